This is an optimization exercise on Yosys and OpenROAD, whose aim is small area, not a production implementation. RTL that was checked went through simulation tests only; none was proved equivalent to the original. Runs are listed by start time; runs that overlapped did not see each other's results, and the first one shown may already differ from the original design. The series may have gaps, and a smaller design here may also do less where the tests do not look. No functional check of the RTL was part of runs 2 to 4. No driver is modelled on the clock port, so clocking that relies on it looks cheaper here than on a real chip. No activity file was given, so power comes from the tool's default toggle rates.

==> run.sh <==
#!/bin/bash
# synth_recipe.tcl (not shown) runs the flow's synth.tcl, then flattens the netlist and writes it again
# the make line also repeats each setting of config.mk as NAME=value (left out here)
make -C /OpenROAD-flow-scripts/flow DESIGN_CONFIG=/design/flow/config.mk WORK_HOME=/design/flow/orfs CLKGATE_MAP_FILE= SYNTH_SCRIPT=/design/flow/synth_recipe.tcl finish
==> config.mk <==
export PLATFORM = sky130hd
export DESIGN_NAME = top_stopwatch_watch
export DESIGN_NICKNAME = top_stopwatch_watch
export VERILOG_FILES = /design/flow/design.v
export SDC_FILE = /design/flow/constraint.sdc
export NUM_CORES = 4
export LEC_CHECK = 0
export CAP_MARGIN = 20
export CORE_MARGIN = 2
export CORE_UTILIZATION = 40
export SLEW_MARGIN = 20
==> constraint.sdc <==
create_clock -name core_clock -period 10.0 [get_ports {clk}]
set_input_delay 2.0000 -clock core_clock [delete_from_list [all_inputs] [get_ports {clk}]]
set_output_delay 2.0000 -clock core_clock [all_outputs]
set_load 0.01 [all_outputs]
==> design.v <==
`timescale 1ns / 1ps
module top_stopwatch_watch (
    input               clk,
    input               reset,
    input   [3:0]       sw_under,
    input   [1:0]       sw_upper,
    input               btn_l,
    input               btn_r,
    input               btn_u,
    input               btn_d,
    input               uart_rx,
    output              uart_tx,
    output  [3:0]       fnd_digit,
    output  [7:0]       fnd_data
);
    reg [2:0] c8;
    reg       b_tick;
    reg [2:0] dsel;
    reg [2:0] m5;
    always @(posedge clk, posedge reset) begin
        if (reset) begin
            c8     <= 3'd0;
            b_tick <= 1'b0;
            dsel   <= 3'd0;
            m5     <= 3'd0;
        end
        else begin
            c8     <= c8 + 3'd1;
            b_tick <= &c8[1:0];
            if (b_tick & ~c8[2]) dsel <= dsel + 3'd1;
            if (&c8[1:0]) m5 <= {m5[1:0], ~(m5[2] | m5[1])};
        end
    end
    wire w_tick = b_tick & ~(|m5);
    wire o_btn_r, o_btn_l, o_btn_up, o_btn_down;
    btn_debounce U_BD_RUNSTOP(.clk(clk), .reset(reset), .sample_en(b_tick), .i_btn(btn_r), .o_btn(o_btn_r));
    btn_debounce U_BD_CLEAR  (.clk(clk), .reset(reset), .sample_en(b_tick), .i_btn(btn_l), .o_btn(o_btn_l));
    btn_debounce U_BD_UP     (.clk(clk), .reset(reset), .sample_en(b_tick), .i_btn(btn_u), .o_btn(o_btn_up));
    btn_debounce U_BD_DOWN   (.clk(clk), .reset(reset), .sample_en(b_tick), .i_btn(btn_d), .o_btn(o_btn_down));
    wire op_r, op_l, op_u, op_d, op_0, op_1, op_2;
    wire w_monitor_type;
    wire [27:0] w_out_time;
    uart_top U_UART (
        .clk        (clk),
        .reset      (reset),
        .b_tick     (b_tick),
        .uart_rx    (uart_rx),
        .uart_tx    (uart_tx),
        .type_sw_w  (w_monitor_type),
        .time_bcd   (w_out_time),
        .op_r(op_r), .op_l(op_l), .op_u(op_u), .op_d(op_d),
        .op_0(op_0), .op_1(op_1), .op_2(op_2)
    );
    reg mode_sel_reg, sw_w_sel_reg, displayarea_sel_reg;
    always @(posedge clk, posedge reset) begin
        if (reset) begin
            mode_sel_reg <= 1'b0;
            sw_w_sel_reg <= 1'b0;
            displayarea_sel_reg <= 1'b0;
        end
        else begin
            mode_sel_reg <= mode_sel_reg ^ op_0;
            sw_w_sel_reg <= sw_w_sel_reg ^ op_1;
            displayarea_sel_reg <= displayarea_sel_reg ^ op_2;
        end
    end
    wire w_mode_sel        = sw_under[3] ? mode_sel_reg        : sw_under[0];
    wire w_sw_w_sel        = sw_under[3] ? sw_w_sel_reg        : sw_under[1];
    wire w_displayarea_sel = sw_under[3] ? displayarea_sel_reg : sw_under[2];
    wire w_modify_mode, w_run, w_clear;
    control_unit U_CTRL_UNIT(
        .clk            (clk),
        .reset          (reset),
        .sel_sw_w       (w_sw_w_sel),
        .sel_modify     (sw_upper[1]),
        .btn_l          (o_btn_l | op_l),
        .btn_r          (o_btn_r | op_r),
        .o_monitor_type (w_monitor_type),
        .o_w_modify_mode(w_modify_mode),
        .o_sw_run       (w_run),
        .o_sw_clear     (w_clear)
    );
    wire w_up   = o_btn_up | op_u;
    wire w_down = o_btn_down | op_d;
    reg [4:0] swc;
    wire swc_20 = swc[4] & swc[2];
    wire swc_19 = swc[4] & swc[1] & swc[0];
    always @(posedge clk, posedge reset) begin
        if (reset) swc <= 5'd0;
        else if (swc_20) swc <= {4'd0, w_run};
        else swc <= swc + {4'd0, w_run | swc_19};
    end
    wire [27:0] sw_time;
    wire sw_c0, sw_c1, sw_c2;
    bcd_field #(.TW(4), .MAX_T(9), .MAX_U(9)) U_SW_MSEC (
        .clk(clk), .reset(reset), .clear(w_clear), .step(swc_20 & w_run), .down(w_mode_sel),
        .tens(sw_time[7:4]), .units(sw_time[3:0]), .wrap(sw_c0));
    bcd_field #(.TW(3), .MAX_T(5), .MAX_U(9)) U_SW_SEC (
        .clk(clk), .reset(reset), .clear(w_clear), .step(sw_c0), .down(w_mode_sel),
        .tens(sw_time[14:12]), .units(sw_time[11:8]), .wrap(sw_c1));
    bcd_field #(.TW(3), .MAX_T(5), .MAX_U(9)) U_SW_MIN (
        .clk(clk), .reset(reset), .clear(w_clear), .step(sw_c1), .down(w_mode_sel),
        .tens(sw_time[21:19]), .units(sw_time[18:15]), .wrap(sw_c2));
    bcd_field #(.TW(2), .MAX_T(2), .MAX_U(3)) U_SW_HOUR (
        .clk(clk), .reset(reset), .clear(w_clear), .step(sw_c2), .down(w_mode_sel),
        .tens(sw_time[27:26]), .units(sw_time[25:22]), .wrap());
    wire [27:0] w_time;
    wire w_c0, w_c1, w_c2, w_c0r, w_c1r, w_c2r;
    wire [3:0] msel;
    assign msel[0] = w_modify_mode & ~w_displayarea_sel & ~sw_upper[0];
    assign msel[1] = w_modify_mode & ~w_displayarea_sel &  sw_upper[0];
    assign msel[2] = w_modify_mode &  w_displayarea_sel & ~sw_upper[0];
    assign msel[3] = w_modify_mode &  w_displayarea_sel &  sw_upper[0];
    wire w_ud = w_up | w_down;
    bcd_field #(.TW(4), .MAX_T(9), .MAX_U(9)) U_W_MSEC (
        .clk(clk), .reset(reset), .clear(1'b0),
        .step(msel[0] ? w_ud : w_tick), .down(msel[0] & ~w_up),
        .tens(w_time[7:4]), .units(w_time[3:0]), .wrap(w_c0r));
    assign w_c0 = w_c0r & ~msel[0];
    bcd_field #(.TW(3), .MAX_T(5), .MAX_U(9)) U_W_SEC (
        .clk(clk), .reset(reset), .clear(1'b0),
        .step(msel[1] ? w_ud : w_c0), .down(msel[1] & ~w_up),
        .tens(w_time[14:12]), .units(w_time[11:8]), .wrap(w_c1r));
    assign w_c1 = w_c1r & ~msel[1];
    bcd_field #(.TW(3), .MAX_T(5), .MAX_U(9)) U_W_MIN (
        .clk(clk), .reset(reset), .clear(1'b0),
        .step(msel[2] ? w_ud : w_c1), .down(msel[2] & ~w_up),
        .tens(w_time[21:19]), .units(w_time[18:15]), .wrap(w_c2r));
    assign w_c2 = w_c2r & ~msel[2];
    bcd_field #(.TW(2), .MAX_T(2), .MAX_U(3)) U_W_HOUR (
        .clk(clk), .reset(reset), .clear(1'b0),
        .step(msel[3] ? w_ud : w_c2), .down(msel[3] & ~w_up),
        .tens(w_time[27:26]), .units(w_time[25:22]), .wrap());
    assign w_out_time = w_monitor_type ? w_time : sw_time;
    fnd_controller U_FND_CTRL(
        .sel_display(w_displayarea_sel),
        .digit_sel  (dsel),
        .time_bcd   (w_out_time),
        .fnd_digit  (fnd_digit),
        .fnd_data   (fnd_data)
    );
endmodule
module bcd_field #(
    parameter TW = 3,
    parameter MAX_T = 5,
    parameter MAX_U = 9
) (
    input               clk,
    input               reset,
    input               clear,
    input               step,
    input               down,
    output reg [TW-1:0] tens,
    output reg [3:0]    units,
    output              wrap
);
    localparam [TW-1:0] MT = MAX_T;
    localparam [3:0]    MU = MAX_U;
    wire t_max  = &(tens | ~MT);
    wire u_max  = &(units | ~MU);
    wire u_9    = units[3] & units[0];
    wire t_zero = ~(|tens);
    wire u_zero = ~(|units);
    wire at_top = t_max & u_max;
    wire at_bot = t_zero & u_zero;
    assign wrap = step & (down ? at_bot : at_top);
    always @(posedge clk, posedge reset) begin
        if (reset) begin
            tens  <= {TW{1'b0}};
            units <= 4'd0;
        end
        else if (clear) begin
            tens  <= {TW{1'b0}};
            units <= 4'd0;
        end
        else if (step) begin
            if (down) begin
                if (at_bot) begin
                    tens  <= MT;
                    units <= MU;
                end
                else if (u_zero) begin
                    tens  <= tens - 1'b1;
                    units <= 4'd9;
                end
                else begin
                    units <= units - 4'd1;
                end
            end
            else begin
                if (at_top) begin
                    tens  <= {TW{1'b0}};
                    units <= 4'd0;
                end
                else if (u_9) begin
                    tens  <= tens + 1'b1;
                    units <= 4'd0;
                end
                else begin
                    units <= units + 4'd1;
                end
            end
        end
    end
endmodule
`timescale 1ns / 1ps
module uart_top (
    input         clk,
    input         reset,
    input         b_tick,        
    input         uart_rx,
    output        uart_tx,
    input         type_sw_w,     
    input  [27:0] time_bcd,
    output        op_r,
    output        op_l,
    output        op_u,
    output        op_d,
    output        op_0,
    output        op_1,
    output        op_2
);
    localparam IDLE = 2'd0, START = 2'd1, DATA = 2'd2, STOP = 2'd3;
    reg [1:0] rs;
    reg [3:0] rtc;       
    reg [2:0] rbit;
    reg [7:0] rbuf;
    reg [1:0] rp;        
    wire r_idle = (rs == IDLE);
    wire r_end  = b_tick & (rtc == 4'd7);
    always @(posedge clk, posedge reset) begin
        if (reset) begin
            rs   <= IDLE;
            rtc  <= 4'd0;
            rbit <= 3'd0;
            rbuf <= 8'd0;
            rp   <= 2'd0;
        end
        else begin
            rtc <= r_idle ? 4'd0 : rtc + {3'd0, b_tick};
            rp  <= (rs == STOP && r_end) ? 2'd1 : rp + {1'b0, |rp};
            case (rs)
                IDLE:  if (b_tick & ~uart_rx) rs <= START;
                START: if (r_end) rs <= DATA;
                DATA:  if (r_end) begin
                           rbuf <= {uart_rx, rbuf[7:1]};
                           rbit <= rbit + 3'd1;
                           if (rbit == 3'd7) rs <= STOP;
                       end
                STOP:  if (r_end) rs <= IDLE;
            endcase
        end
    end
    wire rx_done = (rp == 2'd1);
    wire cmd     = (rp == 2'd3);
    assign op_r = cmd & (rbuf == 8'h72);
    assign op_l = cmd & (rbuf == 8'h6C);
    assign op_u = cmd & (rbuf == 8'h75);
    assign op_d = cmd & (rbuf == 8'h64);
    assign op_0 = cmd & (rbuf == 8'h30);
    assign op_1 = cmd & (rbuf == 8'h31);
    assign op_2 = cmd & (rbuf == 8'h32);
    wire   op_s = cmd & (rbuf == 8'h73);
    localparam S_IDLE = 5'd0, S_WAIT = 5'd1, S_START_SPACE = 5'd2;
    localparam S_ALPHA_S = 5'd3, S_ALPHA_W = 5'd4;
    localparam S_COLON = 5'd5, S_SPACE = 5'd6;
    localparam S_HOUR_UP = 5'd7, S_HOUR_LOW = 5'd8, S_HOUR_COL = 5'd9;
    localparam S_MIN_UP = 5'd10, S_MIN_LOW = 5'd11, S_MIN_COL = 5'd12;
    localparam S_SEC_UP = 5'd13, S_SEC_LOW = 5'd14, S_SEC_DOT = 5'd15;
    localparam S_MSEC_UP = 5'd16, S_MSEC_LOW = 5'd17, S_END_SPACE = 5'd18;
    reg [4:0] ss;
    reg       s_tx_start;
    reg       running;
    wire t_busy;
    reg  t_done;
    always @(posedge clk, posedge reset) begin
        if (reset) begin
            ss         <= S_IDLE;
            s_tx_start <= 1'b0;
            running    <= 1'b0;
        end
        else begin
            running    <= (ss != S_IDLE) | op_s;
            s_tx_start <= 1'b0;
            case (ss)
                S_IDLE: if (op_s) ss <= S_WAIT;
                S_WAIT: if (~t_busy) begin
                    s_tx_start <= 1'b1;
                    ss <= S_START_SPACE;
                end
                S_START_SPACE: if (t_done) begin
                    s_tx_start <= 1'b1;
                    ss <= type_sw_w ? S_ALPHA_W : S_ALPHA_S;
                end
                S_END_SPACE: if (t_done) begin
                    s_tx_start <= 1'b1;
                    ss <= S_IDLE;
                end
                default: if (t_done) begin
                    s_tx_start <= 1'b1;
                    ss <= ss + 5'd1;
                end
            endcase
        end
    end
    reg [3:0] digit;
    reg [7:0] s_data;
    always @(*) begin
        digit = 4'd0;
        case (ss)
            S_HOUR_UP:  digit = {2'b00, time_bcd[27:26]};
            S_HOUR_LOW: digit = time_bcd[25:22];
            S_MIN_UP:   digit = {1'b0, time_bcd[21:19]};
            S_MIN_LOW:  digit = time_bcd[18:15];
            S_SEC_UP:   digit = {1'b0, time_bcd[14:12]};
            S_SEC_LOW:  digit = time_bcd[11:8];
            S_MSEC_UP:  digit = time_bcd[7:4];
            S_MSEC_LOW: digit = time_bcd[3:0];
            default:    digit = 4'd0;
        endcase
        case (ss)
            S_ALPHA_S:                          s_data = 8'h53;
            S_ALPHA_W:                          s_data = 8'h57;
            S_COLON, S_HOUR_COL, S_MIN_COL:     s_data = 8'h3A;
            S_START_SPACE, S_SPACE, S_END_SPACE: s_data = 8'h20;
            S_SEC_DOT:                          s_data = 8'h2E;
            S_HOUR_UP, S_HOUR_LOW, S_MIN_UP, S_MIN_LOW,
            S_SEC_UP, S_SEC_LOW, S_MSEC_UP, S_MSEC_LOW:
                                                s_data = {4'h3, digit};
            default:                            s_data = 8'h00;
        endcase
    end
    wire       tx_start = running ? s_tx_start : rx_done;
    wire [7:0] tx_data  = running ? s_data : rbuf;
    reg [1:0] ts;
    reg [3:0] ttc;       
    reg [2:0] tbit;      
    reg [7:0] tbuf;
    reg       txr;
    wire t_idle = (ts == IDLE);
    wire t_end  = b_tick & (&ttc);
    assign t_busy = ~t_idle;
    always @(posedge clk, posedge reset) begin
        if (reset) begin
            ts     <= IDLE;
            ttc    <= 4'd0;
            tbit   <= 3'd0;
            tbuf   <= 8'd0;
            txr    <= 1'b1;
            t_done <= 1'b0;
        end
        else begin
            ttc    <= ttc + {3'd0, b_tick & ~t_idle};
            t_done <= (ts == STOP) & t_end;
            case (ts)
                IDLE:  txr <= 1'b1;
                START: txr <= 1'b0;
                DATA:  txr <= tbuf[0];
                STOP:  txr <= 1'b1;
            endcase
            case (ts)
                IDLE:  begin
                    tbuf <= tx_data;
                    if (tx_start) ts <= START;
                end
                START: if (t_end) ts <= DATA;
                DATA:  if (t_end) begin
                    tbuf <= {1'b0, tbuf[7:1]};
                    tbit <= tbit + 3'd1;
                    if (tbit == 3'd7) ts <= STOP;
                end
                STOP:  if (t_end) ts <= IDLE;
            endcase
        end
    end
    assign uart_tx = txr;
endmodule
`timescale 1ns / 1ps
module control_unit(
    input           clk,
    input           reset,
    input           sel_sw_w,
    input           sel_modify,
    input           btn_l,
    input           btn_r,
    output reg      o_monitor_type,  
    output reg      o_w_modify_mode,
    output reg      o_sw_run,
    output reg      o_sw_clear
);
    always @(posedge clk, posedge reset) begin
        if (reset) begin
            o_monitor_type  <= 1'b0;
            o_w_modify_mode <= 1'b0;
            o_sw_run        <= 1'b0;
            o_sw_clear      <= 1'b0;
        end
        else begin
            o_monitor_type  <= sel_sw_w;
            o_w_modify_mode <= sel_sw_w & sel_modify;
            o_sw_clear      <= ~o_monitor_type & ~o_sw_run & ~o_sw_clear & btn_l;
            if (o_sw_run)
                o_sw_run <= o_monitor_type | ~btn_r;
            else
                o_sw_run <= ~o_monitor_type & ~o_sw_clear & ~btn_l & btn_r;
        end
    end
endmodule
`timescale 1ns / 1ps
module fnd_controller(
    input         sel_display,
    input  [2:0]  digit_sel,
    input  [27:0] time_bcd,      
    output [3:0]  fnd_digit,
    output [7:0]  fnd_data
);
    assign fnd_digit = ~(4'b0001 << digit_sel[1:0]);
    reg [3:0] digit;
    always @(*) begin
        case ({sel_display, digit_sel[1:0]})
            3'b000: digit = time_bcd[3:0];
            3'b001: digit = time_bcd[7:4];
            3'b010: digit = time_bcd[11:8];
            3'b011: digit = {1'b0, time_bcd[14:12]};
            3'b100: digit = time_bcd[18:15];
            3'b101: digit = {1'b0, time_bcd[21:19]};
            3'b110: digit = time_bcd[25:22];
            3'b111: digit = {2'b00, time_bcd[27:26]};
        endcase
    end
    wire [3:0] ms_t = time_bcd[7:4];
    wire dot_off = ms_t[3] | (ms_t[2] & (ms_t[1] | ms_t[0]));
    wire [6:0] seg;
    seg7 U_SEG (.d(digit), .seg(seg));
    assign fnd_data[6:0] = ~seg | {7{digit_sel[2]}};
    assign fnd_data[7]   = ~(digit_sel == 3'b110) | dot_off;
endmodule
module seg7 (
    input  [3:0] d,
    output [6:0] seg
);
    wire D = d[3], C = d[2], B = d[1], A = d[0];
    assign seg[0] = D | B | ~(C ^ A);                                    
    assign seg[1] = ~C | ~(B ^ A);                                       
    assign seg[2] = C | ~B | A;                                          
    assign seg[3] = D | (~C & ~A) | (B & ~A) | (~C & B) | (C & ~B & A);  
    assign seg[4] = (~C & ~A) | (B & ~A);                                
    assign seg[5] = D | (~B & ~A) | (C & ~B) | (C & ~A);                 
    assign seg[6] = D | (C ^ B) | (B & ~A);                              
endmodule
`timescale 1ns / 1ps
module btn_debounce(
    input  clk,
    input  reset,
    input  sample_en,
    input  i_btn,
    output o_btn
);
    reg [3:0] cnt;
    always @(posedge clk, posedge reset) begin
        if (reset) begin
            cnt <= 4'd0;
        end
        else if (cnt[3]) begin
            cnt <= (sample_en & ~i_btn) ? 4'd0 : 4'd9;
        end
        else if (sample_en) begin
            cnt <= i_btn ? cnt + 4'd1 : 4'd0;
        end
    end
    assign o_btn = cnt[3] & ~cnt[0];
endmodule
==> run notes, run 1 <==
status=finished clean; Avg Cell Area, Syn=8.764 µm²; wire length per cell=17.02 µm; reported max-cap violation count=0; number of buffers on the longest clock path=2; first-pass GRT wire length=40,990 µm; via count of the first global-routing pass=7,791; overall die width=160.6 µm; final antenna-violating net count=0; floorplan die area=0.02579 mm²; final worst clock skew=0.009930 ns; total wire length after detailed routing=24,670 µm; placer congestion estimate=0.9074; clock tree sinks=139; initial cell density of the core=40.56%; most common cell in the synthesized netlist=sky130_fd_sc_hd__dfrtp_1; pin count of the biggest net entering global routing=79; Via density=5.674; via count=8,228; Comb pwr share=23.7%; internal power summed over all cells=1154 µW; Crit path arrival time=5.83 ns; instance count of the mapped netlist=1,119; aggregate global-route resource usage=19.68%; clock transition time at the flip-flop clock pins of the worst setup and hold paths=0.07 ns; area taken by flip-flops and latches=0.003480 mm²; number of flops mapped to enable cells by yosys=0; post-synth cell types=81; Crit Path Class=input port to output pin; number of port buffers=25; Sum Neg Setup Slack=0 ns; worst-margin pin slew=1.001 ns; core region area=0.02418 mm²; cts-stage hold buffer count=0; CP Capture Type=output pin; Req. time, crit path=8.00 ns; leading area contributor after synthesis=sky130_fd_sc_hd__dfrtp_1; starting DRC count in detailed routing=594; Finished Core Util=45.15%; area of the multi-input gates=0.005846 mm²; minimum clock period after layout=7.825 ns; die outline height=160.6 µm; Synth Register Bits=139; final number of setup-violating endpoints=0; syn_nets=1,211; summed instance area of the synthesized netlist=0.009807 mm²; switching power as a share of total power=36.76%; clock latency of the later-clocked register in the worst-skew pair=0.43 ns; Setup crit start kind=input port; count of instances resized after the clock tree is built=0; DRC violations left=0; CTS buffer count=17; number of nets in the final layout=1,205; f_max=127.8 MHz; fraction of layout cells with a size suffix above 1=8.348%; most frequently used flop master after synthesis=sky130_fd_sc_hd__dfrtp_1; share of flip-flops with an asynchronous set or reset=100.0%; Final Non-Filler Cells=1,450; Rows=57; post-route worst setup slack=2.175 ns; antenna violations before repair=0; number of max-slew violations in the final report=0; Power Dens Cells=167.2 mW/mm²; TritonCTS clock tree=built; largest cells by area after synthesis=sky130_fd_sc_hd__dfrtp_1 35%, sky130_fd_sc_hd__ha_1 10%, sky130_fd_sc_hd__nor2_1 3.9%, sky130_fd_sc_hd__a21oi_1 3.6%, sky130_fd_sc_hd__mux2_2 3.6%; clock network fraction of design power=34.7%; area fraction of the dominant cell type after synthesis=35.21%; total leakage power=0.004750 µW; placed inst area=0.01031 mm²; number of inserted diodes=0; Seq/Total Area, Yosys=35.48%; count of warnings emitted by yosys=8; Detailed Routing Iterations Pass 1=5; largest registers=U_UART.rbuf: 8 flops, U_UART.tbuf: 8 flops; type of the worst min-delay path=flop to flop; top cells by count, synth=138 x sky130_fd_sc_hd__dfrtp_1, 103 x sky130_fd_sc_hd__nor2_1, 90 x sky130_fd_sc_hd__nand2_1; cell at the root of the clock tree=sky130_fd_sc_hd__clkbuf_16; worst max-slew margin expressed relative to the limit=33.11%; peak ir drop on the vdd network=82.59 µV; layout filler cell count=2,312; placed cells=1,418; Post-CTS Setup Repair Bufs=0; count of final hold-check violations=0; Final HPWL DP=17,810 µm; net switching power=670.8 µW; number of top-level pins=26; unrepaired setup endpoints after global routing=false; finished layout cell area=0.01092 mm²; Area Overhead vs Synth=11.32%; overflow left after global routing=0; CTS H-tree depth=4; sequential power share=41.6%; period utilization=78.25%; crit path max fanout=13; Setup WS pre-CTS=2.223 ns
## worst max-delay path, stage by stage
cell	delay, ns
sky130_fd_sc_hd__clkdlybuf4s50_1	0.74
sky130_fd_sc_hd__mux2_2	0.53
sky130_fd_sc_hd__a2111oi_2	0.68
sky130_fd_sc_hd__a311oi_1	0.09
sky130_fd_sc_hd__o221a_2	0.35
sky130_fd_sc_hd__ha_1	0.22
sky130_fd_sc_hd__or4_1	0.50
sky130_fd_sc_hd__o21ai_0	0.17
sky130_fd_sc_hd__clkdlybuf4s50_1	0.55
## final timing paths
path | slack (ns) | depth (start not counted) | endpoint | from
worst max register to register | 6.72 | 8 | U_SW_SEC.tens[1] | U_SW_MSEC.units[0]
min in group asynchronous | 2.07 | 2 | U_UART.rtc[1] | reset
worst min register to register | 0.42 | 1 | c8[0] | c8[0]
max in group asynchronous | 6.59 | 3 | dsel[0] | reset
worst min-delay path | 0.42 | 1 | c8[0] | c8[0]
worst max-delay path | 2.17 | 9 | fnd_data[3] | sw_under[3]
## power by group through the flow
stage	registers [µW]	clock network [µW]	logic (µW)
2_1_floorplan	694	0	371
3_3_place_gp	770	0	419
3_5_place_dp	769	0	428
4_1_cts	760	652	432
5_1_grt	772	674	496
6_report	759	634	433
## cells in the final DEF, fill, tap and decap left out, drive strengths merged, types with 18 or more instances in the layout
cell and n:
o21ai 69, dfrtp 138, mux2 31, mux2i 34, inv 77, a211oi 18, nand2 90, nand3 33
nor3 43, clkdlybuf4s50 25, ha 79, nor2 103, nor2b 24, a21oi 72
## cells by family after synthesis
logic type,after synthesis,share of synthesized area [%]
fa+ha+maj,79,10.08
compound gates,291,19.74
flops,139,35.48
buf+inv,129,5.167
simple gates,398,20.62
mux,67,7.489
xor+xnor,16,1.429
## routing by layer
metal	part of all wire, %	routed length, µm	track usage (%)	vias up
met4	2.8	689	7.576	0
met2	46	11240	30.80	221
li1	-	-	-	4068
met3	4.6	1140	3.667	33
met5	0	0	0	-
met1	47	11600	27.08	3906
## per-stage QoR
step,total power [µW],hold slack (ns)
final,1825,0.4210
after floorplan,1065,0.4006
after CTS,1843,0.4290
after detailed placement,1198,0.4176
after global placement,1189,0.4154
after global routing,1942,0.4663
## cell type report
type / count / share of cell area [%]
multi-input cells: 851 / 53.55
flip-flops and latches: 139 / 31.87
clock buffers: 17 / 3.897
well taps: 324 / 3.713
repair buffers: 33 / 2.842
inverters: 71 / 2.487
clock inverters: 15 / 1.639
==> run 2, diff against run 1 <==
--- a/design.v
+++ b/design.v
@@ -92,18 +92,18 @@
     end
     wire [27:0] sw_time;
     wire sw_c0, sw_c1, sw_c2;
-    bcd_field #(.TW(4), .MAX_T(9), .MAX_U(9)) U_SW_MSEC (
+    bcd_field #(.TW(4), .MAX_T(9)) U_SW_MSEC (
         .clk(clk), .reset(reset), .clear(w_clear), .step(swc_20 & w_run), .down(w_mode_sel),
         .tens(sw_time[7:4]), .units(sw_time[3:0]), .wrap(sw_c0));
-    bcd_field #(.TW(3), .MAX_T(5), .MAX_U(9)) U_SW_SEC (
+    bcd_field #(.TW(3), .MAX_T(5)) U_SW_SEC (
         .clk(clk), .reset(reset), .clear(w_clear), .step(sw_c0), .down(w_mode_sel),
         .tens(sw_time[14:12]), .units(sw_time[11:8]), .wrap(sw_c1));
-    bcd_field #(.TW(3), .MAX_T(5), .MAX_U(9)) U_SW_MIN (
+    bcd_field #(.TW(3), .MAX_T(5)) U_SW_MIN (
         .clk(clk), .reset(reset), .clear(w_clear), .step(sw_c1), .down(w_mode_sel),
         .tens(sw_time[21:19]), .units(sw_time[18:15]), .wrap(sw_c2));
-    bcd_field #(.TW(2), .MAX_T(2), .MAX_U(3)) U_SW_HOUR (
+    hour_field U_SW_HOUR (
         .clk(clk), .reset(reset), .clear(w_clear), .step(sw_c2), .down(w_mode_sel),
-        .tens(sw_time[27:26]), .units(sw_time[25:22]), .wrap());
+        .tens(sw_time[27:26]), .units(sw_time[25:22]));
     wire [27:0] w_time;
     wire w_c0, w_c1, w_c2, w_c0r, w_c1r, w_c2r;
     wire [3:0] msel;
@@ -112,25 +112,25 @@
     assign msel[2] = w_modify_mode &  w_displayarea_sel & ~sw_upper[0];
     assign msel[3] = w_modify_mode &  w_displayarea_sel &  sw_upper[0];
     wire w_ud = w_up | w_down;
-    bcd_field #(.TW(4), .MAX_T(9), .MAX_U(9)) U_W_MSEC (
+    bcd_field #(.TW(4), .MAX_T(9)) U_W_MSEC (
         .clk(clk), .reset(reset), .clear(1'b0),
         .step(msel[0] ? w_ud : w_tick), .down(msel[0] & ~w_up),
         .tens(w_time[7:4]), .units(w_time[3:0]), .wrap(w_c0r));
     assign w_c0 = w_c0r & ~msel[0];
-    bcd_field #(.TW(3), .MAX_T(5), .MAX_U(9)) U_W_SEC (
+    bcd_field #(.TW(3), .MAX_T(5)) U_W_SEC (
         .clk(clk), .reset(reset), .clear(1'b0),
         .step(msel[1] ? w_ud : w_c0), .down(msel[1] & ~w_up),
         .tens(w_time[14:12]), .units(w_time[11:8]), .wrap(w_c1r));
     assign w_c1 = w_c1r & ~msel[1];
-    bcd_field #(.TW(3), .MAX_T(5), .MAX_U(9)) U_W_MIN (
+    bcd_field #(.TW(3), .MAX_T(5)) U_W_MIN (
         .clk(clk), .reset(reset), .clear(1'b0),
         .step(msel[2] ? w_ud : w_c1), .down(msel[2] & ~w_up),
         .tens(w_time[21:19]), .units(w_time[18:15]), .wrap(w_c2r));
     assign w_c2 = w_c2r & ~msel[2];
-    bcd_field #(.TW(2), .MAX_T(2), .MAX_U(3)) U_W_HOUR (
+    hour_field U_W_HOUR (
         .clk(clk), .reset(reset), .clear(1'b0),
         .step(msel[3] ? w_ud : w_c2), .down(msel[3] & ~w_up),
-        .tens(w_time[27:26]), .units(w_time[25:22]), .wrap());
+        .tens(w_time[27:26]), .units(w_time[25:22]));
     assign w_out_time = w_monitor_type ? w_time : sw_time;
     fnd_controller U_FND_CTRL(
         .sel_display(w_displayarea_sel),
@@ -142,64 +142,91 @@
 endmodule
 module bcd_field #(
     parameter TW = 3,
-    parameter MAX_T = 5,
-    parameter MAX_U = 9
+    parameter MAX_T = 5
 ) (
     input               clk,
     input               reset,
     input               clear,
     input               step,
     input               down,
-    output reg [TW-1:0] tens,
-    output reg [3:0]    units,
+    output [TW-1:0]     tens,
+    output [3:0]        units,
     output              wrap
 );
-    localparam [TW-1:0] MT = MAX_T;
-    localparam [3:0]    MU = MAX_U;
-    wire t_max  = &(tens | ~MT);
-    wire u_max  = &(units | ~MU);
-    wire u_9    = units[3] & units[0];
-    wire t_zero = ~(|tens);
-    wire u_zero = ~(|units);
-    wire at_top = t_max & u_max;
-    wire at_bot = t_zero & u_zero;
-    assign wrap = step & (down ? at_bot : at_top);
+    wire u_zero, u_max, t_zero, t_max;
+    wire step_t = step & (down ? u_zero : u_max);
+    assign wrap = step_t & (down ? t_zero : t_max);
+    bcd_digit #(.W(4), .MAX(9)) U_UNITS (
+        .clk(clk), .reset(reset), .clear(clear), .step(step), .down(down),
+        .q(units), .zero(u_zero), .max(u_max));
+    bcd_digit #(.W(TW), .MAX(MAX_T)) U_TENS (
+        .clk(clk), .reset(reset), .clear(clear), .step(step_t), .down(down),
+        .q(tens), .zero(t_zero), .max(t_max));
+endmodule
+module bcd_digit #(
+    parameter W = 4,
+    parameter MAX = 9
+) (
+    input              clk,
+    input              reset,
+    input              clear,
+    input              step,
+    input              down,
+    output reg [W-1:0] q,
+    output             zero,
+    output             max
+);
+    wire [3:0] x = {{(4-W){1'b0}}, q};    
+    wire [3:0] t_up, t_dn;
+    generate
+        if (MAX == 9) begin : g9
+            assign t_up = {x[0] & (x[3] | (x[1] & x[2])), x[0] & x[1], x[0] & ~x[3], 1'b1};
+            assign t_dn = {~x[0] & ~x[1] & ~x[2], ~x[0] & ~x[1] & (x[2] | x[3]),
+                           ~x[0] & (x[1] | x[2] | x[3]), 1'b1};
+            assign max  = x[3] & x[0];
+        end
+        else begin : g5
+            assign t_up = {1'b0, x[0] & (x[1] | x[2]), x[0] & ~x[2], 1'b1};
+            assign t_dn = {1'b0, ~x[0] & ~x[1], ~x[0] & (x[1] | x[2]), 1'b1};
+            assign max  = x[2] & x[0];
+        end
+    endgenerate
+    assign zero = ~(|q);
+    wire [W-1:0] t = down ? t_dn[W-1:0] : t_up[W-1:0];
+    always @(posedge clk, posedge reset) begin
+        if (reset) q <= {W{1'b0}};
+        else q <= {W{~clear}} & (q ^ ({W{step}} & t));
+    end
+endmodule
+module hour_field (
+    input            clk,
+    input            reset,
+    input            clear,
+    input            step,
+    input            down,
+    output reg [1:0] tens,
+    output reg [3:0] units
+);
+    wire [3:0] u = units;
+    wire [1:0] h = tens;
+    wire u_zero = ~(|u);
+    wire u_max  = u[3] & u[0];
+    wire at23   = h[1] & u[1] & u[0];
+    wire [3:0] tu_up = {u[0] & (u[3] | (u[1] & u[2])), u[0] & u[1] & ~h[1], u[0] & ~u[3], 1'b1};
+    wire [3:0] tu_dn = {~u[0] & ~u[1] & ~u[2] & (u[3] | h[0] | h[1]), ~u[0] & ~u[1] & (u[2] | u[3]),
+                        ~u[0] & (u[1] | u[2] | u[3] | ~(h[0] | h[1])), 1'b1};
+    wire [1:0] th_up = {(u_max & h[0]) | at23, u_max};
+    wire [1:0] th_dn = {u_zero & ~h[0], u_zero & (h[0] | h[1])};
+    wire [3:0] tu = down ? tu_dn : tu_up;
+    wire [1:0] th = down ? th_dn : th_up;
     always @(posedge clk, posedge reset) begin
         if (reset) begin
-            tens  <= {TW{1'b0}};
-            units <= 4'd0;
-        end
-        else if (clear) begin
-            tens  <= {TW{1'b0}};
+            tens  <= 2'd0;
             units <= 4'd0;
         end
-        else if (step) begin
-            if (down) begin
-                if (at_bot) begin
-                    tens  <= MT;
-                    units <= MU;
-                end
-                else if (u_zero) begin
-                    tens  <= tens - 1'b1;
-                    units <= 4'd9;
-                end
-                else begin
-                    units <= units - 4'd1;
-                end
-            end
-            else begin
-                if (at_top) begin
-                    tens  <= {TW{1'b0}};
-                    units <= 4'd0;
-                end
-                else if (u_9) begin
-                    tens  <= tens + 1'b1;
-                    units <= 4'd0;
-                end
-                else begin
-                    units <= units + 4'd1;
-                end
-            end
+        else begin
+            tens  <= {2{~clear}} & (tens ^ ({2{step}} & th));
+            units <= {4{~clear}} & (units ^ ({4{step}} & tu));
         end
     end
 endmodule
@@ -457,15 +484,19 @@
     output o_btn
 );
     reg [3:0] cnt;
+    wire g = sample_en & ~i_btn;     
+    wire a0 = sample_en & cnt[0];
+    wire a1 = a0 & cnt[1];
+    wire a2 = a1 & cnt[2];
     always @(posedge clk, posedge reset) begin
         if (reset) begin
             cnt <= 4'd0;
         end
-        else if (cnt[3]) begin
-            cnt <= (sample_en & ~i_btn) ? 4'd0 : 4'd9;
-        end
-        else if (sample_en) begin
-            cnt <= i_btn ? cnt + 4'd1 : 4'd0;
+        else begin
+            cnt[0] <= ~g & (cnt[3] | (cnt[0] ^ sample_en));
+            cnt[1] <= ~g & ~cnt[3] & (cnt[1] ^ a0);
+            cnt[2] <= ~g & ~cnt[3] & (cnt[2] ^ a1);
+            cnt[3] <= ~g & (cnt[3] | a2);
         end
     end
     assign o_btn = cnt[3] & ~cnt[0];
--- a/config.mk
+++ b/config.mk
@@ -5,7 +5,11 @@
 export SDC_FILE = /design/flow/constraint.sdc
 export NUM_CORES = 4
 export LEC_CHECK = 0
+export ABC_AREA = 1
 export CAP_MARGIN = 20
 export CORE_MARGIN = 2
 export CORE_UTILIZATION = 40
+export CTS_BUF_LIST = sky130_fd_sc_hd__clkbuf_8
+export CTS_CLUSTER_DIAMETER = 100
+export CTS_CLUSTER_SIZE = 30
 export SLEW_MARGIN = 20
==> run 2 against run 1 <==
Net effect:
- non-clock buffer count is 3 lower
- core utilization up 0.30 points
- via count down 11%
- global-route usage fell by 1.0 points
- combinational power is 33% lower
- highest routed layer unchanged
- setup slack improved by 0.63 ns
- cell area fell by 12%
==> run notes, run 2 <==
share of flip-flops with an asynchronous set or reset=100.0%; Synth Register Bits=139; Final HPWL DP=14,780 µm; clock transition time at the flip-flop clock pins of the worst setup and hold paths=0.10 ns; number of top-level pins=26; Sum Neg Setup Slack=0 ns; overflow left after global routing=0; number of flops mapped to enable cells by yosys=0; period utilization=72.00%; count of final hold-check violations=0; flop2flop setup slack=7.55 ns; Detailed Routing Iterations Pass 1=5; peak ir drop on the vdd network=97.25 µV; initial cell density of the core=41.11%; final number of setup-violating endpoints=0; largest cells by area after synthesis=sky130_fd_sc_hd__dfrtp_1 40%, sky130_fd_sc_hd__nand2_1 8.9%, sky130_fd_sc_hd__inv_1 7.1%, sky130_fd_sc_hd__ha_1 7.1%, sky130_fd_sc_hd__o21ai_0 6.4%; Setup WS pre-CTS=2.841 ns; count of instances resized after the clock tree is built=0; antenna violations before repair=1; via count=7,327; most common cell in the synthesized netlist=sky130_fd_sc_hd__nand2_1; Hold Crit Endpoint=c8[0]; Rows=53; starting DRC count in detailed routing=531; floorplan die area=0.02294 mm²; worst flop-to-flop path startpoint=mode_sel_reg; Req. time, crit path=8.00 ns; final antenna-violating net count=0; Post-CTS Setup Repair Bufs=0; overall die width=151.4 µm; instance count of the mapped netlist=1,125; fraction of layout cells with a size suffix above 1=6.609%; startpoint of the tightest hold check path=c8[0]; capturing point of the worst reg2reg path=U_SW_HOUR.units[2]; most common cell after layout, fill and taps aside=sky130_fd_sc_hd__nand2_1; leading area contributor after synthesis=sky130_fd_sc_hd__dfrtp_1; placer congestion estimate=0.9210; worst max-slew margin expressed relative to the limit=51.11%; Seq/Total Area, Yosys=40.01%; clock latency of the later-clocked register in the worst-skew pair=0.46 ns; number of buffers on the longest clock path=2; CP Capture Type=output pin; post-synth cell types=54; Crit Path Class=input port to output pin; worst-margin pin slew=0.7257 ns; wire length per cell=13.99 µm; pin count of the biggest net entering global routing=81; largest registers=U_UART.rbuf: 8 flops, U_UART.tbuf: 8 flops; CTS buffer count=17; Area Overhead vs Synth=10.58%; layout filler cell count=2,106; Crit path arrival time=5.20 ns; DRC violations left=0; crit path max fanout=7; number of nets in the final layout=1,214; total leakage power=0.004646 µW; post-route worst setup slack=2.800 ns; number of port buffers=25; cell at the root of the clock tree=sky130_fd_sc_hd__clkbuf_8; top library cells by usage in the layout, fill and taps aside=207 x sky130_fd_sc_hd__nand2_1, 164 x sky130_fd_sc_hd__inv_1, 138 x sky130_fd_sc_hd__dfrtp_1, 133 x sky130_fd_sc_hd__nor2_1, 112 x sky130_fd_sc_hd__o21ai_0; number of inserted diodes=0; Via density=5.088; core region area=0.02115 mm²; cts-stage hold buffer count=0; R2R cell count=13; f_max=138.9 MHz; first-pass GRT wire length=33,670 µm; Power Dens Cells=147.4 mW/mm²; summed instance area of the synthesized netlist=0.008696 mm²; most frequently used flop master after synthesis=sky130_fd_sc_hd__dfrtp_1; status=finished clean; reported max-cap violation count=0; die outline height=151.4 µm; Avg Cell Area, Syn=7.730 µm²; top cells by count, synth=207 x sky130_fd_sc_hd__nand2_1, 164 x sky130_fd_sc_hd__inv_1, 138 x sky130_fd_sc_hd__dfrtp_1; hold-critical path depth=1; aggregate global-route resource usage=18.64%; total wire length after detailed routing=20,140 µm; TritonCTS clock tree=built; clock tree sinks=139; via count of the first global-routing pass=6,930; Setup crit start kind=input port; unrepaired setup endpoints after global routing=false; area fraction of the dominant cell type after synthesis=39.71%; type of the worst min-delay path=flop to flop; count of warnings emitted by yosys=8; final worst clock skew=0.01915 ns; CTS H-tree depth=4; syn_nets=1,187; number of max-slew violations in the final report=0; minimum clock period after layout=7.200 ns
## run 2: worst max-delay path, stage by stage
cell                              delay, ns
sky130_fd_sc_hd__clkdlybuf4s50_1       0.53
sky130_fd_sc_hd__nand2_1               0.10
sky130_fd_sc_hd__nand2_1               0.23
sky130_fd_sc_hd__inv_1                 0.17
sky130_fd_sc_hd__nor2_1                0.26
sky130_fd_sc_hd__a22o_1                0.20
sky130_fd_sc_hd__a21oi_1               0.04
sky130_fd_sc_hd__nand4_1               0.09
sky130_fd_sc_hd__o21ai_0               0.28
sky130_fd_sc_hd__ha_1                  0.33
sky130_fd_sc_hd__nor3_1                0.23
sky130_fd_sc_hd__o211ai_1              0.12
sky130_fd_sc_hd__nand2_1               0.09
sky130_fd_sc_hd__clkdlybuf4s50_1       0.53
## run 2: kinds of logic after synthesis
kind of cell / after synthesis / share of synthesized area, %
buffers and inverters: 193 / 8.460
AO/OA/AOI/OAI: 231 / 15.54
adder cells (fa/ha/maj): 49 / 7.050
XOR/XNOR: 55 / 5.540
flip-flops: 139 / 40.01
AND/OR/NAND/NOR: 454 / 22.88
multiplexers: 4 / 0.5179
## run 2: metal layers
layer	share of wire, %	routed length [µm]	GRT usage, %	up-vias
met5	0	0	0	-
met4	1.9	380	5.981	0
met3	4.7	955	3.916	26
met2	45	8986	29.52	158
met1	49	9816	25.53	3398
li1	-	-	-	3745
## run 2: how the worst max path moves through the flow
stage / cells past startpoint / slack (ns) / endpoint / from
floorplan: 7 / 4.25 / fnd_data[0] / sw_under[3]
global placement: 10 / 2.90 / fnd_data[0] / sw_under[3]
detailed placement: 10 / 2.84 / fnd_data[0] / sw_under[3]
CTS: 10 / 2.84 / fnd_data[0] / sw_under[3]
global route: 14 / 2.54 / fnd_data[3] / sw_under[3]
finish: 14 / 2.80 / fnd_data[3] / sw_under[3]
## run 2: where the power goes
part,internal [µW],total (µW),switching [µW]
Combinational,107,292,186
Clock,181,440,259
Sequential,623,685,61.7
## run 2: cell type report
type                    instances  area, µm²  area share [%]
multi-input cells             793       4481           46.60
flip-flops and latches        139       3480           36.19
inverters                     171      646.9           6.727
well taps                     275      344.1           3.578
repair buffers                 30      300.3           3.123
clock buffers                  17      234.0           2.433
clock inverters                15      130.1           1.353
## run 2: through the flow
stage	instances	hold WS, ns	cell area, µm²	util [%]	power, µW
floorplan	1125	0.4006	8696	-	904.1
global route	1440	0.4783	9615	45.45	1514
detailed placement	1407	0.4257	9231	43.64	984.4
CTS	1439	0.4409	9595	45.36	1430
finish	1440	0.4376	9615	45.45	1417
global placement	1407	0.4185	9231	43.64	979.5
==> run 3, diff against run 2 <==
--- a/config.mk
+++ b/config.mk
@@ -10,6 +10,4 @@
 export CORE_MARGIN = 2
 export CORE_UTILIZATION = 40
 export CTS_BUF_LIST = sky130_fd_sc_hd__clkbuf_8
-export CTS_CLUSTER_DIAMETER = 100
-export CTS_CLUSTER_SIZE = 30
 export SLEW_MARGIN = 20
==> run 3 against run 2 <==
Net effect:
- core utilization is the same
- area after synthesis stayed put
- register-to-register slack is essentially flat
- still clean on timing, DRC and antenna
- die area unchanged
==> run notes, run 3 <==
status=finished clean; startpoint of the worst setup timing path=sw_under[3]; pin count of the biggest net entering global routing=81; most common cell after layout, fill and taps aside=sky130_fd_sc_hd__nand2_1; reported max-cap violation count=0; minimum clock period after layout=7.200 ns; top library cells by usage in the layout, fill and taps aside=207 x sky130_fd_sc_hd__nand2_1, 164 x sky130_fd_sc_hd__inv_1, 138 x sky130_fd_sc_hd__dfrtp_1, 133 x sky130_fd_sc_hd__nor2_1, 112 x sky130_fd_sc_hd__o21ai_0; final antenna-violating net count=0; total wire length after detailed routing=20,140 µm; flop2flop setup slack=7.55 ns; cell at the root of the clock tree=sky130_fd_sc_hd__clkbuf_8; largest cells by area after synthesis=sky130_fd_sc_hd__dfrtp_1 40%, sky130_fd_sc_hd__nand2_1 8.9%, sky130_fd_sc_hd__inv_1 7.1%, sky130_fd_sc_hd__ha_1 7.1%, sky130_fd_sc_hd__o21ai_0 6.4%; area fraction of the dominant cell type after synthesis=39.71%; CTS buffer count=17; first-pass GRT wire length=33,670 µm; CTS H-tree depth=4; layout filler cell count=2,106; CP Capture Type=output pin; Detailed Routing Iterations Pass 1=5; Crit Path Class=input port to output pin; instance count of the mapped netlist=1,125; fraction of layout cells with a size suffix above 1=6.609%; summed instance area of the synthesized netlist=0.008696 mm²; number of flops mapped to enable cells by yosys=0; Total Power=1417 µW; number of buffers on the longest clock path=2; post-synth cell types=54; Via density=5.088; Seq/Total Area, Yosys=40.01%; top cells by count, synth=207 x sky130_fd_sc_hd__nand2_1, 164 x sky130_fd_sc_hd__inv_1, 138 x sky130_fd_sc_hd__dfrtp_1; period utilization=72.00%; DRC violations left=0; cts-stage hold buffer count=0; clock transition time at the flip-flop clock pins of the worst setup and hold paths=0.10 ns; overall die width=151.4 µm; TritonCTS clock tree=built; capturing point of the worst reg2reg path=U_SW_HOUR.units[2]; type of the worst min-delay path=flop to flop; clock latency of the later-clocked register in the worst-skew pair=0.46 ns; placer congestion estimate=0.9210; count of final hold-check violations=0; share of flip-flops with an asynchronous set or reset=100.0%; number of port buffers=25; capturing element of the worst setup path=fnd_data[3]; worst-margin pin slew=0.7257 ns; Sum Neg Setup Slack=0 ns; Setup crit start kind=input port; total leakage power=0.004646 µW; number of nets in the final layout=1,214; count of warnings emitted by yosys=8; Crit path arrival time=5.20 ns; startpoint of the tightest hold check path=c8[0]; initial cell density of the core=41.11%; most frequently used flop master after synthesis=sky130_fd_sc_hd__dfrtp_1; peak ir drop on the vdd network=97.25 µV; most common cell in the synthesized netlist=sky130_fd_sc_hd__nand2_1; f_max=138.9 MHz; final number of setup-violating endpoints=0; leading area contributor after synthesis=sky130_fd_sc_hd__dfrtp_1; R2R cell count=13; Power Dens Cells=147.4 mW/mm²; Area Overhead vs Synth=10.58%; wire length per cell=13.99 µm; finished layout cell area=0.009615 mm²; number of top-level pins=26; unrepaired setup endpoints after global routing=false; Avg Cell Area, Syn=7.730 µm²; worst max-slew margin expressed relative to the limit=51.11%; number of max-slew violations in the final report=0; syn_nets=1,187; number of inserted diodes=0; placed inst area=0.009231 mm²; count of instances resized after the clock tree is built=0; crit path max fanout=7; final worst clock skew=0.01915 ns; die outline height=151.4 µm; largest registers=U_UART.rbuf: 8 flops, U_UART.tbuf: 8 flops; Synth Register Bits=139; via count of the first global-routing pass=6,930; clock tree sinks=139; Final HPWL DP=14,780 µm; worst flop-to-flop path startpoint=mode_sel_reg; aggregate global-route resource usage=18.64%; overflow left after global routing=0; antenna violations before repair=1; Rows=53; via count=7,327; floorplan die area=0.02294 mm²; Post-CTS Setup Repair Bufs=0; core region area=0.02115 mm²; Req. time, crit path=8.00 ns; starting DRC count in detailed routing=531
-- run 3: cell counts after synthesis --
No cell type changed its count.
-- run 3: critical path, stage by stage --
cell                              delay [ns]
sky130_fd_sc_hd__clkdlybuf4s50_1        0.53
sky130_fd_sc_hd__nand2_1                0.10
sky130_fd_sc_hd__nand2_1                0.23
sky130_fd_sc_hd__inv_1                  0.17
sky130_fd_sc_hd__nor2_1                 0.26
sky130_fd_sc_hd__a22o_1                 0.20
sky130_fd_sc_hd__a21oi_1                0.04
sky130_fd_sc_hd__nand4_1                0.09
sky130_fd_sc_hd__o21ai_0                0.28
sky130_fd_sc_hd__ha_1                   0.33
sky130_fd_sc_hd__nor3_1                 0.23
sky130_fd_sc_hd__o211ai_1               0.12
sky130_fd_sc_hd__nand2_1                0.09
sky130_fd_sc_hd__clkdlybuf4s50_1        0.53
-- run 3: area by class of cell --
class                   instances  area [µm²]  area share, %
clock buffers                  17       234.0          2.433
clock inverters                15       130.1          1.353
repair buffers                 30       300.3          3.123
multi-input cells             793        4481          46.60
inverters                     171       646.9          6.727
flip-flops and latches        139        3480          36.19
well taps                     275       344.1          3.578
-- run 3: cell families (layout without fill, tap and decap cells) --
group,Yosys count,count (layout),share of synthesized area [%]
mux,4,4,0.5179
flops,139,139,40.01
buf+inv,193,233,8.460
compound gates,231,231,15.54
xor+xnor,55,55,5.540
simple gates,454,454,22.88
fa+ha+maj,49,49,7.050
-- run 3: metal layers --
| metal | GRT usage, % | vias up | routed length, µm |
|---|---|---|---|
| met5 | 0 | - | 0 |
| met4 | 5.981 | 0 | 380 |
| met3 | 3.916 | 26 | 955 |
| met2 | 29.52 | 158 | 8986 |
| met1 | 25.53 | 3398 | 9816 |
| li1 | - | 3745 | - |
-- run 3: power by group --
part           internal, µW  switching, µW  total (µW)
clock                   181            259         440
combinational           107            186         292
sequential              623           61.7         685
total                   911            507        1420
-- run 3: worst min path at each step --
| stage | end | slack, ns | cells after the start |
|---|---|---|---|
| after floorplan | c8[0] | 0.40 | 1 |
| after global placement | c8[0] | 0.42 | 1 |
| after detailed placement | c8[0] | 0.43 | 1 |
| after CTS | c8[0] | 0.44 | 1 |
| after global routing | c8[0] | 0.48 | 1 |
| final | c8[0] | 0.44 | 1 |
-- run 3: per-stage QoR --
| stage | hold slack [ns] | util [%] | cells | worst slack (ns) |
|---|---|---|---|---|
| final | 0.4376 | 45.45 | 1440 | 2.800 |
| after global routing | 0.4783 | 45.45 | 1440 | 2.542 |
| after CTS | 0.4409 | 45.36 | 1439 | 2.843 |
| after detailed placement | 0.4257 | 43.64 | 1407 | 2.841 |
| after global placement | 0.4185 | 43.64 | 1407 | 2.905 |
| after floorplan | 0.4006 | - | 1125 | 4.252 |
==> run 4, diff against run 3 <==
--- a/design.v
+++ b/design.v
@@ -288,18 +288,15 @@
     assign op_1 = cmd & (rbuf == 8'h31);
     assign op_2 = cmd & (rbuf == 8'h32);
     wire   op_s = cmd & (rbuf == 8'h73);
-    localparam S_IDLE = 5'd0, S_WAIT = 5'd1, S_START_SPACE = 5'd2;
-    localparam S_ALPHA_S = 5'd3, S_ALPHA_W = 5'd4;
-    localparam S_COLON = 5'd5, S_SPACE = 5'd6;
-    localparam S_HOUR_UP = 5'd7, S_HOUR_LOW = 5'd8, S_HOUR_COL = 5'd9;
-    localparam S_MIN_UP = 5'd10, S_MIN_LOW = 5'd11, S_MIN_COL = 5'd12;
-    localparam S_SEC_UP = 5'd13, S_SEC_LOW = 5'd14, S_SEC_DOT = 5'd15;
-    localparam S_MSEC_UP = 5'd16, S_MSEC_LOW = 5'd17, S_END_SPACE = 5'd18;
+    localparam S_IDLE = 5'b00000, S_WAIT = 5'b00001, S_START_SPACE = 5'b01011;
     reg [4:0] ss;
     reg       s_tx_start;
     reg       running;
     wire t_busy;
     reg  t_done;
+    wire body = ss[4];
+    wire [1:0] f = ss[3:2];
+    wire [1:0] p = ss[1:0];
     always @(posedge clk, posedge reset) begin
         if (reset) begin
             ss         <= S_IDLE;
@@ -307,54 +304,53 @@
             running    <= 1'b0;
         end
         else begin
-            running    <= (ss != S_IDLE) | op_s;
+            running    <= (|ss) | op_s;
             s_tx_start <= 1'b0;
-            case (ss)
-                S_IDLE: if (op_s) ss <= S_WAIT;
-                S_WAIT: if (~t_busy) begin
+            if (ss == S_IDLE) begin
+                if (op_s) ss <= S_WAIT;
+            end
+            else if (ss == S_WAIT) begin
+                if (~t_busy) begin
                     s_tx_start <= 1'b1;
                     ss <= S_START_SPACE;
                 end
-                S_START_SPACE: if (t_done) begin
-                    s_tx_start <= 1'b1;
-                    ss <= type_sw_w ? S_ALPHA_W : S_ALPHA_S;
-                end
-                S_END_SPACE: if (t_done) begin
-                    s_tx_start <= 1'b1;
-                    ss <= S_IDLE;
-                end
-                default: if (t_done) begin
-                    s_tx_start <= 1'b1;
-                    ss <= ss + 5'd1;
-                end
-            endcase
+            end
+            else if (t_done) begin
+                s_tx_start <= 1'b1;
+                if (ss == S_START_SPACE) ss <= {4'b0110, type_sw_w};
+                else ss <= ss + {3'd0, body & p[1], ~(body & p[1])};
+            end
         end
     end
     reg [3:0] digit;
-    reg [7:0] s_data;
     always @(*) begin
-        digit = 4'd0;
-        case (ss)
-            S_HOUR_UP:  digit = {2'b00, time_bcd[27:26]};
-            S_HOUR_LOW: digit = time_bcd[25:22];
-            S_MIN_UP:   digit = {1'b0, time_bcd[21:19]};
-            S_MIN_LOW:  digit = time_bcd[18:15];
-            S_SEC_UP:   digit = {1'b0, time_bcd[14:12]};
-            S_SEC_LOW:  digit = time_bcd[11:8];
-            S_MSEC_UP:  digit = time_bcd[7:4];
-            S_MSEC_LOW: digit = time_bcd[3:0];
-            default:    digit = 4'd0;
+        case ({f, p[0]})
+            3'b000: digit = {2'b00, time_bcd[27:26]};
+            3'b001: digit = time_bcd[25:22];
+            3'b010: digit = {1'b0, time_bcd[21:19]};
+            3'b011: digit = time_bcd[18:15];
+            3'b100: digit = {1'b0, time_bcd[14:12]};
+            3'b101: digit = time_bcd[11:8];
+            3'b110: digit = time_bcd[7:4];
+            3'b111: digit = time_bcd[3:0];
         endcase
-        case (ss)
-            S_ALPHA_S:                          s_data = 8'h53;
-            S_ALPHA_W:                          s_data = 8'h57;
-            S_COLON, S_HOUR_COL, S_MIN_COL:     s_data = 8'h3A;
-            S_START_SPACE, S_SPACE, S_END_SPACE: s_data = 8'h20;
-            S_SEC_DOT:                          s_data = 8'h2E;
-            S_HOUR_UP, S_HOUR_LOW, S_MIN_UP, S_MIN_LOW,
-            S_SEC_UP, S_SEC_LOW, S_MSEC_UP, S_MSEC_LOW:
-                                                s_data = {4'h3, digit};
-            default:                            s_data = 8'h00;
+    end
+    reg [7:0] s_data;
+    always @(*) begin
+        if (body) begin
+            if (~p[1]) s_data = {4'h3, digit};
+            else case (f)
+                2'd2:    s_data = 8'h2E;
+                2'd3:    s_data = 8'h20;
+                default: s_data = 8'h3A;
+            endcase
+        end
+        else case (ss[3:0])
+            4'b1100: s_data = 8'h53;     
+            4'b1101: s_data = 8'h57;     
+            4'b1110: s_data = 8'h3A;     
+            4'b1011, 4'b1111: s_data = 8'h20;
+            default: s_data = 8'h00;
         endcase
     end
     wire       tx_start = running ? s_tx_start : rx_done;
==> flow/run.sh (new file) <==
#!/bin/bash
# Own layout flow: the standard synthesis, then its combinational logic
# re-mapped by ABC with an area-oriented script (registers, their names and
# cell types untouched), then the standard layout steps with a smaller clock
# tree and smaller port buffers. Each tool's output goes to a log file here.
set -euo pipefail
W=$PWD
F=$W/flow
R=$W/orfs/results/${FLOW_PLATFORM}/top_stopwatch_watch/base
LIB=$FLOW_HOME/platforms/${FLOW_PLATFORM}/lib/sky130_fd_sc_hd__tt_025C_1v80.lib

# 1. standard synthesis, unchanged
bash standard.sh synth > $W/log_1_standard_synth.log 2>&1

# 2. re-map the combinational logic
cp $R/1_2_yosys.v $W/1_2_yosys_standard.v
DONT_USE=$(sed -n '/DONT_USE_CELLS/,/^$/p' $FLOW_HOME/platforms/${FLOW_PLATFORM}/config.mk | grep -o 'sky130_fd_sc_hd__[A-Za-z0-9_]*' | tr '\n' ' ')
LIB=$LIB NET_IN=$W/1_2_yosys_standard.v NET_OUT=$W/1_2_yosys_resynth.v TOP=$FLOW_TOP \
  STAT_PRE=$W/resynth_stat_pre.txt STAT_POST=$W/resynth_stat_post.txt \
  DONT_USE="$DONT_USE" ABC_SCRIPT=$F/resynth.abc \
  yosys -c $F/resynth.tcl > $W/log_2_resynth.log 2>&1
cp $W/1_2_yosys_resynth.v $R/1_2_yosys.v
rm -f $R/1_synth.odb $R/1_synth.sdc
touch $R/1_2_yosys.v

# 3. standard layout steps
export CTS_ARGS="-sink_clustering_enable -repair_clock_nets -dont_use_dummy_load ${OWN_CTS_ARGS:--buf_list sky130_fd_sc_hd__clkbuf_8}"
export BUFFER_PORTS_ARGS="-buffer_cell sky130_fd_sc_hd__buf_1"
bash standard.sh finish > $W/log_3_standard_layout.log 2>&1
==> flow/resynth.abc (new file) <==
strash
 &get -n
 &fraig -x
 &put
 balance -l
 resub -K 6 -l
 rewrite -l
 resub -K 6 -N 2 -l
 refactor -l
 resub -K 8 -l
 balance -l
 resub -K 8 -N 2 -l
 rewrite -l
 resub -K 10 -l
 rewrite -z -l
 resub -K 10 -N 2 -l
 balance -l
 resub -K 12 -l
 refactor -z -l
 resub -K 12 -N 2 -l
 rewrite -z -l
 balance -l
 balance -l
 resub -K 6 -l
 rewrite -l
 resub -K 6 -N 2 -l
 refactor -l
 resub -K 8 -l
 balance -l
 resub -K 8 -N 2 -l
 rewrite -l
 resub -K 10 -l
 rewrite -z -l
 resub -K 10 -N 2 -l
 balance -l
 resub -K 12 -l
 refactor -z -l
 resub -K 12 -N 2 -l
 rewrite -z -l
 balance -l
 dch -f
 amap
==> flow/resynth.tcl (new file) <==
# Re-map the combinational logic of the standard synthesis netlist with a
# stronger ABC script. Registers (and their names and cell types) are kept.
yosys -import
set lib $::env(LIB)
set net_in $::env(NET_IN)
set net_out $::env(NET_OUT)
set seq_cells {sky130_fd_sc_hd__dfrtp_1 sky130_fd_sc_hd__dfrtp_2 sky130_fd_sc_hd__dfrtp_4 sky130_fd_sc_hd__dfstp_1 sky130_fd_sc_hd__dfstp_2 sky130_fd_sc_hd__dfstp_4 sky130_fd_sc_hd__dfxtp_1 sky130_fd_sc_hd__dfxtp_2 sky130_fd_sc_hd__dfxtp_4 sky130_fd_sc_hd__dfrbp_1 sky130_fd_sc_hd__dfrbp_2 sky130_fd_sc_hd__dfsbp_1 sky130_fd_sc_hd__dfsbp_2 sky130_fd_sc_hd__dfbbp_1 sky130_fd_sc_hd__dfbbn_1 sky130_fd_sc_hd__dfbbn_2}
read_liberty -ignore_miss_func $lib
read_verilog $net_in
hierarchy -top $::env(TOP)
foreach c $seq_cells { catch { setattr -mod -set keep_hierarchy 1 $c } }
# every cell type the netlist uses that is not in seq_cells gets flattened
flatten
opt_clean -purge
tee -o $::env(STAT_PRE) stat -liberty $lib
set dont_use {}
foreach c $::env(DONT_USE) { lappend dont_use -dont_use $c }
abc -liberty $lib -script $::env(ABC_SCRIPT) {*}$dont_use
opt_clean -purge
hilomap -singleton -hicell sky130_fd_sc_hd__conb_1 HI -locell sky130_fd_sc_hd__conb_1 LO
insbuf -buf sky130_fd_sc_hd__buf_4 A X
opt_clean -purge
tee -o $::env(STAT_POST) stat -liberty $lib
# keep only the top module; the cell library stays outside the netlist
foreach m [split [string trim [tee -q -s result.string select -list-mod =* ]] "\n"] { }
select -module $::env(TOP)
write_verilog -noattr -nohex -nodec -selected $net_out
==> standard.sh (new file) <==
#!/bin/bash
# synth_recipe.tcl (not shown) runs the flow's synth.tcl, then flattens the netlist and writes it again
# the make line also repeats each setting of config.mk as NAME=value (left out here)
make -C /OpenROAD-flow-scripts/flow DESIGN_CONFIG=/design/flow/config.mk WORK_HOME=/design/flow/orfs CLKGATE_MAP_FILE= SYNTH_SCRIPT=/design/flow/synth_recipe.tcl "${@:-finish}"
--- a/config.mk
+++ b/config.mk
@@ -9,5 +9,4 @@
 export CAP_MARGIN = 20
 export CORE_MARGIN = 2
 export CORE_UTILIZATION = 40
-export CTS_BUF_LIST = sky130_fd_sc_hd__clkbuf_8
 export SLEW_MARGIN = 20
removed: run.sh
==> run 4 against run 3 <==
Net effect:
- global-route usage rose by 1.3 points
- worst hold slack improved by 0.033 ns
- setup slack got worse by 0.062 ns
- sequential power rose by 0.9%
- routed wire length fell by 6.0%
- cell area fell by 17%
- highest routed layer unchanged
- clock skew rose by 0.016 ns
- sequential share of layout area rose by 7.2 points
- die area fell by 15%
- clock power fell by 23%
==> run notes, run 4 <==
status=finished clean; overall die width=139.7 µm; Detailed Routing Iterations Pass 1=5; DRC violations left=0; final antenna-violating net count=0; die outline height=139.7 µm; unrepaired setup endpoints after global routing=false; final worst clock skew=0.03525 ns; most common cell after layout, fill and taps aside=sky130_fd_sc_hd__nor2_1; overflow left after global routing=0; floorplan die area=0.01951 mm²; instance count of the mapped netlist=907; stage delay of the slowest cell on the critical path=0.62 ns; final number of setup-violating endpoints=0; minimum clock period after layout=7.262 ns; CP Capture Type=flop; count of final hold-check violations=0; wire length per cell=16.01 µm; flop2flop setup slack=3.74 ns; initial cell density of the core=40.85%; hold-critical path depth=1; Critical-path top delay cell=sky130_fd_sc_hd__o32ai_1; crit path max fanout=7; antenna violations before repair=0; Crit Path Class=input port to flop; number of nets in the final layout=969; Power Dens Cells=157.5 mW/mm²; Setup crit start kind=input port; Final HPWL DP=13,910 µm; Via density=5.664; post-route worst setup slack=2.738 ns; fraction of layout cells with a size suffix above 1=2.516%; area of the multi-input gates=0.003475 mm²; clock transition time at the flip-flop clock pins of the worst setup and hold paths=0.07 ns; number of max-slew violations in the final report=0; Total Power=1263 µW; cts-stage hold buffer count=0; aggregate global-route resource usage=19.95%; top library cells by usage in the layout, fill and taps aside=186 x sky130_fd_sc_hd__nor2_1, 138 x sky130_fd_sc_hd__dfrtp_1, 108 x sky130_fd_sc_hd__clkinv_1, 75 x sky130_fd_sc_hd__nand2_1, 65 x sky130_fd_sc_hd__o21ai_0; syn_nets=920; worst-margin pin slew=1.049 ns; startpoint of the tightest hold check path=c8[0]; TritonCTS clock tree=built; starting DRC count in detailed routing=414; reported max-cap violation count=0; worst flop-to-flop path startpoint=U_UART.rbuf[7]; first-pass GRT wire length=31,250 µm; Req. time, crit path=10.37 ns; Avg Cell Area, Syn=8.118 µm²; placer congestion estimate=1.001; total wire length after detailed routing=18,940 µm; clock latency of the later-clocked register in the worst-skew pair=0.47 ns; CTS H-tree depth=4; period utilization=72.62%; Sum Neg Setup Slack=0 ns; count of instances resized after the clock tree is built=0; summed instance area of the synthesized netlist=0.007363 mm²; number of top-level pins=26; Bufs and invs on worst path=6; peak ir drop on the vdd network=100.1 µV; via count=6,701; R2R cell count=21; area taken by flip-flops and latches=0.003480 mm²; number of buffers on the longest clock path=2; Area Overhead vs Synth=8.921%; number of inserted diodes=0; Final Non-Filler Cells=1,183; type of the worst min-delay path=flop to flop; Hold Crit Endpoint=c8[0]; Post-CTS Setup Repair Bufs=0; worst max-slew margin expressed relative to the limit=29.83%; Finished Core Util=44.50%; f_max=137.7 MHz; pin count of the biggest net entering global routing=73; number of port buffers=25; Crit path arrival time=7.63 ns; layout filler cell count=1,841; Rows=49; capturing point of the worst reg2reg path=U_W_HOUR.tens[0]; clock tree sinks=139; core region area=0.01802 mm²; CTS buffer count=17; placed cells=1,166; cell at the root of the clock tree=sky130_fd_sc_hd__clkbuf_8; Setup WS pre-CTS=2.353 ns; total leakage power=0.003141 µW; largest registers=U_UART.rbuf: 8 flops, U_UART.tbuf: 8 flops; count of warnings emitted by yosys=8; kind of cell with the highest combined delay on the critical path=simple AND/OR/NAND/NOR gates; via count of the first global-routing pass=6,176
-- run 4: worst register-to-register path, delay by kind of cell (launching register included) --
| family | cells | cell delay (ns) |
|---|---|---|
| flip-flops | 1 | 0.40 |
| AO/OA/AOI/OAI | 7 | 3.00 |
| AND/OR/NAND/NOR | 11 | 2.30 |
| buffers and inverters | 3 | 0.46 |
-- run 4: layout make-up --
class	count	share of cell area (%)
Multi-Input combinational cell	659	43.32
Clock buffer	17	2.917
Timing Repair Buffer	30	1.638
Inverter	109	5.164
Tap cell	229	3.573
Sequential cell	139	43.39
-- run 4: per-stage QoR --
| stage | hold WS, ns | area, µm² |
|---|---|---|
| finish | 0.4703 | 8020 |
| CTS | 0.4754 | 8020 |
| detailed placement | 0.4587 | 7786 |
| global placement | 0.4547 | 7786 |
| floorplan | 0.4384 | 7363 |
| global route | 0.4916 | 8020 |
-- run 4: worst max path at each step --
stage | from | to | cells past startpoint
global placement | sw_under[3] | U_W_HOUR.tens[0] | 25
floorplan | sw_under[3] | U_W_HOUR.tens[0] | 24
global route | sw_under[3] | U_W_HOUR.units[3] | 24
CTS | sw_under[3] | U_W_HOUR.tens[0] | 25
detailed placement | sw_under[3] | U_W_HOUR.tens[0] | 25
finish | sw_under[3] | U_W_HOUR.tens[0] | 25
-- run 4: routing by layer --
metal  up-vias  global-route usage [%]  wire [µm]  part of all wire (%)
li1       3370                       -          -                     -
met1      3126                   28.26       9236                    49
met2       167                   30.44       8378                    44
met3        38                   4.198        866                   4.6
met4         0                   7.000        454                   2.4
met5         -                       0          0                     0
-- run 4: report_power, final --
| part | switching, µW | internal [µW] |
|---|---|---|
| registers | 71.1 | 620 |
| logic | 147 | 85.5 |
| clock network | 191 | 149 |
==> run 5, diff against run 4 <==
--- a/design.v
+++ b/design.v
@@ -252,7 +252,6 @@
     reg [3:0] rtc;       
     reg [2:0] rbit;
     reg [7:0] rbuf;
-    reg [1:0] rp;        
     wire r_idle = (rs == IDLE);
     wire r_end  = b_tick & (rtc == 4'd7);
     always @(posedge clk, posedge reset) begin
@@ -261,11 +260,12 @@
             rtc  <= 4'd0;
             rbit <= 3'd0;
             rbuf <= 8'd0;
-            rp   <= 2'd0;
         end
         else begin
-            rtc <= r_idle ? 4'd0 : rtc + {3'd0, b_tick};
-            rp  <= (rs == STOP && r_end) ? 2'd1 : rp + {1'b0, |rp};
+            if (r_idle)
+                rtc <= (rtc[3] & ~rtc[1]) ? {2'b10, rtc[0], ~rtc[0]} : 4'd0;
+            else
+                rtc <= rtc + {3'd0, b_tick};
             case (rs)
                 IDLE:  if (b_tick & ~uart_rx) rs <= START;
                 START: if (r_end) rs <= DATA;
@@ -278,8 +278,8 @@
             endcase
         end
     end
-    wire rx_done = (rp == 2'd1);
-    wire cmd     = (rp == 2'd3);
+    wire rx_done = r_idle & (rtc == 4'd8);
+    wire cmd     = r_idle & (rtc == 4'd10);
     assign op_r = cmd & (rbuf == 8'h72);
     assign op_l = cmd & (rbuf == 8'h6C);
     assign op_u = cmd & (rbuf == 8'h75);
@@ -291,7 +291,7 @@
     localparam S_IDLE = 5'b00000, S_WAIT = 5'b00001, S_START_SPACE = 5'b01011;
     reg [4:0] ss;
     reg       s_tx_start;
-    reg       running;
+    wire      running = (|ss) | s_tx_start;
     wire t_busy;
     reg  t_done;
     wire body = ss[4];
@@ -301,10 +301,8 @@
         if (reset) begin
             ss         <= S_IDLE;
             s_tx_start <= 1'b0;
-            running    <= 1'b0;
         end
         else begin
-            running    <= (|ss) | op_s;
             s_tx_start <= 1'b0;
             if (ss == S_IDLE) begin
                 if (op_s) ss <= S_WAIT;
==> run 5 against run 4 <==
Net effect:
- setup slack worse by 0.76 ns
- fmax fell by 9.4%
- combinational power barely moved
- flip-flop and latch count is 3 lower
- synthesized cell count stayed put
- cell count up 0.17%
- highest routed layer unchanged
==> run notes, run 5 <==
finished layout cell area=0.007915 mm²; first-pass GRT wire length=31,860 µm; internal power summed over all cells=835.0 µW; Post-CTS Setup Repair Bufs=0; Setup WS pre-CTS=1.590 ns; period utilization=80.20%; overall die width=138.5 µm; most common cell after layout, fill and taps aside=sky130_fd_sc_hd__nor2_1; aggregate global-route resource usage=20.52%; minimum hold slack=0.4703 ns; Setup crit start kind=input port; TritonCTS clock tree=built; Via density=5.673; reported max-cap violation count=0; post-route worst setup slack=1.980 ns; Comb pwr share=18.5%; Req. time, crit path=8.00 ns; Critical-path top delay cell=sky130_fd_sc_hd__nor4_1; die outline height=138.5 µm; Area Overhead vs Synth=9.333%; CTS buffer count=17; clock network fraction of design power=27.2%; Sum Neg Setup Slack=0 ns; clock transition time at the flip-flop clock pins of the worst setup and hold paths=0.06 ns; number of port buffers=25; status=finished clean; via count of the first global-routing pass=6,298; CP Capture Type=output pin; Rows=49; Bufs and invs on worst path=5; count of instances resized after the clock tree is built=0; fraction of layout cells with a size suffix above 1=2.720%; minimum clock period after layout=8.020 ns; type of the worst min-delay path=flop to flop; net switching power=402.3 µW; cts-stage hold buffer count=0; sequential power share=54.3%; clock latency of the later-clocked register in the worst-skew pair=0.44 ns; count of warnings emitted by yosys=8; total leakage power=0.003084 µW; final number of setup-violating endpoints=0; DRC violations left=0; Detailed Routing Iterations Pass 1=8; Crit path arrival time=6.02 ns; crit path max fanout=6; stage delay of the slowest cell on the critical path=0.72 ns; number of inserted diodes=0; Crit Path Class=input port to output pin; top library cells by usage in the layout, fill and taps aside=179 x sky130_fd_sc_hd__nor2_1, 135 x sky130_fd_sc_hd__dfrtp_1, 118 x sky130_fd_sc_hd__clkinv_1, 81 x sky130_fd_sc_hd__nand2_1, 73 x sky130_fd_sc_hd__o22ai_1; worst-margin pin slew=0.8003 ns; layout filler cell count=1,788; overflow left after global routing=0; critical path's most frequent cell=sky130_fd_sc_hd__clkinv_1; Total Power=1237 µW; pin count of the biggest net entering global routing=78; largest registers=U_UART.rbuf: 8 flops, U_UART.tbuf: 8 flops; kind of cell with the highest combined delay on the critical path=simple AND/OR/NAND/NOR gates; unrepaired setup endpoints after global routing=false; total wire length after detailed routing=19,030 µm; number of nets in the final layout=971; number of buffers on the longest clock path=2; starting DRC count in detailed routing=533; wire length per cell=16.06 µm; syn_nets=920; cell at the root of the clock tree=sky130_fd_sc_hd__clkbuf_8; final worst clock skew=0.02889 ns; final antenna-violating net count=0; core region area=0.01784 mm²; antenna violations before repair=0; CTS H-tree depth=4; clock tree sinks=136; switching power as a share of total power=32.51%; f_max=124.7 MHz; instance count of the mapped netlist=907; summed instance area of the synthesized netlist=0.007239 mm²; initial cell density of the core=40.58%; Avg Cell Area, Syn=7.982 µm²; placed inst area=0.007677 mm²; peak ir drop on the vdd network=84.68 µV; sequence of cells on the critical path=buf_1, clkinv_1, o22ai_1, clkinv_1, nand3_1, o22ai_1, nor4_1, clkinv_1, nor2_1, a211oi_1, or4_1, o21bai_1, o21ai_0, o21a_1, buf_1; worst max-slew margin expressed relative to the limit=46.16%; floorplan die area=0.01919 mm²; number of top-level pins=26; Final HPWL DP=14,100 µm; number of max-slew violations in the final report=0; via count=6,723; placer congestion estimate=0.9737; Power Dens Cells=156.3 mW/mm²; count of final hold-check violations=0
## run 5: final cells by class
cell class                      count  area (µm²)  area share, %
Sequential cell                   136        3405          43.01
Multi-Input combinational cell    652        3388          42.81
Inverter                          119       451.7          5.707
Tap cell                          229       286.5          3.620
Clock buffer                       17       234.0          2.956
Timing Repair Buffer               32       150.1          1.897
## run 5: per-layer routing
metal  up-vias  global-route usage [%]  wire [µm]
li1       3370                       -          -
met1      3127                   28.47       8965
met2       197                   32.10       8692
met3        29                   4.869       1004
met4         0                   6.284        371
met5         -                       0          0
## run 5: final timing paths
kind / to / depth (start not counted) / slack (ns) / start
min in group asynchronous: U_BD_UP.cnt[0] / 2 / 1.65 / reset
max reg2reg: U_W_HOUR.tens[0] / 24 / 3.37 / U_UART.rs[0]
min reg2reg: c8[2] / 1 / 0.47 / c8[2]
max in group asynchronous: U_W_MSEC.U_UNITS.q[3] / 3 / 7.25 / reset
max: fnd_data[0] / 15 / 1.98 / sw_under[3]
min: c8[2] / 1 / 0.47 / c8[2]
## run 5: worst reg2reg max path: stages, from the launching register on
cell                       delay [ns]
sky130_fd_sc_hd__dfrtp_1         0.40
sky130_fd_sc_hd__nor2_1          0.39
sky130_fd_sc_hd__nand3_1         0.16
sky130_fd_sc_hd__or3_1           0.34
sky130_fd_sc_hd__or3_1           0.39
sky130_fd_sc_hd__o32ai_1         0.29
sky130_fd_sc_hd__buf_4           0.22
sky130_fd_sc_hd__nor2_1          0.14
sky130_fd_sc_hd__nor2_1          0.12
sky130_fd_sc_hd__a31oi_1         0.10
sky130_fd_sc_hd__nor3_1          0.48
sky130_fd_sc_hd__clkinv_1        0.18
sky130_fd_sc_hd__o32ai_1         0.36
sky130_fd_sc_hd__clkinv_1        0.22
sky130_fd_sc_hd__nor3b_1         0.42
sky130_fd_sc_hd__clkinv_1        0.16
sky130_fd_sc_hd__o22ai_1         0.29
sky130_fd_sc_hd__clkinv_1        0.20
sky130_fd_sc_hd__nor3_1          0.32
sky130_fd_sc_hd__nand2_1         0.13
sky130_fd_sc_hd__o32ai_1         0.55
sky130_fd_sc_hd__o21ai_0         0.24
sky130_fd_sc_hd__nor3_1          0.29
sky130_fd_sc_hd__nor2_1          0.07
sky130_fd_sc_hd__a21oi_1         0.11
## run 5: metrics by stage
step	instances	utilization [%]
final	1185	44.37
after global routing	1185	44.37
after CTS	1185	44.34
after detailed placement	1168	43.03
after global placement	1168	43.03
after floorplan	907	-
## run 5: power by group through the flow
stage	Sequential [µW]	Clock (µW)	Combinational, µW
5_1_grt	682	370	261
2_1_floorplan	659	0	174
3_5_place_dp	680	0	227
3_3_place_gp	679	0	225
4_1_cts	670	347	227
6_report	672	337	229
==> run 6, diff against run 5 <==
==> flow/run.sh (replaced) <==
#!/bin/bash
# Own layout flow: the standard synthesis, then its combinational logic
# re-mapped by ABC with area-oriented scripts (registers, their names and
# cell types untouched; the smallest of several mappings is kept), then the
# standard layout steps with a clock tree without dummy loads and with
# smaller port buffers. Each tool's output goes to a log file here.
set -euo pipefail
W=$PWD
F=$W/flow
R=$W/orfs/results/${FLOW_PLATFORM}/top_stopwatch_watch/base
LIB=$FLOW_HOME/platforms/${FLOW_PLATFORM}/lib/sky130_fd_sc_hd__tt_025C_1v80.lib

# 1. standard synthesis, unchanged
bash standard.sh synth > $W/log_1_standard_synth.log 2>&1

# 2. re-map the combinational logic with each script, keep the smallest
cp $R/1_2_yosys.v $W/1_2_yosys_standard.v
DONT_USE=$(sed -n '/DONT_USE_CELLS/,/^$/p' $FLOW_HOME/platforms/${FLOW_PLATFORM}/config.mk | grep -o 'sky130_fd_sc_hd__[A-Za-z0-9_]*' | tr '\n' ' ')
for s in a d1 d2 d3; do
  LIB=$LIB NET_IN=$W/1_2_yosys_standard.v NET_OUT=$W/1_2_yosys_resynth_$s.v TOP=$FLOW_TOP \
    STAT_PRE=$W/resynth_stat_pre_$s.txt STAT_POST=$W/resynth_stat_post_$s.txt \
    DONT_USE="$DONT_USE" ABC_SCRIPT=$F/resynth_$s.abc \
    yosys -c $F/resynth.tcl > $W/log_2_resynth_$s.log 2>&1 &
done
wait
best=""; best_area=""
for s in a d1 d2 d3; do
  area=$(grep -m1 "Chip area for module" $W/resynth_stat_post_$s.txt | awk '{print $NF}')
  echo "resynth $s: $area" >> $W/log_2_resynth_choice.log
  if [[ -z "$best" ]] || awk "BEGIN{exit !($area < $best_area)}"; then best=$s; best_area=$area; fi
done
echo "chosen: $best ($best_area)" >> $W/log_2_resynth_choice.log
cp $W/1_2_yosys_resynth_$best.v $R/1_2_yosys.v
rm -f $R/1_synth.odb $R/1_synth.sdc
touch $R/1_2_yosys.v

# 3. standard layout steps
export CTS_ARGS="-sink_clustering_enable -repair_clock_nets -dont_use_dummy_load -buf_list sky130_fd_sc_hd__clkbuf_8"
export BUFFER_PORTS_ARGS="-buffer_cell sky130_fd_sc_hd__buf_1"
bash standard.sh finish > $W/log_3_standard_layout.log 2>&1
==> flow/resynth_a.abc (new file) <==
strash
&get -n
&fraig -x
&put
balance -l
resub -K 6 -l
rewrite -l
resub -K 6 -N 2 -l
refactor -l
resub -K 8 -l
balance -l
resub -K 8 -N 2 -l
rewrite -l
resub -K 10 -l
rewrite -z -l
resub -K 10 -N 2 -l
balance -l
resub -K 12 -l
refactor -z -l
resub -K 12 -N 2 -l
rewrite -z -l
balance -l
balance -l
resub -K 6 -l
rewrite -l
resub -K 6 -N 2 -l
refactor -l
resub -K 8 -l
balance -l
resub -K 8 -N 2 -l
rewrite -l
resub -K 10 -l
rewrite -z -l
resub -K 10 -N 2 -l
balance -l
resub -K 12 -l
refactor -z -l
resub -K 12 -N 2 -l
rewrite -z -l
balance -l
dch -f
amap -F 4 -A 8
==> flow/resynth_d1.abc (new file) <==
strash
&get -n
&fraig -x
&put
&get -n
&deepsyn -T 60 -S 1
&put
dch -f
amap -F 4 -A 8
==> flow/resynth_d2.abc (new file) <==
strash
&get -n
&fraig -x
&put
&get -n
&deepsyn -T 60 -S 2
&put
dch -f
amap -F 4 -A 8
==> flow/resynth_d3.abc (new file) <==
strash
&get -n
&fraig -x
&put
&get -n
&deepsyn -T 60 -S 3
&put
dch -f
amap -F 4 -A 8
removed: flow/resynth.abc
==> run 6 against run 5 <==
Net effect:
- non-clock buffer count decreased by 2
- critical path depth up 14
- via count is 4.6% lower
- area after synthesis decreased by 1.9%
- largest cell class unchanged
- highest routed layer unchanged
- fmax is 12% higher
- sequential power increased by 6.7%
- die area is 1.9% lower
- still clean on timing, DRC and antenna
- core utilization increased by 0.45 points
==> run notes, run 6 <==
Crit path arrival time=7.46 ns; peak ir drop on the vdd network=101.0 µV; antenna violations before repair=0; final worst clock skew=0.04918 ns; top library cells by usage in the layout, fill and taps aside=150 x sky130_fd_sc_hd__nor2_1, 135 x sky130_fd_sc_hd__dfrtp_1, 132 x sky130_fd_sc_hd__clkinv_1, 69 x sky130_fd_sc_hd__o21ai_0, 64 x sky130_fd_sc_hd__nand2_1; Post-CTS Setup Repair Bufs=0; CP Capture Type=flop; overflow left after global routing=0; final number of setup-violating endpoints=0; core region area=0.01730 mm²; summed instance area of the synthesized netlist=0.007099 mm²; minimum clock period after layout=7.149 ns; total leakage power=0.003084 µW; crit path max fanout=9; Rows=48; status=finished clean; fraction of layout cells with a size suffix above 1=2.637%; die outline height=137.2 µm; clock latency of the later-clocked register in the worst-skew pair=0.46 ns; count of warnings emitted by yosys=8; via count=6,416; worst max-slew margin expressed relative to the limit=37.64%; net switching power=463.9 µW; internal power summed over all cells=897.3 µW; clock network fraction of design power=24.5%; clock transition time at the flip-flop clock pins of the worst setup and hold paths=0.07 ns; initial cell density of the core=41.04%; overall die width=137.2 µm; routing usage on met3=4.673%; total wire length after detailed routing=18,210 µm; first-pass GRT wire length=30,130 µm; number of top-level pins=26; unrepaired setup endpoints after global routing=false; number of max-slew violations in the final report=0; post-route worst setup slack=2.851 ns; worst-margin pin slew=0.9354 ns; placer congestion estimate=0.9465; number of port buffers=25; most used routing layer=met2; stage delay of the slowest cell on the critical path=0.57 ns; number of inserted diodes=0; Power Dens Cells=175.6 mW/mm²; met1 global-route usage=29.06%; period utilization=71.49%; reported max-cap violation count=0; CTS buffer count=17; most common cell after layout, fill and taps aside=sky130_fd_sc_hd__nor2_1; CTS H-tree depth=4; Critical-path top delay cell=sky130_fd_sc_hd__o22ai_1; Setup crit start kind=input port; Req. time, crit path=10.31 ns; sequential power share=52.7%; count of final hold-check violations=0; Area Overhead vs Synth=9.182%; Setup WS pre-CTS=2.479 ns; type of the worst min-delay path=flop to flop; f_max=139.9 MHz; Detailed Routing Iterations Pass 1=5; count of instances resized after the clock tree is built=0; Sum Neg Setup Slack=0 ns; number of buffers on the longest clock path=2; wire length per cell=16.05 µm; aggregate global-route resource usage=20.70%; Avg Cell Area, Syn=8.226 µm²; starting DRC count in detailed routing=546; final antenna-violating net count=0; Final HPWL DP=13,430 µm; cell at the root of the clock tree=sky130_fd_sc_hd__clkbuf_8; clock tree sinks=136; TritonCTS clock tree=built; pin count of the biggest net entering global routing=76; layout filler cell count=1,797; floorplan die area=0.01883 mm²; syn_nets=876; largest registers=U_UART.rbuf: 8 flops, U_UART.tbuf: 8 flops; Comb pwr share=22.8%; Via density=5.653; number of nets in the final layout=925; DRC violations left=0; Crit Path Class=input port to flop; via count of the first global-routing pass=6,046; met2 global-route usage=31.23%; switching power as a share of total power=34.08%; cts-stage hold buffer count=0; critical path's most frequent cell=sky130_fd_sc_hd__clkinv_1; instance count of the mapped netlist=863
==> run 6: worst paths after layout <==
check | startpoint | endpoint | slack, ns | cells past startpoint
worst max-delay path | sw_under[3] | U_W_HOUR.units[1] | 2.85 | 29
worst min-delay path | displayarea_sel_reg | displayarea_sel_reg | 0.47 | 1
worst max register to register | U_UART.rs[0] | U_W_HOUR.units[1] | 4.03 | 31
worst min register to register | displayarea_sel_reg | displayarea_sel_reg | 0.47 | 1
max in group asynchronous | reset | U_W_HOUR.units[3] | 6.97 | 3
min in group asynchronous | reset | swc[3] | 1.59 | 2
==> run 6: area by class of cell <==
class / count / area [µm²] / share of cell area [%]
multi-input cells: 594 / 3196 / 41.23
inverters: 133 / 504.2 / 6.505
clock buffers: 17 / 234.0 / 3.019
flip-flops and latches: 136 / 3405 / 43.92
well taps: 225 / 281.5 / 3.632
repair buffers: 30 / 131.4 / 1.695
==> run 6: power by group through the flow <==
| stage | clock network [µW] | logic, µW | registers (µW) |
|---|---|---|---|
| finish | 334 | 310 | 717 |
| global route | 368 | 352 | 731 |
| CTS | 348 | 309 | 715 |
| detailed placement | 0 | 309 | 724 |
| global placement | 0 | 307 | 725 |
| floorplan | 0 | 229 | 708 |
==> run 6: critical path, delay by kind of cell <==
kind | cells | cell delay, ns
AO/OA/AOI/OAI | 9 | 2.07
buffers and inverters | 8 | 1.31
AND/OR/NAND/NOR | 12 | 2.05
==> run 6: per-stage QoR <==
step | std cells | power, µW | cell area (µm²) | utilization, % | hold slack [ns]
6_report | 1135 | 1361 | 7751 | 44.81 | 0.4708
3_5_place_dp | 1118 | 1033 | 7517 | 43.46 | 0.4603
5_1_grt | 1135 | 1451 | 7751 | 44.81 | 0.4812
3_3_place_gp | 1118 | 1032 | 7517 | 43.46 | 0.4570
2_1_floorplan | 863 | 936.8 | 7099 | - | 0.4384
4_1_cts | 1135 | 1372 | 7751 | 44.81 | 0.4742
==> run 6: metal layers <==
| layer | up-vias | part of all wire, % |
|---|---|---|
| met5 | - | 0 |
| met4 | 0 | 2.7 |
| met3 | 43 | 5.5 |
| met2 | 174 | 44 |
| met1 | 3014 | 48 |
| li1 | 3185 | - |
==> run 7, diff against run 6 <==
--- a/design.v
+++ b/design.v
@@ -250,16 +250,14 @@
     localparam IDLE = 2'd0, START = 2'd1, DATA = 2'd2, STOP = 2'd3;
     reg [1:0] rs;
     reg [3:0] rtc;       
-    reg [2:0] rbit;
-    reg [7:0] rbuf;
+    reg [8:0] rbuf;      
     wire r_idle = (rs == IDLE);
     wire r_end  = b_tick & (rtc == 4'd7);
     always @(posedge clk, posedge reset) begin
         if (reset) begin
             rs   <= IDLE;
             rtc  <= 4'd0;
-            rbit <= 3'd0;
-            rbuf <= 8'd0;
+            rbuf <= 9'd0;
         end
         else begin
             if (r_idle)
@@ -268,26 +266,29 @@
                 rtc <= rtc + {3'd0, b_tick};
             case (rs)
                 IDLE:  if (b_tick & ~uart_rx) rs <= START;
-                START: if (r_end) rs <= DATA;
+                START: if (r_end) begin
+                           rbuf <= 9'b1_0000_0000;
+                           rs <= DATA;
+                       end
                 DATA:  if (r_end) begin
-                           rbuf <= {uart_rx, rbuf[7:1]};
-                           rbit <= rbit + 3'd1;
-                           if (rbit == 3'd7) rs <= STOP;
+                           rbuf <= {uart_rx, rbuf[8:1]};
+                           if (rbuf[1]) rs <= STOP;
                        end
                 STOP:  if (r_end) rs <= IDLE;
             endcase
         end
     end
+    wire [7:0] rx_data = rbuf[8:1];
     wire rx_done = r_idle & (rtc == 4'd8);
     wire cmd     = r_idle & (rtc == 4'd10);
-    assign op_r = cmd & (rbuf == 8'h72);
-    assign op_l = cmd & (rbuf == 8'h6C);
-    assign op_u = cmd & (rbuf == 8'h75);
-    assign op_d = cmd & (rbuf == 8'h64);
-    assign op_0 = cmd & (rbuf == 8'h30);
-    assign op_1 = cmd & (rbuf == 8'h31);
-    assign op_2 = cmd & (rbuf == 8'h32);
-    wire   op_s = cmd & (rbuf == 8'h73);
+    assign op_r = cmd & (rx_data == 8'h72);
+    assign op_l = cmd & (rx_data == 8'h6C);
+    assign op_u = cmd & (rx_data == 8'h75);
+    assign op_d = cmd & (rx_data == 8'h64);
+    assign op_0 = cmd & (rx_data == 8'h30);
+    assign op_1 = cmd & (rx_data == 8'h31);
+    assign op_2 = cmd & (rx_data == 8'h32);
+    wire   op_s = cmd & (rx_data == 8'h73);
     localparam S_IDLE = 5'b00000, S_WAIT = 5'b00001, S_START_SPACE = 5'b01011;
     reg [4:0] ss;
     reg       s_tx_start;
@@ -352,21 +353,20 @@
         endcase
     end
     wire       tx_start = running ? s_tx_start : rx_done;
-    wire [7:0] tx_data  = running ? s_data : rbuf;
+    wire [7:0] tx_data  = running ? s_data : rx_data;
     reg [1:0] ts;
     reg [3:0] ttc;       
-    reg [2:0] tbit;      
-    reg [7:0] tbuf;
+    reg [8:0] tbuf;      
     reg       txr;
     wire t_idle = (ts == IDLE);
     wire t_end  = b_tick & (&ttc);
+    wire t_last = ~(|tbuf[8:2]);     
     assign t_busy = ~t_idle;
     always @(posedge clk, posedge reset) begin
         if (reset) begin
             ts     <= IDLE;
             ttc    <= 4'd0;
-            tbit   <= 3'd0;
-            tbuf   <= 8'd0;
+            tbuf   <= 9'd0;
             txr    <= 1'b1;
             t_done <= 1'b0;
         end
@@ -381,14 +381,13 @@
             endcase
             case (ts)
                 IDLE:  begin
-                    tbuf <= tx_data;
+                    tbuf <= {1'b1, tx_data};
                     if (tx_start) ts <= START;
                 end
                 START: if (t_end) ts <= DATA;
                 DATA:  if (t_end) begin
-                    tbuf <= {1'b0, tbuf[7:1]};
-                    tbit <= tbit + 3'd1;
-                    if (tbit == 3'd7) ts <= STOP;
+                    tbuf <= {1'b0, tbuf[8:1]};
+                    if (t_last) ts <= STOP;
                 end
                 STOP:  if (t_end) ts <= IDLE;
             endcase
==> run 7 against run 6 <==
Net effect:
- highest routed layer unchanged
- flip-flop and latch count down 5
- routed wire length down 0.99%
- first-iteration DRC count up 11%
- clock power down 2%
- critical endpoint is now U_W_HOUR.units[2]
- power down 12%
- still clean on timing, DRC and antenna
- combinational power down 24%
- fmax down 6.4%
==> run notes, run 7 <==
clock transition time at the flip-flop clock pins of the worst setup and hold paths=0.08 ns; Final HPWL DP=13,090 µm; first-pass GRT wire length=29,990 µm; peak ir drop on the vdd network=78.74 µV; starting DRC count in detailed routing=605; worst-margin pin slew=0.8392 ns; pin count of the biggest net entering global routing=76; layout filler cell count=1,731; floorplan die area=0.01848 mm²; Post-CTS Setup Repair Bufs=0; met1 global-route usage=30.00%; number of top-level pins=26; count of final hold-check violations=0; overflow left after global routing=0; CTS H-tree depth=4; cts-stage hold buffer count=0; number of max-slew violations in the final report=0; count of instances resized after the clock tree is built=0; via count of the first global-routing pass=5,960; Setup WS pre-CTS=2.093 ns; fraction of layout cells with a size suffix above 1=2.533%; aggregate global-route resource usage=20.75%; core region area=0.01718 mm²; TritonCTS clock tree=built; final worst clock skew=0.02983 ns; CP Capture Type=flop; Power Dens Cells=158.0 mW/mm²; CTS buffer count=17; Via density=5.610; minimum hold slack=0.4733 ns; routing usage on met3=4.213%; Req. time, crit path=10.30 ns; critical path's most frequent cell=sky130_fd_sc_hd__clkinv_1; Crit path arrival time=7.94 ns; total leakage power=0.002917 µW; met2 global-route usage=31.14%; wire length per cell=15.92 µm; clock latency of the later-clocked register in the worst-skew pair=0.45 ns; worst max-slew margin expressed relative to the limit=43.46%; clock tree sinks=131; syn_nets=875; area of the multi-input gates=0.003164 mm²; count of warnings emitted by yosys=8; Critical-path top delay cell=sky130_fd_sc_hd__o32ai_1; cell at the root of the clock tree=sky130_fd_sc_hd__clkbuf_8; largest registers=U_UART.tbuf: 9 flops, U_UART.rbuf: 8 flops; most used routing layer=met2; Sum Neg Setup Slack=0 ns; sequence of cells on the critical path=buf_1, clkinv_1, o22ai_1, clkinv_1, nor4_1, o21ai_0, nor2_1, nand2_1, o32ai_1, clkinv_1, nor3_1, nand2_1, o32ai_1, nand2_1, nor2_1, clkinv_1, nor2_1, nand2_1, o32ai_1, clkinv_1, or2_0, o21ai_0, a21oi_1; max reg flops=9; register name with the most flops=U_UART.tbuf; number of buffers on the longest clock path=2; area taken by flip-flops and latches=0.003279 mm²; f_max=131.0 MHz; DRC violations left=0; crit path max fanout=10; via count=6,356; stage delay of the slowest cell on the critical path=0.60 ns; unrepaired setup endpoints after global routing=false; reported max-cap violation count=0; die outline height=135.9 µm; period utilization=76.35%; number of inserted diodes=0; summed instance area of the synthesized netlist=0.006962 mm²; Rows=48; final antenna-violating net count=0; instance count of the mapped netlist=862; worst flop-to-flop path startpoint=displayarea_sel_reg; status=finished clean; top library cells by usage in the layout, fill and taps aside=168 x sky130_fd_sc_hd__nor2_1, 137 x sky130_fd_sc_hd__clkinv_1, 130 x sky130_fd_sc_hd__dfrtp_1, 66 x sky130_fd_sc_hd__o21ai_0, 60 x sky130_fd_sc_hd__o22ai_1; Detailed Routing Iterations Pass 1=5; antenna violations before repair=0; number of nets in the final layout=923; Crit Path Class=input port to flop; initial cell density of the core=40.53%; overall die width=135.9 µm; Setup crit start kind=input port; number of port buffers=25; startpoint of the tightest hold check path=c8[0]; placer congestion estimate=0.9096; post-route worst setup slack=2.365 ns; final number of setup-violating endpoints=0; Area Overhead vs Synth=9.256%; startpoint of the worst setup timing path=sw_under[3]; Avg Cell Area, Syn=8.076 µm²; minimum clock period after layout=7.635 ns; most common cell after layout, fill and taps aside=sky130_fd_sc_hd__nor2_1; type of the worst min-delay path=flop to flop; total wire length after detailed routing=18,030 µm
==> run 7: report_power, final <==
part / leakage [µW] / internal (µW) / switching (µW) / total (µW)
clock: 0.000122 / 149 / 178 / 328
sequential: 0.00167 / 588 / 50.0 / 638
combinational: 0.00113 / 79.7 / 156 / 236
==> run 7: critical path: cells and delay by family <==
kind,cells,cell delay [ns]
buffers and inverters,6,1.42
AND/OR/NAND/NOR,10,2.11
AO/OA/AOI/OAI,7,2.39
==> run 7: per-stage QoR <==
step	area [µm²]	power, µW	cells	util, %
floorplan	6962	808.1	862	-
global placement	7372	877.1	1116	42.92
detailed placement	7372	880.4	1116	42.92
CTS	7606	1211	1133	44.28
global route	7606	1274	1133	44.28
finish	7606	1201	1133	44.28
==> run 7: path summary, 6_finish.rpt <==
kind / end / slack, ns / depth (start not counted)
worst max register to register: U_W_HOUR.units[2] / 3.80 / 21
worst min register to register: c8[0] / 0.47 / 1
max in group asynchronous: U_UART.ss[2] / 7.10 / 3
min in group asynchronous: swc[2] / 1.69 / 2
worst min-delay path: c8[0] / 0.47 / 1
worst max-delay path: U_W_HOUR.units[2] / 2.36 / 23
==> run 7: cell type report <==
class,instances,area share (%)
timing repair buffer,29,1.629
clock buffer,17,3.076
tap,225,3.701
sequential,131,43.12
inverter,138,6.876
multi-input combinational,593,41.60
==> run 7: routing by layer <==
metal / vias to the layer above / part of all wire (%)
met5: - / 0
met4: 0 / 1.8
met3: 28 / 5.3
met2: 201 / 43
met1: 2928 / 50
li1: 3199 / -
==> run 8, diff against run 7 <==
--- a/design.v
+++ b/design.v
@@ -14,24 +14,22 @@
     output  [7:0]       fnd_data
 );
     reg [2:0] c8;
-    reg       b_tick;
     reg [2:0] dsel;
     reg [2:0] m5;
+    wire b_tick = ~c8[1] & ~c8[0] & (|m5);
     always @(posedge clk, posedge reset) begin
         if (reset) begin
             c8     <= 3'd0;
-            b_tick <= 1'b0;
             dsel   <= 3'd0;
             m5     <= 3'd0;
         end
         else begin
             c8     <= c8 + 3'd1;
-            b_tick <= &c8[1:0];
             if (b_tick & ~c8[2]) dsel <= dsel + 3'd1;
-            if (&c8[1:0]) m5 <= {m5[1:0], ~(m5[2] | m5[1])};
+            if (&c8[1:0]) m5 <= {m5[1:0], ~m5[1] | (~m5[2] & m5[0])};
         end
     end
-    wire w_tick = b_tick & ~(|m5);
+    wire w_tick = ~c8[1] & ~c8[0] & m5[2] & ~m5[1];
     wire o_btn_r, o_btn_l, o_btn_up, o_btn_down;
     btn_debounce U_BD_RUNSTOP(.clk(clk), .reset(reset), .sample_en(b_tick), .i_btn(btn_r), .o_btn(o_btn_r));
     btn_debounce U_BD_CLEAR  (.clk(clk), .reset(reset), .sample_en(b_tick), .i_btn(btn_l), .o_btn(o_btn_l));
--- a/flow/run.sh
+++ b/flow/run.sh
@@ -2,8 +2,9 @@
 # Own layout flow: the standard synthesis, then its combinational logic
 # re-mapped by ABC with area-oriented scripts (registers, their names and
 # cell types untouched; the smallest of several mappings is kept), then the
-# standard layout steps with a clock tree without dummy loads and with
-# smaller port buffers. Each tool's output goes to a log file here.
+# standard layout steps with a smaller clock tree (six leaf buffers, one
+# per group of nearby registers, under one root buffer) and smaller port
+# buffers. Each tool's output goes to a log file here.
 set -euo pipefail
 W=$PWD
 F=$W/flow
@@ -35,6 +36,7 @@
 touch $R/1_2_yosys.v
 
 # 3. standard layout steps
-export CTS_ARGS="-sink_clustering_enable -repair_clock_nets -dont_use_dummy_load -buf_list sky130_fd_sc_hd__clkbuf_8"
+export PRE_CTS_TCL=$F/mytree.tcl
+export CTS_ARGS="-clk_nets clk -sink_clustering_enable -repair_clock_nets -dont_use_dummy_load -buf_list sky130_fd_sc_hd__clkbuf_8"
 export BUFFER_PORTS_ARGS="-buffer_cell sky130_fd_sc_hd__buf_1"
 bash standard.sh finish > $W/log_3_standard_layout.log 2>&1
==> flow/mytree.tcl (new file) <==
# Split the clock net's register sinks into K groups by location and drive
# each group from its own clock buffer placed at the group's centre.
proc my_clock_tree { K bufmaster root } {
  set block [ord::get_db_block]
  set db [ord::get_db]
  set master [$db findMaster $bufmaster]
  set clknet [$block findNet clk]
  set sinks {}
  foreach it [$clknet getITerms] {
    set inst [$it getInst]
    lappend sinks [list $it [lindex [$inst getLocation] 0] [lindex [$inst getLocation] 1]]
  }
  set n [llength $sinks]
  # k-means, initial centres spread along x
  set sorted [lsort -integer -index 1 $sinks]
  set cx {}; set cy {}
  for {set k 0} {$k < $K} {incr k} {
    set s [lindex $sorted [expr {int(($k + 0.5) * $n / $K)}]]
    lappend cx [lindex $s 1]; lappend cy [lindex $s 2]
  }
  for {set iter 0} {$iter < 30} {incr iter} {
    set sx [lrepeat $K 0.0]; set sy [lrepeat $K 0.0]; set cnt [lrepeat $K 0]
    set assign {}
    foreach s $sinks {
      set best 0; set bd 1e30
      for {set k 0} {$k < $K} {incr k} {
        set d [expr {abs([lindex $s 1]-[lindex $cx $k]) + abs([lindex $s 2]-[lindex $cy $k])}]
        if {$d < $bd} { set bd $d; set best $k }
      }
      lappend assign $best
      lset sx $best [expr {[lindex $sx $best] + [lindex $s 1]}]
      lset sy $best [expr {[lindex $sy $best] + [lindex $s 2]}]
      lset cnt $best [expr {[lindex $cnt $best] + 1}]
    }
    for {set k 0} {$k < $K} {incr k} {
      if {[lindex $cnt $k] > 0} {
        lset cx $k [expr {int([lindex $sx $k] / [lindex $cnt $k])}]
        lset cy $k [expr {int([lindex $sy $k] / [lindex $cnt $k])}]
      }
    }
  }
  puts "my_clock_tree: group sizes $cnt"
  set leafnet $clknet
  if {$root ne ""} {
    set rinst [odb::dbInst_create $block [$db findMaster $root] "myclkroot"]
    set sx 0; set sy 0
    for {set k 0} {$k < $K} {incr k} { set sx [expr {$sx + [lindex $cx $k]}]; set sy [expr {$sy + [lindex $cy $k]}] }
    $rinst setLocation [expr {int($sx / $K)}] [expr {int($sy / $K)}]
    $rinst setPlacementStatus PLACED
    set leafnet [odb::dbNet_create $block "myclknet_root"]
    $leafnet setSigType CLOCK
    [$rinst findITerm A] connect $clknet
    [$rinst findITerm X] connect $leafnet
  }
  for {set k 0} {$k < $K} {incr k} {
    set inst [odb::dbInst_create $block $master "myclkbuf_$k"]
    $inst setLocation [lindex $cx $k] [lindex $cy $k]
    $inst setPlacementStatus PLACED
    set net [odb::dbNet_create $block "myclknet_$k"]
    $net setSigType CLOCK
    [$inst findITerm A] connect $leafnet
    [$inst findITerm X] connect $net
    set nets($k) $net
  }
  foreach s $sinks a $assign {
    set it [lindex $s 0]
    $it disconnect
    $it connect $nets($a)
  }
}

# A root buffer on the clock port drives K leaf buffers, one per group of
# registers; clock_tree_synthesis then runs on the port's net only.
my_clock_tree 6 sky130_fd_sc_hd__clkbuf_16 sky130_fd_sc_hd__clkbuf_8
==> run 8 against run 7 <==
Net effect:
- still clean
- critical path depth fell by 11
- global-route usage decreased by 1.4 points
- clock power decreased by 14%
- largest power group unchanged
==> run notes, run 8 <==
hold-critical path depth=1; CP Capture Type=output pin; worst max-slew margin expressed relative to the limit=44.45%; number of inserted diodes=0; number of logic stages on the critical path including buffering=12; Crit Path Class=input port to output pin; register name with the most flops=U_UART.tbuf; overflow left after global routing=0; via count of the first global-routing pass=5,817; layout filler cell count=1,675; aggregate global-route resource usage=19.34%; f_max=145.7 MHz; total wire length after detailed routing=17,770 µm; via count=6,236; placed inst area=0.007307 mm²; max reg flops=9; Critical-path top delay cell=sky130_fd_sc_hd__o22ai_1; wire length per cell=16.08 µm; largest registers=U_UART.tbuf: 9 flops, U_UART.rbuf: 8 flops; Detailed Routing Iterations Pass 1=7; die outline height=135.2 µm; R2R cell count=26; unrepaired setup endpoints after global routing=false; crit path max fanout=9; sequence of cells on the critical path=buf_1, clkinv_1, o22ai_1, clkinv_1, o2111ai_1, a21boi_0, nor2_1, a21oi_1, nand2b_1, o21ai_0, o21a_1, buf_1; syn_nets=861; cts-stage hold buffer count=0; area taken by flip-flops and latches=0.003254 mm²; Sum Neg Setup Slack=0 ns; core region area=0.01670 mm²; count of warnings emitted by yosys=8; Req. time, crit path=8.00 ns; count of final hold-check violations=0; initial cell density of the core=41.26%; antenna violations before repair=0; minimum clock period after layout=6.861 ns; starting DRC count in detailed routing=646; total leakage power=0.002911 µW; Via density=5.643; number of port buffers=25; worst-margin pin slew=0.8245 ns; type of the worst min-delay path=flop to flop; final worst clock skew=0.02532 ns; reported max-cap violation count=0; finished layout cell area=0.007471 mm²; instance count of the mapped netlist=848; pin count of the biggest net entering global routing=77; Rows=47; most common cell after layout, fill and taps aside=sky130_fd_sc_hd__nor2_1; placed cells=1,098; Bufs and invs on worst path=4; final antenna-violating net count=0; overall die width=135.2 µm; Finished Core Util=44.73%; count of instances resized after the clock tree is built=0; summed instance area of the synthesized netlist=0.006890 mm²; area of the multi-input gates=0.003172 mm²; minimum hold slack=0.4830 ns; Setup crit start kind=input port; clock transition time at the flip-flop clock pins of the worst setup and hold paths=0.10 ns; stage delay of the slowest cell on the critical path=0.63 ns; Final Non-Filler Cells=1,105; peak ir drop on the vdd network=114.4 µV; floorplan die area=0.01829 mm²; Power Dens Cells=159.0 mW/mm²; Final HPWL DP=13,240 µm; Post-CTS Setup Repair Bufs=0; Avg Cell Area, Syn=8.125 µm²; Area Overhead vs Synth=8.426%; DRC violations left=0; status=finished clean; period utilization=68.61%; number of max-slew violations in the final report=0; first-pass GRT wire length=29,170 µm; number of nets in the final layout=900; kind of cell with the highest combined delay on the critical path=compound AO/OA/AOI/OAI gates; Crit path arrival time=4.86 ns; number of top-level pins=26; clock latency of the later-clocked register in the worst-skew pair=0.43 ns; top library cells by usage in the layout, fill and taps aside=153 x sky130_fd_sc_hd__nor2_1, 129 x sky130_fd_sc_hd__dfrtp_1, 124 x sky130_fd_sc_hd__clkinv_1, 79 x sky130_fd_sc_hd__o21ai_0, 61 x sky130_fd_sc_hd__nand2_1; placer congestion estimate=0.9269; fraction of layout cells with a size suffix above 1=1.695%; final number of setup-violating endpoints=0
run 8: power by group:
| group | total, µW | leakage (µW) | internal (µW) | switching (µW) |
|---|---|---|---|---|
| combinational | 244 | 0.00117 | 88.5 | 156 |
| clock | 282 | 0.0000811 | 116 | 165 |
| sequential | 661 | 0.00165 | 593 | 68.1 |
| total | 1190 | 0.00291 | 798 | 390 |
run 8: cell type report:
class	instances	share of cell area, %
plain buffers	7	2.194
inverters	125	6.347
multi-input cells	593	42.46
flip-flops and latches	130	43.56
well taps	220	3.684
repair buffers	30	1.758
run 8: worst paths after layout:
| path | from | end | slack, ns |
|---|---|---|---|
| setup / recovery | sw_under[3] | fnd_data[6] | 3.14 |
| max in group asynchronous | reset | U_W_SEC.U_UNITS.q[2] | 7.14 |
| setup reg to reg | U_UART.rs[1] | U_W_HOUR.units[3] | 4.54 |
| min in group asynchronous | reset | U_BD_RUNSTOP.cnt[2] | 1.67 |
| hold reg to reg | c8[2] | c8[2] | 0.48 |
| hold / removal | c8[2] | c8[2] | 0.48 |
run 8: routing by layer:
metal	vias up	global-route usage (%)	routed length (µm)
met5	-	0	0
met4	0	4.572	475
met3	30	1.459	772
met2	162	31.42	8024
met1	2902	28.34	8496
li1	3142	-	-
run 8: through the flow:
stage | worst slack [ns] | total power, µW
after floorplan | 3.769 | 837.9
after global placement | 3.179 | 911.1
after detailed placement | 3.102 | 913.4
after CTS | 3.091 | 1126
after global routing | 2.802 | 1262
final | 3.139 | 1188
==> run 9, diff against run 8 <==
--- a/flow/run.sh
+++ b/flow/run.sh
@@ -17,15 +17,16 @@
 # 2. re-map the combinational logic with each script, keep the smallest
 cp $R/1_2_yosys.v $W/1_2_yosys_standard.v
 DONT_USE=$(sed -n '/DONT_USE_CELLS/,/^$/p' $FLOW_HOME/platforms/${FLOW_PLATFORM}/config.mk | grep -o 'sky130_fd_sc_hd__[A-Za-z0-9_]*' | tr '\n' ' ')
-for s in a d1 d2 d3; do
+for s in a d1 d2 d3 e1 e2; do
   LIB=$LIB NET_IN=$W/1_2_yosys_standard.v NET_OUT=$W/1_2_yosys_resynth_$s.v TOP=$FLOW_TOP \
     STAT_PRE=$W/resynth_stat_pre_$s.txt STAT_POST=$W/resynth_stat_post_$s.txt \
     DONT_USE="$DONT_USE" ABC_SCRIPT=$F/resynth_$s.abc \
     yosys -c $F/resynth.tcl > $W/log_2_resynth_$s.log 2>&1 &
+  if [[ $s == d2 ]]; then wait; fi
 done
 wait
 best=""; best_area=""
-for s in a d1 d2 d3; do
+for s in a d1 d2 d3 e1 e2; do
   area=$(grep -m1 "Chip area for module" $W/resynth_stat_post_$s.txt | awk '{print $NF}')
   echo "resynth $s: $area" >> $W/log_2_resynth_choice.log
   if [[ -z "$best" ]] || awk "BEGIN{exit !($area < $best_area)}"; then best=$s; best_area=$area; fi
==> flow/resynth_e1.abc (new file) <==
strash
&get -n
&fraig -x
&put
balance -l
resub -K 6 -l
rewrite -l
resub -K 6 -N 2 -l
refactor -l
resub -K 8 -l
balance -l
resub -K 8 -N 2 -l
rewrite -l
resub -K 10 -l
rewrite -z -l
resub -K 10 -N 2 -l
balance -l
resub -K 12 -l
refactor -z -l
resub -K 12 -N 2 -l
rewrite -z -l
balance -l
balance -l
resub -K 6 -l
rewrite -l
resub -K 6 -N 2 -l
refactor -l
resub -K 8 -l
balance -l
resub -K 8 -N 2 -l
rewrite -l
resub -K 10 -l
rewrite -z -l
resub -K 10 -N 2 -l
balance -l
resub -K 12 -l
refactor -z -l
resub -K 12 -N 2 -l
rewrite -z -l
balance -l
&get -n
&deepsyn -T 60 -S 1
&put
dch -f
amap -F 4 -A 8
==> flow/resynth_e2.abc (new file) <==
strash
&get -n
&fraig -x
&put
balance -l
resub -K 6 -l
rewrite -l
resub -K 6 -N 2 -l
refactor -l
resub -K 8 -l
balance -l
resub -K 8 -N 2 -l
rewrite -l
resub -K 10 -l
rewrite -z -l
resub -K 10 -N 2 -l
balance -l
resub -K 12 -l
refactor -z -l
resub -K 12 -N 2 -l
rewrite -z -l
balance -l
balance -l
resub -K 6 -l
rewrite -l
resub -K 6 -N 2 -l
refactor -l
resub -K 8 -l
balance -l
resub -K 8 -N 2 -l
rewrite -l
resub -K 10 -l
rewrite -z -l
resub -K 10 -N 2 -l
balance -l
resub -K 12 -l
refactor -z -l
resub -K 12 -N 2 -l
rewrite -z -l
balance -l
&get -n
&deepsyn -T 60 -S 2
&put
dch -f
amap -F 4 -A 8
--- a/config.mk
+++ b/config.mk
@@ -9,4 +9,5 @@
 export CAP_MARGIN = 20
 export CORE_MARGIN = 2
 export CORE_UTILIZATION = 40
+export GPL_TIMING_DRIVEN = 0
 export SLEW_MARGIN = 20
==> run 9 against run 8 <==
Net effect:
- global-route usage increased by 0.093 points
- sequential share of layout area fell by 0.22 points
- flip-flop and latch count unchanged
- still clean on timing, DRC and antenna
- via count grew 0.22%
- cell count decreased by 0.18%
- core utilization grew 0.22 points
- sequential power about the same
- largest power group unchanged
- area after synthesis unchanged
- critical endpoint is now U_SW_HOUR.units[3]
- setup slack lost 0.49 ns
==> run notes, run 9 <==
most common cell after layout, fill and taps aside=sky130_fd_sc_hd__nor2_1; top library cells by usage in the layout, fill and taps aside=153 x sky130_fd_sc_hd__nor2_1, 129 x sky130_fd_sc_hd__dfrtp_1, 124 x sky130_fd_sc_hd__clkinv_1, 79 x sky130_fd_sc_hd__o21ai_0, 61 x sky130_fd_sc_hd__nand2_1; Area Overhead vs Synth=8.970%; register name with the most flops=U_UART.tbuf; crit path max fanout=8; aggregate global-route resource usage=19.44%; count of instances resized after the clock tree is built=0; placed cells=1,096; Final HPWL DP=13,300 µm; Post-CTS Setup Repair Bufs=0; minimum hold slack=0.4673 ns; overflow left after global routing=0; switching power as a share of total power=32.69%; number of top-level pins=26; Req. time, crit path=10.32 ns; clock latency of the later-clocked register in the worst-skew pair=0.43 ns; via count of the first global-routing pass=5,895; capturing point of the worst reg2reg path=U_SW_HOUR.units[3]; routing usage on met3=1.534%; overall die width=135.2 µm; peak ir drop on the vdd network=125.2 µV; Crit path arrival time=7.67 ns; worst max-slew margin expressed relative to the limit=31.71%; final number of setup-violating endpoints=0; type of the worst min-delay path=flop to flop; syn_nets=861; die outline height=135.2 µm; first-pass GRT wire length=29,390 µm; internal power summed over all cells=799.2 µW; Finished Core Util=44.96%; layout filler cell count=1,725; sequential power share=55.7%; hold-critical path depth=1; count of warnings emitted by yosys=8; startpoint of the tightest hold check path=sw_w_sel_reg; number of port buffers=25; flop2flop setup slack=4.12 ns; CP Capture Type=flop; Avg Cell Area, Syn=8.125 µm²; summed instance area of the synthesized netlist=0.006890 mm²; instance count of the mapped netlist=848; fraction of layout cells with a size suffix above 1=1.472%; Setup crit start kind=input port; DRC violations left=0; minimum clock period after layout=7.352 ns; unrepaired setup endpoints after global routing=false; Rows=47; Power Dens Cells=158.1 mW/mm²; Crit Path Class=input port to flop; count of final hold-check violations=0; period utilization=73.52%; f_max=136.0 MHz; total leakage power=0.002920 µW; wire length per cell=15.90 µm; R2R cell count=22; total wire length after detailed routing=17,540 µm; number of nets in the final layout=898; starting DRC count in detailed routing=507; Comb pwr share=20.4%; largest registers=U_UART.tbuf: 9 flops, U_UART.rbuf: 8 flops; net switching power=388.2 µW; antenna violations before repair=0; floorplan die area=0.01829 mm²; initial cell density of the core=41.26%; Final Non-Filler Cells=1,103; core region area=0.01670 mm²; met1 global-route usage=28.14%; via count=6,250; reported max-cap violation count=0; placer congestion estimate=0.8507; number of inserted diodes=0; Hold Crit Endpoint=sw_w_sel_reg; worst-margin pin slew=1.024 ns; clock transition time at the flip-flop clock pins of the worst setup and hold paths=0.11 ns; worst flop-to-flop path startpoint=mode_sel_reg; status=finished clean; Detailed Routing Iterations Pass 1=5; final antenna-violating net count=0; pin count of the biggest net entering global routing=50; max reg flops=9; Via density=5.666; number of max-slew violations in the final report=0; Sum Neg Setup Slack=0 ns; Total Power=1187 µW; met2 global-route usage=31.87%; cts-stage hold buffer count=0; most used routing layer=met2; clock network fraction of design power=23.8%; final worst clock skew=0.03493 ns
## run 9: changes by cell type in the layout (fill, tap and decap cells not counted)
cell | previous run | this run
sky130_fd_sc_hd__buf_4 | 5 | 0
sky130_fd_sc_hd__clkinv_4 | 0 | 1
sky130_fd_sc_hd__o31ai_2 | 1 | 0
sky130_fd_sc_hd__buf_6 | 0 | 1
sky130_fd_sc_hd__buf_16 | 0 | 2
sky130_fd_sc_hd__inv_6 | 1 | 0
sky130_fd_sc_hd__o31ai_4 | 0 | 1
## run 9: worst max-delay path by stage
| stage | from | endpoint | slack, ns | cells past startpoint |
|---|---|---|---|---|
| floorplan | sw_under[3] | U_SW_HOUR.units[3] | 3.77 | 23 |
| global placement | sw_under[3] | U_SW_HOUR.units[3] | 2.29 | 24 |
| detailed placement | sw_under[3] | U_SW_HOUR.units[3] | 2.28 | 24 |
| CTS | sw_under[3] | U_SW_HOUR.units[3] | 2.26 | 24 |
| global route | sw_under[3] | U_SW_HOUR.units[3] | 1.91 | 24 |
| finish | sw_under[3] | U_SW_HOUR.units[3] | 2.65 | 24 |
## run 9: metrics by stage
step           cell area, µm²  setup slack, ns
6_report                 7508            2.648
5_1_grt                  7508            1.911
4_1_cts                  7508            2.257
3_5_place_dp             7345            2.277
3_3_place_gp             7259            2.287
2_1_floorplan            6890            3.769
## run 9: critical path: stages
cell and delay [ns]:
sky130_fd_sc_hd__buf_1 0.15, sky130_fd_sc_hd__clkinv_1 0.13, sky130_fd_sc_hd__o22ai_1 0.74, sky130_fd_sc_hd__nand3_1 0.24, sky130_fd_sc_hd__o22ai_1 0.34, sky130_fd_sc_hd__nand2_1 0.09, sky130_fd_sc_hd__nor3_1 0.34, sky130_fd_sc_hd__nand2_1 0.17
sky130_fd_sc_hd__or3_1 0.41, sky130_fd_sc_hd__nor2_1 0.21, sky130_fd_sc_hd__nand2_1 0.12, sky130_fd_sc_hd__or3_1 0.38, sky130_fd_sc_hd__nor3_1 0.25, sky130_fd_sc_hd__nand2_1 0.13, sky130_fd_sc_hd__nor3_1 0.24, sky130_fd_sc_hd__o22ai_1 0.17
sky130_fd_sc_hd__nor4_1 0.39, sky130_fd_sc_hd__nand2_1 0.16, sky130_fd_sc_hd__nor3_1 0.32, sky130_fd_sc_hd__nor2_1 0.22, sky130_fd_sc_hd__clkinv_1 0.12, sky130_fd_sc_hd__o21ai_0 0.11, sky130_fd_sc_hd__o21ai_0 0.17, sky130_fd_sc_hd__a21oi_1 0.07
## run 9: area by class of cell
type                    instances  area, µm²  area share [%]
repair buffers                 28      160.2           2.133
multi-input cells             593       3181           42.36
flip-flops and latches        130       3254           43.34
plain buffers                   7      163.9           2.183
inverters                     125      474.2           6.316
well taps                     220      275.3           3.666
## run 9: power by group through the flow
stage | logic [µW] | registers (µW) | clock network (µW)
after floorplan | 184 | 654 | 0
after global placement | 234 | 669 | 0
after detailed placement | 242 | 671 | 0
after CTS | 242 | 673 | 211
after global routing | 275 | 674 | 311
final | 242 | 662 | 283
## run 9: per-layer routing
metal  vias up  wire [µm]
met1      2938       8406
li1       3135          -
met5         -          0
met3        24        778
met2       153       7938
met4         0        420
==> run 10, diff against run 9 <==
--- a/design.v
+++ b/design.v
@@ -292,7 +292,7 @@
     reg       s_tx_start;
     wire      running = (|ss) | s_tx_start;
     wire t_busy;
-    reg  t_done;
+    wire t_done;
     wire body = ss[4];
     wire [1:0] f = ss[3:2];
     wire [1:0] p = ss[1:0];
@@ -360,17 +360,16 @@
     wire t_end  = b_tick & (&ttc);
     wire t_last = ~(|tbuf[8:2]);     
     assign t_busy = ~t_idle;
+    assign t_done = t_idle & ~tbuf[8];
     always @(posedge clk, posedge reset) begin
         if (reset) begin
             ts     <= IDLE;
             ttc    <= 4'd0;
-            tbuf   <= 9'd0;
+            tbuf   <= 9'b1_0000_0000;
             txr    <= 1'b1;
-            t_done <= 1'b0;
         end
         else begin
             ttc    <= ttc + {3'd0, b_tick & ~t_idle};
-            t_done <= (ts == STOP) & t_end;
             case (ts)
                 IDLE:  txr <= 1'b1;
                 START: txr <= 1'b0;
--- a/config.mk
+++ b/config.mk
@@ -9,5 +9,4 @@
 export CAP_MARGIN = 20
 export CORE_MARGIN = 2
 export CORE_UTILIZATION = 40
-export GPL_TIMING_DRIVEN = 0
 export SLEW_MARGIN = 20
==> run 10 against run 9 <==
Net effect:
- still clean on timing, DRC and antenna
- cell area is 0.80% lower
- global-route usage hardly changed
- power is 3.2% lower
- largest power group unchanged
==> run notes, run 10 <==
Critical-path top delay cell=sky130_fd_sc_hd__o22ai_1; R2R cell count=31; core region area=0.01670 mm²; Post-CTS Setup Repair Bufs=0; reported max-cap violation count=0; cts-stage hold buffer count=0; flop2flop setup slack=4.37 ns; number of inserted diodes=0; antenna violations before repair=0; final worst clock skew=0.02973 ns; Crit path arrival time=4.46 ns; unrepaired setup endpoints after global routing=false; Avg Cell Area, Syn=7.930 µm²; kind of cell with the highest combined delay on the critical path=compound AO/OA/AOI/OAI gates; floorplan die area=0.01827 mm²; peak ir drop on the vdd network=138.6 µV; number of nets in the final layout=918; Bufs and invs on worst path=5; Req. time, crit path=8.00 ns; top library cells by usage in the layout, fill and taps aside=162 x sky130_fd_sc_hd__nor2_1, 137 x sky130_fd_sc_hd__clkinv_1, 127 x sky130_fd_sc_hd__dfrtp_1, 77 x sky130_fd_sc_hd__o21ai_0; Hold Crit Endpoint=c8[0]; hold-critical path depth=1; crit path max fanout=7; largest registers=U_UART.tbuf: 9 flops, U_UART.rbuf: 8 flops; placer congestion estimate=0.9789; total leakage power=0.002865 µW; max reg flops=9; final antenna-violating net count=0; via count of the first global-routing pass=5,721; final number of setup-violating endpoints=0; via count=6,333; total wire length after detailed routing=17,910 µm; capturing point of the worst reg2reg path=U_SW_HOUR.units[3]; die outline height=135.2 µm; summed instance area of the synthesized netlist=0.006883 mm²; status=finished clean; sequence of cells on the critical path=buf_1, clkinv_1, o22ai_1, o21ai_0, o22ai_1, clkinv_1, nand2_1, clkinv_1, o22ai_1, o21ai_0, o21ai_0, buf_1; Power Dens Cells=154.4 mW/mm²; initial cell density of the core=41.21%; Via density=5.639; Finished Core Util=44.60%; worst-margin pin slew=0.9041 ns; instance count of the mapped netlist=868; Detailed Routing Iterations Pass 1=8; fraction of layout cells with a size suffix above 1=1.550%; number of top-level pins=26; count of warnings emitted by yosys=8; starting DRC count in detailed routing=533; startpoint of the tightest hold check path=c8[0]; worst flop-to-flop path startpoint=swc[2]; type of the worst min-delay path=flop to flop; Sum Neg Setup Slack=0 ns; most common cell after layout, fill and taps aside=sky130_fd_sc_hd__nor2_1; clock latency of the later-clocked register in the worst-skew pair=0.43 ns; Rows=47; clock transition time at the flip-flop clock pins of the worst setup and hold paths=0.09 ns; worst max-slew margin expressed relative to the limit=39.73%; count of final hold-check violations=0; first-pass GRT wire length=29,120 µm; aggregate global-route resource usage=19.48%; register name with the most flops=U_UART.tbuf; number of port buffers=25; stage delay of the slowest cell on the critical path=0.52 ns; wire length per cell=15.95 µm; layout filler cell count=1,726; minimum clock period after layout=6.455 ns; area taken by flip-flops and latches=0.003231 mm²; DRC violations left=0; pin count of the biggest net entering global routing=72; Setup crit start kind=input port; Final HPWL DP=13,690 µm; Setup WS pre-CTS=3.179 ns; area of the multi-input gates=0.003139 mm²; count of instances resized after the clock tree is built=0; post-route worst setup slack=3.545 ns; overall die width=135.2 µm; syn_nets=881; number of max-slew violations in the final report=0; overflow left after global routing=0; Crit Path Class=input port to output pin; period utilization=64.55%; Area Overhead vs Synth=8.217%; f_max=154.9 MHz; CP Capture Type=output pin
run 10: worst max path at each step:
stage / startpoint / slack (ns) / depth (start not counted) / end
5_1_grt: sw_under[3] / 2.97 / 30 / U_SW_HOUR.units[3]
4_1_cts: sw_under[3] / 3.20 / 30 / U_SW_HOUR.units[3]
6_report: sw_under[3] / 3.54 / 12 / fnd_data[6]
3_5_place_dp: sw_under[3] / 3.18 / 30 / U_SW_HOUR.units[3]
2_1_floorplan: sw_under[3] / 4.01 / 30 / U_SW_HOUR.units[3]
3_3_place_gp: sw_under[3] / 3.35 / 30 / U_SW_HOUR.units[3]
run 10: metrics by stage:
| step | instances | instance area [µm²] | power [µW] | hold WS, ns |
|---|---|---|---|---|
| 2_1_floorplan | 868 | 6883 | 808.3 | 0.4406 |
| 3_3_place_gp | 1116 | 7284 | 879.9 | 0.4606 |
| 3_5_place_dp | 1116 | 7284 | 880.2 | 0.4607 |
| 4_1_cts | 1123 | 7448 | 1093 | 0.4618 |
| 5_1_grt | 1123 | 7448 | 1222 | 0.4922 |
| 6_report | 1123 | 7448 | 1150 | 0.4743 |
run 10: power by group:
part           internal [µW]  switching (µW)  total [µW]
Sequential               586            66.3         652
Clock                    116             160         276
Combinational           80.0             141         221
Total                    782             368        1150
run 10: area by class of cell:
cell class	count	share of cell area (%)
repair buffers	28	1.562
plain buffers	7	2.201
inverters	138	7.022
flip-flops and latches	129	43.37
multi-input cells	601	42.15
well taps	220	3.696
run 10: routing by layer:
layer | global-route usage, % | wire [µm] | up-vias | part of all wire (%)
li1 | - | - | 3180 | -
met1 | 29.61 | 8734 | 2943 | 49
met2 | 30.12 | 7776 | 179 | 43
met3 | 2.469 | 1008 | 31 | 5.6
met4 | 3.646 | 391 | 0 | 2.2
met5 | 0 | 0 | - | 0
run 10: worst register-to-register path: cells and delay by family, from the launching register on:
family	cells	cell delay [ns]
DFF	1	0.34
AOI/OAI and AO/OA	4	0.49
and+or+nand+nor	23	4.35
buffers and inverters	4	0.38
==> run 11, diff against run 10 <==
--- a/flow/run.sh
+++ b/flow/run.sh
@@ -17,16 +17,16 @@
 # 2. re-map the combinational logic with each script, keep the smallest
 cp $R/1_2_yosys.v $W/1_2_yosys_standard.v
 DONT_USE=$(sed -n '/DONT_USE_CELLS/,/^$/p' $FLOW_HOME/platforms/${FLOW_PLATFORM}/config.mk | grep -o 'sky130_fd_sc_hd__[A-Za-z0-9_]*' | tr '\n' ' ')
-for s in a d1 d2 d3 e1 e2; do
+for s in d1 d2 d3 d4 e1 e2 e3 e4; do
   LIB=$LIB NET_IN=$W/1_2_yosys_standard.v NET_OUT=$W/1_2_yosys_resynth_$s.v TOP=$FLOW_TOP \
     STAT_PRE=$W/resynth_stat_pre_$s.txt STAT_POST=$W/resynth_stat_post_$s.txt \
     DONT_USE="$DONT_USE" ABC_SCRIPT=$F/resynth_$s.abc \
     yosys -c $F/resynth.tcl > $W/log_2_resynth_$s.log 2>&1 &
-  if [[ $s == d2 ]]; then wait; fi
+  if [[ $s == d4 ]]; then wait; fi
 done
 wait
 best=""; best_area=""
-for s in a d1 d2 d3 e1 e2; do
+for s in d1 d2 d3 d4 e1 e2 e3 e4; do
   area=$(grep -m1 "Chip area for module" $W/resynth_stat_post_$s.txt | awk '{print $NF}')
   echo "resynth $s: $area" >> $W/log_2_resynth_choice.log
   if [[ -z "$best" ]] || awk "BEGIN{exit !($area < $best_area)}"; then best=$s; best_area=$area; fi
==> flow/resynth_d4.abc (new file) <==
strash
&get -n
&fraig -x
&put
&get -n
&deepsyn -T 60 -S 4
&put
dch -f
amap -F 4 -A 8
==> flow/resynth_e3.abc (new file) <==
strash
&get -n
&fraig -x
&put
balance -l
resub -K 6 -l
rewrite -l
resub -K 6 -N 2 -l
refactor -l
resub -K 8 -l
balance -l
resub -K 8 -N 2 -l
rewrite -l
resub -K 10 -l
rewrite -z -l
resub -K 10 -N 2 -l
balance -l
resub -K 12 -l
refactor -z -l
resub -K 12 -N 2 -l
rewrite -z -l
balance -l
balance -l
resub -K 6 -l
rewrite -l
resub -K 6 -N 2 -l
refactor -l
resub -K 8 -l
balance -l
resub -K 8 -N 2 -l
rewrite -l
resub -K 10 -l
rewrite -z -l
resub -K 10 -N 2 -l
balance -l
resub -K 12 -l
refactor -z -l
resub -K 12 -N 2 -l
rewrite -z -l
balance -l
&get -n
&deepsyn -T 60 -S 3
&put
dch -f
amap -F 4 -A 8
==> flow/resynth_e4.abc (new file) <==
strash
&get -n
&fraig -x
&put
balance -l
resub -K 6 -l
rewrite -l
resub -K 6 -N 2 -l
refactor -l
resub -K 8 -l
balance -l
resub -K 8 -N 2 -l
rewrite -l
resub -K 10 -l
rewrite -z -l
resub -K 10 -N 2 -l
balance -l
resub -K 12 -l
refactor -z -l
resub -K 12 -N 2 -l
rewrite -z -l
balance -l
balance -l
resub -K 6 -l
rewrite -l
resub -K 6 -N 2 -l
refactor -l
resub -K 8 -l
balance -l
resub -K 8 -N 2 -l
rewrite -l
resub -K 10 -l
rewrite -z -l
resub -K 10 -N 2 -l
balance -l
resub -K 12 -l
refactor -z -l
resub -K 12 -N 2 -l
rewrite -z -l
balance -l
&get -n
&deepsyn -T 60 -S 4
&put
dch -f
amap -F 4 -A 8
removed: flow/resynth_a.abc
==> run 11 against run 10 <==
Net effect:
- first-iteration DRC count stayed put
- largest cell class unchanged
- still clean
- combinational power is essentially flat
- critical path type unchanged
- register-to-register slack hardly changed
- clock skew did not move
- largest power group unchanged
==> run notes, run 11 <==
status=finished clean; clock network fraction of design power=24.0%; net switching power=367.7 µW; most common cell after layout, fill and taps aside=sky130_fd_sc_hd__nor2_1; hold-critical path depth=1; startpoint of the worst setup timing path=sw_under[3]; worst max-slew margin expressed relative to the limit=39.73%; Via density=5.639; capturing point of the worst reg2reg path=U_SW_HOUR.units[3]; switching power as a share of total power=31.98%; Detailed Routing Iterations Pass 1=8; count of warnings emitted by yosys=8; Final HPWL DP=13,690 µm; overflow left after global routing=0; DRC violations left=0; top library cells by usage in the layout, fill and taps aside=162 x sky130_fd_sc_hd__nor2_1, 137 x sky130_fd_sc_hd__clkinv_1, 127 x sky130_fd_sc_hd__dfrtp_1, 77 x sky130_fd_sc_hd__o21ai_0; initial cell density of the core=41.21%; core region area=0.01670 mm²; floorplan die area=0.01827 mm²; Post-CTS Setup Repair Bufs=0; f_max=154.9 MHz; crit path max fanout=7; placed inst area=0.007284 mm²; Crit path arrival time=4.46 ns; clock latency of the later-clocked register in the worst-skew pair=0.43 ns; first-pass GRT wire length=29,120 µm; Sum Neg Setup Slack=0 ns; Avg Cell Area, Syn=7.930 µm²; number of inserted diodes=0; minimum hold slack=0.4743 ns; type of the worst min-delay path=flop to flop; worst flop-to-flop path startpoint=swc[2]; fraction of layout cells with a size suffix above 1=1.550%; Rows=47; Req. time, crit path=8.00 ns; unrepaired setup endpoints after global routing=false; max reg flops=9; overall die width=135.2 µm; reported max-cap violation count=0; final number of setup-violating endpoints=0; instance count of the mapped netlist=868; Setup crit start kind=input port; worst-margin pin slew=0.9041 ns; number of top-level pins=26; register name with the most flops=U_UART.tbuf; flop2flop setup slack=4.37 ns; sequential power share=56.7%; Hold Crit Endpoint=c8[0]; clock transition time at the flip-flop clock pins of the worst setup and hold paths=0.09 ns; count of final hold-check violations=0; cts-stage hold buffer count=0; total wire length after detailed routing=17,910 µm; startpoint of the tightest hold check path=c8[0]; Power Dens Cells=154.4 mW/mm²; pin count of the biggest net entering global routing=72; Setup WS pre-CTS=3.179 ns; peak ir drop on the vdd network=138.6 µV; via count of the first global-routing pass=5,721; starting DRC count in detailed routing=533; Area Overhead vs Synth=8.217%; number of nets in the final layout=918; summed instance area of the synthesized netlist=0.006883 mm²; period utilization=64.55%; number of port buffers=25; minimum clock period after layout=6.455 ns; R2R cell count=31; finished layout cell area=0.007448 mm²; final antenna-violating net count=0; die outline height=135.2 µm; Critical-path top delay cell=sky130_fd_sc_hd__o22ai_1; post-route worst setup slack=3.545 ns; wire length per cell=15.95 µm; final worst clock skew=0.02973 ns; internal power summed over all cells=782.0 µW; number of max-slew violations in the final report=0; syn_nets=881; sequence of cells on the critical path=buf_1, clkinv_1, o22ai_1, o21ai_0, o22ai_1, clkinv_1, nand2_1, clkinv_1, o22ai_1, o21ai_0, o21ai_0, buf_1; count of instances resized after the clock tree is built=0; CP Capture Type=output pin; largest registers=U_UART.tbuf: 9 flops, U_UART.rbuf: 8 flops; Crit Path Class=input port to output pin; antenna violations before repair=0; aggregate global-route resource usage=19.48%; stage delay of the slowest cell on the critical path=0.52 ns; total leakage power=0.002865 µW; via count=6,333; placer congestion estimate=0.9789; Comb pwr share=19.2%
## run 11: worst max-delay path, delay by kind of cell
family,cells,cell delay [ns]
AO/OA/AOI/OAI,6,1.63
buffers and inverters,5,0.69
AND/OR/NAND/NOR,1,0.14
## run 11: worst max-delay path by stage
stage / end / slack [ns]
after global placement: U_SW_HOUR.units[3] / 3.35
after floorplan: U_SW_HOUR.units[3] / 4.01
after detailed placement: U_SW_HOUR.units[3] / 3.18
after CTS: U_SW_HOUR.units[3] / 3.20
after global routing: U_SW_HOUR.units[3] / 2.97
final: fnd_data[6] / 3.54
## run 11: final cells by class
class | count | area, µm²
buffer | 7 | 163.9
fill | 1726 | 9253
inverter | 138 | 523.0
multi-input combinational | 601 | 3139
sequential | 129 | 3231
tap | 220 | 275.3
timing repair buffer | 28 | 116.4
## run 11: power groups by stage
| stage | clock network (µW) | logic (µW) | registers (µW) |
|---|---|---|---|
| after floorplan | 0 | 168 | 640 |
| after global placement | 0 | 218 | 662 |
| after detailed placement | 0 | 220 | 660 |
| after CTS | 210 | 220 | 662 |
| after global routing | 308 | 252 | 662 |
| final | 276 | 221 | 652 |
## run 11: through the flow
stage	utilization (%)	std cells	power (µW)
after floorplan	-	868	808.3
after global placement	43.62	1116	879.9
after detailed placement	43.62	1116	880.2
after CTS	44.60	1123	1093
after global routing	44.60	1123	1222
final	44.60	1123	1150
## run 11: per-layer routing
layer,GRT usage (%),vias up,routed length (µm)
met5,0,-,0
met4,3.646,0,391
met3,2.469,31,1008
met2,30.12,179,7776
met1,29.61,2943,8734
li1,-,3180,-
==> run 12, diff against run 11 <==
--- a/config.mk
+++ b/config.mk
@@ -8,5 +8,5 @@
 export ABC_AREA = 1
 export CAP_MARGIN = 20
 export CORE_MARGIN = 2
-export CORE_UTILIZATION = 40
+export CORE_UTILIZATION = 65
 export SLEW_MARGIN = 20
==> run 12 against run 11 <==
Net effect:
- core utilization grew 27 points
- still clean on timing, DRC and antenna
- worst hold slack gained 0.0044 ns
- via count grew 6.1%
- clock power shrank 1%
- register-to-register slack lost 0.25 ns
- fmax shrank 3.7%
==> run notes, run 12 <==
status=finished clean; Setup crit start kind=input port; Crit path arrival time=6.98 ns; wire length per cell=17.87 µm; sequential power share=56.9%; DRC violations left=0; instance count of the mapped netlist=868; clock transition time at the flip-flop clock pins of the worst setup and hold paths=0.08 ns; summed instance area of the synthesized netlist=0.006883 mm²; Area Overhead vs Synth=6.653%; first-pass GRT wire length=29,900 µm; cts-stage hold buffer count=0; internal power summed over all cells=782.0 µW; period utilization=67.05%; Rows=37; Crit Path Class=input port to flop; Via density=6.468; Req. time, crit path=10.28 ns; number of port buffers=25; fraction of layout cells with a size suffix above 1=1.550%; Total Power=1152 µW; placed inst area=0.007177 mm²; final number of setup-violating endpoints=0; initial cell density of the core=66.67%; critical path's most frequent cell=sky130_fd_sc_hd__clkinv_1; number of max-slew violations in the final report=0; crit path max fanout=7; max reg flops=9; reported max-cap violation count=0; via count of the first global-routing pass=6,261; worst-margin pin slew=0.8347 ns; f_max=149.1 MHz; worst max-slew margin expressed relative to the limit=43.76%; Detailed Routing Iterations Pass 1=6; sequence of cells on the critical path=buf_1, clkinv_1, o22ai_1, clkinv_1, nor2_1, a32oi_1, a31oi_1, nand2_1, nor2_1, nand3_1, o32ai_1, clkinv_1, nor3_1, nand2_1, clkinv_1, nand3_1, o21ai_0, clkinv_1, nor2_1, clkinv_1, o32ai_1; most common cell after layout, fill and taps aside=sky130_fd_sc_hd__nor2_1; CP Capture Type=flop; Avg Cell Area, Syn=7.930 µm²; clock network fraction of design power=23.6%; type of the worst min-delay path=flop to flop; unrepaired setup endpoints after global routing=false; number of inserted diodes=0; Post-CTS Setup Repair Bufs=0; total wire length after detailed routing=18,570 µm; Final HPWL DP=14,100 µm; antenna violations before repair=0; stage delay of the slowest cell on the critical path=0.56 ns; minimum clock period after layout=6.705 ns; Setup WS pre-CTS=3.032 ns; finished layout cell area=0.007341 mm²; aggregate global-route resource usage=32.48%; starting DRC count in detailed routing=730; core region area=0.01032 mm²; count of instances resized after the clock tree is built=0; switching power as a share of total power=32.13%; overall die width=106.9 µm; final worst clock skew=0.02343 ns; placer congestion estimate=0.9372; Comb pwr share=19.5%; post-route worst setup slack=3.295 ns; peak ir drop on the vdd network=166.8 µV; floorplan die area=0.01143 mm²; via count=6,720; pin count of the biggest net entering global routing=68; number of top-level pins=26; minimum hold slack=0.4787 ns; register name with the most flops=U_UART.tbuf; Critical-path top delay cell=sky130_fd_sc_hd__o22ai_1; die outline height=106.9 µm; count of warnings emitted by yosys=8; final antenna-violating net count=0; syn_nets=881; layout filler cell count=810; net switching power=370.3 µW; overflow left after global routing=0; Sum Neg Setup Slack=0 ns; number of nets in the final layout=918; Power Dens Cells=157.0 mW/mm²; total leakage power=0.002864 µW; largest registers=U_UART.tbuf: 9 flops, U_UART.rbuf: 8 flops; clock latency of the later-clocked register in the worst-skew pair=0.41 ns; count of final hold-check violations=0; top library cells by usage in the layout, fill and taps aside=162 x sky130_fd_sc_hd__nor2_1, 137 x sky130_fd_sc_hd__clkinv_1, 127 x sky130_fd_sc_hd__dfrtp_1, 77 x sky130_fd_sc_hd__o21ai_0
==> run 12: cell type report <==
type | instances | area, µm² | area share (%)
timing repair buffer | 28 | 116.4 | 1.585
sequential | 129 | 3231 | 44.01
inverter | 138 | 520.5 | 7.091
tap | 136 | 170.2 | 2.318
multi-input combinational | 601 | 3139 | 42.76
buffer | 7 | 163.9 | 2.233
==> run 12: power groups by stage <==
| stage | sequential [µW] | clock, µW | combinational [µW] |
|---|---|---|---|
| floorplan | 640 | 0 | 168 |
| global placement | 658 | 0 | 207 |
| detailed placement | 662 | 0 | 221 |
| CTS | 663 | 210 | 221 |
| global route | 663 | 291 | 251 |
| finish | 655 | 272 | 225 |
==> run 12: layer usage <==
metal,up-vias,track usage (%),share of wire (%)
met3,43,3.587,8.5
li1,3174,-,-
met2,328,53.46,47
met4,0,9.555,2.6
met5,-,0,0
met1,3175,45.89,42
==> run 12: stage by stage <==
step,instances,utilization (%)
global route,1039,71.11
finish,1039,71.11
detailed placement,1032,69.52
CTS,1039,71.11
floorplan,868,-
global placement,1032,69.52
==> run 12: final timing paths <==
path | start | to | slack (ns) | cells after the start
max reg2reg | swc[2] | U_SW_HOUR.units[3] | 4.12 | 31
min | c8[0] | c8[0] | 0.48 | 1
min reg2reg | c8[0] | c8[0] | 0.48 | 1
max | sw_under[3] | U_W_HOUR.tens[0] | 3.29 | 21
min in group asynchronous | reset | U_BD_CLEAR.cnt[0] | 1.71 | 2
max in group asynchronous | reset | U_W_MIN.U_TENS.q[2] | 6.94 | 3
==> run 12: worst max-delay path, delay by kind of cell <==
kind                   cells  cell delay [ns]
buffers and inverters      7             1.38
AOI/OAI and AO/OA          6             1.99
and+or+nand+nor            8             1.59
==> run 13, diff against run 12 <==
--- a/flow/run.sh
+++ b/flow/run.sh
@@ -2,7 +2,7 @@
 # Own layout flow: the standard synthesis, then its combinational logic
 # re-mapped by ABC with area-oriented scripts (registers, their names and
 # cell types untouched; the smallest of several mappings is kept), then the
-# standard layout steps with a smaller clock tree (six leaf buffers, one
+# standard layout steps with a smaller clock tree (eight leaf buffers, one
 # per group of nearby registers, under one root buffer) and smaller port
 # buffers. Each tool's output goes to a log file here.
 set -euo pipefail
--- a/flow/mytree.tcl
+++ b/flow/mytree.tcl
@@ -71,4 +71,4 @@
 
 # A root buffer on the clock port drives K leaf buffers, one per group of
 # registers; clock_tree_synthesis then runs on the port's net only.
-my_clock_tree 6 sky130_fd_sc_hd__clkbuf_16 sky130_fd_sc_hd__clkbuf_8
+my_clock_tree 8 sky130_fd_sc_hd__clkbuf_8 sky130_fd_sc_hd__clkbuf_4
--- a/config.mk
+++ b/config.mk
@@ -8,5 +8,5 @@
 export ABC_AREA = 1
 export CAP_MARGIN = 20
 export CORE_MARGIN = 2
-export CORE_UTILIZATION = 65
+export CORE_UTILIZATION = 80
 export SLEW_MARGIN = 20
==> run 13 against run 12 <==
Net effect:
- still clean on timing, DRC and antenna
- sequential share of layout area increased by 0.52 points
- flip-flop and latch count stayed put
- sequential power is 0.9% lower
==> run notes, run 13 <==
Crit path arrival time=7.27 ns; final number of setup-violating endpoints=0; Area Overhead vs Synth=5.417%; Final HPWL DP=14,020 µm; register name with the most flops=U_UART.tbuf; clock latency of the later-clocked register in the worst-skew pair=0.53 ns; count of final hold-check violations=0; Detailed Routing Iterations Pass 1=9; DRC violations left=0; Avg Cell Area, Syn=7.930 µm²; critical path's most frequent cell=sky130_fd_sc_hd__nor2_1; placed cells=1,001; minimum hold slack=0.4843 ns; minimum clock period after layout=6.834 ns; number of port buffers=25; worst max-slew margin expressed relative to the limit=34.59%; highest metal layer with signal wires=met4; first-pass GRT wire length=31,500 µm; count of instances resized after the clock tree is built=0; Final Non-Filler Cells=1,010; Sum Neg Setup Slack=0 ns; die outline height=96.76 µm; initial cell density of the core=83.35%; Power Dens Cells=154.3 mW/mm²; Critical-path top delay cell=sky130_fd_sc_hd__nor3_1; starting DRC count in detailed routing=836; hold-critical path depth=1; summed instance area of the synthesized netlist=0.006883 mm²; Rows=33; Finished Core Util=87.86%; Req. time, crit path=10.44 ns; Total Power=1120 µW; period utilization=68.34%; final antenna-violating net count=0; syn_nets=881; placer congestion estimate=1.027; total wire length after detailed routing=18,910 µm; number of inserted diodes=0; cts-stage hold buffer count=0; peak ir drop on the vdd network=153.8 µV; crit path max fanout=5; floorplan die area=0.009362 mm²; sum of met3 wire segment lengths after detailed routing=2156 µm; total leakage power=0.002845 µW; top library cells by usage in the layout, fill and taps aside=162 x sky130_fd_sc_hd__nor2_1, 137 x sky130_fd_sc_hd__clkinv_1, 127 x sky130_fd_sc_hd__dfrtp_1, 77 x sky130_fd_sc_hd__o21ai_0; overflow left after global routing=0; met2 wire length=8883 µm; CP Capture Type=flop; final worst clock skew=0.02872 ns; number of top-level pins=26; Via density=7.035; Crit Path Class=input port to flop; count of warnings emitted by yosys=8; overall die width=96.76 µm; instance count of the mapped netlist=868; number of max-slew violations in the final report=0; clock transition time at the flip-flop clock pins of the worst setup and hold paths=0.10 ns; fraction of layout cells with a size suffix above 1=1.768%; worst-margin pin slew=0.9811 ns; unrepaired setup endpoints after global routing=false; most common cell after layout, fill and taps aside=sky130_fd_sc_hd__nor2_1; pin count of the biggest net entering global routing=80; status=finished clean; met1 routed wirelength after detailed routing=6919 µm; type of the worst min-delay path=flop to flop; antenna violations before repair=0; stage delay of the slowest cell on the critical path=0.41 ns; number of nets in the final layout=920; via count of the first global-routing pass=6,778; Post-CTS Setup Repair Bufs=0; core region area=0.008258 mm²; aggregate global-route resource usage=40.20%; wire length per cell=18.72 µm; Setup crit start kind=input port; R2R cell count=31; largest registers=U_UART.tbuf: 9 flops, U_UART.rbuf: 8 flops; layout filler cell count=413; max reg flops=9; f_max=146.3 MHz; reported max-cap violation count=0; via count=7,105
==> run 13: stage by stage <==
step / cell area, µm² / setup slack (ns)
global placement: 7138 / 3.531
detailed placement: 7138 / 2.900
finish: 7256 / 3.166
floorplan: 6883 / 4.009
global route: 7256 / 2.642
CTS: 7256 / 2.882
==> run 13: area by class of cell <==
class	count	area [µm²]	area share [%]
multi-input cells	601	3139	43.27
inverters	138	520.5	7.174
repair buffers	28	116.4	1.604
plain buffers	9	117.6	1.621
flip-flops and latches	129	3231	44.52
well taps	105	131.4	1.811
==> run 13: metal layers <==
metal | vias to the layer above | GRT usage [%]
li1 | 3172 | -
met1 | 3256 | 51.69
met2 | 535 | 67.41
met3 | 142 | 8.671
met4 | 0 | 15.49
met5 | - | 0
==> run 13: critical path, delay by kind of cell <==
kind,cells,cell delay [ns]
simple gates,21,4.05
buf+inv,4,0.49
compound gates,5,0.72
==> run 13: path summary, 6_finish.rpt <==
check / from / end / slack, ns
setup reg to reg: swc[4] / U_SW_HOUR.units[3] / 3.86
min in group asynchronous: reset / U_UART.ttc[2] / 1.53
setup / recovery: sw_under[3] / U_SW_HOUR.units[3] / 3.17
hold / removal: displayarea_sel_reg / displayarea_sel_reg / 0.48
hold reg to reg: displayarea_sel_reg / displayarea_sel_reg / 0.48
max in group asynchronous: reset / U_SW_MSEC.U_TENS.q[1] / 7.05
==> run 13: power by group <==
| part | leakage (µW) | switching, µW | total, µW | internal (µW) |
|---|---|---|---|---|
| logic | 0.00115 | 160 | 240 | 80.2 |
| clock network | 0.0000621 | 154 | 230 | 75.7 |
| registers | 0.00163 | 63.5 | 649 | 586 |
| total | 0.00285 | 378 | 1120 | 742 |
==> run 14, diff against run 13 <==
--- a/flow/run.sh
+++ b/flow/run.sh
@@ -2,7 +2,7 @@
 # Own layout flow: the standard synthesis, then its combinational logic
 # re-mapped by ABC with area-oriented scripts (registers, their names and
 # cell types untouched; the smallest of several mappings is kept), then the
-# standard layout steps with a smaller clock tree (eight leaf buffers, one
+# standard layout steps with a smaller clock tree (five leaf buffers, one
 # per group of nearby registers, under one root buffer) and smaller port
 # buffers. Each tool's output goes to a log file here.
 set -euo pipefail
--- a/flow/mytree.tcl
+++ b/flow/mytree.tcl
@@ -71,4 +71,4 @@
 
 # A root buffer on the clock port drives K leaf buffers, one per group of
 # registers; clock_tree_synthesis then runs on the port's net only.
-my_clock_tree 8 sky130_fd_sc_hd__clkbuf_8 sky130_fd_sc_hd__clkbuf_4
+my_clock_tree 5 sky130_fd_sc_hd__clkbuf_16 sky130_fd_sc_hd__clkbuf_4
==> run 14 against run 13 <==
Net effect:
- still clean
- global-route usage grew 1.9 points
- die area is the same
- cell count shrank 0.30%
- sequential share of layout area shrank 0.092 points
- clock power grew 7%
- flip-flop and latch count is the same
- largest cell class unchanged
- clock skew shrank 0.019 ns
- first-iteration DRC count grew 8.1%
- sequential power is essentially flat
- highest routed layer unchanged
- register-to-register slack lost 0.18 ns
- critical path depth is the same
- setup slack lost 0.34 ns
==> run notes, run 14 <==
unrepaired setup endpoints after global routing=false; layout filler cell count=401; capturing point of the worst reg2reg path=U_SW_HOUR.units[3]; count of warnings emitted by yosys=8; number of inserted diodes=0; switching power as a share of total power=33.10%; top library cells by usage in the layout, fill and taps aside=162 x sky130_fd_sc_hd__nor2_1, 137 x sky130_fd_sc_hd__clkinv_1, 127 x sky130_fd_sc_hd__dfrtp_1, 77 x sky130_fd_sc_hd__o21ai_0; clock latency of the later-clocked register in the worst-skew pair=0.50 ns; instance count of the mapped netlist=868; via count=7,171; DRC violations left=0; Final Non-Filler Cells=1,007; fraction of layout cells with a size suffix above 1=1.441%; placed inst area=0.007138 mm²; Rows=33; syn_nets=881; placed cells=1,001; initial cell density of the core=83.35%; number of max-slew violations in the final report=0; antenna violations before repair=0; sequential power share=57.2%; count of final hold-check violations=0; core region area=0.008258 mm²; Sum Neg Setup Slack=0 ns; Power Dens Cells=156.2 mW/mm²; CP Capture Type=flop; f_max=139.5 MHz; flop2flop setup slack=3.68 ns; Req. time, crit path=10.42 ns; status=finished clean; final number of setup-violating endpoints=0; cts-stage hold buffer count=0; overall die width=96.76 µm; final antenna-violating net count=0; finished layout cell area=0.007271 mm²; placer congestion estimate=1.027; internal power summed over all cells=759.5 µW; startpoint of the worst setup timing path=sw_under[3]; worst-margin pin slew=0.9824 ns; Via density=7.121; count of instances resized after the clock tree is built=0; register name with the most flops=U_UART.tbuf; Critical-path top delay cell=sky130_fd_sc_hd__nor3_1; stage delay of the slowest cell on the critical path=0.42 ns; Detailed Routing Iterations Pass 1=9; net switching power=375.8 µW; total leakage power=0.002850 µW; wire length per cell=19.46 µm; number of port buffers=25; floorplan die area=0.009362 mm²; minimum clock period after layout=7.170 ns; Crit path arrival time=7.59 ns; Setup crit start kind=input port; Finished Core Util=88.05%; Area Overhead vs Synth=5.635%; reported max-cap violation count=0; clock network fraction of design power=21.7%; overflow left after global routing=0; number of logic stages on the critical path including buffering=30; crit path max fanout=5; most common cell after layout, fill and taps aside=sky130_fd_sc_hd__nor2_1; worst max-slew margin expressed relative to the limit=34.51%; R2R cell count=31; type of the worst min-delay path=flop to flop; Final HPWL DP=14,020 µm; peak ir drop on the vdd network=216.8 µV; die outline height=96.76 µm; Bufs and invs on worst path=4; total wire length after detailed routing=19,600 µm; via count of the first global-routing pass=6,927; period utilization=71.70%; max reg flops=9; Post-CTS Setup Repair Bufs=0; clock transition time at the flip-flop clock pins of the worst setup and hold paths=0.10 ns; critical path's most frequent cell=sky130_fd_sc_hd__nor2_1; Total Power=1135 µW; starting DRC count in detailed routing=904; number of top-level pins=26; final worst clock skew=0.009601 ns; kind of cell with the highest combined delay on the critical path=simple AND/OR/NAND/NOR gates; Comb pwr share=21.1%; number of nets in the final layout=917; worst flop-to-flop path startpoint=swc[4]; Avg Cell Area, Syn=7.930 µm²; pin count of the biggest net entering global routing=80; capturing element of the worst setup path=U_SW_HOUR.units[3]; first-pass GRT wire length=32,850 µm; largest registers=U_UART.tbuf: 9 flops, U_UART.rbuf: 8 flops; summed instance area of the synthesized netlist=0.006883 mm²; Crit Path Class=input port to flop; aggregate global-route resource usage=42.07%
## run 14: how the worst min path moves through the flow
stage	start	depth (start not counted)	slack, ns	end
6_report	c8[0]	1	0.49	c8[0]
5_1_grt	sw_w_sel_reg	1	0.50	sw_w_sel_reg
3_5_place_dp	c8[0]	1	0.46	c8[0]
4_1_cts	c8[0]	1	0.46	c8[0]
3_3_place_gp	c8[0]	1	0.45	c8[0]
2_1_floorplan	sw_w_sel_reg	1	0.44	sw_w_sel_reg
## run 14: area by class of cell
type,instances,area (µm²),share of cell area (%)
flip-flops and latches,129,3231,44.43
multi-input cells,601,3139,43.18
inverters,138,520.5,7.159
plain buffers,6,132.6,1.824
well taps,105,131.4,1.807
repair buffers,28,116.4,1.600
## run 14: through the flow
step | worst slack [ns] | hold WS [ns]
5_1_grt | 2.315 | 0.5045
6_report | 2.830 | 0.4872
3_5_place_dp | 2.900 | 0.4626
2_1_floorplan | 4.009 | 0.4406
3_3_place_gp | 3.531 | 0.4537
4_1_cts | 2.587 | 0.4645
## run 14: power groups by stage
stage	clock network, µW	registers, µW	logic (µW)
after global placement	0	652	209
final	246	649	240
after floorplan	0	640	168
after CTS	186	658	229
after global routing	262	658	266
after detailed placement	0	656	226
## run 14: layer usage
| layer | global-route usage (%) | up-vias | wire length [µm] |
|---|---|---|---|
| met5 | 0 | - | 0 |
| met4 | 17.44 | 0 | 1093 |
| met3 | 9.610 | 153 | 2336 |
| met2 | 69.98 | 596 | 9136 |
| met1 | 53.64 | 3260 | 7031 |
| li1 | - | 3162 | - |
==> run 15, diff against run 14 <==
--- a/flow/run.sh
+++ b/flow/run.sh
@@ -2,7 +2,7 @@
 # Own layout flow: the standard synthesis, then its combinational logic
 # re-mapped by ABC with area-oriented scripts (registers, their names and
 # cell types untouched; the smallest of several mappings is kept), then the
-# standard layout steps with a smaller clock tree (five leaf buffers, one
+# standard layout steps with a smaller clock tree (eight leaf buffers, one
 # per group of nearby registers, under one root buffer) and smaller port
 # buffers. Each tool's output goes to a log file here.
 set -euo pipefail
--- a/flow/mytree.tcl
+++ b/flow/mytree.tcl
@@ -71,4 +71,4 @@
 
 # A root buffer on the clock port drives K leaf buffers, one per group of
 # registers; clock_tree_synthesis then runs on the port's net only.
-my_clock_tree 5 sky130_fd_sc_hd__clkbuf_16 sky130_fd_sc_hd__clkbuf_4
+my_clock_tree 8 sky130_fd_sc_hd__clkbuf_8 sky130_fd_sc_hd__clkbuf_4
--- a/config.mk
+++ b/config.mk
@@ -8,5 +8,5 @@
 export ABC_AREA = 1
 export CAP_MARGIN = 20
 export CORE_MARGIN = 2
-export CORE_UTILIZATION = 80
+export CORE_UTILIZATION = 90
 export SLEW_MARGIN = 20
==> run 15 against run 14 <==
Net effect:
- the run now fails in global placement without I/O (3_1_place_gp_skip_io)
- synthesized cell count did not move
- area after synthesis is the same
==> run notes, run 15 <==
status=aborted with a tool error; stage where the run ended=global placement without I/O (3_1_place_gp_skip_io); tool error=[ERROR GPL-0301] Utilization 108.999 % exceeds 100%.; initial cell density of the core=93.89%; die outline height=91.45 µm; count of warnings emitted by yosys=8; overall die width=91.45 µm; Avg Cell Area, Syn=7.930 µm²; summed instance area of the synthesized netlist=0.006883 mm²; syn_nets=881; Rows=31; instance count of the mapped netlist=868
==> run 16, diff against run 15 <==
--- a/flow/run.sh
+++ b/flow/run.sh
@@ -2,7 +2,7 @@
 # Own layout flow: the standard synthesis, then its combinational logic
 # re-mapped by ABC with area-oriented scripts (registers, their names and
 # cell types untouched; the smallest of several mappings is kept), then the
-# standard layout steps with a smaller clock tree (eight leaf buffers, one
+# standard layout steps with a smaller clock tree (seven leaf buffers, one
 # per group of nearby registers, under one root buffer) and smaller port
 # buffers. Each tool's output goes to a log file here.
 set -euo pipefail
--- a/flow/mytree.tcl
+++ b/flow/mytree.tcl
@@ -71,4 +71,4 @@
 
 # A root buffer on the clock port drives K leaf buffers, one per group of
 # registers; clock_tree_synthesis then runs on the port's net only.
-my_clock_tree 8 sky130_fd_sc_hd__clkbuf_8 sky130_fd_sc_hd__clkbuf_4
+my_clock_tree 7 sky130_fd_sc_hd__clkbuf_8 sky130_fd_sc_hd__clkbuf_4
==> run 16 against run 15 <==
Net effect:
- the run again fails in global placement without I/O (3_1_place_gp_skip_io)
- area after synthesis unchanged
- synthesized cell count unchanged
==> run notes, run 16 <==
Rows=31; syn_nets=881; overall die width=91.45 µm; tool error=[ERROR GPL-0301] Utilization 108.999 % exceeds 100%.; instance count of the mapped netlist=868; summed instance area of the synthesized netlist=0.006883 mm²; initial cell density of the core=93.89%; stage where the run ended=global placement without I/O (3_1_place_gp_skip_io); count of warnings emitted by yosys=8; die outline height=91.45 µm; Avg Cell Area, Syn=7.930 µm²; status=aborted with a tool error
==> run 17, diff against run 16 <==
--- a/flow/run.sh
+++ b/flow/run.sh
@@ -2,7 +2,7 @@
 # Own layout flow: the standard synthesis, then its combinational logic
 # re-mapped by ABC with area-oriented scripts (registers, their names and
 # cell types untouched; the smallest of several mappings is kept), then the
-# standard layout steps with a smaller clock tree (seven leaf buffers, one
+# standard layout steps with a smaller clock tree (eight leaf buffers, one
 # per group of nearby registers, under one root buffer) and smaller port
 # buffers. Each tool's output goes to a log file here.
 set -euo pipefail
@@ -27,12 +27,13 @@
 wait
 best=""; best_area=""
 for s in d1 d2 d3 d4 e1 e2 e3 e4; do
-  area=$(grep -m1 "Chip area for module" $W/resynth_stat_post_$s.txt | awk '{print $NF}')
+  area=$(grep -m1 "Chip area for module" $W/resynth_stat_post_$s.txt 2>/dev/null | awk '{print $NF}' || true)
+  [[ -n "$area" && -s $W/1_2_yosys_resynth_$s.v ]] || continue
   echo "resynth $s: $area" >> $W/log_2_resynth_choice.log
   if [[ -z "$best" ]] || awk "BEGIN{exit !($area < $best_area)}"; then best=$s; best_area=$area; fi
 done
 echo "chosen: $best ($best_area)" >> $W/log_2_resynth_choice.log
-cp $W/1_2_yosys_resynth_$best.v $R/1_2_yosys.v
+if [[ -n "$best" ]]; then cp $W/1_2_yosys_resynth_$best.v $R/1_2_yosys.v; fi
 rm -f $R/1_synth.odb $R/1_synth.sdc
 touch $R/1_2_yosys.v
 
--- a/flow/mytree.tcl
+++ b/flow/mytree.tcl
@@ -71,4 +71,4 @@
 
 # A root buffer on the clock port drives K leaf buffers, one per group of
 # registers; clock_tree_synthesis then runs on the port's net only.
-my_clock_tree 7 sky130_fd_sc_hd__clkbuf_8 sky130_fd_sc_hd__clkbuf_4
+my_clock_tree 8 sky130_fd_sc_hd__clkbuf_8 sky130_fd_sc_hd__clkbuf_4
--- a/config.mk
+++ b/config.mk
@@ -6,7 +6,7 @@
 export NUM_CORES = 4
 export LEC_CHECK = 0
 export ABC_AREA = 1
-export CAP_MARGIN = 20
+export CAP_MARGIN = 5
 export CORE_MARGIN = 2
-export CORE_UTILIZATION = 90
-export SLEW_MARGIN = 20
+export CORE_UTILIZATION = 85
+export SLEW_MARGIN = 5
==> run 17 against run 16 <==
Net effect:
- the flow again stops in global placement without I/O (3_1_place_gp_skip_io)
- area after synthesis unchanged
- synthesized cell count unchanged
==> run notes, run 17 <==
status=aborted with a tool error; stage where the run ended=global placement without I/O (3_1_place_gp_skip_io); tool error=[ERROR GPL-0301] Utilization 102.822 % exceeds 100%.; instance count of the mapped netlist=868; Rows=32; initial cell density of the core=88.61%; summed instance area of the synthesized netlist=0.006883 mm²; overall die width=93.99 µm; Avg Cell Area, Syn=7.930 µm²; count of warnings emitted by yosys=8; die outline height=93.99 µm; syn_nets=881
==> run 18, diff against run 17 <==
--- a/config.mk
+++ b/config.mk
@@ -8,5 +8,5 @@
 export ABC_AREA = 1
 export CAP_MARGIN = 5
 export CORE_MARGIN = 2
-export CORE_UTILIZATION = 85
+export CORE_UTILIZATION = 80
 export SLEW_MARGIN = 5
==> run 18 against run 17 <==
Net effect:
- the run now finishes clean
- area after synthesis stayed put
- synthesized cell count stayed put
==> run notes, run 18 <==
status=finished clean; Rows=33; instance count of the mapped netlist=868; total leakage power=0.002845 µW; CP Capture Type=flop; Area Overhead vs Synth=5.417%; Setup crit start kind=input port; Comb pwr share=21.5%; peak ir drop on the vdd network=153.8 µV; starting DRC count in detailed routing=836; pin count of the biggest net entering global routing=80; first-pass GRT wire length=31,500 µm; Crit path arrival time=7.27 ns; Detailed Routing Iterations Pass 1=9; Finished Core Util=87.86%; net switching power=377.9 µW; unrepaired setup endpoints after global routing=false; initial cell density of the core=83.35%; hold-critical path depth=1; Sum Neg Setup Slack=0 ns; Total Power=1120 µW; number of inserted diodes=0; sequential power share=58.0%; register name with the most flops=U_UART.tbuf; floorplan die area=0.009362 mm²; number of nets in the final layout=920; Post-CTS Setup Repair Bufs=0; overflow left after global routing=0; reported max-cap violation count=0; type of the worst min-delay path=flop to flop; f_max=146.3 MHz; core region area=0.008258 mm²; fraction of layout cells with a size suffix above 1=1.768%; antenna violations before repair=0; clock transition time at the flip-flop clock pins of the worst setup and hold paths=0.10 ns; Via density=7.035; number of max-slew violations in the final report=0; crit path max fanout=5; final number of setup-violating endpoints=0; Crit Path Class=input port to flop; via count=7,105; Final HPWL DP=14,020 µm; Req. time, crit path=10.44 ns; cts-stage hold buffer count=0; clock latency of the later-clocked register in the worst-skew pair=0.53 ns; Avg Cell Area, Syn=7.930 µm²; top library cells by usage in the layout, fill and taps aside=162 x sky130_fd_sc_hd__nor2_1, 137 x sky130_fd_sc_hd__clkinv_1, 127 x sky130_fd_sc_hd__dfrtp_1, 77 x sky130_fd_sc_hd__o21ai_0; syn_nets=881; count of instances resized after the clock tree is built=0; minimum clock period after layout=6.834 ns; critical path's most frequent cell=sky130_fd_sc_hd__nor2_1; R2R cell count=31; total wire length after detailed routing=18,910 µm; count of warnings emitted by yosys=8; via count of the first global-routing pass=6,778; final worst clock skew=0.02872 ns; largest registers=U_UART.tbuf: 9 flops, U_UART.rbuf: 8 flops; number of top-level pins=26; die outline height=96.76 µm; Critical-path top delay cell=sky130_fd_sc_hd__nor3_1; worst-margin pin slew=0.9811 ns; most common cell after layout, fill and taps aside=sky130_fd_sc_hd__nor2_1; overall die width=96.76 µm; clock network fraction of design power=20.5%; final antenna-violating net count=0; placer congestion estimate=1.027; switching power as a share of total power=33.75%; Power Dens Cells=154.3 mW/mm²; max reg flops=9; DRC violations left=0; stage delay of the slowest cell on the critical path=0.41 ns; summed instance area of the synthesized netlist=0.006883 mm²; worst max-slew margin expressed relative to the limit=34.59%; internal power summed over all cells=741.8 µW; count of final hold-check violations=0; period utilization=68.34%; aggregate global-route resource usage=40.20%; wire length per cell=18.72 µm; number of port buffers=25
[run 18: per-stage QoR]
step / hold slack, ns / setup slack (ns) / area, µm² / std cells
4_1_cts: 0.4702 / 2.882 / 7256 / 1010
2_1_floorplan: 0.4406 / 4.009 / 6883 / 868
3_5_place_dp: 0.4626 / 2.900 / 7138 / 1001
5_1_grt: 0.5049 / 2.642 / 7256 / 1010
6_report: 0.4843 / 3.166 / 7256 / 1010
3_3_place_gp: 0.4537 / 3.531 / 7138 / 1001
[run 18: worst max-delay path: cells and delay by family]
family                 cells  cell delay [ns]
AND/OR/NAND/NOR           21             4.05
AO/OA/AOI/OAI              5             0.72
buffers and inverters      4             0.49
[run 18: layout make-up]
class / instances / area, µm²
multi-input cells: 601 / 3139
repair buffers: 28 / 116.4
fillers: 413 / 1002
well taps: 105 / 131.4
flip-flops and latches: 129 / 3231
plain buffers: 9 / 117.6
inverters: 138 / 520.5
[run 18: per-layer routing]
metal | track usage (%) | wire length, µm | up-vias
met3 | 8.671 | 2156 | 142
li1 | - | - | 3172
met2 | 67.41 | 8883 | 535
met4 | 15.49 | 949 | 0
met1 | 51.69 | 6919 | 3256
met5 | 0 | 0 | -
[run 18: final timing paths]
| kind | startpoint | slack [ns] | endpoint |
|---|---|---|---|
| worst max register to register | swc[4] | 3.86 | U_SW_HOUR.units[3] |
| worst max-delay path | sw_under[3] | 3.17 | U_SW_HOUR.units[3] |
| min in group asynchronous | reset | 1.53 | U_UART.ttc[2] |
| worst min-delay path | displayarea_sel_reg | 0.48 | displayarea_sel_reg |
| worst min register to register | displayarea_sel_reg | 0.48 | displayarea_sel_reg |
| max in group asynchronous | reset | 7.05 | U_SW_MSEC.U_TENS.q[1] |
[run 18: power by group through the flow]
stage	combinational [µW]	sequential [µW]	clock (µW)
final	240	649	230
after global routing	264	657	246
after CTS	230	658	167
after detailed placement	226	656	0
after global placement	209	652	0
after floorplan	168	640	0

## port drivers added, routing unchanged
No port has a modelled driver above. Below, the same layouts with a new extraction and two added sets of constraints. Step 1 sets driving cells, clkbuf_16 on the clock port and buf_2 on the other inputs (assumed; they add their load-dependent delay and slew). Step 2 adds t to the input delays and takes it off the output delays; t is the mean of the earliest and latest rising clock arrival at the registers after step 1. Input paths then give back, and output paths get back, about the clock's delay inside the block. a / b / c = no drivers / after step 1 / after step 2; a / b = the first two.
run | t, ns | setup slack, ns | worst setup path after step 2 | worst data-port slew with drivers (ns) | pins driven straight from the clock port
run 1 | 0.478 | 2.175 / 2.151 / 2.151 | input to output | 0.04 | 1
run 2 | 0.495 | 2.800 / 2.757 / 2.757 | input to output | 0.05 | 1
run 3 | 0.495 | 2.800 / 2.757 / 2.757 | input to output | 0.05 | 1
run 4 | 0.488 | 2.738 / 2.753 / 2.265 | input to register | 0.06 | 1
run 5 | 0.470 | 1.980 / 1.958 / 1.561 | input to register | 0.03 | 1
run 6 | 0.476 | 2.851 / 2.865 / 2.389 | input to register | 0.03 | 1
run 7 | 0.472 | 2.365 / 2.380 / 1.908 | input to register | 0.05 | 1
run 8 | 0.449 | 3.139 / 3.117 / 3.016 | input to register | 0.03 | 1
run 9 | 0.446 | 2.648 / 2.656 / 2.210 | input to register | 0.04 | 1
run 10 | 0.447 | 3.545 / 3.524 / 3.129 | input to register | 0.03 | 1
run 11 | 0.447 | 3.545 / 3.524 / 3.129 | input to register | 0.03 | 1
run 12 | 0.430 | 3.295 / 3.300 / 2.870 | input to register | 0.03 | 1
run 13 | 0.548 | 3.166 / 3.178 / 2.630 | input to register | 0.05 | 1
run 14 | 0.529 | 2.830 / 2.835 / 2.306 | input to register | 0.04 | 1
run 18 | 0.548 | 3.166 / 3.178 / 2.630 | input to register | 0.05 | 1
After both steps setup and hold are still met in every run listed.
